This design comes from an exercise in tuning for small area on the open sky130 flow, not from production work.
Where RTL was checked, it was by simulation tests only, not by an equivalence proof against the original.
Order is by start time. A run may have started before the one above it ended, and the first run may already hold edits.
Not every run is shown, and edits may drop behaviour that the tests do not exercise.
Only the layout flow was run in runs 4 to 6 and 9; the RTL was not checked for function there.
No activity file was given, so power comes from the tool's default toggle rates.

## design/flow/run.sh

```bash
#!/bin/bash
# synth_recipe.tcl (not shown) runs the flow's synth.tcl, then flattens the netlist and writes it again
# the make line also repeats each setting of config.mk as NAME=value (left out here)
make -C /OpenROAD-flow-scripts/flow DESIGN_CONFIG=/design/flow/config.mk WORK_HOME=/design/flow/orfs CLKGATE_MAP_FILE= SYNTH_SCRIPT=/design/flow/synth_recipe.tcl finish
```

## design/flow/config.mk

```make
export PLATFORM = sky130hd
export DESIGN_NAME = Guitar_Villains
export DESIGN_NICKNAME = Guitar_Villains
export VERILOG_FILES = /design/flow/design.v
export SDC_FILE = /design/flow/constraint.sdc
export NUM_CORES = 4
export LEC_CHECK = 0
export CAP_MARGIN = 20
export CORE_MARGIN = 2
export CORE_UTILIZATION = 40
export SLEW_MARGIN = 20
```

## design/flow/constraint.sdc

```tcl
create_clock -name core_clock -period 20.0 [get_ports {clk}]
set_input_delay 4.0000 -clock core_clock [delete_from_list [all_inputs] [get_ports {clk}]]
set_output_delay 4.0000 -clock core_clock [all_outputs]
set_load 0.01 [all_outputs]
```

## design/flow/design.v

```verilog
module bcd9comp1 (
  input logic [3:0] in,
  output logic [3:0] out
);
  always_comb
    case (in)
      4'b0000: out = 4'b1001;
      4'b0001: out = 4'b1000;
      4'b0010: out = 4'b0111;
      4'b0011: out = 4'b0110;
      4'b0100: out = 4'b0101;
      4'b0101: out = 4'b0100;
      4'b0110: out = 4'b0011;
      4'b0111: out = 4'b0010;
      4'b1000: out = 4'b0001;
      4'b1001: out = 4'b0000;
      default: out = 4'b0000;
    endcase
endmodule
module bcdadd1 (
  input logic [3:0] a, b,
  input logic ci,
  output logic [3:0] s,
  output logic co
);
  logic[4:0] result; 
  assign result = {1'b0, a} + {1'b0, b} + {4'b0, ci} ;
  assign {co, s} = (result[4] == 1'b1 || result[3:0] > 4'd9) ? result + 6 : result;
endmodule
module bcdadd4 (
  input logic [15:0] a, b,
  input logic ci,
  output logic [15:0] s,
  output logic co
);
  wire [2:0] x;
  bcdadd1 add1(.a(a[3:0]), .b(b[3:0]), .ci(ci), .s(s[3:0]), .co(x[0]));
  bcdadd1 add2(.a(a[7:4]), .b(b[7:4]), .ci(x[0]), .s(s[7:4]), .co(x[1]));
  bcdadd1 add3(.a(a[11:8]), .b(b[11:8]), .ci(x[1]), .s(s[11:8]), .co(x[2]));
  bcdadd1 add4(.a(a[15:12]), .b(b[15:12]), .ci(x[2]), .s(s[15:12]), .co(co));
endmodule
module bcdaddsub4 (
  input logic [15:0] a, b,
  input logic op,
  output logic [15:0] s
);
  logic [15:0] x;
  logic[15:0] z;
  logic co;
  bcd9comp1 comp(.in(b[3:0]), .out(x[3:0]));
  bcd9comp1 comp1(.in(b[7:4]), .out(x[7:4]));
  bcd9comp1 comp2(.in(b[11:8]), .out(x[11:8]));
  bcd9comp1 comp3(.in(b[15:12]), .out(x[15:12]));
  always_comb begin
    if(op)
      z = x; 
    else 
      z = b; 
  end
  bcdadd4 addsub(.a(a), .b(z), .ci(op), .s(s), .co(co));
endmodule
module bcdssdec (
    input logic enable,
    input logic [7:0] in,
    output logic [13:0] out
);
logic [6:0] SEG7 [15:0];
always_comb begin
    SEG7[4'b0000] = 7'b0111111;
    SEG7[4'b0001] = 7'b0000110;
    SEG7[4'b0010] = 7'b1011011;
    SEG7[4'b0011] = 7'b1001111;
    SEG7[4'b0100] = 7'b1100110;
    SEG7[4'b0101] = 7'b1101101;
    SEG7[4'b0110] = 7'b1111101;
    SEG7[4'b0111] = 7'b0000111;
    SEG7[4'b1000] = 7'b1111111;
    SEG7[4'b1001] = 7'b1100111;
    SEG7[4'b1010] = 7'b0000000;
    SEG7[4'b1011] = 7'b0000000;
    SEG7[4'b1100] = 7'b0000000;
    SEG7[4'b1101] = 7'b0000000;
    SEG7[4'b1110] = 7'b0000000;
    SEG7[4'b1111] = 7'b0000000;
end
assign out = (enable) ? {SEG7[in[7:4]], SEG7[in[3:0]]} : 0;
endmodule
module clk_div(
  input logic clk, n_rst,
  input logic [22:0] lim,
  input logic [2:0]mode,
  output logic hzX,
  output logic [22:0] counter
);
  logic [16:0] count;
  assign counter = {6'b0, count};
  always_ff @ (posedge clk, negedge n_rst) begin
    if (~n_rst) begin
      count <= 0;
      hzX <= 0;
    end
    else begin
      if ((counter == lim) && (mode == 3'd4)) begin
        count <= 0;
        hzX <= 1'b1;
      end
      else begin
        count <= count + 1;
        hzX <= 1'b0;
      end
    end
  end
endmodule
module diff_speed(
    input logic clk,
    input logic n_rst,
    input logic [2:0]mode,
    input logic pushed_1,
    output logic [22:0]diff_speed,
    output logic [1:0]level 
);
    localparam EASY = 2'd1;
    localparam MEDIUM = 2'd2;
    localparam HARD = 2'd3;
    localparam DIFF = 3'd3;
    logic [1:0]nxt_lvl;
    logic pb_1out;
    sync_posedgeqiao u4(.clk(clk), .n_rst(n_rst), .button(pushed_1), .posout(pb_1out));
    always_ff @(posedge clk, negedge n_rst)
    begin
        if(n_rst == 1'b0) begin
            level <= EASY;
        end
        else begin
            level <= nxt_lvl;
        end
    end
    always_comb begin
        if (mode == DIFF) begin
            if (pb_1out == 1'b1) begin
                case(level)
                    EASY: begin
                        nxt_lvl = MEDIUM;
                    end
                    MEDIUM: begin
                        nxt_lvl = HARD;
                    end
                    HARD: begin
                        nxt_lvl = EASY;
                    end
                    default: begin
                        nxt_lvl = EASY;
                    end
                endcase
            end
            else begin
                nxt_lvl = level;
            end
        end
        else begin
            nxt_lvl = level;
        end
    end
    always_comb begin
        if (level == EASY)
            diff_speed = 23'd50000;
        else if (level == MEDIUM)
            diff_speed = 23'd40000;
        else if (level == HARD)
            diff_speed = 23'd30000;
        else 
            diff_speed = 23'd50000;
    end
endmodule
module finish_counter (
    input logic clk, beat_clk, n_rst,
    output logic finish
);
logic [5:0] nxt_pulse, fin_pulse;
always_comb begin
    if ((beat_clk == 1'd1) && (fin_pulse != 6'd41))
        nxt_pulse = fin_pulse + 1;
    else if (fin_pulse == 6'd41)
        nxt_pulse = 6'b0;
    else   
        nxt_pulse = fin_pulse;
end
always_ff @ (posedge clk, negedge n_rst) begin
    if (!n_rst)
        fin_pulse <= 6'b0;
    else   
        fin_pulse <= nxt_pulse;
end
always_comb begin
    if (fin_pulse == 6'd41)
        finish = 1'b1;
    else
        finish = 1'b0;
end
endmodule
`default_nettype none
module hit_scanning_and_scoring(
  input logic clk, n_rst, pushed,
  input logic [2:0] mode,
  input logic [38:0] padded_notes,
  input logic [22:0] counter, lim,
  output logic [15:0] num_misses, num_hits, 
  output logic missed, good
);
  logic [2:0] next_acc, acc;
  logic [22:0] counts, next_count;
  logic [15:0] next_num_misses, next_num_hits;
  logic [15:0] add_hit, add_miss;
  logic [22:0] next_flash_counter_1, flash_counter_1, next_flash_counter_2, flash_counter_2;
  logic start_count, next_start_count, hit, next_hit, check, next_missed, next_good;
  negedge_det check_hit(.clk(clk), .n_rst(n_rst), .in(start_count), .neg_edge(check));  
  always_ff @ (posedge clk, negedge n_rst) begin
    if (~n_rst) begin
      counts <= 0;
      hit <= 0;
      start_count <= 0;
      num_misses <= 0;
      num_hits <= 0;
      acc <= 1;
      good <= 0;
      missed <= 0;
      flash_counter_1 <= 0;
      flash_counter_2 <= 0;
    end
    else begin
      acc <= next_acc;
      counts <= next_count;
      hit <= next_hit;
      start_count <= next_start_count;
      num_misses <= next_num_misses;
      num_hits <= next_num_hits;
      good <= next_good;
      missed <= next_missed;
      flash_counter_1 <= next_flash_counter_1;
      flash_counter_2 <= next_flash_counter_2;
    end
  end
  bcdaddsub4 addhit(.a(num_hits), .b({13'b0, acc}), .op(1'b0), .s(add_hit));
  bcdaddsub4 addmiss(.a(num_misses), .b(16'b1), .op(1'b0), .s(add_miss));
  always_comb begin
    next_num_misses = num_misses;
    next_num_hits = num_hits;
    next_hit = hit;
    next_acc = acc;
    next_good = good;
    next_missed = missed;
    next_flash_counter_2 = 0;
    next_flash_counter_1 = 0;
    if (mode == 3'd1) begin
      next_num_misses = 0;
      next_num_hits = 0;
    end
    if (good) begin
      if (flash_counter_1 == 10000) begin
        next_flash_counter_1 = 0;
        next_good = 0;
      end
      else
        next_flash_counter_1 = flash_counter_1 + 1;
    end
    if (missed) begin
      if (flash_counter_2 == 10000) begin
        next_flash_counter_2 = 0;
        next_missed = 0;
      end
      else
        next_flash_counter_2 = flash_counter_2 + 1;
    end
    if (padded_notes[37]) begin
      if (counter == lim - 23'd11000)
        next_start_count = 1'b1;
      else if (counter == 23'd11000)
        next_start_count = 1'b0;
      else
        next_start_count = start_count;
    end
    else if (counter == 11000)
      next_start_count = 1'b0;
    else
      next_start_count = start_count;
    if (start_count) begin
      next_count = counter + 1;
      if (pushed)
        next_good = 1'b1;
    end
    else begin
      next_count = 0;
      if (pushed)
        next_missed = 1'b1;
    end
    if ((counts >= 1 && counts <= 60000) || (counts >= 16000 && counts <= 22000)) begin
      if (pushed) begin
        next_hit = 1'b1;
        next_acc = 3;
      end
    end
    else if ((counts >= 6001 && counts <= 9000) || (counts >= 13000 && counts <= 1599)) begin
      if (pushed) begin
        next_hit = 1'b1;
        next_acc = 5;
      end
    end
    else if ((counts >= 9001) && (counts <= 12999)) begin
      if (pushed) begin
        next_hit = 1'b1;
        next_acc = 7;
      end
    end 
    else if (pushed) begin
        next_num_misses = num_misses + 1;
    end
    if (check) begin
      next_hit = 1'b0;
      if(hit)
        next_num_hits = add_hit;
      else
        next_num_misses = add_miss;
    end
  end
endmodule
module main_game (
  input logic [31 : 0] notes1, notes2,
  input logic [2:0] mode,
  input logic clk, n_rst, button_1, button_2, 
  input logic [22:0] diff,
  output logic [13:0] out,
  output logic [7:0] num_misses, num_hits, score,
  output logic hit, missed, beat_clk, flash_on, is_neg
);
  logic [38 : 0] padded_notes1, padded_notes2;
  logic [22:0] counter; 
  logic [23:0] flash_counter, next_flash_counter;
  logic [15:0] num_hits_1, num_misses_1, num_hits_2, num_misses_2, total_num_hits, total_num_misses, total_score;
  logic [3:0] nine_cmp1, nine_cmp2;
  logic [15:0] disp_neg;
  logic scroll, pushed_1, pushed_2, hit_1, hit_2, missed_1, missed_2;
  clk_div speed(.clk(clk), .n_rst(n_rst), .lim(diff), .hzX(scroll), .counter(counter), .mode(mode));
  sync_posedge edge_button_1(.mode(mode), .clk(clk), .n_rst(n_rst), .button(button_1), .posout(pushed_1));
  sync_posedge edge_button_2(.mode(mode), .clk(clk), .n_rst(n_rst), .button(button_2), .posout(pushed_2));
  scroll_and_display play_song(.mode(mode), .clk(clk), .n_rst(n_rst), .scroll(scroll), .notes1(notes1), .notes2(notes2), .padded_notes1(padded_notes1), .padded_notes2(padded_notes2), .out(out));
  hit_scanning_and_scoring scoring_button_1(.clk(clk), .n_rst(n_rst), .pushed(pushed_1), .mode(mode), .lim(diff), .padded_notes(padded_notes1), .counter(counter), .num_misses(num_misses_1), .num_hits(num_hits_1), .missed(missed_1), .good(hit_1));
  hit_scanning_and_scoring scoring_button_2(.clk(clk), .n_rst(n_rst), .pushed(pushed_2), .mode(mode), .lim(diff), .padded_notes(padded_notes2), .counter(counter), .num_misses(num_misses_2), .num_hits(num_hits_2), .missed(missed_2), .good(hit_2));
  assign beat_clk = scroll;
  bcdadd4 addhits(.a(num_hits_1), .b(num_hits_2), .ci(0), .s(total_num_hits), .co());
  bcdadd4 addmisses(.a(num_misses_1), .b(num_misses_2), .ci(0), .s(total_num_misses), .co());
  assign num_hits = (total_num_hits > 16'h99) ? 8'h99 : total_num_hits[7:0];
  assign num_misses = (total_num_misses > 16'h99) ? 8'h99 : total_num_misses[7:0];
  bcdaddsub4 calc_score(.a(total_num_hits), .b(total_num_misses), .op(1'b1), .s(total_score));
  bcd9comp1 comp(.in(total_score[3:0]), .out(nine_cmp1));
  bcd9comp1 comp1(.in(total_score[7:4]), .out(nine_cmp2));
  bcdadd4 make_neg(.a({8'b0, nine_cmp2, nine_cmp1}), .b(16'b0), .ci(1'b1), .s(disp_neg), .co());
  always_ff @ (posedge clk, negedge n_rst) begin
    if (~n_rst)
      flash_counter <= 0;
    else
      flash_counter <= next_flash_counter;
  end
  always_comb begin
    flash_on = 1'b1;
    is_neg = 0;
    next_flash_counter = flash_counter;  
    if (total_score > 16'h99 && total_score < 16'h5000)   
      score = 8'h99;
    else if (total_score >= 16'h5000) begin
      is_neg = 1'b1;
      if (flash_counter == 99999)  
        next_flash_counter = 0;
      else 
        next_flash_counter = flash_counter + 1;
      if (flash_counter < 49999) 
        flash_on = 1'b1;
      else
        flash_on = 1'b0;
      if (total_score <= 16'h9999 && total_score >= 16'h9901)
        score = disp_neg[7:0];  
      else
        score = 8'h99;  
    end
    else 
      score = total_score[7:0];  
  end
  assign missed  = missed_1 | missed_2;
  assign hit = hit_1 | hit_2;
endmodule
module negedge_det(
    input logic clk, n_rst, in,
    output logic neg_edge
);
  logic edge_1, edge_2;
  always_ff @ (posedge clk, negedge n_rst) begin
    if (~n_rst) begin
      edge_1 <= 0;
      edge_2 <= 0;
    end
    else begin
      edge_1 <= in;
      edge_2 <= edge_1;
    end
  end
  assign neg_edge = ~edge_1 & edge_2;
endmodule
module NEW_high_score_check (
    input logic clk, n_rst, score_tog, flash, is_neg,
    input logic [7:0] score, hits, misses,
    input logic [2:0] mode,
    output logic [13:0] SS_disp,
    output logic red, green
);
logic [7:0] next_high, highest_score;
logic [6:0] SEG7 [15:0];
localparam FINISH = 3'd6;
always_comb begin
    if (mode == FINISH) begin  
        if (score > highest_score && ~is_neg)
            next_high = score;
        else
            next_high = highest_score;
    end
    else   
        next_high = highest_score;
end
always_ff @ (posedge clk, negedge n_rst) begin
    if (!n_rst)
        highest_score <= 0;
    else
        highest_score <= next_high;
end
logic [1:0] nxt_mode, score_mode;
logic sync_edg_det;
sync_posedgeqiao u1(.clk(clk), .n_rst(n_rst), .button(score_tog), .posout(sync_edg_det));
localparam curr_score = 2'd0;
localparam hi_score = 2'd1;
localparam hit = 2'd2;
localparam miss = 2'd3;
always_comb begin
    SEG7[4'b0000] = 7'b0111111;
    SEG7[4'b0001] = 7'b0000110;
    SEG7[4'b0010] = 7'b1011011;
    SEG7[4'b0011] = 7'b1001111;
    SEG7[4'b0100] = 7'b1100110;
    SEG7[4'b0101] = 7'b1101101;
    SEG7[4'b0110] = 7'b1111101;
    SEG7[4'b0111] = 7'b0000111;
    SEG7[4'b1000] = 7'b1111111;
    SEG7[4'b1001] = 7'b1100111;
    SEG7[4'b1010] = 7'b0000000;
    SEG7[4'b1011] = 7'b0000000;
    SEG7[4'b1100] = 7'b0000000;
    SEG7[4'b1101] = 7'b0000000;
    SEG7[4'b1110] = 7'b0000000;
    SEG7[4'b1111] = 7'b0000000;
end
always_ff @ (posedge clk, negedge n_rst) begin
    if (!n_rst)
        score_mode <= curr_score;
    else 
        score_mode <= nxt_mode;
end
always_comb begin 
    case (score_mode)
        curr_score : begin
            SS_disp = (flash) ? {SEG7[score[7:4]], SEG7[score[3:0]]} : 0;
            red = 0;
            green = 0;
        end
        hi_score : begin
            SS_disp = {SEG7[highest_score[7:4]], SEG7[highest_score[3:0]]};
            red = 1;
            green = 1;
        end
        hit : begin
            SS_disp = {SEG7[hits[7:4]], SEG7[hits[3:0]]};
            red = 0;
            green = 1;
        end
        miss: begin
            SS_disp = {SEG7[misses[7:4]], SEG7[misses[3:0]]};
            red = 1;
            green = 0;
        end
        default: begin 
            SS_disp = {SEG7[score[7:4]], SEG7[score[3:0]]};
            red = 0;
            green = 0;
        end
    endcase
end
always_comb begin
    case (score_mode)
        curr_score : begin
            if (sync_edg_det == 1)
                nxt_mode = hi_score;
            else
                nxt_mode = curr_score;
        end
        hi_score : begin
            if (sync_edg_det == 1)
                nxt_mode = hit;
            else
                nxt_mode = hi_score;
        end
        hit : begin
            if (sync_edg_det == 1)
                nxt_mode = miss;
            else
                nxt_mode = hit;
        end
        miss : begin
            if (sync_edg_det == 1)
                nxt_mode = curr_score;
            else
                nxt_mode = miss;
        end
    endcase
end
endmodule
module note_led_display (
    input logic [2:0] mode, 
    input logic nrst, clk, 
    input logic [31:0] next_note1, next_note2, 
    input logic [4:0] next_idx1, next_idx2,
    output logic [6:0] display_note1 , display_note2);
    logic [6:0] next_d1, next_d2;
    always_ff @(posedge clk, negedge nrst) begin
        if(nrst == 1'b0) begin
            display_note1 <= 7'b0;
            display_note2 <= 7'b0;
        end
        else begin
            display_note1 <= next_d1;
            display_note2 <= next_d2;
        end
    end
    always_comb begin
        next_d1 = display_note1;
        next_d2 = display_note2;
        if(mode == 3'd2) begin 
            case(next_idx2)
            0: next_d2 = {next_note2[0], 6'b0};
            1: next_d2 = {next_note2[1:0], 5'b0};
            2: next_d2 = {next_note2[2:0], 4'b0};
            3: next_d2 = {next_note2[3:0], 3'b0};
            4: next_d2 = {next_note2[4:0], 2'b0};
            5: next_d2 = {next_note2[5:0], 1'b0};
            default: begin
                next_d2[0] = next_note2[next_idx2 - 6];
                next_d2[1] = next_note2[next_idx2 - 5];
                next_d2[2] = next_note2[next_idx2 - 4];
                next_d2[3] = next_note2[next_idx2 - 3];
                next_d2[4] = next_note2[next_idx2 - 2];
                next_d2[5] = next_note2[next_idx2 - 1];
                next_d2[6] = next_note2[next_idx2];
            end
            endcase
            case(next_idx1)
            0: next_d1 = {next_note1[0], 6'b0};
            1: next_d1 = {next_note1[1:0], 5'b0};
            2: next_d1 = {next_note1[2:0], 4'b0};
            3: next_d1 = {next_note1[3:0], 3'b0};
            4: next_d1 = {next_note1[4:0], 2'b0};
            5: next_d1 = {next_note1[5:0], 1'b0};
            default: begin
                next_d1[0] = next_note1[next_idx1 - 6];
                next_d1[1] = next_note1[next_idx1 - 5];
                next_d1[2] = next_note1[next_idx1 - 4];
                next_d1[3] = next_note1[next_idx1 - 3];
                next_d1[4] = next_note1[next_idx1 - 2];
                next_d1[5] = next_note1[next_idx1 - 1];
                next_d1[6] = next_note1[next_idx1];
            end
            endcase
        end
        else begin
            next_d1 = 0;
            next_d2 = 0;
        end
    end
    endmodule
module scroll_and_display (
    input logic clk, n_rst, scroll,
    input logic [31:0] notes1, notes2,
    input logic [2:0] mode,
    output logic [38:0] padded_notes1, padded_notes2,
    output logic [13:0] out
);
  logic [38 : 0] shift1, shift2;
  logic [6:0] curr1, curr2;
  always_ff @ (posedge clk, negedge n_rst) begin
    if (~n_rst) begin
      padded_notes1 <= {7'b0, 32'hcccccccc};
      padded_notes2 <= {7'b0, 32'hAAAAAAAA};
    end
    else begin
      padded_notes1 <= shift1;
      padded_notes2 <= shift2;
    end
  end
  always_comb begin
    if(mode == 3'd3) begin 
      shift1 = {7'b0, notes1};
      shift2 = {7'b0, notes2};   
    end
    else begin
      shift1 = padded_notes1;
      shift2 = padded_notes2;   
    end   
    if(mode == 3'd4) begin
      if (scroll) begin
        shift1 = padded_notes1 << 1;
        shift2 = padded_notes2 << 1;
      end
      else begin
        shift1 = padded_notes1;
        shift2 = padded_notes2;
      end
    end
    curr1 = padded_notes1[38: 32];
    curr2 = padded_notes2[38: 32];
    out = {curr2, curr1};
  end
endmodule
module song_display ( output logic toggle_green, toggle_red, input logic clk, nrst, toggle, input logic [2:0] mode,
                     input logic [1:0] note, output logic [31:0] note1, note2, output logic [6:0] units, tens, output logic [6:0] display_note1 , display_note2) ;
    logic toggle_state, next_green, next_red;
    logic [4:0] position;
    song_editor um (.clk(clk), .nrst(nrst), .toggle(toggle), .note(note), .note1(note1), 
                    .display_note1(display_note1), .display_note2(display_note2), 
                    .note2(note2), .position(position), .toggle_state(toggle_state), .mode(mode));
    ssdec mi6 (.in(position), .out(units), .tens(tens));
    always_ff @(posedge clk, negedge nrst) begin
        if(nrst == 1'b0) begin
            toggle_green <= 0;
            toggle_red <= 0;
        end
        else begin
            toggle_green <= next_green;
            toggle_red <= next_red;
        end
    end
    always_comb begin
        if(mode == 3'd2) begin
        next_green = ~toggle_state;
        next_red = toggle_state;
        end
        else begin
            next_green = 1'b0;
            next_red = 1'b0;
        end
    end
endmodule
module song_editor (  
    input logic clk, nrst, toggle, 
    input logic [2:0] mode,
    input logic [1:0] note,
    output logic [31:0] note1, note2, 
    output logic [6:0] display_note1 , display_note2,
    output logic [4:0] position, 
    output logic toggle_state
);
logic [31:0] next_note1, next_note2;
logic [4:0] idx_note1, idx_note2, next_idx1, next_idx2;
logic next_toggle;
logic [4:0] next_position;
logic [1:0] boton_e;
logic boton02e;
parameter [31:0] initial1 = 32'hcccccccc;
parameter [31:0] initial2 = 32'hAAAAAAAA;
sync_edge_det boton0e ( .clk(clk), .Rst(nrst), .button_i(note[0]), .sig_f(boton_e[0]));
sync_edge_det boton1e ( .clk(clk), .Rst(nrst), .button_i(note[1]), .sig_f(boton_e[1]));
sync_edge_det boton2e ( .clk(clk), .Rst(nrst), .button_i(toggle), .sig_f(boton02e));
note_led_display drum (.clk(clk), .nrst(nrst), .next_note1(next_note1), .next_note2(next_note2), .mode(mode),
                         .next_idx1(next_idx1), .next_idx2(next_idx2), .display_note1(display_note1), .display_note2(display_note2));
always_ff @(posedge clk, negedge nrst) begin
    if(nrst == 0) begin     
        idx_note1 <= 5'd31;
        idx_note2 <= 5'd31;
        position <= 5'd31;
        toggle_state <= 1'b0;
        note1 <= initial1;
        note2 <= initial2;
    end
    else begin
        idx_note1 <= next_idx1;
        idx_note2 <= next_idx2;
        position <= next_position;
        toggle_state <= next_toggle;
        note1 <= next_note1;
        note2 <= next_note2;
    end
end
always_comb begin
    if(mode == 3'd2) begin
    next_toggle = toggle_state;
        if(boton02e) begin
            next_toggle = ~toggle_state;
        end
        next_note1 = note1; 
        next_idx1 = idx_note1;
        next_note2 = note2; 
        next_idx2 = idx_note2;
        next_position = position;
        if(toggle_state) begin
            next_note1[idx_note1] = note1[idx_note1]; 
            next_idx1 = idx_note1;
            next_position = idx_note2;
            case(boton_e)
                1: begin next_note2[idx_note2] = 1'b0; next_idx2 = idx_note2 - 1; end
                2: begin next_note2[idx_note2] = 1'b1; next_idx2 = idx_note2 - 1;end
                default: begin next_note2[idx_note2] = note2[idx_note2] ; next_idx2 = idx_note2; end
            endcase  
        end
    else begin
        next_note2[idx_note2] = note2[idx_note2]; 
        next_idx2 = idx_note2;
        next_position = idx_note1;
        case(boton_e)
            1: begin next_note1[idx_note1] = 1'b0; next_idx1 = idx_note1 - 1; end
            2: begin next_note1[idx_note1] = 1'b1; next_idx1 = idx_note1 - 1; end
            default: begin next_note1[idx_note1] = note1[idx_note1] ; next_idx1 = idx_note1; end
        endcase
    end
end 
else begin 
    next_idx1 = 5'd31;
    next_idx2 = 5'd31;
    next_position = 5'd31;
    next_toggle = 1'b0;
    next_note1 = note1;
    next_note2 = note2;
end
end
endmodule
module ssdec (input logic [4:0] in, output logic [6:0] out, tens);
always_comb begin
case(in)
0: out = 7'b0111111;
1: out = 7'b0000110;
2: out = 7'b1011011;
3: out = 7'b1001111;
4: out = 7'b1100110;
5: out = 7'b1101101;
6: out = 7'b1111101;
7: out = 7'b0000111;
8: out = 7'b1111111;
9: out = 7'b1100111;
10: out = 7'b0111111;
11: out = 7'b0000110;
12: out = 7'b1011011;
13: out = 7'b1001111;
14: out = 7'b1100110;
15: out = 7'b1101101;
16: out = 7'b1111101;
17: out = 7'b0000111;
18: out = 7'b1111111;
19: out = 7'b1100111;
20: out = 7'b0111111;
21: out = 7'b0000110;
22: out = 7'b1011011;
23: out = 7'b1001111;
24: out = 7'b1100110;
25: out = 7'b1101101;
26: out = 7'b1111101;
27: out = 7'b0000111;
28: out = 7'b1111111;
29: out = 7'b1100111;
30: out = 7'b0111111;
31: out = 7'b0000110;
default: out = 7'b0;
endcase
if (in < 5'd10) begin
    tens = 7'b0111111;
end
else if(in < 5'd20)begin
    tens = 7'b0000110;
end
else if(in < 5'd30)begin
    tens = 7'b1011011;
end
else begin
    tens = 7'b1001111;
end
end
endmodule
module state_fsm(
    input logic clk,
    input logic n_rst,
    input logic pushed_3,
    input logic pushed_4,
    input logic fin_check,
    output logic [2:0]mode
);
    localparam IDLE = 3'd1;
    localparam EDIT = 3'd2;
    localparam DIFF = 3'd3;
    localparam RUN = 3'd4;
    localparam PAUSE = 3'd5;
    localparam FINISH = 3'd6;
    logic [2:0]nxt_mode;
    logic pb_3out;
    logic pb_4out;
    sync_posedgeqiao u2(.clk(clk), .n_rst(n_rst), .button(pushed_3), .posout(pb_3out));
    sync_posedgeqiao u3(.clk(clk), .n_rst(n_rst), .button(pushed_4), .posout(pb_4out));
    always_ff @( posedge clk, negedge n_rst)
    begin
        if (~n_rst) begin
            mode <= IDLE;
        end
        else begin
            mode <= nxt_mode;
        end
    end
    always_comb 
    begin
        if(pb_3out == 1'b1) begin
            case(mode)
                IDLE:
                    nxt_mode = EDIT;
                EDIT:
                    nxt_mode = DIFF;
                DIFF:
                    nxt_mode = RUN;
                RUN:
                    nxt_mode = PAUSE;
                PAUSE:
                    nxt_mode = RUN;
                FINISH:
                    nxt_mode = IDLE;
                default:
                    nxt_mode = IDLE;
            endcase
        end
        else if (pb_4out == 1'b1) begin
            if (mode != EDIT)
                nxt_mode = FINISH;
            else
                nxt_mode = mode;
        end
        else begin
            if(fin_check == 1'b1)
                nxt_mode = FINISH;
            else
                nxt_mode = mode;
        end
    end
endmodule
module sync_edge_det( input logic clk, Rst, button_i, output logic sig_f);
logic sync_b, edge_1, edge_2;
always_ff @(posedge clk, negedge Rst) begin
if(Rst == 1'b0) begin
    sync_b <= 1'b0;
    edge_1 <= 1'b0;
    edge_2 <= 1'b0;
end
else begin
    sync_b <= button_i;
    edge_1 <= sync_b;
    edge_2 <= edge_1;
end
end
assign sig_f = edge_1 & (~edge_2);
endmodule
module sync_posedge(
    input logic clk, n_rst, button,
    input logic [2:0] mode,
    output logic posout
);
    logic sync_out, edge_1, edge_2;  
    logic [22:0] counter, next_count;
    always_ff @ (posedge clk, negedge n_rst) begin
        if (~n_rst) begin
            sync_out <= 0;
            edge_1 <= 0;
            edge_2 <= 0;
            counter <= 0;
        end
        else begin
            sync_out <= button;
            edge_1 <= sync_out;
            edge_2 <= edge_1;
            counter <= next_count;
        end
    end
    always_comb begin
        next_count = 0;
        posout = 0;
        if (mode == 3'd4) begin
            posout = edge_1 & ~edge_2;
        end
    end
endmodule
module sync_posedgeqiao(
    input logic clk,
    input logic n_rst,
    input logic button,
    output logic posout
);
    logic Q1;
    logic Q2;
    logic sync_pb;
    always_ff @(posedge clk, negedge n_rst)
    begin
        if (n_rst == 1'b0)
        begin
            sync_pb <= 0;
            Q1 <= 0;
            Q2 <= 0;
        end
        else
        begin
            sync_pb <= button;
            Q1 <= sync_pb;
            Q2 <= Q1;
        end
    end
    assign posout = Q1 & ~Q2;
endmodule
module Guitar_Villains(
    input logic clk,
    input logic n_rst,
    input logic [3:0]button,
    input logic chip_select,
    output logic [6:0]top_row,
    output logic [6:0]bottom_row,
    output logic red_disp,
    output logic green_disp,
    output logic [6:0]ss0,
    output logic [6:0]ss1
);
  logic button2_act, button3_act;     
  logic [22:0]diff_speed;
  logic finishpulse;
  logic beat_clk;
  logic [31:0]notes[1:0];   
  logic [13:0]finish_vals;
  logic [2:0]mode; 
  logic [1:0]level;
  logic [7:0]score;
  logic [7:0]num_misses;
  logic [7:0]num_hits;
  logic toggle_state;
  logic [4:0]position;
  logic [13:0] curr_score;
  logic [13:0]outputs;
  logic hit;
  logic missed;
  logic flash_on;
  logic is_neg;
  logic toggle1;
  logic toggle2;
  logic [6:0]ed_disp1;
  logic [6:0]ed_disp2;
  logic [6:0]units;
  logic [6:0]tens;
  logic o_red;
  logic o_green;
  localparam IDLE = 3'd1;
  localparam EDIT = 3'd2;
  localparam DIFF = 3'd3;
  localparam RUN = 3'd4;
  localparam PAUSE = 3'd5;
  localparam FINISH = 3'd6;
  always_comb begin
    if(~chip_select) begin
      button2_act = button[2];
      button3_act= button[3]; 
  end
  else begin
    button2_act = 0;
    button3_act= 0; 
  end
  end
  always_comb begin
    if(~chip_select) begin
    case(mode)
      IDLE: begin
        green_disp = 1'b0;
        red_disp = 1'b0;
        top_row = 7'b1111111;
        bottom_row = 7'b1111111;
        ss1 = 7'b0;
        ss0 = 7'b0;
      end
      EDIT: begin
        green_disp = toggle1;
        red_disp = toggle2;
        top_row = ed_disp2;
        bottom_row = ed_disp1;
        ss0 = units;
        ss1 = tens;
      end
      DIFF: begin
        top_row = 7'b0;
        red_disp = 1'b0;
        green_disp = 1'b0;
        bottom_row = 7'b0;
        case(level)
          2'd1:
          begin
            ss0 = 7'b0000110;
            ss1 = 7'b1011110;
          end
          2'd2:
          begin
            ss0 = 7'b1011011;
            ss1 = 7'b1011110;
          end
          2'd3:
          begin
            ss0 = 7'b1001111;
            ss1 = 7'b1011110;
          end
          default:
          begin
            ss0 = 7'b0;
            ss1 = 7'b0;
          end
        endcase
      end
      RUN: begin
        green_disp = hit;
        red_disp = missed;
        top_row = outputs[6:0];
        bottom_row = outputs[13:7];
        {ss1, ss0} = curr_score;
      end
      PAUSE: begin
        green_disp = hit;
        red_disp = missed;
        top_row = outputs[6:0];
        bottom_row = outputs[13:7];
        {ss1, ss0} = curr_score;
      end
      FINISH: begin
        green_disp = o_green;
        red_disp = o_red;
        {ss1, ss0} = finish_vals;
        top_row = 7'b0;
        bottom_row = 7'b0;
      end
      default: begin
        green_disp = 1'b0;
        red_disp = 1'b0;
        top_row = 7'b0;
        bottom_row = 7'b0;
        ss1 = 7'b0;
        ss0 = 7'b0;
      end
    endcase
    end 
    else begin
       green_disp = 1'b0;
        red_disp = 1'b0;
        top_row = 7'b0;
        bottom_row = 7'b0;
        ss1 = 7'b0;
        ss0 = 7'b0;
    end
  end
  finish_counter pulseout(.clk(clk), .n_rst(n_rst), .beat_clk(beat_clk), .finish(finishpulse));
  state_fsm modetrans(.clk(clk), .n_rst(n_rst), .pushed_3(button2_act), .pushed_4(button3_act), .fin_check(finishpulse), .mode(mode));
  diff_speed lvls(.clk(clk), .n_rst(n_rst), .mode(mode), .pushed_1(button[1]), .diff_speed(diff_speed), .level(level));
  main_game game(.clk(clk), .n_rst(n_rst), .mode(mode), .notes1(notes[0]), .notes2(notes[1]), .diff(diff_speed), .button_1(button[0]), .button_2(button[1]), .out(outputs), .num_misses(num_misses), .num_hits(num_hits), .hit(hit), .missed(missed), .score(score), .beat_clk(beat_clk), .flash_on(flash_on), .is_neg(is_neg));
  bcdssdec curr_score_disp(.enable(flash_on), .in(score), .out(curr_score));
  NEW_high_score_check highest_score(.clk(clk), .n_rst(n_rst), .flash(flash_on), .is_neg(is_neg), .score(score), .mode(mode), .score_tog(button[0]), .hits(num_hits), .misses(num_misses), .SS_disp(finish_vals), .red(o_red), .green(o_green));
  song_display disp_song( .clk(clk), .nrst(n_rst), .toggle_green(toggle1), .toggle_red(toggle2), .toggle(button[3]), .note(button[1:0]), .mode(mode), .note1(notes[0]), .note2(notes[1]), .display_note1(ed_disp1), .display_note2(ed_disp2), .units(units), .tens(tens));
endmodule
```

==> reports/metrics.yaml, run 1 <==
status: "no timing/DRC/antenna violations"
grt_antenna_before_repair: 0
wl_per_cell_um: 19.4
multi_input_area_um2: 24400
pre_cts_ws_ns: 4.47
power.density_nw_per_um2: 125
fin_area_um2: 40900
slowest_delay_ns: 0.66
hold_depth: 0
r2r-end: "highest_score.highest_score[3]"
cts-root-buf: "clkbuf_16"
cts_resized: 0
grt_pass1_wl_mm: 182
drtIter0Drc: 3214
crit_arrival_ns: 12.34
gp_congestion: 0.940
path_class: "reg2out"
ys_async_sr_fraction: 1.00
cp_num_buf_inv: 6
numCtsBuffers: 55
rsz0062_at_grt: "no"
skew_ns: 0.0637
synth_nets: 4842
ys_warn_count: 25
synth_edf_count: 0
clockBufferDepth: 3
area_growth_syn_to_layout_pct: 8.09
fillerInstances: 9370
cts_max_level: 2
slowest_stage: "clkdlybuf4s50_1"
synth_cells: 4633
core_um2: 93600
rr_worst_depth: 48
worstSkewPairLatency_ns: 0.66
num_vias: 34615
io_buffers: 36
holdPathEnd: "disp_song.um.boton2e.edge_1"
holdBufCountCts: 0
synth.avg_cell_area_um2: 8.17
clk_pin_slew_worst_paths_ns: 0.06
via_per_inst: 5.96
fin_crit_ns: 16.34
min_from: "disp_song.um.boton2e.sync_b"
grt_usage: 0.226
crit_family: "adder cells"
ff2ff_setup_slack_ns: 8.19
synth_ff_type: "dfrtp_1"
finalSetupViolCount: 0
max_cap_violations: 0
routed_wl_mm: 113
synth.distinct_cells: 123
r2r-start: "game.scoring_button_2.num_misses[1]"
gr-total-overflow: 0
cts_tree: "built"
crit_top_cell: "fa_1"
drtPass1Iterations: 6
final-max-slew-violation-count: 0
start_util: 0.404
timing.final.crit_share: 0.817
cp-end-kind: "output pin"
path_max_fanout: 10
drc_errors: 0
layout-drive-gt1-share: 0.0824
synth-seq-area-share: 0.307
finalHoldViolCount: 0
synth_area_leaders: "dfrtp_1, ha_1, dfstp_2"
hpwlAfterDp_mm: 81.4
worstMarginPinSlew_ns: 1.13
final_core_util: 0.437
ff_latch_area_um2: 11600
num_rows: 112
relSlewSlack: 0.240
clock.fmax_ghz: 0.0612
ios: 37
fin_ws_ns: 3.66
ys_ff_latch: 460
grt_max_degree: 169
synth_top_area_cell: "dfrtp_1"
irDropWorstVdd_mv: 0.186
synth_area_um2: 37800
ant_nets: 0
synthTopCellsByCount: "nand2_1, nor2_1, dfrtp_1"
nets: 4716
die_x_um: 312
fin_setup_tns_ns: 0
dieArea_um2: 97100
synthMostInstantiatedCell: "nand2_1"
power_leakage_nw: 16.6
cp-start-kind: "register"
required_ns: 16.00
hp-class: "reg2reg"
hold-worst-slack_ns: 0.314
placed_area_um2: 39000
grt_pass1_vias: 32682
cts_setup_buffers: 0
numClockSinks: 460
die_y_um: 312
yosysTopAreaCellShare: 0.251
per-stage QoR:
stage	power [mW]	cells
after detailed placement	4.02	5703
after floorplan	3.31	4633
after CTS	5.09	5806
after global placement	4.01	5703
after global routing	5.50	5807
final	5.10	5808
kinds of logic (layout without fill, tap and decap cells):
logic type      Yosys count  in the layout  share of synthesized area
flops                   460            460                      0.307
mux                     213            213                     0.0628
compound gates         1345           1345                      0.234
xor+xnor                245            245                     0.0567
fa+ha+maj               205            205                     0.0721
other cells               0              1                          0
simple gates           1709           1709                      0.217
buf+inv                 456            376                     0.0510
state kept, by name, summed over array words and instances (netlist names), 8 cells and up:
name                                   flops
game.scoring_button_1.counts              18
disp_song.um.note2                        32
game.speed.count                          17
game.scoring_button_1.flash_counter_1     23
game.scoring_button_2.flash_counter_2     23
game.scoring_button_1.num_misses          16
disp_song.um.note1                        32
game.scoring_button_2.flash_counter_1     23
highest_score.highest_score                8
game.scoring_button_1.num_hits            16
game.scoring_button_2.counts              18
game.scoring_button_2.num_misses          16
game.flash_counter                        24
game.scoring_button_1.flash_counter_2     23
game.scoring_button_2.num_hits            16
game.play_song.padded_notes1              39
game.play_song.padded_notes2              39
layout by cell type (no fill, tap or decap), types with 46 or more instances in the layout:
cell type  count
a211oi_1      57
a21oi_1      310
a31oi_1       84
and3_1        69
buf_4         47
clkbuf_16     55
dfrtp_1      379
dfstp_2       81
ha_1         179
inv_1        177
mux2i_1      163
nand2_1      486
nand3_1      179
nand4_1       47
nor2_1       456
nor2b_1       72
nor3_1       100
o21ai_0      356
or3_1         46
xnor2_1      163
xor2_1        82
area by class of cell:
type	instances	share of cell area
Clock buffer	78	0.0377
Timing Repair Buffer	86	0.0192
Sequential cell	460	0.284
Tap cell	1254	0.0384
Clock inverter	25	0.00801
Multi-Input combinational cell	3717	0.596
Inverter	187	0.0172
Antenna cell	1	0.0000612
where the power goes:
part / leakage, nW / switching (mW) / internal (mW) / total (mW)
sequential: 6.03 / 0.0953 / 1.02 / 1.12
combinational: 9.71 / 1.80 / 1.14 / 2.94
clock: 0.902 / 0.431 / 0.607 / 1.04
routing by layer:
layer	routed length, um	share of wire	up-vias	track usage
met3	7090	0.063	243	0.0295
met1	51500	0.46	16569	0.317
met4	4220	0.037	0	0.0851
met5	0	0	-	0
met2	50000	0.44	1179	0.354
li1	-	-	16624	-
worst max path at each step:
stage	slack, ns	endpoint	from	cells past startpoint
after floorplan	6.44	ss0[5]	game.scoring_button_2.num_misses[0]	43
after global placement	4.75	ss0[3]	game.scoring_button_1.num_hits[0]	39
after detailed placement	4.47	ss0[3]	game.scoring_button_1.num_misses[1]	43
after CTS	3.72	ss0[3]	game.scoring_button_1.num_misses[1]	43
after global routing	2.86	ss0[3]	game.scoring_button_2.num_misses[1]	42
final	3.66	ss0[3]	game.scoring_button_2.num_misses[1]	43
worst reg2reg max path: cells and delay by family, from the launching register on:
family,cells,cell delay (ns)
XOR/XNOR,5,1.19
buffers and inverters,6,0.63
AO/OA/AOI/OAI,13,2.98
flip-flops,1,0.47
AND/OR/NAND/NOR,14,2.87
adder cells (fa/ha/maj),10,3.52
==> inputs of run 2 (changes only) <==
==> design/flow/design.v (replaced) <==
module gv_sync (
  input  logic clk, n_rst, in,
  output logic edge_o
);
  logic s1, s2, s3;
  always_ff @(posedge clk, negedge n_rst)
    if (!n_rst) {s1, s2, s3} <= 3'b0;
    else        {s1, s2, s3} <= {in, s1, s2};
  assign edge_o = s2 & ~s3;
endmodule
module gv_row (
  input  logic        clk, n_rst,
  input  logic        pushed,       
  input  logic        idle,
  input  logic        p37,          
  input  logic        set_win,      
  input  logic        clr_win,      
  input  logic        cnt_le,       
  output logic [15:0] nh, nm,
  output logic        good, missed
);
  logic sc, win, hit, ne1, ne2, chk;
  logic [13:0] fcg, fcm;
  function automatic [4:0] bcdadd1(input [3:0] a, input [3:0] b, input ci);
    logic [4:0] r;
    r = {1'b0, a} + {1'b0, b} + {4'b0, ci};
    bcdadd1 = (r[4] || r[3:0] > 4'd9) ? r + 5'd6 : r;
  endfunction
  function automatic [15:0] bcdinc(input [15:0] a);
    logic [4:0] d0, d1, d2, d3;
    d0 = bcdadd1(a[3:0], 4'd1, 1'b0);
    d1 = bcdadd1(a[7:4], 4'd0, d0[4]);
    d2 = bcdadd1(a[11:8], 4'd0, d1[4]);
    d3 = bcdadd1(a[15:12], 4'd0, d2[4]);
    bcdinc = {d3[3:0], d2[3:0], d1[3:0], d0[3:0]};
  endfunction
  function automatic [15:0] bcdadd3(input [15:0] a);
    logic [4:0] d0, d1, d2, d3;
    d0 = bcdadd1(a[3:0], 4'd3, 1'b0);
    d1 = bcdadd1(a[7:4], 4'd0, d0[4]);
    d2 = bcdadd1(a[11:8], 4'd0, d1[4]);
    d3 = bcdadd1(a[15:12], 4'd0, d2[4]);
    bcdadd3 = {d3[3:0], d2[3:0], d1[3:0], d0[3:0]};
  endfunction
  assign chk = ~ne1 & ne2;
  always_ff @(posedge clk, negedge n_rst) begin
    if (!n_rst) begin
      sc <= 0; win <= 0; hit <= 0; ne1 <= 0; ne2 <= 0;
      nh <= 0; nm <= 0; good <= 0; missed <= 0; fcg <= 0; fcm <= 0;
    end else begin
      if (p37 && set_win) sc <= 1'b1;
      else if (clr_win)   sc <= 1'b0;
      win <= sc & cnt_le;
      ne1 <= sc;
      ne2 <= ne1;
      if (chk) hit <= 1'b0;
      else if (pushed && win) hit <= 1'b1;
      if (chk && hit) nh <= bcdadd3(nh);
      else if (idle)  nh <= 16'd0;
      if (chk && !hit)          nm <= bcdinc(nm);
      else if (pushed && !win)  nm <= nm + 16'd1;
      else if (idle)            nm <= 16'd0;
      if (sc && pushed) good <= 1'b1;
      else if (good && fcg == 14'd10000) good <= 1'b0;
      fcg <= (good && fcg != 14'd10000) ? fcg + 14'd1 : 14'd0;
      if (!sc && pushed) missed <= 1'b1;
      else if (missed && fcm == 14'd10000) missed <= 1'b0;
      fcm <= (missed && fcm != 14'd10000) ? fcm + 14'd1 : 14'd0;
    end
  end
endmodule
module gv_notes #(parameter logic [31:0] INIT = 32'h0) (
  input  logic       clk, n_rst,
  input  logic       edit, run, diff, pause, first,
  input  logic       entry,      
  input  logic       b,          
  input  logic       scroll,     
  input  logic       done,       
  output logic [4:0] idx,
  output logic [6:0] v,          
  output logic [6:0] w           
);
  logic [31:0] n;
  logic [4:0] sel;
  logic rd;
  assign sel = edit ? idx - 5'd7 : idx;
  assign rd = n[sel];
  always_ff @(posedge clk, negedge n_rst) begin
    if (!n_rst) begin
      n <= INIT; idx <= 5'd31; v <= 7'd0; w <= 7'd0;
    end else begin
      if (entry) n[idx] <= b;
      if (edit) begin
        if (entry) idx <= idx - 5'd1;
      end else if (run) begin
        if (scroll && !done) idx <= idx - 5'd1;
      end else if (!pause)
        idx <= 5'd31;
      if (diff) v <= 7'd0;
      else if (scroll) v <= {v[5:0], rd & ~done};
      if (!edit) w <= 7'd0;
      else if (first) w <= entry ? n[30:24] : n[31:25];
      else if (entry) begin
        if (idx == 5'd0) w <= n[31:25];
        else w <= {w[5:0], (idx >= 5'd7) ? rd : 1'b0};
      end
    end
  end
endmodule
module Guitar_Villains(
    input logic clk,
    input logic n_rst,
    input logic [3:0]button,
    input logic chip_select,
    output logic [6:0]top_row,
    output logic [6:0]bottom_row,
    output logic red_disp,
    output logic green_disp,
    output logic [6:0]ss0,
    output logic [6:0]ss1
);
  localparam IDLE = 3'd1;
  localparam EDIT = 3'd2;
  localparam DIFF = 3'd3;
  localparam RUN = 3'd4;
  localparam PAUSE = 3'd5;
  localparam FINISH = 3'd6;
  function automatic [4:0] bcdadd1(input [3:0] a, input [3:0] b, input ci);
    logic [4:0] r;
    r = {1'b0, a} + {1'b0, b} + {4'b0, ci};
    bcdadd1 = (r[4] || r[3:0] > 4'd9) ? r + 5'd6 : r;
  endfunction
  function automatic [15:0] bcdadd4(input [15:0] a, input [15:0] b, input ci);
    logic [4:0] d0, d1, d2, d3;
    d0 = bcdadd1(a[3:0], b[3:0], ci);
    d1 = bcdadd1(a[7:4], b[7:4], d0[4]);
    d2 = bcdadd1(a[11:8], b[11:8], d1[4]);
    d3 = bcdadd1(a[15:12], b[15:12], d2[4]);
    bcdadd4 = {d3[3:0], d2[3:0], d1[3:0], d0[3:0]};
  endfunction
  function automatic [3:0] comp9(input [3:0] a);
    comp9 = (a <= 4'd9) ? 4'd9 - a : 4'd0;
  endfunction
  function automatic [6:0] seg7(input [3:0] a);
    case (a)
      4'd0: seg7 = 7'b0111111;
      4'd1: seg7 = 7'b0000110;
      4'd2: seg7 = 7'b1011011;
      4'd3: seg7 = 7'b1001111;
      4'd4: seg7 = 7'b1100110;
      4'd5: seg7 = 7'b1101101;
      4'd6: seg7 = 7'b1111101;
      4'd7: seg7 = 7'b0000111;
      4'd8: seg7 = 7'b1111111;
      4'd9: seg7 = 7'b1100111;
      default: seg7 = 7'b0000000;
    endcase
  endfunction
  logic e0, e1, e2, e3, e3r;
  gv_sync sy0 (.clk(clk), .n_rst(n_rst), .in(button[0]), .edge_o(e0));
  gv_sync sy1 (.clk(clk), .n_rst(n_rst), .in(button[1]), .edge_o(e1));
  gv_sync sy2 (.clk(clk), .n_rst(n_rst), .in(button[2] & ~chip_select), .edge_o(e2));
  gv_sync sy3 (.clk(clk), .n_rst(n_rst), .in(button[3] & ~chip_select), .edge_o(e3));
  gv_sync sy4 (.clk(clk), .n_rst(n_rst), .in(button[3]), .edge_o(e3r));
  logic [2:0] mode;
  logic m_idle, m_edit, m_diff, m_run, m_pause, m_fin;
  assign m_idle  = mode == IDLE;
  assign m_edit  = mode == EDIT;
  assign m_diff  = mode == DIFF;
  assign m_run   = mode == RUN;
  assign m_pause = mode == PAUSE;
  assign m_fin   = mode == FINISH;
  logic [5:0] fp;
  logic finish;
  assign finish = fp == 6'd41;
  always_ff @(posedge clk, negedge n_rst) begin
    if (!n_rst) mode <= IDLE;
    else if (e2) begin
      case (mode)
        IDLE: mode <= EDIT;
        EDIT: mode <= DIFF;
        DIFF: mode <= RUN;
        RUN: mode <= PAUSE;
        PAUSE: mode <= RUN;
        default: mode <= IDLE;
      endcase
    end else if (e3) begin
      if (!m_edit) mode <= FINISH;
    end else if (finish) mode <= FINISH;
  end
  logic [1:0] level;
  always_ff @(posedge clk, negedge n_rst) begin
    if (!n_rst) level <= 2'd1;
    else if (m_diff && e1) level <= (level == 2'd1) ? 2'd2 : (level == 2'd2) ? 2'd3 : 2'd1;
  end
  logic [16:0] cnt;
  logic hz;
  logic at_lim, set_win, clr_win, cnt_le;
  always_comb begin
    case (level)
      2'd2: begin at_lim = cnt == 17'd40000; set_win = cnt == 17'd29000; end
      2'd3: begin at_lim = cnt == 17'd30000; set_win = cnt == 17'd19000; end
      default: begin at_lim = cnt == 17'd50000; set_win = cnt == 17'd39000; end
    endcase
  end
  assign clr_win = cnt == 17'd11000;
  assign cnt_le = cnt <= 17'd59999;
  always_ff @(posedge clk, negedge n_rst) begin
    if (!n_rst) begin
      cnt <= 0; hz <= 0;
    end else begin
      hz <= at_lim & m_run;
      cnt <= (at_lim & m_run) ? 17'd0 : cnt + 17'd1;
    end
  end
  always_ff @(posedge clk, negedge n_rst) begin
    if (!n_rst) fp <= 0;
    else if (finish) fp <= 0;
    else if (hz) fp <= fp + 6'd1;
  end
  logic ts, tg, tr, first;
  logic [4:0] idx1, idx2, position;
  logic [6:0] v1, v2, w1, w2;
  logic done, scroll;
  logic ent, ent1, ent2;
  assign scroll = m_run & hz;
  assign ent = m_edit & (e0 ^ e1);
  assign ent1 = ent & ~ts;
  assign ent2 = ent & ts;
  assign first = ~(tg | tr);
  gv_notes #(.INIT(32'hcccccccc)) nt1 (.clk(clk), .n_rst(n_rst), .edit(m_edit), .run(m_run), .diff(m_diff),
    .pause(m_pause), .first(first), .entry(ent1), .b(e1), .scroll(scroll), .done(done), .idx(idx1), .v(v1), .w(w1));
  gv_notes #(.INIT(32'haaaaaaaa)) nt2 (.clk(clk), .n_rst(n_rst), .edit(m_edit), .run(m_run), .diff(m_diff),
    .pause(m_pause), .first(first), .entry(ent2), .b(e1), .scroll(scroll), .done(done), .idx(idx2), .v(v2), .w(w2));
  always_ff @(posedge clk, negedge n_rst) begin
    if (!n_rst) begin
      ts <= 0; tg <= 0; tr <= 0; position <= 5'd31; done <= 0;
    end else begin
      ts <= m_edit & (ts ^ e3r);
      tg <= m_edit & ~ts;
      tr <= m_edit & ts;
      position <= m_edit ? (ts ? idx2 : idx1) : 5'd31;
      if (m_diff) done <= 1'b0;
      else if (scroll && idx1 == 5'd0) done <= 1'b1;
    end
  end
  logic [15:0] nh1, nm1, nh2, nm2;
  logic good1, good2, missed1, missed2;
  gv_row r1 (.clk(clk), .n_rst(n_rst), .pushed(m_run & e0), .idle(m_idle), .p37(v1[5]),
    .set_win(set_win), .clr_win(clr_win), .cnt_le(cnt_le), .nh(nh1), .nm(nm1), .good(good1), .missed(missed1));
  gv_row r2 (.clk(clk), .n_rst(n_rst), .pushed(m_run & e1), .idle(m_idle), .p37(v2[5]),
    .set_win(set_win), .clr_win(clr_win), .cnt_le(cnt_le), .nh(nh2), .nm(nm2), .good(good2), .missed(missed2));
  logic [15:0] th, tm, tsc, tm9;
  logic [7:0] hits8, misses8, score, dneg;
  logic is_neg, flash_on;
  logic [16:0] fc;
  assign th = bcdadd4(nh1, nh2, 1'b0);
  assign tm = bcdadd4(nm1, nm2, 1'b0);
  assign tm9 = {comp9(tm[15:12]), comp9(tm[11:8]), comp9(tm[7:4]), comp9(tm[3:0])};
  assign tsc = bcdadd4(th, tm9, 1'b1);
  assign hits8 = (th > 16'h99) ? 8'h99 : th[7:0];
  assign misses8 = (tm > 16'h99) ? 8'h99 : tm[7:0];
  logic [15:0] dn16;
  assign dn16 = bcdadd4({8'b0, comp9(tsc[7:4]), comp9(tsc[3:0])}, 16'b0, 1'b1);
  assign dneg = dn16[7:0];
  assign is_neg = tsc >= 16'h5000;
  assign flash_on = ~is_neg | (fc < 17'd49999);
  always_comb begin
    if (tsc > 16'h99 && tsc < 16'h5000) score = 8'h99;
    else if (is_neg) score = (tsc <= 16'h9999 && tsc >= 16'h9901) ? dneg : 8'h99;
    else score = tsc[7:0];
  end
  always_ff @(posedge clk, negedge n_rst) begin
    if (!n_rst) fc <= 0;
    else if (is_neg) fc <= (fc == 17'd99999) ? 17'd0 : fc + 17'd1;
  end
  logic [7:0] hs;
  logic [1:0] sm;
  always_ff @(posedge clk, negedge n_rst) begin
    if (!n_rst) begin
      hs <= 0; sm <= 0;
    end else begin
      if (m_fin && score > hs && !is_neg) hs <= score;
      if (e0) sm <= sm + 2'd1;
    end
  end
  logic [7:0] dv;
  logic den;
  logic [3:0] pu;
  logic [1:0] pt;
  always_comb begin
    if (position >= 5'd30) begin pt = 2'd3; pu = position - 5'd30; end
    else if (position >= 5'd20) begin pt = 2'd2; pu = position - 5'd20; end
    else if (position >= 5'd10) begin pt = 2'd1; pu = position - 5'd10; end
    else begin pt = 2'd0; pu = position[3:0]; end
  end
  always_comb begin
    dv = score;
    den = flash_on;
    if (m_edit) begin
      dv = {2'b0, pt, pu}; den = 1'b1;
    end else if (m_fin) begin
      case (sm)
        2'd1: begin dv = hs; den = 1'b1; end
        2'd2: begin dv = hits8; den = 1'b1; end
        2'd3: begin dv = misses8; den = 1'b1; end
        default: ;
      endcase
    end
  end
  always_comb begin
    top_row = 7'b0; bottom_row = 7'b0; red_disp = 1'b0; green_disp = 1'b0;
    ss0 = 7'b0; ss1 = 7'b0;
    if (!chip_select) begin
      case (mode)
        IDLE: begin top_row = 7'h7f; bottom_row = 7'h7f; end
        EDIT: begin
          green_disp = tg; red_disp = tr; top_row = w2; bottom_row = w1;
          ss0 = seg7(dv[3:0]); ss1 = seg7(dv[7:4]);
        end
        DIFF: begin
          ss0 = seg7({2'b0, level}); ss1 = 7'b1011110;
        end
        RUN, PAUSE: begin
          green_disp = good1 | good2; red_disp = missed1 | missed2;
          top_row = v1; bottom_row = v2;
          if (den) begin ss0 = seg7(dv[3:0]); ss1 = seg7(dv[7:4]); end
        end
        FINISH: begin
          green_disp = (sm == 2'd1) | (sm == 2'd2);
          red_disp = (sm == 2'd1) | (sm == 2'd3);
          if (den) begin ss0 = seg7(dv[3:0]); ss1 = seg7(dv[7:4]); end
        end
        default: ;
      endcase
    end
  end
endmodule
==> run 2 against run 1 <==
Effect of this change: routed wire length fell by 42%; worst setup slack got worse by 1.1 ns; utilization rose by 0.80 points; area after synthesis fell by 35%; highest routed layer is now met5; critical path depth fell by 4; flip-flop and latch count fell by 144; sequential share of layout area rose by 1.2 points; largest cell class unchanged; design area fell by 34%; count of clock-buffer cells in the layout fell by 20; clock skew fell by 0.038 ns.
==> reports/metrics.yaml, run 2 <==
status: "no timing/DRC/antenna violations"
gr-total-overflow: 0  # unchanged
crit_family: "adder cells"
fin_setup_tns_ns: 0  # unchanged
synth.distinct_cells: 98  # -20%
num_rows: 90  # -20%
yosysTopAreaCellShare: 0.273  # +0.0223
n_antenna_cell: 0  # -1
synth_area_um2: 24500  # -35%
via_per_inst: 5.75  # -3.5%
skew_ns: 0.0260  # -0.0377 ns
final-max-slew-violation-count: 0  # unchanged
dieArea_um2: 63200  # -35%
num_vias: 21240  # -39%
hpwlAfterDp_mm: 48.5  # -40%
max_cap_violations: 0  # unchanged
core_um2: 60500  # -35%
die_y_um: 251  # -19%
ys_ff_latch: 316  # -31%
path_class: "reg2out"
grt_usage: 0.206  # -0.0206
cp-end-kind: "output pin"
drtIter0Drc: 1690  # -47%
largest_registers: "nt1.n: 32 flops, nt2.n: 32 flops"
grt_antenna_before_repair: 1  # +1
cp_num_buf_inv: 3  # -3
crit_arrival_ns: 13.45  # +1.11 ns
clockBufferDepth: 3  # unchanged
timing.final.crit_share: 0.873  # +0.0555
cts_resized: 0  # unchanged
slowest_delay_ns: 0.66  # about the same
gp_congestion: 0.900  # -4.3%
drtPass1Iterations: 5  # -1
rsz0062_at_grt: "no"
grt_pass1_vias: 20345  # -38%
start_util: 0.405  # +0.000577
hp-class: "reg2reg"
crit_top_cell: "fa_1"
ant_nets: 0  # unchanged
synth_top_area_cell: "dfrtp_1"
io_buffers: 36  # unchanged
synthTopCellsByCount: "nand2_1, nor2_1, dfrtp_1"
clock.fmax_ghz: 0.0573  # -6.4%
holdBufCountCts: 0  # unchanged
synth-seq-area-share: 0.325  # +0.0187
ys_async_sr_fraction: 1.00  # unchanged
layout-drive-gt1-share: 0.0821  # -0.000261
worstMarginPinSlew_ns: 0.990  # -0.145 ns
synth_area_leaders: "dfrtp_1, ha_1, dfstp_2"
wl_per_cell_um: 17.8  # -8.4%
path_max_fanout: 11  # +1
final_common_cell: "nand2_1"
cts_tree: "built"
finalHoldViolCount: 0  # unchanged
synth_cells: 2897  # -37%
cp-start-kind: "register"
synth_nets: 3090  # -36%
nets: 3073  # -35%
grt_pass1_wl_mm: 107  # -41%
numCtsBuffers: 40  # -27%
routed_wl_mm: 65.7  # -42%
slowest_stage: "a211oi_1"
clk_pin_slew_worst_paths_ns: 0.06  # about the same
numClockSinks: 316  # -31%
die_x_um: 251  # -19%
cts_max_level: 2  # unchanged
synth.avg_cell_area_um2: 8.45  # +3.5%
relSlewSlack: 0.336  # +0.0957
synth_edf_count: 0  # unchanged
cts_setup_buffers: 0  # unchanged
final_cell_mix: "nand2_1, nor2_1, dfrtp_1, a21oi_1, ha_1"
worstSkewPairLatency_ns: 0.57  # -0.09 ns
synthMostInstantiatedCell: "nand2_1"
synth_ff_type: "dfrtp_1"
finalSetupViolCount: 0  # unchanged
ios: 37  # unchanged
drc_errors: 0  # unchanged
grt_max_degree: 158  # -6.5%
area_growth_syn_to_layout_pct: 9.90
fin_crit_ns: 17.45  # +1.11 ns
required_ns: 16.00  # about the same
cts-root-buf: "clkbuf_16"
ys_warn_count: 5  # -80%
[run 2: changes by cell type after synthesis, sizes merged, moves of 55 or more]
cell,previous run,this run
a21oi,313,193
buf,76,21
clkbuf,193,99
dfrtp,379,267
mux2i,163,39
nand2,489,332
nand3,181,99
nor2,457,331
o21ai,371,173
xnor2,163,97
[run 2: through the flow]
step	utilization	cells	hold WS, ns	setup WS (ns)	cell area, um2
global route	0.445	3693	0.349	1.47	26900
finish	0.445	3693	0.352	2.55	26900
global placement	0.422	3620	0.331	3.68	25500
floorplan	-	2897	0.331	5.43	24500
detailed placement	0.422	3620	0.336	3.34	25500
CTS	0.445	3693	0.351	2.66	26900
[run 2: layer usage]
| layer | wire length [um] | up-vias | track usage | share of wire |
|---|---|---|---|---|
| met5 | 11 | - | 0 | 0.00017 |
| met4 | 1920 | 2 | 0.0656 | 0.029 |
| met3 | 3060 | 120 | 0.0302 | 0.047 |
| met2 | 30400 | 475 | 0.339 | 0.46 |
| met1 | 30400 | 10316 | 0.278 | 0.46 |
| li1 | - | 10327 | - | - |
[run 2: layout make-up]
| cell class | count | area [um2] |
|---|---|---|
| Fill cell | 5761 | 33600 |
| Multi-Input combinational cell | 2312 | 15500 |
| Sequential cell | 316 | 7970 |
| Clock buffer | 58 | 1160 |
| Tap cell | 782 | 978 |
| Timing Repair Buffer | 61 | 566 |
| Inverter | 149 | 559 |
| Clock inverter | 15 | 199 |
[run 2: worst paths after layout]
kind	startpoint	end	slack, ns	cells past startpoint
worst min-delay path	sy2.s1	sy2.s2	0.35	0
max in group asynchronous	n_rst	r1.nh[4]	15.12	2
worst max-delay path	r1.nm[0]	ss1[0]	2.55	39
min in group asynchronous	n_rst	nt2.n[22]	3.46	1
worst min register to register	sy2.s1	sy2.s2	0.35	0
worst max register to register	r1.nm[0]	hs[7]	7.36	44
[run 2: logic make-up after synthesis]
| group | synth area share |
|---|---|
| and+or+nand+nor | 0.217 |
| AOI/OAI and AO/OA | 0.195 |
| DFF | 0.325 |
| buffers and inverters | 0.0428 |
| adders and majority gates | 0.101 |
| xor gates and xnor gates | 0.0640 |
| muxes | 0.0537 |
Power of run 2 is not shown: the default activity estimate is doubtful for this run.
==> inputs of run 3 (changes only) <==
==> design/flow/design.v (replaced) <==
module gv_sync (
  input  logic clk, n_rst, in,
  output logic edge_o
);
  logic s1, s2, s3;
  always_ff @(posedge clk, negedge n_rst)
    if (!n_rst) {s1, s2, s3} <= 3'b0;
    else        {s1, s2, s3} <= {in, s1, s2};
  assign edge_o = s2 & ~s3;
endmodule
module gv_row (
  input  logic        clk, n_rst,
  input  logic        pushed,       
  input  logic        idle,
  input  logic        p37,          
  input  logic        set_win,      
  input  logic        clr_win,      
  input  logic        cnt_le,       
  output logic [15:0] nh, nm,
  output logic        good, missed
);
  logic sc, win, hit, ne1, ne2, chk, g_end, m_end;
  logic [13:0] fcg, fcm;
  logic [15:0] nh_inc, nm_inc;
  always_comb begin
    logic c;
    logic [3:0] d;
    d = nh[3:0];
    c = d >= 4'd7;
    nh_inc[3:0] = c ? d - 4'd7 : d + 4'd3;
    for (int k = 1; k < 4; k++) begin
      d = nh[4*k +: 4];
      nh_inc[4*k +: 4] = c ? ((d == 4'd9) ? 4'd0 : d + 4'd1) : d;
      c = c & (d == 4'd9);
    end
  end
  logic bcd_mode;
  assign bcd_mode = chk & ~hit;
  always_comb begin
    logic c, ov;
    logic [4:0] r;
    c = 1'b1;
    for (int k = 0; k < 4; k++) begin
      r = {1'b0, nm[4*k +: 4]} + {4'b0, c};
      ov = r[4] | (r[3] & (r[2] | r[1]));
      if (bcd_mode) begin
        nm_inc[4*k +: 4] = ov ? r[3:0] + 4'd6 : r[3:0];
        c = ov;
      end else begin
        nm_inc[4*k +: 4] = r[3:0];
        c = r[4];
      end
    end
  end
  function automatic [13:0] step14(input [13:0] a);
    step14 = {a[12:0], ~(a[13] ^ a[12])};
  endfunction
  assign chk = ~ne1 & ne2;
  assign g_end = fcg == 14'h184b;
  assign m_end = fcm == 14'h184b;
  always_ff @(posedge clk, negedge n_rst) begin
    if (!n_rst) begin
      sc <= 0; hit <= 0; ne1 <= 0; ne2 <= 0;
      nh <= 0; nm <= 0; good <= 0; missed <= 0;
    end else begin
      if (p37 && set_win) sc <= 1'b1;
      else if (clr_win)   sc <= 1'b0;
      ne1 <= sc;
      ne2 <= ne1;
      if (chk) hit <= 1'b0;
      else if (pushed && win) hit <= 1'b1;
      if (chk && hit) nh <= nh_inc;
      else if (idle)  nh <= 16'd0;
      if ((chk && !hit) || (pushed && !win)) nm <= nm_inc;
      else if (idle) nm <= 16'd0;
      if (sc && pushed) good <= 1'b1;
      else if (good && g_end) good <= 1'b0;
      if (!sc && pushed) missed <= 1'b1;
      else if (missed && m_end) missed <= 1'b0;
    end
  end
  always_ff @(posedge clk) begin
    win <= sc & cnt_le;
    fcg <= (good && !g_end) ? step14(fcg) : 14'd0;
    fcm <= (missed && !m_end) ? step14(fcm) : 14'd0;
  end
endmodule
module gv_notes #(parameter logic [31:0] INIT = 32'h0) (
  input  logic       clk, n_rst,
  input  logic       edit, clr, load24, load31, first,
  input  logic       entry,      
  input  logic       b,          
  input  logic       scroll,     
  input  logic       done,       
  input  logic       diff,
  output logic [4:0] p,
  output logic [6:0] x,
  output logic       p37
);
  logic [31:0] n;
  logic rd, dec;
  logic [4:0] pm1;
  assign rd = n[p];
  assign dec = entry | (scroll & ~done);
  always_comb begin
    logic bw;
    bw = 1'b1;
    for (int k = 0; k < 5; k++) begin
      pm1[k] = p[k] ^ bw;
      bw = bw & ~p[k];
    end
  end
  always_ff @(posedge clk, negedge n_rst) begin
    if (!n_rst) begin
      n <= INIT; p37 <= 1'b0;
    end else begin
      for (int j = 0; j < 32; j++)
        if (entry && p == 5'((j + 25) % 32)) n[j] <= b;
      if (diff) p37 <= 1'b0;
      else if (scroll) p37 <= x[4];
    end
  end
  always_ff @(posedge clk) begin
    if (load24) p <= 5'd24;
    else if (load31) p <= 5'd31;
    else if (dec) p <= pm1;
    if (clr) x <= 7'd0;
    else if (scroll) x <= {x[5:0], rd & ~done};
    else if (edit) begin
      if (first) x <= entry ? n[30:24] : n[31:25];
      else if (entry) begin
        if (p == 5'd25) x <= n[31:25];
        else x <= {x[5:0], (p <= 5'd24) ? rd : 1'b0};
      end
    end
  end
endmodule
module Guitar_Villains(
    input logic clk,
    input logic n_rst,
    input logic [3:0]button,
    input logic chip_select,
    output logic [6:0]top_row,
    output logic [6:0]bottom_row,
    output logic red_disp,
    output logic green_disp,
    output logic [6:0]ss0,
    output logic [6:0]ss1
);
  localparam IDLE = 3'd1;
  localparam EDIT = 3'd2;
  localparam DIFF = 3'd3;
  localparam RUN = 3'd4;
  localparam PAUSE = 3'd5;
  localparam FINISH = 3'd6;
  function automatic [4:0] bcdadd1(input [3:0] a, input [3:0] b, input ci);
    logic [4:0] r;
    logic ov;
    r = {1'b0, a} + {1'b0, b} + {4'b0, ci};
    ov = r[4] | (r[3] & (r[2] | r[1]));
    bcdadd1 = ov ? r + 5'd6 : r;
  endfunction
  function automatic [4:0] bcdadd1v(input [3:0] a, input [3:0] b, input ci);
    logic [4:0] r;
    logic ov;
    r = {1'b0, a} + {1'b0, b} + {4'b0, ci};
    ov = r[4] | (r[3] & (r[2] | r[1]));
    bcdadd1v = {ov, ov ? r[3:0] + 4'd6 : r[3:0]};
  endfunction
  function automatic [15:0] bcdadd4(input [15:0] a, input [15:0] b, input ci);
    logic [4:0] d0, d1, d2, d3;
    d0 = bcdadd1(a[3:0], b[3:0], ci);
    d1 = bcdadd1(a[7:4], b[7:4], d0[4]);
    d2 = bcdadd1(a[11:8], b[11:8], d1[4]);
    d3 = bcdadd1(a[15:12], b[15:12], d2[4]);
    bcdadd4 = {d3[3:0], d2[3:0], d1[3:0], d0[3:0]};
  endfunction
  function automatic [15:0] bcdadd4v(input [15:0] a, input [15:0] b, input ci);
    logic [4:0] d0, d1, d2, d3;
    d0 = bcdadd1v(a[3:0], b[3:0], ci);
    d1 = bcdadd1v(a[7:4], b[7:4], d0[4]);
    d2 = bcdadd1v(a[11:8], b[11:8], d1[4]);
    d3 = bcdadd1v(a[15:12], b[15:12], d2[4]);
    bcdadd4v = {d3[3:0], d2[3:0], d1[3:0], d0[3:0]};
  endfunction
  function automatic [3:0] comp9(input [3:0] a);
    comp9 = (a <= 4'd9) ? 4'd9 - a : 4'd0;
  endfunction
  function automatic [6:0] seg7(input [3:0] a);
    case (a)
      4'd0: seg7 = 7'b0111111;
      4'd1: seg7 = 7'b0000110;
      4'd2: seg7 = 7'b1011011;
      4'd3: seg7 = 7'b1001111;
      4'd4: seg7 = 7'b1100110;
      4'd5: seg7 = 7'b1101101;
      4'd6: seg7 = 7'b1111101;
      4'd7: seg7 = 7'b0000111;
      4'd8: seg7 = 7'b1111111;
      4'd9: seg7 = 7'b1100111;
      default: seg7 = 7'b0000000;
    endcase
  endfunction
  logic e0, e1, e2, e3, e3r;
  gv_sync sy0 (.clk(clk), .n_rst(n_rst), .in(button[0]), .edge_o(e0));
  gv_sync sy1 (.clk(clk), .n_rst(n_rst), .in(button[1]), .edge_o(e1));
  gv_sync sy2 (.clk(clk), .n_rst(n_rst), .in(button[2] & ~chip_select), .edge_o(e2));
  gv_sync sy3 (.clk(clk), .n_rst(n_rst), .in(button[3] & ~chip_select), .edge_o(e3));
  gv_sync sy4 (.clk(clk), .n_rst(n_rst), .in(button[3]), .edge_o(e3r));
  logic [2:0] mode;
  logic [1:0] level;
  logic m_idle, m_edit, m_diff, m_run, m_pause, m_fin;
  assign m_idle  = mode == IDLE;
  assign m_edit  = mode == EDIT;
  assign m_diff  = mode == DIFF;
  assign m_run   = mode == RUN;
  assign m_pause = mode == PAUSE;
  assign m_fin   = mode == FINISH;
  logic [5:0] fp;
  logic finish;
  assign finish = fp == 6'h34;
  always_ff @(posedge clk, negedge n_rst) begin
    if (!n_rst) mode <= IDLE;
    else if (e2) begin
      case (mode)
        IDLE: mode <= EDIT;
        EDIT: mode <= DIFF;
        DIFF: mode <= RUN;
        RUN: mode <= PAUSE;
        PAUSE: mode <= RUN;
        default: mode <= IDLE;
      endcase
    end else if (e3) begin
      if (!m_edit) mode <= FINISH;
    end else if (finish) mode <= FINISH;
  end
  always_ff @(posedge clk, negedge n_rst) begin
    if (!n_rst) level <= 2'd1;
    else if (m_diff && e1) level <= (level == 2'd1) ? 2'd2 : (level == 2'd2) ? 2'd3 : 2'd1;
  end
  localparam logic [16:0] C50000 = 17'h05de1, C40000 = 17'h13ec6, C30000 = 17'h06390;
  localparam logic [16:0] C39000 = 17'h0581d, C29000 = 17'h0f637, C19000 = 17'h10d19;
  localparam logic [16:0] C11000 = 17'h1c182, C59999 = 17'h12d38, CLAST = 17'h10000;
  logic [16:0] cnt, cnt_step;
  logic hz, ge60k;
  logic at_lim, set_win, clr_win;
  always_comb begin
    case (level)
      2'd2: begin at_lim = cnt == C40000; set_win = cnt == C29000; end
      2'd3: begin at_lim = cnt == C30000; set_win = cnt == C19000; end
      default: begin at_lim = cnt == C50000; set_win = cnt == C39000; end
    endcase
  end
  assign clr_win = cnt == C11000;
  assign cnt_step = {cnt[15:0], ~(cnt[16] ^ cnt[13]) ^ (&cnt[15:0])};
  always_ff @(posedge clk, negedge n_rst) begin
    if (!n_rst) begin
      cnt <= 0; hz <= 0; ge60k <= 0;
    end else begin
      hz <= at_lim & m_run;
      cnt <= (at_lim & m_run) ? 17'd0 : cnt_step;
      ge60k <= (cnt == C59999) | (ge60k & (cnt != CLAST));
    end
  end
  always_ff @(posedge clk, negedge n_rst) begin
    if (!n_rst) fp <= 0;
    else if (finish) fp <= 0;
    else if (hz) fp <= {fp[4:0], ~(fp[5] ^ fp[4])};
  end
  logic ts, tg, tr, first;
  logic [4:0] p1, p2, position;
  logic [6:0] x1, x2;
  logic p37_1, p37_2;
  logic done, scroll, xclr, load24;
  logic ent, ent1, ent2;
  assign scroll = m_run & hz;
  assign ent = m_edit & (e0 ^ e1);
  assign ent1 = ent & ~ts;
  assign ent2 = ent & ts;
  assign first = ~(tg | tr);
  assign load24 = m_idle | m_fin;
  assign xclr = load24 | m_diff;
  gv_notes #(.INIT(32'hcccccccc)) nt1 (.clk(clk), .n_rst(n_rst), .edit(m_edit), .clr(xclr),
    .load24(load24), .load31(m_diff), .first(first), .entry(ent1), .b(e1), .scroll(scroll),
    .done(done), .diff(m_diff), .p(p1), .x(x1), .p37(p37_1));
  gv_notes #(.INIT(32'haaaaaaaa)) nt2 (.clk(clk), .n_rst(n_rst), .edit(m_edit), .clr(xclr),
    .load24(load24), .load31(m_diff), .first(first), .entry(ent2), .b(e1), .scroll(scroll),
    .done(done), .diff(m_diff), .p(p2), .x(x2), .p37(p37_2));
  always_ff @(posedge clk) begin
    ts <= m_edit & (ts ^ e3r);
    tg <= m_edit & ~ts;
    tr <= m_edit & ts;
    position <= m_edit ? (ts ? p2 : p1) : 5'd24;
    if (m_diff) done <= 1'b0;
    else if (scroll && p1 == 5'd0) done <= 1'b1;
  end
  logic [15:0] nh1, nm1, nh2, nm2;
  logic good1, good2, missed1, missed2;
  gv_row r1 (.clk(clk), .n_rst(n_rst), .pushed(m_run & e0), .idle(m_idle), .p37(p37_1),
    .set_win(set_win), .clr_win(clr_win), .cnt_le(~ge60k), .nh(nh1), .nm(nm1), .good(good1), .missed(missed1));
  gv_row r2 (.clk(clk), .n_rst(n_rst), .pushed(m_run & e1), .idle(m_idle), .p37(p37_2),
    .set_win(set_win), .clr_win(clr_win), .cnt_le(~ge60k), .nh(nh2), .nm(nm2), .good(good2), .missed(missed2));
  logic [15:0] th, tm, tsc, tm9;
  logic [7:0] hits8, misses8, score, dneg;
  logic is_neg, flash_on, fl;
  logic [16:0] fc;
  assign th = bcdadd4v(nh1, nh2, 1'b0);
  assign tm = bcdadd4(nm1, nm2, 1'b0);
  assign tm9 = {comp9(tm[15:12]), comp9(tm[11:8]), comp9(tm[7:4]), comp9(tm[3:0])};
  assign tsc = bcdadd4v(th, tm9, 1'b1);
  assign hits8 = (th[15:8] != 8'h00) ? 8'h99 : th[7:0];
  assign misses8 = (tm > 16'h99) ? 8'h99 : tm[7:0];
  logic [4:0] dn0, dn1;
  assign dn0 = bcdadd1v(comp9(tsc[3:0]), 4'd0, 1'b1);
  assign dn1 = bcdadd1v(comp9(tsc[7:4]), 4'd0, dn0[4]);
  assign dneg = {dn1[3:0], dn0[3:0]};
  assign is_neg = tsc[15:12] >= 4'd5;
  assign flash_on = ~is_neg | ~fl;
  always_comb begin
    if (tsc[15:8] == 8'h00) score = tsc[7:0];
    else if (tsc[15:8] == 8'h99 && tsc[7:0] != 8'h00) score = dneg;
    else score = 8'h99;
  end
  always_ff @(posedge clk, negedge n_rst) begin
    if (!n_rst) begin
      fc <= 0; fl <= 0;
    end else if (is_neg) begin
      fc <= (fc == 17'h0546b) ? 17'd0 : {fc[15:0], ~(fc[16] ^ fc[13])};
      if (fc == 17'h0546b) fl <= 1'b0;
      else if (fc == 17'h12ef0) fl <= 1'b1;
    end
  end
  logic [7:0] hs;
  logic [1:0] sm;
  always_ff @(posedge clk, negedge n_rst) begin
    if (!n_rst) begin
      hs <= 0; sm <= 0;
    end else begin
      if (m_fin && score > hs && !is_neg) hs <= score;
      if (e0) sm <= sm + 2'd1;
    end
  end
  logic [7:0] dv, pbcd;
  logic den;
  always_comb begin
    case (position)    
      5'd0: pbcd = 8'h07;  5'd1: pbcd = 8'h08;  5'd2: pbcd = 8'h09;  5'd3: pbcd = 8'h10;
      5'd4: pbcd = 8'h11;  5'd5: pbcd = 8'h12;  5'd6: pbcd = 8'h13;  5'd7: pbcd = 8'h14;
      5'd8: pbcd = 8'h15;  5'd9: pbcd = 8'h16;  5'd10: pbcd = 8'h17; 5'd11: pbcd = 8'h18;
      5'd12: pbcd = 8'h19; 5'd13: pbcd = 8'h20; 5'd14: pbcd = 8'h21; 5'd15: pbcd = 8'h22;
      5'd16: pbcd = 8'h23; 5'd17: pbcd = 8'h24; 5'd18: pbcd = 8'h25; 5'd19: pbcd = 8'h26;
      5'd20: pbcd = 8'h27; 5'd21: pbcd = 8'h28; 5'd22: pbcd = 8'h29; 5'd23: pbcd = 8'h30;
      5'd24: pbcd = 8'h31; 5'd25: pbcd = 8'h00; 5'd26: pbcd = 8'h01; 5'd27: pbcd = 8'h02;
      5'd28: pbcd = 8'h03; 5'd29: pbcd = 8'h04; 5'd30: pbcd = 8'h05; default: pbcd = 8'h06;
    endcase
  end
  always_comb begin
    dv = score;
    den = flash_on;
    if (m_edit) begin
      dv = pbcd; den = 1'b1;
    end else if (m_fin) begin
      case (sm)
        2'd1: begin dv = hs; den = 1'b1; end
        2'd2: begin dv = hits8; den = 1'b1; end
        2'd3: begin dv = misses8; den = 1'b1; end
        default: ;
      endcase
    end
  end
  always_comb begin
    top_row = 7'b0; bottom_row = 7'b0; red_disp = 1'b0; green_disp = 1'b0;
    ss0 = 7'b0; ss1 = 7'b0;
    if (!chip_select) begin
      case (mode)
        IDLE: begin top_row = 7'h7f; bottom_row = 7'h7f; end
        EDIT: begin
          green_disp = tg; red_disp = tr; top_row = x2; bottom_row = x1;
          ss0 = seg7(dv[3:0]); ss1 = seg7(dv[7:4]);
        end
        DIFF: begin
          ss0 = seg7({2'b0, level}); ss1 = 7'b1011110;
        end
        RUN, PAUSE: begin
          green_disp = good1 | good2; red_disp = missed1 | missed2;
          top_row = x1; bottom_row = x2;
          if (den) begin ss0 = seg7(dv[3:0]); ss1 = seg7(dv[7:4]); end
        end
        FINISH: begin
          green_disp = (sm == 2'd1) | (sm == 2'd2);
          red_disp = (sm == 2'd1) | (sm == 2'd3);
          if (den) begin ss0 = seg7(dv[3:0]); ss1 = seg7(dv[7:4]); end
        end
        default: ;
      endcase
    end
  end
endmodule
--- a/design/flow/config.mk
+++ b/design/flow/config.mk
@@ -5,6 +5,7 @@
 export SDC_FILE = /design/flow/constraint.sdc
 export NUM_CORES = 4
 export LEC_CHECK = 0
+export ABC_AREA = 1
 export CAP_MARGIN = 20
 export CORE_MARGIN = 2
 export CORE_UTILIZATION = 40
==> run 3 against run 2 <==
Effect of this change: still clean on timing, DRC and antenna; critical path depth up 31; register-to-register slack better by 0.32 ns; area after synthesis down 19%.
==> reports/metrics.yaml, run 3 <==
status: "no timing/DRC/antenna violations"
grt_pass1_wl_mm: 83.4  # -22%
drtIter0Drc: 1096  # -35%
die_y_um: 227  # -9.8%
largest_registers: "nt1.n: 32 flops, nt2.n: 32 flops"
grt_usage: 0.199  # -0.00703
skew_ns: 0.0222  # -0.00380 ns
synthTopCellsByCount: "nand2_1, inv_1, nor2_1"
cp-start-kind: "register"
cts_tree: "built"
pre_cts_ws_ns: 3.57  # +0.229 ns
synthMostInstantiatedCell: "nand2_1"
ys_ff_latch: 307  # -2.8%
ys_warn_count: 5  # unchanged
start_util: 0.405  # +0.000449
grt_antenna_before_repair: 1  # unchanged
ant_nets: 0  # unchanged
ys_async_sr_fraction: 0.700  # -0.300
crit_top_cell: "inv_1"
slowest_delay_ns: 0.64  # -0.02 ns
holdBufCountCts: 0  # unchanged
path_class: "reg2out"
gr-total-overflow: 0  # unchanged
clockBufferDepth: 3  # unchanged
num_rows: 81  # -10%
timing.final.crit_share: 0.849  # -0.0231
routed_wl_mm: 49.9  # -24%
num_vias: 17388  # -18%
synth_ff_type: "dfrtp_1"
rsz0062_at_grt: "no"
dieArea_um2: 51400  # -19%
grt_pass1_vias: 17161  # -16%
synth.avg_cell_area_um2: 7.51  # -11%
path_max_fanout: 21  # +10
finalHoldViolCount: 0  # unchanged
synth_area_um2: 19800  # -19%
synth_cells: 2642  # -8.8%
layout-drive-gt1-share: 0.0680  # -0.0141
fin_area_um2: 22100  # -18%
rr_worst_depth: 72  # +64%
hold_depth: 0  # unchanged
final_cell_mix: "nand2_1, inv_1, nor2_1, o21ai_0, dfrtp_1"
cts_setup_buffers: 0  # unchanged
grt_max_degree: 90  # -43%
synth_edf_count: 0  # unchanged
n_antenna_cell: 0  # unchanged
hp-class: "reg2reg"
synth.distinct_cells: 67  # -32%
finalSetupViolCount: 0  # unchanged
cp-end-kind: "output pin"
max_cap_violations: 0  # unchanged
fin_setup_tns_ns: 0  # unchanged
clk_pin_slew_worst_paths_ns: 0.06  # about the same
relSlewSlack: 0.325  # -0.0109
final-max-slew-violation-count: 0  # unchanged
clock.fmax_ghz: 0.0589  # +2.7%
placed_area_um2: 20900  # -18%
wl_per_cell_um: 14.8  # -17%
numCtsBuffers: 38  # -5.0%
final_common_cell: "nand2_1"
io_buffers: 36  # unchanged
synth_nets: 2836  # -8.2%
core_um2: 49000  # -19%
synth_area_leaders: "dfrtp_1, ha_1, dfxtp_1"
cts_resized: 0  # unchanged
worstMarginPinSlew_ns: 1.01  # +0.0192 ns
synth-seq-area-share: 0.366  # +0.0407
fin_crit_ns: 16.99  # -0.463 ns
die_x_um: 227  # -9.8%
nets: 2869  # -6.6%
area_growth_syn_to_layout_pct: 11.4
ios: 37  # unchanged
drtPass1Iterations: 6  # +1
drc_errors: 0  # unchanged
cts_max_level: 2  # unchanged
via_per_inst: 5.16  # -10%
yosysTopAreaCellShare: 0.228  # -0.0446
fin_ws_ns: 3.01  # +0.463 ns
slowest_stage: "clkdlybuf4s50_1"
required_ns: 16.00  # about the same
cts-root-buf: "clkbuf_16"
worstSkewPairLatency_ns: 0.56  # about the same
hpwlAfterDp_mm: 37.1  # -24%
gp_congestion: 0.885  # -1.7%
crit_arrival_ns: 12.99  # -0.46 ns
numClockSinks: 307  # -2.8%
synth_top_area_cell: "dfrtp_1"
-- run 3: kinds of logic after synthesis --
family,Yosys count,share of synthesized area
AO/OA/AOI/OAI,545,0.157
adder cells (fa/ha/maj),187,0.126
AND/OR/NAND/NOR,1053,0.228
buffers and inverters,486,0.0923
flip-flops,307,0.366
multiplexers,5,0.00252
XOR/XNOR,59,0.0279
-- run 3: worst paths after layout --
check	startpoint	to	slack [ns]
max in group asynchronous	n_rst	hs[4]	14.37
setup reg to reg	r1.nm[0]	hs[6]	7.68
min in group asynchronous	n_rst	r2.nm[14]	3.49
hold / removal	sy3.s1	sy3.s2	0.34
setup / recovery	r1.nm[0]	ss1[0]	3.01
hold reg to reg	sy3.s1	sy3.s2	0.34
-- run 3: cell type report --
type / instances / area [um2]
Fill cell: 4820 / 26800
Tap cell: 664 / 831
Clock inverter: 12 / 120
Sequential cell: 307 / 7260
Inverter: 435 / 1630
Clock buffer: 57 / 1080
Timing Repair Buffer: 44 / 425
Multi-Input combinational cell: 1849 / 10700
-- run 3: per-layer routing --
layer | vias up | GRT usage | share of wire
met5 | - | 0 | 0.00026
met4 | 2 | 0.0677 | 0.028
met3 | 90 | 0.0272 | 0.039
met2 | 335 | 0.349 | 0.48
met1 | 8221 | 0.249 | 0.45
li1 | 8740 | - | -
-- run 3: critical path, delay by kind of cell, from the launching register on --
family | cells | cell delay [ns]
compound gates | 2 | 0.36
xor+xnor | 3 | 0.59
fa+ha+maj | 19 | 5.31
buf+inv | 19 | 2.14
flops | 1 | 0.41
simple gates | 27 | 3.59
-- run 3: per-stage QoR --
step,hold slack (ns),cells,util
after global routing,0.353,3368,0.452
after global placement,0.331,3299,0.427
after detailed placement,0.336,3299,0.427
after CTS,0.348,3368,0.451
after floorplan,0.331,2642,-
final,0.344,3368,0.452
Power of run 3 is not shown: the default activity estimate is doubtful for this run.
==> inputs of run 4 (changes only) <==
--- a/design/flow/design.v
+++ b/design/flow/design.v
@@ -26,29 +26,43 @@
     logic c;
     logic [3:0] d;
     d = nh[3:0];
-    c = d >= 4'd7;
-    nh_inc[3:0] = c ? d - 4'd7 : d + 4'd3;
+    c = d[3] | (d[2] & d[1] & d[0]);            
+    nh_inc[0] = ~d[0];
+    nh_inc[1] = c ? (d[3] & d[0]) : ~(d[1] ^ d[0]);
+    nh_inc[2] = ~c & (d[2] ^ (d[1] | d[0]));
+    nh_inc[3] = ~c & d[2] & (d[1] | d[0]);
     for (int k = 1; k < 4; k++) begin
       d = nh[4*k +: 4];
-      nh_inc[4*k +: 4] = c ? ((d == 4'd9) ? 4'd0 : d + 4'd1) : d;
-      c = c & (d == 4'd9);
+      nh_inc[4*k]     = d[0] ^ c;
+      nh_inc[4*k + 1] = d[1] ^ (c & d[0] & ~d[3]);
+      nh_inc[4*k + 2] = d[2] ^ (c & d[1] & d[0]);
+      nh_inc[4*k + 3] = d[3] ^ (c & ((d[2] & d[1] & d[0]) | (d[3] & d[0])));
+      c = c & d[3] & d[0];                       
     end
   end
   logic bcd_mode;
   assign bcd_mode = chk & ~hit;
   always_comb begin
-    logic c, ov;
-    logic [4:0] r;
+    logic c, ov, c4;
+    logic [3:0] d, r;
     c = 1'b1;
     for (int k = 0; k < 4; k++) begin
-      r = {1'b0, nm[4*k +: 4]} + {4'b0, c};
-      ov = r[4] | (r[3] & (r[2] | r[1]));
+      d = nm[4*k +: 4];
+      r[0] = d[0] ^ c;
+      r[1] = d[1] ^ (c & d[0]);
+      r[2] = d[2] ^ (c & d[1] & d[0]);
+      r[3] = d[3] ^ (c & d[2] & d[1] & d[0]);
+      c4 = c & d[3] & d[2] & d[1] & d[0];
+      ov = c4 | (r[3] & (r[2] | r[1]));
       if (bcd_mode) begin
-        nm_inc[4*k +: 4] = ov ? r[3:0] + 4'd6 : r[3:0];
+        nm_inc[4*k]     = r[0];
+        nm_inc[4*k + 1] = r[1] ^ ov;
+        nm_inc[4*k + 2] = r[2] ^ (ov & ~r[1]);
+        nm_inc[4*k + 3] = r[3] ^ (ov & (r[2] | r[1]));
         c = ov;
       end else begin
-        nm_inc[4*k +: 4] = r[3:0];
-        c = r[4];
+        nm_inc[4*k +: 4] = r;
+        c = c4;
       end
     end
   end
@@ -153,35 +167,32 @@
   localparam RUN = 3'd4;
   localparam PAUSE = 3'd5;
   localparam FINISH = 3'd6;
-  function automatic [4:0] bcdadd1(input [3:0] a, input [3:0] b, input ci);
-    logic [4:0] r;
-    logic ov;
-    r = {1'b0, a} + {1'b0, b} + {4'b0, ci};
-    ov = r[4] | (r[3] & (r[2] | r[1]));
-    bcdadd1 = ov ? r + 5'd6 : r;
-  endfunction
-  function automatic [4:0] bcdadd1v(input [3:0] a, input [3:0] b, input ci);
-    logic [4:0] r;
-    logic ov;
-    r = {1'b0, a} + {1'b0, b} + {4'b0, ci};
-    ov = r[4] | (r[3] & (r[2] | r[1]));
-    bcdadd1v = {ov, ov ? r[3:0] + 4'd6 : r[3:0]};
-  endfunction
-  function automatic [15:0] bcdadd4(input [15:0] a, input [15:0] b, input ci);
-    logic [4:0] d0, d1, d2, d3;
-    d0 = bcdadd1(a[3:0], b[3:0], ci);
-    d1 = bcdadd1(a[7:4], b[7:4], d0[4]);
-    d2 = bcdadd1(a[11:8], b[11:8], d1[4]);
-    d3 = bcdadd1(a[15:12], b[15:12], d2[4]);
-    bcdadd4 = {d3[3:0], d2[3:0], d1[3:0], d0[3:0]};
+  function automatic [4:0] bdig(input [3:0] a, input [3:0] b, input ci, input weird);
+    logic [4:0] c;
+    logic [3:0] z;
+    logic ov, k;
+    c[0] = ci;
+    for (int i = 0; i < 4; i++) begin
+      z[i] = a[i] ^ b[i] ^ c[i];
+      c[i+1] = (a[i] & b[i]) | (c[i] & (a[i] ^ b[i]));
+    end
+    ov = c[4] | (z[3] & (z[2] | z[1]));
+    k = ov & (z[2] | z[1]);
+    bdig[0] = z[0];
+    bdig[1] = z[1] ^ ov;
+    bdig[2] = z[2] ^ (ov & ~z[1]);
+    bdig[3] = z[3] ^ k;
+    bdig[4] = weird ? ov & ~(c[4] & z[3] & (z[2] | z[1])) : ov;
   endfunction
-  function automatic [15:0] bcdadd4v(input [15:0] a, input [15:0] b, input ci);
-    logic [4:0] d0, d1, d2, d3;
-    d0 = bcdadd1v(a[3:0], b[3:0], ci);
-    d1 = bcdadd1v(a[7:4], b[7:4], d0[4]);
-    d2 = bcdadd1v(a[11:8], b[11:8], d1[4]);
-    d3 = bcdadd1v(a[15:12], b[15:12], d2[4]);
-    bcdadd4v = {d3[3:0], d2[3:0], d1[3:0], d0[3:0]};
+  function automatic [15:0] badd(input [15:0] a, input [15:0] b, input ci, input weird);
+    logic [4:0] d;
+    logic c;
+    c = ci;
+    for (int i = 0; i < 4; i++) begin
+      d = bdig(a[4*i +: 4], b[4*i +: 4], c, weird);
+      badd[4*i +: 4] = d[3:0];
+      c = d[4];
+    end
   endfunction
   function automatic [3:0] comp9(input [3:0] a);
     comp9 = (a <= 4'd9) ? 4'd9 - a : 4'd0;
@@ -304,17 +315,17 @@
   logic [7:0] hits8, misses8, score, dneg;
   logic is_neg, flash_on, fl;
   logic [16:0] fc;
-  assign th = bcdadd4v(nh1, nh2, 1'b0);
-  assign tm = bcdadd4(nm1, nm2, 1'b0);
+  assign th = badd(nh1, nh2, 1'b0, 1'b0);
+  assign tm = badd(nm1, nm2, 1'b0, 1'b1);
   assign tm9 = {comp9(tm[15:12]), comp9(tm[11:8]), comp9(tm[7:4]), comp9(tm[3:0])};
-  assign tsc = bcdadd4v(th, tm9, 1'b1);
+  assign tsc = badd(th, tm9, 1'b1, 1'b0);
   assign hits8 = (th[15:8] != 8'h00) ? 8'h99 : th[7:0];
-  assign misses8 = (tm > 16'h99) ? 8'h99 : tm[7:0];
-  logic [4:0] dn0, dn1;
-  assign dn0 = bcdadd1v(comp9(tsc[3:0]), 4'd0, 1'b1);
-  assign dn1 = bcdadd1v(comp9(tsc[7:4]), 4'd0, dn0[4]);
-  assign dneg = {dn1[3:0], dn0[3:0]};
-  assign is_neg = tsc[15:12] >= 4'd5;
+  assign misses8 = ((tm[15:8] != 8'h00) || (tm[7:4] > 4'd9) || (tm[7:4] == 4'd9 && tm[3:0] > 4'd9)) ? 8'h99 : tm[7:0];
+  logic z0;
+  assign z0 = tsc[3:0] == 4'd0;
+  assign dneg[3:0] = z0 ? 4'd0 : 4'd10 - tsc[3:0];
+  assign dneg[7:4] = 4'd9 - tsc[7:4] + {3'b0, z0};
+  assign is_neg = tsc[15] | (tsc[14] & (tsc[13] | tsc[12]));
   assign flash_on = ~is_neg | ~fl;
   always_comb begin
     if (tsc[15:8] == 8'h00) score = tsc[7:0];
--- a/design/flow/config.mk
+++ b/design/flow/config.mk
@@ -8,5 +8,6 @@
 export ABC_AREA = 1
 export CAP_MARGIN = 20
 export CORE_MARGIN = 2
-export CORE_UTILIZATION = 40
+export CORE_UTILIZATION = 60
+export CTS_BUF_LIST = sky130_fd_sc_hd__clkbuf_8
 export SLEW_MARGIN = 20
==> run 4 against run 3 <==
Effect of this change: area after synthesis down 7.2%; register-to-register slack worse by 2.1 ns; global-route usage up 8.3 points; worst setup slack worse by 2.0 ns; largest cell class unchanged; cell count down 16%; count of clock-buffer cells in the layout up 11; critical endpoint is now ss0[3]; routed wire length down 10%; via count down 8.2%; still clean.
==> reports/metrics.yaml, run 4 <==
status: "no timing/DRC/antenna violations"
wl_per_cell_um: 15.7  # +6.2%
synth_area_leaders: "dfrtp_1, dfxtp_1, nand2_1"
synth.avg_cell_area_um2: 7.80  # +3.8%
routed_wl_mm: 44.7  # -10%
synth_edf_count: 0  # unchanged
rr_worst_depth: 63  # -13%
max_cap_violations: 0  # unchanged
instances_no_fill: 2843  # -16%
yosysTopAreaCellShare: 0.246  # +0.0177
numClockSinks: 307  # unchanged
multi_input_area_um2: 9440  # -12%
final-max-slew-violation-count: 0  # unchanged
final_core_util: 0.665  # +0.214
ys_warn_count: 5  # unchanged
grt_pass1_wl_mm: 73.3  # -12%
num_vias: 15956  # -8.2%
grt_usage: 0.281  # +0.0826
met3_usage: 0.0430  # +0.0158
path_class: "reg2out"
synthTopCellsByCount: "nand2_1, inv_1, nor2_1"
synth_nets: 2508  # -12%
ys_async_sr_fraction: 0.700  # unchanged
synth_ff_type: "dfrtp_1"
hp-class: "reg2reg"
clk_pin_slew_worst_paths_ns: 0.06  # about the same
die_y_um: 179  # -21%
grt_util_met1: 0.390  # +0.141
area_growth_syn_to_layout_pct: 9.94
nets: 2550  # -11%
dieArea_um2: 32100  # -38%
drtIter0Drc: 992  # -9.5%
ys_ff_latch: 307  # unchanged
power.density_nw_per_um2: 153
gp_congestion: 0.953  # +7.7%
clock.fmax_ghz: 0.0528  # -10%
cts_max_level: 2  # unchanged
crit_top_cell: "fa_1"
cts_tree: "built"
cp-start-kind: "register"
gr-total-overflow: 0  # unchanged
worstMarginPinSlew_ns: 1.02  # +0.0143 ns
num_rows: 64  # -21%
final_common_cell: "nand2_1"
cp_num_buf_inv: 11  # -8
fillerInstances: 2611  # -46%
fin_ws_ns: 1.05  # -1.96 ns
grt_pass1_vias: 15032  # -12%
hpwlAfterDp_mm: 32.6  # -12%
irDropWorstVdd_mv: 0.149
timing.final.crit_share: 0.948  # +0.0980
power_leakage_nw: 9.34
pre_cts_ws_ns: 1.37  # -2.20 ns
final_cell_mix: "nand2_1, inv_1, nor2_1, o21ai_0, dfrtp_1"
fin_crit_ns: 18.95  # +1.96 ns
path_max_fanout: 5  # -76%
ff2ff_setup_slack_ns: 5.61  # -2.07 ns
required_ns: 16.00  # about the same
hold_depth: 0  # unchanged
grt_antenna_before_repair: 0  # -1
drc_errors: 0  # unchanged
holdBufCountCts: 0  # unchanged
ios: 37  # unchanged
synth_area_um2: 18400  # -7.2%
fin_setup_tns_ns: 0  # unchanged
n_antenna_cell: 0  # unchanged
cp-end-kind: "output pin"
dpl.cell_count: 2745  # -17%
drtPass1Iterations: 5  # -1
synth-seq-area-share: 0.395  # +0.0284
slowest_delay_ns: 0.56  # -0.08 ns
ff_latch_area_um2: 7260  # unchanged
start_util: 0.605  # +0.200
synth.distinct_cells: 65  # -3.0%
cts-root-buf: "clkbuf_8"
grt_max_degree: 84  # -6.7%
finalHoldViolCount: 0  # unchanged
numCtsBuffers: 53  # +39%
layout-drive-gt1-share: 0.0891  # +0.0210
skew_ns: 0.0274  # +0.00518 ns
synth_cells: 2362  # -11%
via_per_inst: 5.61  # +8.7%
gr-usage-met2: 0.454  # +0.104
synthMostInstantiatedCell: "nand2_1"
crit_arrival_ns: 14.95  # +1.96 ns
synth_top_area_cell: "dfrtp_1"
path_depth: 62  # -11%
slowest_stage: "clkdlybuf4s50_1"
io_buffers: 36  # unchanged
rsz0062_at_grt: "no"
crit_family: "adder cells"
largest_registers: "nt1.n: 32 flops, nt2.n: 32 flops"
finalSetupViolCount: 0  # unchanged
relSlewSlack: 0.313  # -0.0116
die_x_um: 179  # -21%
grt-busiest-layer: "met2"
worstSkewPairLatency_ns: 0.61  # +0.05 ns
ant_nets: 0  # unchanged
core_um2: 30400  # -38%
clockBufferDepth: 3  # unchanged
[run 4: cell types whose count changed after synthesis, sizes merged, moves of 10 or more]
| cell | previous run | this run |
|---|---|---|
| a21oi | 178 | 137 |
| a31oi | 29 | 44 |
| fa | 21 | 45 |
| ha | 166 | 94 |
| inv | 429 | 397 |
| nand2 | 460 | 416 |
| nand3 | 165 | 81 |
| nor2 | 343 | 268 |
| nor4 | 15 | 27 |
| o21ai | 214 | 246 |
| xnor2 | 24 | 14 |
| xor2 | 35 | 21 |
[run 4: cell families after synthesis]
kind of cell               after synthesis  synth area share
AOI/OAI and AO/OA                      559             0.175
DFF                                    307             0.395
buffers and inverters                  462            0.0950
adders and majority gates              139             0.113
xor gates and xnor gates                35            0.0166
and+or+nand+nor                        860             0.206
[run 4: final timing paths]
kind | from | end
worst max-delay path | r1.nm[0] | ss0[3]
worst min-delay path | sy0.s1 | sy0.s2
worst max register to register | r1.nm[0] | hs[2]
worst min register to register | sy0.s1 | sy0.s2
max in group asynchronous | n_rst | nt1.n[25]
min in group asynchronous | n_rst | r2.nh[12]
[run 4: worst reg2reg max path, delay by kind of cell (launching register included)]
family	cells	cell delay (ns)
fa+ha+maj	24	8.77
buf+inv	11	1.03
xor+xnor	4	0.80
flops	1	0.43
simple gates	19	2.54
compound gates	5	0.72
[run 4: cell type report]
cell class,instances,area share
clock buffers,68,0.0462
clock inverters,30,0.00711
inverters,402,0.0747
multi-input cells,1593,0.466
flip-flops and latches,307,0.359
well taps,396,0.0245
repair buffers,47,0.0225
[run 4: what timing repair did]
action                                  4_1_cts  5_1_grt
setup buffers                                 0        0
gates resized for setup                       0       10
endpoints found under the setup margin        0       10
[run 4: stage by stage]
step | area, um2 | total power, mW | hold slack [ns]
detailed placement | 19100 | 2.48 | 0.336
global route | 20200 | 3.38 | 0.352
CTS | 20200 | 3.07 | 0.350
floorplan | 18400 | 2.04 | 0.331
finish | 20200 | 3.09 | 0.347
global placement | 19100 | 2.44 | 0.332
[run 4: where the power goes]
part | leakage (nW) | internal, mW | switching, mW
clock network | 0.633 | 0.306 | 0.267
registers | 3.49 | 0.715 | 0.0777
logic | 5.22 | 0.584 | 1.14
total | 9.34 | 1.61 | 1.48
[run 4: per-layer routing]
layer	part of all wire	wire length, um	vias up
met5	0	0	-
met4	0.027	1220	0
met3	0.051	2290	90
met2	0.46	20400	405
met1	0.47	20800	7574
li1	-	-	7887
==> inputs of run 5 (changes only) <==
--- a/design/flow/config.mk
+++ b/design/flow/config.mk
@@ -10,4 +10,6 @@
 export CORE_MARGIN = 2
 export CORE_UTILIZATION = 60
 export CTS_BUF_LIST = sky130_fd_sc_hd__clkbuf_8
+export CTS_CLUSTER_DIAMETER = 80
+export CTS_CLUSTER_SIZE = 15
 export SLEW_MARGIN = 20
==> run 5 against run 4 <==
Effect of this change: first-iteration DRC count shrank 3.2%; routed wire length down 2.1%; critical path type unchanged; clock skew hardly changed; cell count shrank 1.9%; largest cell class unchanged; still clean on timing, DRC and antenna; sequential share of layout area rose by 1.0 points; clock power down 35%; critical endpoint is now ss1[6].
==> reports/metrics.yaml, run 5 <==
slowest_delay_ns: 0.60  # +0.04 ns
synth_area_um2: 18400  # unchanged
drc_errors: 0  # unchanged
clock.fmax_ghz: 0.0528  # about the same
drtIter0Drc: 960  # -3.2%
synth.distinct_cells: 65  # unchanged
cp-start-kind: "register"
instances_no_fill: 2790  # -1.9%
fillerInstances: 2649  # +1.5%
r2r-end: "hs[6]"
yosysTopAreaCellShare: 0.246  # unchanged
final_core_util: 0.647  # -0.0187
fin_crit_ns: 18.95  # +0.00148 ns
skew_ns: 0.0269  # -0.000461 ns
start_util: 0.605  # unchanged
crit_family: "adder cells"
crit_top_cell: "fa_1"
layout-drive-gt1-share: 0.0706  # -0.0185
io_buffers: 36  # unchanged
routed_wl_mm: 43.8  # -2.1%
clk_pin_slew_worst_paths_ns: 0.11  # +0.05 ns
path_class: "reg2out"
worstSkewPairLatency_ns: 0.59  # -0.02 ns
hold-worst-slack_ns: 0.339  # -0.00756 ns
finalHoldViolCount: 0  # unchanged
grt_pass1_wl_mm: 72.1  # -1.6%
synth.avg_cell_area_um2: 7.80  # unchanged
cts_tree: "built"
n_antenna_cell: 0  # unchanged
final-max-slew-violation-count: 0  # unchanged
grt_antenna_before_repair: 0  # unchanged
irDropWorstVdd_mv: 0.147  # -1.5%
synthMostInstantiatedCell: "nand2_1"
hp-class: "reg2reg"
crit_arrival_ns: 14.95  # about the same
grt_usage: 0.275  # -0.00569
synth_nets: 2508  # unchanged
synth_edf_count: 0  # unchanged
synth-seq-area-share: 0.395  # unchanged
largest_registers: "nt1.n: 32 flops, nt2.n: 32 flops"
final_common_cell: "nand2_1"
nets: 2522  # -1.1%
clockBufferDepth: 3  # unchanged
grt_max_degree: 84  # unchanged
ys_ff_latch: 307  # unchanged
status: "no timing/DRC/antenna violations"
hold_depth: 0  # unchanged
cts-root-buf: "clkbuf_8"
gp_congestion: 0.953  # unchanged
placed_area_um2: 19100  # unchanged
wl_per_cell_um: 15.7  # -0.21%
synthTopCellsByCount: "nand2_1, inv_1, nor2_1"
ys_warn_count: 5  # unchanged
synth_area_leaders: "dfrtp_1, dfxtp_1, nand2_1"
fin_setup_tns_ns: 0  # unchanged
cp_num_buf_inv: 12  # +1
ys_async_sr_fraction: 0.700  # unchanged
numCtsBuffers: 25  # -53%
path_depth: 63  # +1.6%
num_vias: 15704  # -1.6%
relSlewSlack: 0.295  # -0.0186
hpwlAfterDp_mm: 32.6  # unchanged
num_rows: 64  # unchanged
drtPass1Iterations: 5  # unchanged
holdPathEnd: "sy4.s2"
cp-end-kind: "output pin"
dieArea_um2: 32100  # unchanged
gr-total-overflow: 0  # unchanged
slowest_stage: "clkdlybuf4s50_1"
synth_cells: 2362  # unchanged
synth_ff_type: "dfrtp_1"
cts_max_level: 1  # -1
path_max_fanout: 5  # unchanged
synth_top_area_cell: "dfrtp_1"
timing.final.crit_share: 0.948  # about the same
worstMarginPinSlew_ns: 1.05  # +0.0277 ns
finalSetupViolCount: 0  # unchanged
rsz0062_at_grt: "no"
rr_worst_depth: 63  # unchanged
ff2ff_setup_slack_ns: 5.61  # about the same
final_cell_mix: "nand2_1, inv_1, nor2_1, o21ai_0, dfrtp_1"
grt_pass1_vias: 14744  # -1.9%
ios: 37  # unchanged
numClockSinks: 307  # unchanged
via_per_inst: 5.63  # +0.29%
dpl.cell_count: 2745  # unchanged
ant_nets: 0  # unchanged
required_ns: 16.00  # about the same
max_cap_violations: 0  # unchanged
core_um2: 30400  # unchanged
power_leakage_nw: 9.01  # -3.6%
die_y_um: 179  # unchanged
die_x_um: 179  # unchanged
area_growth_syn_to_layout_pct: 6.86
power.density_nw_per_um2: 147  # -3.9%
fin_area_um2: 19700  # -2.8%
min_from: "sy4.s1"
r2r-start: "r1.nm[0]"
run 5: cell counts after synthesis:
Identical to the previous run, type by type.
run 5: how the worst max path moves through the flow:
stage | end | start
2_1_floorplan | ss0[3] | r1.nm[0]
3_3_place_gp | ss0[3] | r1.nm[0]
3_5_place_dp | ss0[3] | r1.nm[0]
4_1_cts | ss0[3] | r1.nm[0]
5_1_grt | ss1[6] | r1.nm[0]
6_report | ss1[6] | r1.nm[0]
run 5: timing repair:
item / 4_1_cts / 5_1_grt
setup buffers: 0 / 0
gates resized for setup: 0 / 10
hold endpoints to repair: 0 / 0
hold buffers: 0 / 0
endpoints found under the setup margin: 0 / 10
run 5: cell type report:
cell class	count	area [um2]	area share
flip-flops and latches	307	7260	0.369
well taps	396	495	0.0252
inverters	402	1510	0.0768
multi-input cells	1593	9440	0.480
clock inverters	20	166	0.00846
clock buffers	25	344	0.0175
repair buffers	47	453	0.0230
run 5: kinds of logic (layout without fill, tap and decap cells):
group,count (synthesis),after routing,share of synthesized area
fa+ha+maj,139,139,0.113
flops,307,307,0.395
compound gates,559,559,0.175
xor+xnor,35,35,0.0166
simple gates,860,860,0.206
buf+inv,462,494,0.0950
run 5: through the flow:
| stage | worst slack (ns) | total power [mW] |
|---|---|---|
| CTS | 0.683 | 2.86 |
| global route | 0.00150 | 3.17 |
| global placement | 1.66 | 2.44 |
| finish | 1.05 | 2.89 |
| floorplan | 2.95 | 2.04 |
| detailed placement | 1.37 | 2.48 |
run 5: power breakdown:
part | leakage (nW) | switching (mW) | internal (mW) | total (mW)
logic | 5.20 | 1.14 | 0.585 | 1.72
clock network | 0.314 | 0.214 | 0.157 | 0.371
registers | 3.49 | 0.0771 | 0.714 | 0.791
run 5: per-layer routing:
layer  wire (um)  global-route usage
met2       19800               0.445
met5           0                   0
met3        2060              0.0307
met1       20600               0.391
met4        1330              0.0820
run 5: worst register-to-register path: cells and delay by family, from the launching register on:
| kind | cells | cell delay [ns] |
|---|---|---|
| buffers and inverters | 11 | 1.04 |
| flip-flops | 1 | 0.44 |
| AND/OR/NAND/NOR | 19 | 2.55 |
| XOR/XNOR | 4 | 0.81 |
| adder cells (fa/ha/maj) | 24 | 8.76 |
| AO/OA/AOI/OAI | 5 | 0.73 |
==> inputs of run 6 (changes only) <==
--- a/design/flow/config.mk
+++ b/design/flow/config.mk
@@ -9,7 +9,7 @@
 export CAP_MARGIN = 20
 export CORE_MARGIN = 2
 export CORE_UTILIZATION = 60
-export CTS_BUF_LIST = sky130_fd_sc_hd__clkbuf_8
-export CTS_CLUSTER_DIAMETER = 80
-export CTS_CLUSTER_SIZE = 15
+export CTS_BUF_LIST = sky130_fd_sc_hd__clkbuf_16
+export CTS_CLUSTER_DIAMETER = 100
+export CTS_CLUSTER_SIZE = 24
 export SLEW_MARGIN = 20
==> run 6 against run 5 <==
Effect of this change: synthesized cell count did not move; total power fell by 0.23%; still clean on timing, DRC and antenna; area after synthesis did not move; count of clock-buffer cells in the layout fell by 8; first-iteration DRC count rose by 4.9%; utilization fell by 0.12 points; critical path depth did not move; fmax barely moved; critical endpoint unchanged; routed wire length fell by 0.26%; clock power barely moved.
==> reports/metrics.yaml, run 6 <==
rr_worst_depth: 63  # unchanged
final_cell_mix: "nand2_1, inv_1, nor2_1, o21ai_0, dfrtp_1"
synth_nets: 2508  # unchanged
grt_usage: 0.274  # -0.00142
fin_ws_ns: 1.05  # +0.000530 ns
ff2ff_setup_slack_ns: 5.61  # about the same
hold_depth: 0  # unchanged
path_class: "reg2out"
cp-start-kind: "register"
clock.fmax_ghz: 0.0528  # about the same
yosysTopAreaCellShare: 0.246  # unchanged
holdBufCountCts: 0  # unchanged
gr-total-overflow: 0  # unchanged
cts_max_level: 1  # unchanged
largest_registers: "nt1.n: 32 flops, nt2.n: 32 flops"
slowest_stage: "clkdlybuf4s50_1"
synth_top_area_cell: "dfrtp_1"
finalHoldViolCount: 0  # unchanged
ys_warn_count: 5  # unchanged
path_max_fanout: 5  # unchanged
gp_congestion: 0.953  # unchanged
synth_edf_count: 0  # unchanged
grt_antenna_before_repair: 0  # unchanged
routed_wl_mm: 43.7  # -0.26%
synth_cells: 2362  # unchanged
io_buffers: 36  # unchanged
crit_top_cell: "fa_1"
rsz0062_at_grt: "no"
finalSetupViolCount: 0  # unchanged
synth.distinct_cells: 65  # unchanged
clk_pin_slew_worst_paths_ns: 0.10  # about the same
grt_pass1_vias: 14583  # -1.1%
fin_area_um2: 19600  # -0.18%
synthMostInstantiatedCell: "nand2_1"
synth_area_leaders: "dfrtp_1, dfxtp_1, nand2_1"
core_um2: 30400  # unchanged
cts_tree: "built"
worstSkewPairLatency_ns: 0.51  # -0.08 ns
via_per_inst: 5.66  # +0.60%
relSlewSlack: 0.294  # -0.000618
hpwlAfterDp_mm: 32.6  # unchanged
timing.final.crit_share: 0.948  # about the same
nets: 2514  # -0.32%
die_y_um: 179  # unchanged
skew_ns: 0.0221  # -0.00477 ns
die_x_um: 179  # unchanged
crit_arrival_ns: 14.95  # about the same
hp-class: "reg2reg"
numCtsBuffers: 17  # -32%
cts-root-buf: "clkbuf_16"
synthTopCellsByCount: "nand2_1, inv_1, nor2_1"
num_rows: 64  # unchanged
layout-drive-gt1-share: 0.0660  # -0.00457
fillerInstances: 2673  # +0.91%
power.density_nw_per_um2: 147  # about the same
power_leakage_nw: 8.93  # -0.83%
start_util: 0.605  # unchanged
placed_area_um2: 19100  # unchanged
final_common_cell: "nand2_1"
clockBufferDepth: 3  # unchanged
irDropWorstVdd_mv: 0.146  # -0.69%
ant_nets: 0  # unchanged
dieArea_um2: 32100  # unchanged
hold-worst-slack_ns: 0.341  # +0.00132 ns
num_vias: 15707  # +0.019%
synth_ff_type: "dfrtp_1"
ys_async_sr_fraction: 0.700  # unchanged
final-max-slew-violation-count: 0  # unchanged
n_antenna_cell: 0  # unchanged
fin_setup_tns_ns: 0  # unchanged
fin_crit_ns: 18.95  # -0.000530 ns
worstMarginPinSlew_ns: 1.05  # +0.000920 ns
drtPass1Iterations: 5  # unchanged
cp-end-kind: "output pin"
numClockSinks: 307  # unchanged
drtIter0Drc: 1007  # +4.9%
synth-seq-area-share: 0.395  # unchanged
ys_ff_latch: 307  # unchanged
area_growth_syn_to_layout_pct: 6.66
pre_cts_ws_ns: 1.37  # unchanged
status: "no timing/DRC/antenna violations"
cts_setup_buffers: 0  # unchanged
ios: 37  # unchanged
drc_errors: 0  # unchanged
slowest_delay_ns: 0.62  # +0.02 ns
grt_max_degree: 84  # unchanged
synth_area_um2: 18400  # unchanged
wl_per_cell_um: 15.8  # +0.31%
required_ns: 16.00  # about the same
grt_pass1_wl_mm: 71.7  # -0.59%
synth.avg_cell_area_um2: 7.80  # unchanged
max_cap_violations: 0  # unchanged
==> run 6: cell families (layout without fill, tap and decap cells) <==
logic type                 Yosys count  after routing  share of synthesized area
DFF                                307            307                      0.395
AOI/OAI and AO/OA                  559            559                      0.175
buffers and inverters              462            478                     0.0950
and+or+nand+nor                    860            860                      0.206
adders and majority gates          139            139                      0.113
xor gates and xnor gates            35             35                     0.0166
==> run 6: critical path, delay by kind of cell, from the launching register on <==
family	cells	cell delay [ns]
XOR/XNOR	3	0.53
AO/OA/AOI/OAI	7	1.23
adder cells (fa/ha/maj)	24	8.67
flip-flops	1	0.45
AND/OR/NAND/NOR	17	2.22
buffers and inverters	12	1.34
==> run 6: through the flow <==
step | power (mW) | util | instances
final | 2.88 | 0.645 | 2774
after global routing | 3.17 | 0.645 | 2774
after CTS | 2.86 | 0.645 | 2774
after detailed placement | 2.48 | 0.628 | 2745
after global placement | 2.44 | 0.628 | 2745
after floorplan | 2.04 | - | 2362
==> run 6: path summary, 6_finish.rpt <==
| path | to | start |
|---|---|---|
| max in group asynchronous | nt1.n[16] | n_rst |
| min | sy2.s2 | sy2.s1 |
| min in group asynchronous | r1.nh[9] | n_rst |
| max reg2reg | hs[6] | r1.nm[0] |
| max | ss1[6] | r1.nm[0] |
| min reg2reg | sy2.s2 | sy2.s1 |
==> run 6: repair_timing <==
item / CTS / global route
gates resized for setup: 0 / 5
endpoints found under the hold margin: 0 / 0
endpoints found under the setup margin: 0 / 7
==> run 6: routing by layer <==
layer,vias up,global-route usage,share of wire
li1,7780,-,-
met1,7493,0.391,0.48
met2,363,0.446,0.45
met3,71,0.0276,0.044
met4,0,0.0749,0.027
met5,-,0,0
==> run 6: layout make-up <==
cell class / count / area (um2) / share of cell area
timing repair buffer: 47 / 448 / 0.0228
sequential: 307 / 7260 / 0.370
tap: 396 / 495 / 0.0252
clock buffer: 17 / 425 / 0.0217
clock inverter: 12 / 67.6 / 0.00344
inverter: 402 / 1510 / 0.0770
multi-input combinational: 1593 / 9430 / 0.480
==> run 6: report_power, final <==
| group | internal (mW) | switching (mW) |
|---|---|---|
| Sequential | 0.714 | 0.0779 |
| Clock | 0.160 | 0.211 |
| Combinational | 0.583 | 1.13 |
==> inputs of run 7 (changes only) <==
--- a/design/flow/design.v
+++ b/design/flow/design.v
@@ -66,12 +66,12 @@
       end
     end
   end
-  function automatic [13:0] step14(input [13:0] a);
-    step14 = {a[12:0], ~(a[13] ^ a[12])};
+  function automatic [13:0] step14n(input [13:0] a);
+    step14n = {a[12:0], a[13] ^ a[12]};
   endfunction
   assign chk = ~ne1 & ne2;
-  assign g_end = fcg == 14'h184b;
-  assign m_end = fcm == 14'h184b;
+  assign g_end = fcg == ~14'h184b;
+  assign m_end = fcm == ~14'h184b;
   always_ff @(posedge clk, negedge n_rst) begin
     if (!n_rst) begin
       sc <= 0; hit <= 0; ne1 <= 0; ne2 <= 0;
@@ -95,13 +95,13 @@
   end
   always_ff @(posedge clk) begin
     win <= sc & cnt_le;
-    fcg <= (good && !g_end) ? step14(fcg) : 14'd0;
-    fcm <= (missed && !m_end) ? step14(fcm) : 14'd0;
+    fcg <= (good && !g_end) ? step14n(fcg) : 14'h3fff;
+    fcm <= (missed && !m_end) ? step14n(fcm) : 14'h3fff;
   end
 endmodule
 module gv_notes #(parameter logic [31:0] INIT = 32'h0) (
   input  logic       clk, n_rst,
-  input  logic       edit, clr, load24, load31, first,
+  input  logic       load24, load31,
   input  logic       entry,      
   input  logic       b,          
   input  logic       scroll,     
@@ -138,14 +138,12 @@
     if (load24) p <= 5'd24;
     else if (load31) p <= 5'd31;
     else if (dec) p <= pm1;
-    if (clr) x <= 7'd0;
+    if (load24) x <= n[31:25];
+    else if (diff) x <= 7'd0;
     else if (scroll) x <= {x[5:0], rd & ~done};
-    else if (edit) begin
-      if (first) x <= entry ? n[30:24] : n[31:25];
-      else if (entry) begin
-        if (p == 5'd25) x <= n[31:25];
-        else x <= {x[5:0], (p <= 5'd24) ? rd : 1'b0};
-      end
+    else if (entry) begin
+      if (p == 5'd25) x <= n[31:25];
+      else x <= {x[5:0], (p <= 5'd24) ? rd : 1'b0};
     end
   end
 endmodule
@@ -282,7 +280,7 @@
   logic [4:0] p1, p2, position;
   logic [6:0] x1, x2;
   logic p37_1, p37_2;
-  logic done, scroll, xclr, load24;
+  logic done, scroll, load24;
   logic ent, ent1, ent2;
   assign scroll = m_run & hz;
   assign ent = m_edit & (e0 ^ e1);
@@ -290,12 +288,9 @@
   assign ent2 = ent & ts;
   assign first = ~(tg | tr);
   assign load24 = m_idle | m_fin;
-  assign xclr = load24 | m_diff;
-  gv_notes #(.INIT(32'hcccccccc)) nt1 (.clk(clk), .n_rst(n_rst), .edit(m_edit), .clr(xclr),
-    .load24(load24), .load31(m_diff), .first(first), .entry(ent1), .b(e1), .scroll(scroll),
+  gv_notes #(.INIT(32'hcccccccc)) nt1 (.clk(clk), .n_rst(n_rst), .load24(load24), .load31(m_diff), .entry(ent1), .b(e1), .scroll(scroll),
     .done(done), .diff(m_diff), .p(p1), .x(x1), .p37(p37_1));
-  gv_notes #(.INIT(32'haaaaaaaa)) nt2 (.clk(clk), .n_rst(n_rst), .edit(m_edit), .clr(xclr),
-    .load24(load24), .load31(m_diff), .first(first), .entry(ent2), .b(e1), .scroll(scroll),
+  gv_notes #(.INIT(32'haaaaaaaa)) nt2 (.clk(clk), .n_rst(n_rst), .load24(load24), .load31(m_diff), .entry(ent2), .b(e1), .scroll(scroll),
     .done(done), .diff(m_diff), .p(p2), .x(x2), .p37(p37_2));
   always_ff @(posedge clk) begin
     ts <= m_edit & (ts ^ e3r);
@@ -386,7 +381,8 @@
       case (mode)
         IDLE: begin top_row = 7'h7f; bottom_row = 7'h7f; end
         EDIT: begin
-          green_disp = tg; red_disp = tr; top_row = x2; bottom_row = x1;
+          green_disp = tg; red_disp = tr;
+          if (!first) begin top_row = x2; bottom_row = x1; end
           ss0 = seg7(dv[3:0]); ss1 = seg7(dv[7:4]);
         end
         DIFF: begin
==> run 7 against run 6 <==
Effect of this change: sequential share of layout area grew 1.3 points; critical path type unchanged; still clean; design area down 1.6%; highest routed layer unchanged; sequential power rose by 2%; first-iteration DRC count up 20%; synthesized cell count shrank 5.6%.
==> reports/metrics.yaml, run 7 <==
synth_area_um2: 18000  # -2.3%
final_cell_mix: "nand2_1, inv_1, nor2_1, dfrtp_1, o21ai_0"
skew_ns: 0.0485  # +0.0264 ns
placed_area_um2: 18700  # -2.1%
start_util: 0.608  # +0.00333
grt_usage: 0.276  # +0.00183
synth.avg_cell_area_um2: 8.07  # +3.5%
grt_max_degree: 78  # -7.1%
gp_congestion: 0.914  # -4.1%
dieArea_um2: 31400  # -2.3%
worstSkewPairLatency_ns: 0.54  # +0.03 ns
fillerInstances: 2567  # -4.0%
hpwlAfterDp_mm: 31.4  # -3.9%
instances_no_fill: 2644  # -4.7%
fin_setup_tns_ns: 0  # unchanged
power.density_nw_per_um2: 151  # +3.1%
synth_edf_count: 14  # +14
timing.final.crit_share: 0.949  # +0.00160
synth.distinct_cells: 61  # -6.2%
worstSetupEndpoint: "ss1[3]"
synth_top_area_cell: "dfrtp_1"
r2r-end: "hs[2]"
slowest_delay_ns: 0.57  # -0.05 ns
ant_nets: 0  # unchanged
nets: 2389  # -5.0%
r2r-start: "r1.nm[0]"
die_x_um: 177  # -1.1%
synth_ff_type: "dfrtp_1"
num_rows: 63  # -1.6%
synth_area_leaders: "dfrtp_1, dfxtp_1, nand2_1"
final_core_util: 0.654  # +0.00836
status: "no timing/DRC/antenna violations"
via_per_inst: 5.69  # +0.43%
grt_pass1_vias: 14380  # -1.4%
crit_top_cell: "fa_1"
synth_nets: 2375  # -5.3%
cts-root-buf: "clkbuf_16"
area_growth_syn_to_layout_pct: 7.45
finalHoldViolCount: 0  # unchanged
drtPass1Iterations: 6  # +1
clockBufferDepth: 3  # unchanged
synthMostInstantiatedCell: "nand2_1"
synthTopCellsByCount: "nand2_1, inv_1, nor2_1"
yosysTopAreaCellShare: 0.252  # +0.00585
path_class: "reg2out"
relSlewSlack: 0.347  # +0.0529
synth_cells: 2229  # -5.6%
die_y_um: 177  # -1.1%
io_buffers: 36  # unchanged
clock.fmax_ghz: 0.0527  # -0.17%
slowest_stage: "fa_1"
fin_crit_ns: 18.98  # +0.0321 ns
dpl.cell_count: 2612  # -4.8%
hold-worst-slack_ns: 0.360  # +0.0191 ns
ys_async_sr_fraction: 0.700  # unchanged
layout-drive-gt1-share: 0.0790  # +0.0129
num_vias: 15036  # -4.3%
fin_area_um2: 19300  # -1.6%
ys_warn_count: 5  # unchanged
irDropWorstVdd_mv: 0.199  # +36%
path_max_fanout: 5  # unchanged
required_ns: 16.00  # about the same
rr_worst_depth: 65  # +3.2%
max_cap_violations: 0  # unchanged
worstMarginPinSlew_ns: 0.979  # -0.0723 ns
hp-class: "reg2reg"
grt_antenna_before_repair: 0  # unchanged
cts_max_level: 1  # unchanged
numCtsBuffers: 17  # unchanged
gr-total-overflow: 0  # unchanged
wl_per_cell_um: 16.0  # +1.9%
routed_wl_mm: 42.4  # -2.9%
n_antenna_cell: 0  # unchanged
synth-seq-area-share: 0.412  # +0.0172
crit_arrival_ns: 14.98  # +0.03 ns
cts_tree: "built"
core_um2: 29600  # -2.9%
grt_pass1_wl_mm: 70.9  # -1.1%
cp-start-kind: "register"
finalPower_mw: 2.92  # +1.4%
ff2ff_setup_slack_ns: 5.38  # -0.23 ns
numClockSinks: 307  # unchanged
final-max-slew-violation-count: 0  # unchanged
drc_errors: 0  # unchanged
power_leakage_nw: 9.04  # +1.3%
clk_pin_slew_worst_paths_ns: 0.09  # about the same
pre_cts_ws_ns: 1.18  # -0.183 ns
largest_registers: "nt1.n: 32 flops, nt2.n: 32 flops"
ys_ff_latch: 307  # unchanged
drtIter0Drc: 1208  # +20%
cp-end-kind: "output pin"
crit_path_start: "r1.nm[0]"
final_common_cell: "nand2_1"
finalSetupViolCount: 0  # unchanged
fin_ws_ns: 1.02  # -0.0321 ns
ios: 37  # unchanged
[run 7: changes by cell type after synthesis, sizes merged, moves of 8 or more]
cell    previous run  this run
dfxtp             92        78
or2               13        42
o21ai            246       179
edfxtp             0        14
inv              397       367
nand2            416       405
nor2             268       200
a31oi             44        54
nand4             30        41
o22ai             40        48
[run 7: final cells by class]
type	instances	area, um2	share of cell area
Timing Repair Buffer	50	470	0.0243
Clock inverter	13	78.8	0.00408
Multi-Input combinational cell	1492	9050	0.468
Tap cell	390	488	0.0252
Clock buffer	17	425	0.0220
Sequential cell	307	7400	0.383
Inverter	375	1410	0.0730
[run 7: logic make-up (layout without fill, tap and decap cells)]
family                     after synthesis  after routing  share of synthesized area
DFF                                    307            307                      0.412
muxes                                    2              2                    0.00125
adders and majority gates              139            139                      0.115
and+or+nand+nor                        816            816                      0.203
xor gates and xnor gates                33             33                     0.0161
buffers and inverters                  430            455                     0.0906
AOI/OAI and AO/OA                      502            502                      0.162
[run 7: report_power, final]
| group | internal, mW | total (mW) | switching [mW] |
|---|---|---|---|
| Combinational | 0.617 | 1.74 | 1.12 |
| Sequential | 0.734 | 0.805 | 0.0712 |
| Clock | 0.161 | 0.374 | 0.214 |
[run 7: worst min path at each step]
stage | startpoint | endpoint | slack [ns] | cells past startpoint
after detailed placement | sy2.s1 | sy2.s2 | 0.34 | 0
after global placement | sy2.s1 | sy2.s2 | 0.33 | 0
after CTS | sy3.s1 | sy3.s2 | 0.36 | 0
final | sy3.s1 | sy3.s2 | 0.36 | 0
after global routing | sy2.s2 | sy2.s3 | 0.37 | 0
after floorplan | sy0.s1 | sy0.s2 | 0.33 | 0
[run 7: worst max-delay path: cells and delay by family (launching register included)]
kind                       cells  cell delay [ns]
AOI/OAI and AO/OA              5             0.92
buffers and inverters         12             1.32
adders and majority gates     24             8.88
xor gates and xnor gates       2             0.39
DFF                            1             0.44
and+or+nand+nor               18             2.51
[run 7: metal layers]
| layer | share of wire | track usage | up-vias |
|---|---|---|---|
| met4 | 0.032 | 0.0888 | 0 |
| met3 | 0.044 | 0.0288 | 75 |
| met1 | 0.44 | 0.365 | 7175 |
| li1 | - | - | 7392 |
| met2 | 0.49 | 0.475 | 394 |
| met5 | 0 | 0 | - |
[run 7: timing repair]
item	in CTS	in global routing
setup endpoints to repair	0	14
resized for setup	0	19
setup buffers	0	2
hold buffers	0	0
==> inputs of run 8 (changes only) <==
==> design/flow/flow/run.sh (new file) <==
#!/bin/bash
# Own layout flow: the standard ORFS flow (standard.sh, unchanged synthesis),
# with two settings passed to ORFS's own scripts through the environment:
#  - port buffers use the smallest buffer cell instead of clkdlybuf4s50_1;
#  - clock tree synthesis without dummy loads, with clkbuf_16 leaf clusters of up to 24 sinks.
# Each tool's full output stays in orfs/logs/; make's output goes to flow.log.
set -euo pipefail
export BUFFER_PORTS_ARGS="-buffer_cell sky130_fd_sc_hd__buf_1"
export CTS_ARGS="-sink_clustering_enable -repair_clock_nets -dont_use_dummy_load -buf_list sky130_fd_sc_hd__clkbuf_16 -sink_clustering_size 24 -sink_clustering_max_diameter 100"
bash standard.sh > flow.log 2>&1
==> design/flow/standard.sh (new file) <==
#!/bin/bash
# synth_recipe.tcl (not shown) runs the flow's synth.tcl, then flattens the netlist and writes it again
# the make line also repeats each setting of config.mk as NAME=value (left out here)
make -C /OpenROAD-flow-scripts/flow DESIGN_CONFIG=/design/flow/config.mk WORK_HOME=/design/flow/orfs CLKGATE_MAP_FILE= SYNTH_SCRIPT=/design/flow/synth_recipe.tcl "${@:-finish}"
removed: design/flow/run.sh
==> run 8 against run 7 <==
Effect of this change: clock skew is 0.036 ns higher; area after synthesis is the same; worst hold slack got worse by 0.0043 ns; clock power fell by 6.7%; fmax grew 0.23%; via count down 1.3%; flip-flop and latch count stayed put; first-iteration DRC count fell by 11%; synthesized cell count did not move; cell count down 0.57%; routed wire length decreased by 0.58%; worst setup slack better by 0.043 ns; critical path type unchanged; critical endpoint is now ss1[5].
==> reports/metrics.yaml, run 8 <==
cp-end-kind: "output pin"
power.density_nw_per_um2: 145  # -3.9%
min_from: "sy0.s1"
core_um2: 29600  # unchanged
ant_nets: 0  # unchanged
numClockSinks: 307  # unchanged
yosysTopAreaCellShare: 0.252  # unchanged
irDropWorstVdd_mv: 0.155  # -22%
layout-drive-gt1-share: 0.0724  # -0.00662
grt_pass1_wl_mm: 69.8  # -1.5%
fin_setup_tns_ns: 0  # unchanged
crit_arrival_ns: 14.94  # -0.04 ns
rr_worst_depth: 60  # -7.7%
synth_area_um2: 18000  # unchanged
final_cell_mix: "nand2_1, inv_1, nor2_1, dfrtp_1, o21ai_0"
largest_registers: "nt1.n: 32 flops, nt2.n: 32 flops"
ios: 37  # unchanged
relSlewSlack: 0.272  # -0.0747
hold_depth: 0  # unchanged
synth_ff_type: "dfrtp_1"
required_ns: 16.00  # about the same
path_class: "reg2out"
path_max_fanout: 5  # unchanged
synth.avg_cell_area_um2: 8.07  # unchanged
cts_max_level: 1  # unchanged
worstSkewPairLatency_ns: 0.53  # about the same
cts_tree: "built"
grt_max_degree: 64  # -18%
io_buffers: 36  # unchanged
fin_area_um2: 18900  # -2.1%
synth.distinct_cells: 61  # unchanged
num_vias: 14840  # -1.3%
num_rows: 63  # unchanged
fillerInstances: 2593  # +1.0%
grt_antenna_before_repair: 0  # unchanged
hp-class: "reg2reg"
timing.final.crit_share: 0.947  # -0.00216
nets: 2387  # -0.084%
clockBufferDepth: 3  # unchanged
r2r-end: "hs[5]"
placed_area_um2: 18500  # -1.2%
final-max-slew-violation-count: 0  # unchanged
synth_cells: 2229  # unchanged
holdPathEnd: "sy0.s2"
die_y_um: 177  # unchanged
start_util: 0.608  # unchanged
multi_input_area_um2: 8970  # -0.88%
synth_top_area_cell: "dfrtp_1"
slowest_delay_ns: 0.61  # +0.04 ns
cts-root-buf: "clkbuf_16"
via_per_inst: 5.64  # -0.74%
status: "no timing/DRC/antenna violations"
ys_async_sr_fraction: 0.700  # unchanged
die_x_um: 177  # unchanged
slowest_stage: "fa_1"
dieArea_um2: 31400  # unchanged
hpwlAfterDp_mm: 31.5  # +0.58%
rsz0062_at_grt: "no"
skew_ns: 0.0843  # +0.0357 ns
area_growth_syn_to_layout_pct: 5.22
final_common_cell: "nand2_1"
synthMostInstantiatedCell: "nand2_1"
synth-seq-area-share: 0.412  # unchanged
grt_pass1_vias: 14373  # -0.049%
routed_wl_mm: 42.2  # -0.58%
drtIter0Drc: 1072  # -11%
synth_area_leaders: "dfrtp_1, dfxtp_1, nand2_1"
drc_errors: 0  # unchanged
n_antenna_cell: 0  # unchanged
gp_congestion: 0.899  # -1.6%
clock.fmax_ghz: 0.0528  # +0.23%
r2r-start: "r1.nm[0]"
gr-total-overflow: 0  # unchanged
ys_warn_count: 5  # unchanged
cp-start-kind: "register"
drtPass1Iterations: 5  # -1
synthTopCellsByCount: "nand2_1, inv_1, nor2_1"
worstMarginPinSlew_ns: 1.09  # +0.112 ns
ys_ff_latch: 307  # unchanged
fin_crit_ns: 18.94  # -0.0432 ns
synth_edf_count: 14  # unchanged
power_leakage_nw: 8.86  # -2.1%
finalSetupViolCount: 0  # unchanged
finalHoldViolCount: 0  # unchanged
ff_latch_area_um2: 7400  # unchanged
cts_setup_buffers: 0  # unchanged
wl_per_cell_um: 16.0  # about the same
clk_pin_slew_worst_paths_ns: 0.09  # about the same
crit_top_cell: "fa_1"
synth_nets: 2375  # unchanged
grt_usage: 0.272  # -0.00388
ff2ff_setup_slack_ns: 5.39  # about the same
numCtsBuffers: 17  # unchanged
max_cap_violations: 0  # unchanged
[run 8: cell count changes in the layout (fill, tap and decap cells not counted), moves of 3 or more]
| cell | before | now |
|---|---|---|
| o21ai_2 | 4 | 1 |
| o21ai_0 | 168 | 172 |
| buf_1 | 0 | 35 |
| clkdlybuf4s50_1 | 35 | 0 |
| inv_1 | 362 | 352 |
[run 8: cells by family after synthesis]
group,share of synthesized area
buffers and inverters,0.0906
XOR/XNOR,0.0161
AND/OR/NAND/NOR,0.203
adder cells (fa/ha/maj),0.115
flip-flops,0.412
AO/OA/AOI/OAI,0.162
multiplexers,0.00125
[run 8: what timing repair did]
item | 4_1_cts | 5_1_grt
resized for setup | 0 | 1
setup endpoints to repair | 0 | 1
hold buffers | 0 | 0
[run 8: metrics by stage]
step                instances  setup WS (ns)  power [mW]  utilization  hold WS, ns
detailed placement       2612           1.43        2.38        0.626        0.335
global placement         2612           1.84        2.33        0.626        0.332
finish                   2629           1.06        2.75        0.640        0.355
global route             2629          0.189        3.03        0.640        0.377
floorplan                2229           2.69        2.01            -        0.331
CTS                      2629          0.903        2.74        0.640        0.357
[run 8: metal layers]
metal | GRT usage | up-vias | share of wire | routed length [um]
li1 | - | 7386 | - | -
met1 | 0.361 | 7087 | 0.45 | 18900
met5 | 0 | - | 0 | 0
met2 | 0.480 | 303 | 0.49 | 20700
met4 | 0.0699 | 0 | 0.024 | 1000
met3 | 0.0234 | 64 | 0.037 | 1540
[run 8: final cells by class]
type,count,share of cell area
clock buffers,17,0.0225
multi-input cells,1492,0.474
repair buffers,48,0.0121
flip-flops and latches,307,0.391
inverters,375,0.0745
well taps,390,0.0258
[run 8: worst max path at each step]
stage,startpoint,to,slack [ns],depth (start not counted)
floorplan,r1.nm[0],ss1[3],2.69,60
global placement,r1.nm[0],ss1[5],1.84,58
detailed placement,r1.nm[0],ss1[5],1.43,58
CTS,r1.nm[0],ss1[5],0.90,58
global route,r1.nm[0],ss1[3],0.19,61
finish,r1.nm[0],ss1[5],1.06,58
[run 8: power by group]
part           total (mW)  switching, mW  internal (mW)
Combinational        1.59           1.04          0.548
Clock               0.349          0.196          0.153
Sequential          0.810         0.0763          0.734
Total                2.75           1.31           1.43
[run 8: critical path: cells and delay by family (launching register included)]
kind                       cells  cell delay (ns)
AOI/OAI and AO/OA              6             1.63
xor gates and xnor gates       2             0.39
adders and majority gates     24             9.00
buffers and inverters         11             0.89
DFF                            1             0.44
and+or+nand+nor               15             2.11
==> inputs of run 9 (changes only) <==
--- a/design/flow/design.v
+++ b/design/flow/design.v
@@ -343,7 +343,7 @@
       hs <= 0; sm <= 0;
     end else begin
       if (m_fin && score > hs && !is_neg) hs <= score;
-      if (e0) sm <= sm + 2'd1;
+      if (e0) sm <= {sm[0], ~sm[1]};    
     end
   end
   logic [7:0] dv, pbcd;
@@ -360,46 +360,38 @@
       5'd28: pbcd = 8'h03; 5'd29: pbcd = 8'h04; 5'd30: pbcd = 8'h05; default: pbcd = 8'h06;
     endcase
   end
+  logic m_rp, show_x;
+  assign m_rp = m_run | m_pause;
+  assign show_x = ~chip_select & (m_rp | (m_edit & ~first));
   always_comb begin
     dv = score;
     den = flash_on;
     if (m_edit) begin
       dv = pbcd; den = 1'b1;
+    end else if (m_diff) begin
+      dv = {6'b0, level}; den = 1'b1;
     end else if (m_fin) begin
       case (sm)
         2'd1: begin dv = hs; den = 1'b1; end
-        2'd2: begin dv = hits8; den = 1'b1; end
-        2'd3: begin dv = misses8; den = 1'b1; end
+        2'd3: begin dv = hits8; den = 1'b1; end
+        2'd2: begin dv = misses8; den = 1'b1; end
         default: ;
       endcase
-    end
+    end else if (m_idle) den = 1'b0;
   end
+  logic [6:0] s0, s1;
+  assign s0 = seg7(dv[3:0]);
+  assign s1 = m_diff ? 7'b1011110 : seg7(dv[7:4]);
+  assign ss0 = (den & ~chip_select) ? s0 : 7'b0;
+  assign ss1 = (den & ~chip_select) ? s1 : 7'b0;
+  assign top_row = (~chip_select & m_idle) ? 7'h7f : show_x ? (m_edit ? x2 : x1) : 7'b0;
+  assign bottom_row = (~chip_select & m_idle) ? 7'h7f : show_x ? (m_edit ? x1 : x2) : 7'b0;
   always_comb begin
-    top_row = 7'b0; bottom_row = 7'b0; red_disp = 1'b0; green_disp = 1'b0;
-    ss0 = 7'b0; ss1 = 7'b0;
+    green_disp = 1'b0; red_disp = 1'b0;
     if (!chip_select) begin
-      case (mode)
-        IDLE: begin top_row = 7'h7f; bottom_row = 7'h7f; end
-        EDIT: begin
-          green_disp = tg; red_disp = tr;
-          if (!first) begin top_row = x2; bottom_row = x1; end
-          ss0 = seg7(dv[3:0]); ss1 = seg7(dv[7:4]);
-        end
-        DIFF: begin
-          ss0 = seg7({2'b0, level}); ss1 = 7'b1011110;
-        end
-        RUN, PAUSE: begin
-          green_disp = good1 | good2; red_disp = missed1 | missed2;
-          top_row = x1; bottom_row = x2;
-          if (den) begin ss0 = seg7(dv[3:0]); ss1 = seg7(dv[7:4]); end
-        end
-        FINISH: begin
-          green_disp = (sm == 2'd1) | (sm == 2'd2);
-          red_disp = (sm == 2'd1) | (sm == 2'd3);
-          if (den) begin ss0 = seg7(dv[3:0]); ss1 = seg7(dv[7:4]); end
-        end
-        default: ;
-      endcase
+      if (m_edit) begin green_disp = tg; red_disp = tr; end
+      else if (m_rp) begin green_disp = good1 | good2; red_disp = missed1 | missed2; end
+      else if (m_fin) begin green_disp = sm[0]; red_disp = sm[0] ^ sm[1]; end
     end
   end
 endmodule
==> design/flow/flow/run.sh (replaced) <==
#!/bin/bash
# Own layout flow: the standard ORFS flow (standard.sh), with settings
# passed to ORFS's own scripts through the environment:
#  - half-adder cells are not used (Yosys's extract_fa then leaves half-adder
#    logic to ABC, which maps it with smaller gates); registers are unchanged;
#  - port buffers use the smallest buffer cell instead of clkdlybuf4s50_1;
#  - clock tree synthesis without dummy loads, clkbuf_16 leaf clusters of up
#    to 24 sinks.
# Each tool's full output stays in orfs/logs/; make's output goes to flow.log.
set -euo pipefail
export DONT_USE_CELLS="sky130_fd_sc_hd__ha_1 sky130_fd_sc_hd__ha_2 sky130_fd_sc_hd__ha_4"
export BUFFER_PORTS_ARGS="-buffer_cell sky130_fd_sc_hd__buf_1"
export CTS_ARGS="-sink_clustering_enable -repair_clock_nets -dont_use_dummy_load -buf_list sky130_fd_sc_hd__clkbuf_16 -sink_clustering_size 24 -sink_clustering_max_diameter 100"
bash standard.sh > flow.log 2>&1
==> run 9 against run 8 <==
Effect of this change: first-iteration DRC count increased by 13%; count of clock-buffer cells in the layout shrank 1; die area decreased by 0.79%; flip-flop and latch count unchanged; via count up 0.53%; largest cell class unchanged; register-to-register slack better by 0.14 ns; worst hold slack better by 0.0014 ns; global-route usage increased by 0.12 points; total power down 15%; sequential power down 2%; cell count rose by 1.0%; still clean on timing, DRC and antenna; utilization shrank 0.43 points.
==> reports/metrics.yaml, run 9 <==
max_cap_violations: 0  # unchanged
hold_depth: 0  # unchanged
core_um2: 29500  # -0.27%
yosysTopAreaCellShare: 0.254  # +0.00207
die_x_um: 176  # -0.40%
power.density_nw_per_um2: 124  # -15%
gp_congestion: 0.915  # +1.7%
num_vias: 14919  # +0.53%
irDropWorstVdd_mv: 0.152  # -1.9%
dieArea_um2: 31100  # -0.79%
ff2ff_setup_slack_ns: 5.53  # +0.14 ns
synth_edf_count: 14  # unchanged
met3_usage: 0.0265  # +0.00308
io_buffers: 36  # unchanged
cts_tree: "built"
area_growth_syn_to_layout_pct: 5.10
grt_pass1_vias: 14321  # -0.36%
path_class: "reg2out"
cts_max_level: 1  # unchanged
routed_wl_mm: 42.2  # about the same
rsz0062_at_grt: "no"
synth_area_leaders: "dfrtp_1, nand2_1, dfxtp_1"
cts-root-buf: "clkbuf_16"
synthMostInstantiatedCell: "nand2_1"
synth.avg_cell_area_um2: 7.93  # -1.7%
synth_nets: 2395  # +0.84%
drtPass1Iterations: 7  # +2
required_ns: 16.00  # about the same
fin_setup_tns_ns: 0  # unchanged
die_y_um: 176  # -0.40%
synth_ff_type: "dfrtp_1"
hp-class: "reg2reg"
finalSetupViolCount: 0  # unchanged
skew_ns: 0.0522  # -0.0320 ns
path_max_fanout: 9  # +4
synth_cells: 2249  # +0.90%
ys_ff_latch: 307  # unchanged
grt_max_degree: 83  # +30%
nets: 2414  # +1.1%
cts_resized: 0  # unchanged
instances_no_fill: 2656  # +1.0%
worstSkewPairLatency_ns: 0.52  # about the same
grt_antenna_before_repair: 0  # unchanged
layout-drive-gt1-share: 0.0622  # -0.0101
finalHoldViolCount: 0  # unchanged
power_leakage_nw: 8.83  # -0.30%
clk_pin_slew_worst_paths_ns: 0.10  # about the same
ios: 37  # unchanged
synthTopCellsByCount: "nand2_1, inv_1, nor2_1"
synth.distinct_cells: 62  # +1.6%
path_depth: 66  # +14%
drc_errors: 0  # unchanged
relSlewSlack: 0.368  # +0.0957
holdBufCountCts: 0  # unchanged
hpwlAfterDp_mm: 31.7  # +0.48%
start_util: 0.605  # -0.00334
gr-total-overflow: 0  # unchanged
crit_family: "adder cells"
crit_top_cell: "fa_1"
worstMarginPinSlew_ns: 0.948  # -0.143 ns
ys_async_sr_fraction: 0.700  # unchanged
grt-busiest-layer: "met2"
synth_area_um2: 17800  # -0.81%
numClockSinks: 307  # unchanged
cp-start-kind: "register"
fin_ws_ns: 1.24  # +0.179 ns
wl_per_cell_um: 15.9  # -1.0%
rr_worst_depth: 66  # +10%
slowest_stage: "fa_1"
grt_util_met1: 0.357  # -0.00442
final_core_util: 0.636  # -0.00427
final_cell_mix: "nand2_1, inv_1, nor2_1, o21ai_0, dfrtp_1"
pre_cts_ws_ns: 1.69  # +0.263 ns
synth-seq-area-share: 0.415  # +0.00338
grt_usage: 0.273  # +0.00125
gr-usage-met2: 0.472  # -0.00735
final_common_cell: "nand2_1"
cp_num_buf_inv: 15  # +4
slowest_delay_ns: 0.54  # -0.07 ns
final-max-slew-violation-count: 0  # unchanged
dpl.cell_count: 2640  # +1.1%
drtIter0Drc: 1214  # +13%
crit_arrival_ns: 14.76  # -0.18 ns
cp-end-kind: "output pin"
n_antenna_cell: 0  # unchanged
grt_pass1_wl_mm: 69.4  # -0.60%
via_per_inst: 5.62  # -0.49%
cts_setup_buffers: 0  # unchanged
status: "no timing/DRC/antenna violations"
ys_warn_count: 5  # unchanged
num_rows: 63  # unchanged
synth_top_area_cell: "dfrtp_1"
largest_registers: "nt1.n: 32 flops, nt2.n: 32 flops"
clockBufferDepth: 3  # unchanged
numCtsBuffers: 16  # -1
fin_crit_ns: 18.76  # -0.179 ns
timing.final.crit_share: 0.938  # -0.00896
ant_nets: 0  # unchanged
clock.fmax_ghz: 0.0533  # +0.96%
run 9: area by class of cell:
type | instances | area [um2]
fillers | 2625 | 10700
flip-flops and latches | 307 | 7400
multi-input cells | 1523 | 8850
inverters | 379 | 1420
repair buffers | 41 | 180
well taps | 390 | 488
clock buffers | 16 | 400
run 9: worst paths after layout:
path                           from       end
setup / recovery           r1.nm[0]    ss1[3]
hold / removal               sy2.s1    sy2.s2
setup reg to reg           r1.nm[0]     hs[2]
hold reg to reg              sy2.s1    sy2.s2
max in group asynchronous     n_rst  nt1.n[5]
min in group asynchronous     n_rst  r1.nh[4]
run 9: stage by stage:
step	total power [mW]	hold WS, ns	cell area, um2
2_1_floorplan	1.68	0.331	17800
3_3_place_gp	1.94	0.332	18300
3_5_place_dp	1.98	0.342	18300
4_1_cts	2.33	0.364	18700
5_1_grt	2.55	0.369	18700
6_report	2.32	0.357	18700
run 9: per-layer routing:
| layer | vias to the layer above | wire length [um] |
|---|---|---|
| met4 | 0 | 1570 |
| met2 | 402 | 20500 |
| li1 | 7369 | - |
| met5 | - | 0 |
| met3 | 88 | 1910 |
| met1 | 7060 | 18200 |
run 9: cells by family (layout without fill, tap and decap cells):
family	Yosys count	after routing	synth area share
compound gates	446	446	0.143
fa+ha+maj	139	139	0.116
buf+inv	419	436	0.0887
xor+xnor	27	27	0.0133
mux	4	4	0.00238
flops	307	307	0.415
simple gates	907	907	0.222
run 9: worst reg2reg max path: cells and delay by family, from the launching register on:
kind / cells / cell delay, ns
adder cells (fa/ha/maj): 24 / 8.45
AND/OR/NAND/NOR: 21 / 2.89
buffers and inverters: 14 / 1.26
AO/OA/AOI/OAI: 5 / 1.00
flip-flops: 1 / 0.44
XOR/XNOR: 2 / 0.37
run 9: where the power goes:
| group | switching (mW) | internal, mW |
|---|---|---|
| combinational | 0.787 | 0.402 |
| clock | 0.195 | 0.144 |
| sequential | 0.0714 | 0.724 |
==> inputs of run 10 (changes only) <==
--- a/design/flow/design.v
+++ b/design/flow/design.v
@@ -66,12 +66,12 @@
       end
     end
   end
-  function automatic [13:0] step14n(input [13:0] a);
-    step14n = {a[12:0], a[13] ^ a[12]};
+  function automatic [13:0] step14(input [13:0] a);
+    step14 = {a[12:0], a[13] ^ a[12]};
   endfunction
   assign chk = ~ne1 & ne2;
-  assign g_end = fcg == ~14'h184b;
-  assign m_end = fcm == ~14'h184b;
+  assign g_end = &fcg;
+  assign m_end = &fcm;
   always_ff @(posedge clk, negedge n_rst) begin
     if (!n_rst) begin
       sc <= 0; hit <= 0; ne1 <= 0; ne2 <= 0;
@@ -95,8 +95,8 @@
   end
   always_ff @(posedge clk) begin
     win <= sc & cnt_le;
-    fcg <= (good && !g_end) ? step14n(fcg) : 14'h3fff;
-    fcm <= (missed && !m_end) ? step14n(fcm) : 14'h3fff;
+    fcg <= (good && !g_end) ? step14(fcg) : 14'h01aa;
+    fcm <= (missed && !m_end) ? step14(fcm) : 14'h01aa;
   end
 endmodule
 module gv_notes #(parameter logic [31:0] INIT = 32'h0) (
@@ -307,15 +307,16 @@
   gv_row r2 (.clk(clk), .n_rst(n_rst), .pushed(m_run & e1), .idle(m_idle), .p37(p37_2),
     .set_win(set_win), .clr_win(clr_win), .cnt_le(~ge60k), .nh(nh2), .nm(nm2), .good(good2), .missed(missed2));
   logic [15:0] th, tm, tsc, tm9;
-  logic [7:0] hits8, misses8, score, dneg;
+  logic [7:0] score, dneg;
   logic is_neg, flash_on, fl;
   logic [16:0] fc;
   assign th = badd(nh1, nh2, 1'b0, 1'b0);
   assign tm = badd(nm1, nm2, 1'b0, 1'b1);
   assign tm9 = {comp9(tm[15:12]), comp9(tm[11:8]), comp9(tm[7:4]), comp9(tm[3:0])};
   assign tsc = badd(th, tm9, 1'b1, 1'b0);
-  assign hits8 = (th[15:8] != 8'h00) ? 8'h99 : th[7:0];
-  assign misses8 = ((tm[15:8] != 8'h00) || (tm[7:4] > 4'd9) || (tm[7:4] == 4'd9 && tm[3:0] > 4'd9)) ? 8'h99 : tm[7:0];
+  logic sat_h, sat_m;
+  assign sat_h = th[15:8] != 8'h00;
+  assign sat_m = (tm[15:8] != 8'h00) || (tm[7:4] > 4'd9) || (tm[7:4] == 4'd9 && tm[3:0] > 4'd9);
   logic z0;
   assign z0 = tsc[3:0] == 4'd0;
   assign dneg[3:0] = z0 ? 4'd0 : 4'd10 - tsc[3:0];
@@ -363,22 +364,26 @@
   logic m_rp, show_x;
   assign m_rp = m_run | m_pause;
   assign show_x = ~chip_select & (m_rp | (m_edit & ~first));
+  logic [7:0] dvr;
+  logic sat;
   always_comb begin
-    dv = score;
+    dvr = score;
     den = flash_on;
+    sat = 1'b0;
     if (m_edit) begin
-      dv = pbcd; den = 1'b1;
+      dvr = pbcd; den = 1'b1;
     end else if (m_diff) begin
-      dv = {6'b0, level}; den = 1'b1;
+      dvr = {6'b0, level}; den = 1'b1;
     end else if (m_fin) begin
       case (sm)
-        2'd1: begin dv = hs; den = 1'b1; end
-        2'd3: begin dv = hits8; den = 1'b1; end
-        2'd2: begin dv = misses8; den = 1'b1; end
+        2'd1: begin dvr = hs; den = 1'b1; end
+        2'd3: begin dvr = th[7:0]; sat = sat_h; den = 1'b1; end
+        2'd2: begin dvr = tm[7:0]; sat = sat_m; den = 1'b1; end
         default: ;
       endcase
     end else if (m_idle) den = 1'b0;
   end
+  assign dv = sat ? 8'h99 : dvr;
   logic [6:0] s0, s1;
   assign s0 = seg7(dv[3:0]);
   assign s1 = m_diff ? 7'b1011110 : seg7(dv[7:4]);
==> design/flow/flow/run.sh (replaced) <==
#!/bin/bash
# Own layout flow: the standard ORFS flow (standard.sh) with these changes,
# all passed to ORFS's own scripts:
#  - half-adder cells are added to the don't-use list, so Yosys's extract_fa
#    leaves XOR logic to ABC, which maps it with smaller gates (the registers
#    and everything else in synthesis are unchanged);
#  - port buffers use the smallest buffer cell instead of clkdlybuf4s50_1;
#  - clock tree synthesis without dummy loads, clkbuf_16 leaf clusters of up
#    to 24 sinks.
# Each tool's full output stays in orfs/logs/; make's output goes to flow.log.
set -euo pipefail
platform_dont_use=$(sed -n '/^export DONT_USE_CELLS += /,/[^\\]$/p' \
  "$FLOW_HOME/platforms/sky130hd/config.mk" | tr -d '\\' | sed 's/export DONT_USE_CELLS += //' | tr -s ' \n' ' ')
export BUFFER_PORTS_ARGS="-buffer_cell sky130_fd_sc_hd__buf_1"
export CTS_ARGS="-sink_clustering_enable -repair_clock_nets -dont_use_dummy_load -buf_list sky130_fd_sc_hd__clkbuf_16 -sink_clustering_size 24 -sink_clustering_max_diameter 100"
bash standard.sh "DONT_USE_CELLS=$platform_dont_use sky130_fd_sc_hd__ha_1 sky130_fd_sc_hd__ha_2 sky130_fd_sc_hd__ha_4" finish > flow.log 2>&1
--- a/design/flow/config.mk
+++ b/design/flow/config.mk
@@ -8,8 +8,6 @@
 export ABC_AREA = 1
 export CAP_MARGIN = 20
 export CORE_MARGIN = 2
-export CORE_UTILIZATION = 60
-export CTS_BUF_LIST = sky130_fd_sc_hd__clkbuf_16
-export CTS_CLUSTER_DIAMETER = 100
-export CTS_CLUSTER_SIZE = 24
+export CORE_UTILIZATION = 75
+export PLACE_DENSITY = 0.85
 export SLEW_MARGIN = 20
==> run 10 against run 9 <==
Effect of this change: clock skew shrank 0.0042 ns; cell count decreased by 2.5%; routed wire length shrank 2.3%; design area is 4.2% lower; flip-flop and latch count is the same; critical endpoint is now ss0[3]; largest cell class unchanged; combinational power is 6% lower; still clean; fmax grew 8.0%; die area is 22% lower; critical path depth shrank 8.
==> reports/metrics.yaml, run 10 <==
status: "no timing/DRC/antenna violations"
synth_cells: 2291  # +1.9%
final_common_cell: "nand2_1"
wl_per_cell_um: 15.9  # +0.15%
clock.fmax_ghz: 0.0576  # +8.0%
clockBufferDepth: 3  # unchanged
numCtsBuffers: 17  # +1
ff2ff_setup_slack_ns: 7.25  # +1.72 ns
r2r-end: "hs[1]"
synth_edf_count: 14  # unchanged
relSlewSlack: 0.280  # -0.0880
cts-root-buf: "clkbuf_16"
synthMostInstantiatedCell: "nand2_1"
synth_area_leaders: "dfrtp_1, nand2_1, dfxtp_1"
max_cap_violations: 0  # unchanged
worstSkewPairLatency_ns: 0.51  # about the same
ys_warn_count: 5  # unchanged
crit_path_start: "r2.nm[0]"
path_class: "reg2out"
die_x_um: 155  # -12%
numClockSinks: 307  # unchanged
gr-total-overflow: 0  # unchanged
hpwlAfterDp_mm: 30.5  # -3.7%
grt_pass1_vias: 14282  # -0.27%
ys_ff_latch: 307  # unchanged
finalHoldViolCount: 0  # unchanged
final_cell_mix: "nand2_1, inv_1, nor2_1, dfrtp_1, o21ai_0"
gp_congestion: 0.972  # +6.3%
r2r-start: "r2.nm[0]"
num_rows: 55  # -13%
fin_crit_ns: 17.37  # -1.40 ns
fin_setup_tns_ns: 0  # unchanged
synth_nets: 2343  # -2.2%
synth_top_area_cell: "dfrtp_1"
worstSetupEndpoint: "ss0[3]"
ios: 37  # unchanged
power_leakage_nw: 8.40  # -4.9%
routed_wl_mm: 41.2  # -2.3%
synth.avg_cell_area_um2: 7.50  # -5.4%
drc_errors: 0  # unchanged
cp-start-kind: "register"
dieArea_um2: 24100  # -22%
rsz0062_at_grt: "no"
nets: 2359  # -2.3%
via_per_inst: 5.94  # +5.8%
cts_tree: "built"
final-max-slew-violation-count: 0  # unchanged
synthTopCellsByCount: "nand2_1, inv_1, nor2_1"
holdBufCountCts: 0  # unchanged
slowest_stage: "fa_1"
drtIter0Drc: 1724  # +42%
grt_antenna_before_repair: 0  # unchanged
largest_registers: "nt1.n: 32 flops, nt2.n: 32 flops"
rr_worst_depth: 60  # -9.1%
cts_resized: 0  # unchanged
yosysTopAreaCellShare: 0.264  # +0.00967
required_ns: 16.00  # about the same
path_max_fanout: 8  # -1
slowest_delay_ns: 0.62  # +0.08 ns
grt_max_degree: 79  # -4.8%
clk_pin_slew_worst_paths_ns: 0.09  # about the same
timing.final.crit_share: 0.868  # -0.0698
die_y_um: 155  # -12%
grt_usage: 0.341  # +0.0676
worstMarginPinSlew_ns: 1.08  # +0.128 ns
cts_setup_buffers: 0  # unchanged
cp-end-kind: "output pin"
core_um2: 22600  # -23%
ys_async_sr_fraction: 0.700  # unchanged
synth_area_um2: 17200  # -3.7%
synth-seq-area-share: 0.431  # +0.0158
n_antenna_cell: 0  # unchanged
crit_arrival_ns: 13.37  # -1.39 ns
finalPower_mw: 2.26  # -2.9%
start_util: 0.761  # +0.156
power.density_nw_per_um2: 126  # +1.4%
irDropWorstVdd_mv: 0.122  # -20%
cts_max_level: 1  # unchanged
drtPass1Iterations: 6  # -1
skew_ns: 0.0480  # -0.00424 ns
io_buffers: 36  # unchanged
grt_pass1_wl_mm: 67.2  # -3.1%
fillerInstances: 1540  # -41%
ant_nets: 0  # unchanged
num_vias: 15396  # +3.2%
hp-class: "reg2reg"
synth_ff_type: "dfrtp_1"
crit_top_cell: "fa_1"
area_growth_syn_to_layout_pct: 4.52
synth.distinct_cells: 60  # -3.2%
finalSetupViolCount: 0  # unchanged
layout-drive-gt1-share: 0.0555  # -0.00669
-- run 10: changes by cell type after synthesis, sizes merged, moves of 7 or more --
cell	delta
a22o	+7
a22oi	+8
inv	+35
nor3	-9
a31oi	+8
o22ai	+7
ha	-94
nand2	+48
nor2	+89
or2	-32
o21ai	-32
nand3	+10
-- run 10: area by class of cell --
| cell class | count | area [um2] | area share |
|---|---|---|---|
| repair buffers | 39 | 161 | 0.00899 |
| clock buffers | 17 | 425 | 0.0237 |
| well taps | 285 | 357 | 0.0199 |
| multi-input cells | 1524 | 8040 | 0.448 |
| inverters | 418 | 1570 | 0.0876 |
| flip-flops and latches | 307 | 7400 | 0.412 |
-- run 10: worst min-delay path by stage --
stage | slack [ns] | cells past startpoint | startpoint | end
floorplan | 0.33 | 0 | sy0.s1 | sy0.s2
global placement | 0.33 | 0 | sy2.s1 | sy2.s2
detailed placement | 0.34 | 0 | sy0.s1 | sy0.s2
CTS | 0.31 | 0 | sy1.s1 | sy1.s2
global route | 0.31 | 0 | sy1.s1 | sy1.s2
finish | 0.31 | 0 | sy1.s1 | sy1.s2
-- run 10: logic make-up after synthesis --
| group | Yosys count | share of synthesized area |
|---|---|---|
| XOR/XNOR | 24 | 0.0122 |
| adder cells (fa/ha/maj) | 45 | 0.0524 |
| AND/OR/NAND/NOR | 1012 | 0.252 |
| buffers and inverters | 460 | 0.101 |
| flip-flops | 307 | 0.431 |
| AO/OA/AOI/OAI | 440 | 0.150 |
| multiplexers | 3 | 0.00175 |
-- run 10: where the power goes --
part / leakage [nW] / switching [mW] / total (mW) / internal (mW)
registers: 3.52 / 0.0570 / 0.785 / 0.728
logic: 4.67 / 0.783 / 1.12 / 0.341
clock network: 0.209 / 0.195 / 0.347 / 0.153
-- run 10: routing by layer --
layer  global-route usage  wire length, um  part of all wire
met1                0.483            17500              0.42
met2                0.570            19600              0.48
met3               0.0351             3200             0.078
met4               0.0887              923             0.022
met5                    0                0                 0
-- run 10: through the flow --
step                      hold WS (ns)   util  cell area [um2]  setup slack, ns  instances
after floorplan                  0.331      -            17200             4.16       2291
after global placement           0.333  0.777            17500             3.71       2573
after detailed placement         0.338  0.777            17500             3.21       2573
after CTS                        0.311  0.796            18000             2.72       2590
after global routing             0.310  0.796            18000             1.76       2590
final                            0.311  0.796            18000             2.63       2590
-- run 10: critical path, delay by kind of cell (launching register included) --
family / cells / cell delay, ns
DFF: 1 / 0.45
adders and majority gates: 19 / 7.74
buffers and inverters: 11 / 0.85
and+or+nand+nor: 22 / 2.70
AOI/OAI and AO/OA: 6 / 1.09
==> inputs of run 11 (changes only) <==
==> design/flow/flow/run.sh (replaced) <==
#!/bin/bash
# Own layout flow: the standard ORFS flow (standard.sh) with these changes,
# all made through ORFS's own variables:
#  - synthesis maps the logic with an area-oriented ABC script (abc_area.script
#    here: two rounds of &dch / &nf with area recovery, no buffering or gate
#    upsizing); ORFS's scripts are used from a copy whose abc_area.script is
#    this one. Registers and every other synthesis step are unchanged;
#  - half-adder cells are added to the don't-use list, so Yosys's extract_fa
#    leaves XOR logic to ABC;
#  - port buffers use the smallest buffer cell instead of clkdlybuf4s50_1;
#  - clock tree synthesis without dummy loads, clkbuf_16 leaf clusters of up
#    to 24 sinks.
# Each tool's full output stays in orfs/logs/; make's output goes to flow.log.
set -euo pipefail
here=$(pwd)
platform_dont_use=$(sed -n '/^export DONT_USE_CELLS += /,/[^\\]$/p' \
  "$FLOW_HOME/platforms/sky130hd/config.mk" | tr -d '\\' | sed 's/export DONT_USE_CELLS += //' | tr -s ' \n' ' ')
rm -rf "$here/orfs_scripts"
cp -r "$FLOW_HOME/scripts" "$here/orfs_scripts"
cp "$here/flow/abc_area.script" "$here/orfs_scripts/abc_area.script"
export BUFFER_PORTS_ARGS="-buffer_cell sky130_fd_sc_hd__buf_1"
export CTS_ARGS="-sink_clustering_enable -repair_clock_nets -dont_use_dummy_load -buf_list sky130_fd_sc_hd__clkbuf_16 -sink_clustering_size 24 -sink_clustering_max_diameter 100"
bash standard.sh "SCRIPTS_DIR=$here/orfs_scripts" \
  "DONT_USE_CELLS=$platform_dont_use sky130_fd_sc_hd__ha_1 sky130_fd_sc_hd__ha_2 sky130_fd_sc_hd__ha_4" \
  finish > flow.log 2>&1
==> design/flow/flow/abc_area.script (new file) <==
strash
&get -n
&st
&dch
&nf -R 1000
&st
&dch
&nf -R 1000
&put
topo
stime -c
--- a/design/flow/config.mk
+++ b/design/flow/config.mk
@@ -8,6 +8,8 @@
 export ABC_AREA = 1
 export CAP_MARGIN = 20
 export CORE_MARGIN = 2
-export CORE_UTILIZATION = 75
-export PLACE_DENSITY = 0.85
+export CORE_UTILIZATION = 60
+export CTS_BUF_LIST = sky130_fd_sc_hd__clkbuf_16
+export CTS_CLUSTER_DIAMETER = 100
+export CTS_CLUSTER_SIZE = 24
 export SLEW_MARGIN = 20
==> run 11 against run 10 <==
Effect of this change: worst setup slack got worse by 1.6 ns; clock power about the same; routed wire length decreased by 4.3%; largest power group unchanged.
==> reports/metrics.yaml, run 11 <==
status: "no timing/DRC/antenna violations"
gr-total-overflow: 0  # unchanged
finalHoldViolCount: 0  # unchanged
grt_pass1_vias: 12656  # -11%
synth_top_area_cell: "dfrtp_1"
skew_ns: 0.0398  # -0.00821 ns
synth_cells: 1722  # -25%
cp-start-kind: "register"
ant_nets: 0  # unchanged
num_vias: 13304  # -14%
irDropWorstVdd_mv: 0.0988  # -19%
synth.distinct_cells: 68  # +13%
crit_top_cell: "fa_1"
path_class: "reg2out"
path_max_fanout: 8  # unchanged
drtIter0Drc: 1390  # -19%
worstMarginPinSlew_ns: 1.06  # -0.0183 ns
synth.avg_cell_area_um2: 9.28  # +24%
fin_ws_ns: 1.03  # -1.60 ns
crit_arrival_ns: 14.97  # +1.60 ns
cts_setup_buffers: 0  # unchanged
hp-class: "reg2reg"
p_clk_frac: 0.159  # +0.005
ff_latch_area_um2: 7400  # unchanged
worstSkewPairLatency_ns: 0.51  # about the same
cts_resized: 0  # unchanged
power.density_nw_per_um2: 127  # +1.3%
multi_input_area_um2: 8290  # +3.1%
io_buffers: 36  # unchanged
die_x_um: 167  # +7.6%
ys_ff_latch: 307  # unchanged
fin_area_um2: 17100  # -4.6%
comb_power_share: 0.466  # -0.032
swShare: 0.429  # -0.0294
clock.fmax_ghz: 0.0527  # -8.4%
timing.final.crit_share: 0.948  # +0.0801
relSlewSlack: 0.292  # +0.0122
holdBufCountCts: 0  # unchanged
fin_setup_tns_ns: 0  # unchanged
hpwlAfterDp_mm: 28.3  # -7.3%
synth_area_um2: 16000  # -7.0%
grt_pass1_wl_mm: 65.6  # -2.5%
synth_edf_count: 14  # unchanged
clockBufferDepth: 3  # unchanged
p_switching_mw: 0.936  # -9.6%
grt_max_degree: 158  # +100%
area_growth_syn_to_layout_pct: 7.22
largest_registers: "nt1.n: 32 flops, nt2.n: 32 flops"
slowest_stage: "o21ai_0"
via_per_inst: 6.25  # +5.2%
numClockSinks: 307  # unchanged
fin_crit_ns: 18.97  # +1.60 ns
fillerInstances: 2240  # +45%
synth-seq-area-share: 0.464  # +0.0326
final_cell_mix: "nand2_1, dfrtp_1, o21ai_0, nor2_1, a21oi_1"
instances_no_fill: 2128  # -18%
p_seq_frac: 0.375  # +0.027
grt_antenna_before_repair: 0  # unchanged
dieArea_um2: 27900  # +16%
pre_cts_ws_ns: 1.69  # -1.51 ns
ys_async_sr_fraction: 0.700  # unchanged
drc_errors: 0  # unchanged
grt_usage: 0.286  # -0.0544
slowest_delay_ns: 0.66  # +0.04 ns
cts_max_level: 1  # unchanged
clk_pin_slew_worst_paths_ns: 0.09  # about the same
placed_area_um2: 16700  # -4.8%
final_common_cell: "nand2_1"
p_int_mw: 1.24  # +1.9%
num_rows: 59  # +7.3%
wl_per_cell_um: 18.5  # +16%
yosysTopAreaCellShare: 0.284  # +0.0200
synth_area_leaders: "dfrtp_1, dfxtp_1, fa_1"
layout-drive-gt1-share: 0.0424  # -0.0131
cp-end-kind: "output pin"
gp_congestion: 0.937  # -3.6%
synthTopCellsByCount: "nand2_1, dfrtp_1, o21ai_0"
max_cap_violations: 0  # unchanged
dpl.cell_count: 2111  # -18%
cts_tree: "built"
nets: 1847  # -22%
drtPass1Iterations: 6  # unchanged
ys_warn_count: 5  # unchanged
synth_nets: 1774  # -24%
ios: 37  # unchanged
n_antenna_cell: 0  # unchanged
cts-root-buf: "clkbuf_16"
synth_ff_type: "dfrtp_1"
required_ns: 16.00  # about the same
synthMostInstantiatedCell: "nand2_1"
power_leakage_nw: 6.67  # -21%
start_util: 0.611  # -0.150
final-max-slew-violation-count: 0  # unchanged
core_um2: 26100  # +16%
routed_wl_mm: 39.4  # -4.3%
finalPower_mw: 2.18  # -3.4%
finalSetupViolCount: 0  # unchanged
rsz0062_at_grt: "no"
die_y_um: 167  # +7.6%
numCtsBuffers: 17  # unchanged
[run 11: cell count changes after synthesis, moves of 47 or more]
| cell | change |
|---|---|
| nand2_1 | -241 |
| nor2_1 | -181 |
| clkinv_1 | +67 |
| inv_1 | -397 |
| and2_0 | +47 |
| nand2b_1 | +51 |
| nor2b_1 | +47 |
[run 11: path summary, 6_finish.rpt]
kind                           from  endpoint  slack [ns]  depth (start not counted)
setup / recovery           r1.nm[0]    ss0[3]        1.03                         52
hold reg to reg              sy2.s1    sy2.s2        0.35                          0
hold / removal               sy2.s1    sy2.s2        0.35                          0
min in group asynchronous     n_rst    fc[10]        3.58                          1
max in group asynchronous     n_rst  nt2.n[4]       15.09                          2
setup reg to reg           r1.nm[0]     hs[0]        4.80                         52
[run 11: area by class of cell]
cell class,instances,area share
clock buffers,17,0.0248
inverters,76,0.0167
multi-input cells,1337,0.484
flip-flops and latches,307,0.432
well taps,335,0.0245
repair buffers,56,0.0176
[run 11: per-stage QoR]
| step | util | hold slack, ns |
|---|---|---|
| 6_report | 0.655 | 0.355 |
| 3_3_place_gp | 0.639 | 0.333 |
| 3_5_place_dp | 0.639 | 0.336 |
| 2_1_floorplan | - | 0.331 |
| 4_1_cts | 0.655 | 0.358 |
| 5_1_grt | 0.655 | 0.368 |
[run 11: power groups by stage]
stage / registers [mW] / clock network [mW] / logic [mW]
finish: 0.817 / 0.347 / 1.02
global route: 0.829 / 0.375 / 1.12
CTS: 0.815 / 0.357 / 1.00
detailed placement: 0.826 / 0 / 0.991
global placement: 0.822 / 0 / 0.978
floorplan: 0.793 / 0 / 0.741
[run 11: critical path, delay by kind of cell (launching register included)]
kind | cells | cell delay, ns
compound gates | 13 | 3.51
xor+xnor | 1 | 0.42
fa+ha+maj | 19 | 7.68
buf+inv | 9 | 0.87
flops | 1 | 0.48
simple gates | 10 | 1.49
[run 11: logic make-up after synthesis]
family,Yosys count,synth area share
and+or+nand+nor,702,0.213
AOI/OAI and AO/OA,506,0.199
DFF,307,0.464
buffers and inverters,78,0.0183
xor gates and xnor gates,52,0.0285
adders and majority gates,47,0.0576
muxes,30,0.0200
[run 11: metal layers]
metal / GRT usage / wire, um / vias up
met3: 0.0324 / 2200 / 76
met1: 0.399 / 17500 / 6415
li1: - / - / 6377
met2: 0.477 / 18400 / 436
met4: 0.0881 / 1270 / 0
met5: 0 / 0 / -
==> inputs of run 12 (changes only) <==
==> design/flow/flow/run.sh (replaced) <==
#!/bin/bash
# Own layout flow: the standard ORFS flow (standard.sh) with these changes,
# all passed to ORFS's own scripts:
#  - half-adder cells are added to the don't-use list, so Yosys's extract_fa
#    leaves XOR logic to ABC, which maps it with smaller gates (the registers
#    and everything else in synthesis are unchanged);
#  - port buffers use the smallest buffer cell instead of clkdlybuf4s50_1;
#  - clock tree synthesis without dummy loads, clkbuf_16 leaf clusters of up
#    to 24 sinks.
# Each tool's full output stays in orfs/logs/; make's output goes to flow.log.
set -euo pipefail
platform_dont_use=$(sed -n '/^export DONT_USE_CELLS += /,/[^\\]$/p' \
  "$FLOW_HOME/platforms/sky130hd/config.mk" | tr -d '\\' | sed 's/export DONT_USE_CELLS += //' | tr -s ' \n' ' ')
export BUFFER_PORTS_ARGS="-buffer_cell sky130_fd_sc_hd__buf_1"
export CTS_ARGS="-sink_clustering_enable -repair_clock_nets -dont_use_dummy_load -buf_list sky130_fd_sc_hd__clkbuf_16 -sink_clustering_size 24 -sink_clustering_max_diameter 100"
bash standard.sh "DONT_USE_CELLS=$platform_dont_use sky130_fd_sc_hd__ha_1 sky130_fd_sc_hd__ha_2 sky130_fd_sc_hd__ha_4" finish > flow.log 2>&1
removed: design/flow/flow/abc_area.script
==> run 12 against run 11 <==
Effect of this change: worst hold slack got worse by 0.0015 ns; sequential power fell by 3.9%; sequential share of layout area fell by 2.3 points; fmax rose by 9.5%; die area rose by 7.4%; via count rose by 12%; flip-flop and latch count did not move; cell count rose by 26%; worst setup slack improved by 1.6 ns; clock skew fell by 0.0068 ns; critical path type unchanged; largest cell class unchanged; highest routed layer unchanged.
==> reports/metrics.yaml, run 12 <==
status: "no timing/DRC/antenna violations"
timing.final.crit_share: 0.866  # -0.0820
comb_power_share: 0.498  # +0.032
fin_setup_tns_ns: 0  # unchanged
required_ns: 16.00  # about the same
synth_ff_type: "dfrtp_1"
hold-worst-slack_ns: 0.353  # -0.00151 ns
die_y_um: 173  # +3.6%
cts_max_level: 1  # unchanged
final-max-slew-violation-count: 0  # unchanged
pre_cts_ws_ns: 3.18  # +1.49 ns
drtIter0Drc: 1205  # -13%
dieArea_um2: 30000  # +7.4%
crit_top_cell: "fa_1"
wl_per_cell_um: 15.2  # -18%
finalPower_mw: 2.26  # +3.5%
power_leakage_nw: 8.40  # +26%
ys_async_sr_fraction: 0.700  # unchanged
swShare: 0.459  # +0.0296
ff2ff_setup_slack_ns: 7.31  # +2.51 ns
num_rows: 61  # +3.4%
grt_usage: 0.273  # -0.0134
die_x_um: 173  # +3.6%
worstMarginPinSlew_ns: 1.02  # -0.0354 ns
slowest_stage: "fa_1"
finalHoldViolCount: 0  # unchanged
synth.avg_cell_area_um2: 7.50  # -19%
wl_met2_mm: 18.6  # +1.1%
fin_crit_ns: 17.33  # -1.64 ns
power.density_nw_per_um2: 125  # -2.0%
cp-start-kind: "register"
max_cap_violations: 0  # unchanged
nets: 2360  # +28%
ant_nets: 0  # unchanged
cts_setup_buffers: 0  # unchanged
hpwlAfterDp_mm: 30.6  # +8.3%
final_common_cell: "nand2_1"
hp-class: "reg2reg"
grt_pass1_wl_mm: 68.3  # +4.1%
synth_area_leaders: "dfrtp_1, nand2_1, dfxtp_1"
layout-drive-gt1-share: 0.0559  # +0.0136
finalSetupViolCount: 0  # unchanged
n_antenna_cell: 0  # unchanged
ys_warn_count: 5  # unchanged
gr-total-overflow: 0  # unchanged
synthTopCellsByCount: "nand2_1, inv_1, nor2_1"
worstSkewPairLatency_ns: 0.51  # about the same
cts_resized: 0  # unchanged
clock.fmax_ghz: 0.0577  # +9.5%
synth_edf_count: 14  # unchanged
path_class: "reg2out"
start_util: 0.614  # +0.00221
area_growth_syn_to_layout_pct: 5.26
path_max_fanout: 9  # +1
grt_max_degree: 79  # -50%
yosysTopAreaCellShare: 0.264  # -0.0200
numClockSinks: 307  # unchanged
ios: 37  # unchanged
instances_no_fill: 2684  # +26%
slowest_delay_ns: 0.63  # -0.03 ns
fillerInstances: 2519  # +12%
grt_pass1_vias: 14093  # +11%
relSlewSlack: 0.316  # +0.0237
irDropWorstVdd_mv: 0.104  # +5.6%
numCtsBuffers: 17  # unchanged
crit_arrival_ns: 13.33  # -1.64 ns
clk_pin_slew_worst_paths_ns: 0.10  # about the same
drtPass1Iterations: 5  # -1
synthMostInstantiatedCell: "nand2_1"
clockBufferDepth: 3  # unchanged
drc_errors: 0  # unchanged
final_cell_mix: "nand2_1, inv_1, nor2_1, dfrtp_1, o21ai_0"
synth_cells: 2291  # +33%
rsz0062_at_grt: "no"
synth.distinct_cells: 60  # -12%
skew_ns: 0.0330  # -0.00676 ns
gp_congestion: 0.954  # +1.7%
io_buffers: 36  # unchanged
fin_ws_ns: 2.67  # +1.64 ns
synth_top_area_cell: "dfrtp_1"
dpl.cell_count: 2667  # +26%
wl_met1_mm: 19.6  # +12%
cts_tree: "built"
synth_nets: 2343  # +32%
ys_ff_latch: 307  # unchanged
p_clk_frac: 0.154  # -0.005
grt_antenna_before_repair: 0  # unchanged
largest_registers: "nt1.n: 32 flops, nt2.n: 32 flops"
p_int_mw: 1.22  # -1.9%
core_um2: 28000  # +7.2%
synth-seq-area-share: 0.431  # -0.0326
synth_area_um2: 17200  # +7.6%
p_seq_frac: 0.348  # -0.027
cts-root-buf: "clkbuf_16"
via_per_inst: 5.55  # -11%
met3WireLength_mm: 1.79  # -19%
routed_wl_mm: 40.9  # +3.7%
num_vias: 14894  # +12%
top_layer_used: "met4"
p_switching_mw: 1.04  # +11%
cp-end-kind: "output pin"
holdBufCountCts: 0  # unchanged
==> run 12: changes by cell type after synthesis, sizes merged, moves of 17 or more <==
cell / change
a21oi: +20
nand2b: -51
nand2: +270
inv: +407
a31oi: -17
xnor2: -31
and2: -45
clkinv: -65
nor2: +190
nor2b: -47
clkbuf: +41
o22ai: +33
a22o: -17
a22oi: -20
==> run 12: power groups by stage <==
stage                     Sequential (mW)  Clock, mW  Combinational, mW
after global routing                0.796      0.375               1.28
final                               0.785      0.348               1.12
after floorplan                     0.777          0              0.876
after global placement              0.793          0               1.09
after CTS                           0.783      0.356               1.11
after detailed placement            0.795          0               1.10
==> run 12: metrics by stage <==
step | util | instance area (um2)
after floorplan | - | 17200
after global placement | 0.631 | 17700
after detailed placement | 0.631 | 17700
after CTS | 0.646 | 18100
after global routing | 0.646 | 18100
final | 0.646 | 18100
==> run 12: cell type report <==
cell class | count | area [um2] | area share
Clock buffer | 17 | 425 | 0.0235
Multi-Input combinational cell | 1524 | 8040 | 0.444
Tap cell | 378 | 473 | 0.0261
Inverter | 418 | 1570 | 0.0870
Sequential cell | 307 | 7400 | 0.409
Timing Repair Buffer | 40 | 173 | 0.00954
==> run 12: per-layer routing <==
layer  vias to the layer above  GRT usage
met5                         -          0
li1                       7401          -
met4                         0     0.0738
met1                      7063      0.402
met2                       383      0.439
met3                        47     0.0213
==> run 12: logic make-up after synthesis <==
kind of cell,share of synthesized area
muxes,0.00175
adders and majority gates,0.0524
buffers and inverters,0.101
xor gates and xnor gates,0.0122
AOI/OAI and AO/OA,0.150
DFF,0.431
and+or+nand+nor,0.252
==> run 12: critical path: cells and delay by family, from the launching register on <==
kind / cells / cell delay (ns)
simple gates: 15 / 1.83
compound gates: 9 / 1.82
buf+inv: 12 / 0.97
fa+ha+maj: 19 / 7.73
flops: 1 / 0.46
==> run 12: final timing paths <==
check                         start        end  depth (start not counted)
setup / recovery           r2.nm[0]     ss0[3]                         55
hold / removal               sy0.s1     sy0.s2                          0
setup reg to reg           r2.nm[0]      hs[3]                         57
hold reg to reg              sy0.s1     sy0.s2                          0
max in group asynchronous     n_rst  nt1.n[17]                          3
min in group asynchronous     n_rst   r1.nm[9]                          1
==> inputs of run 13 (changes only) <==
--- a/design/flow/design.v
+++ b/design/flow/design.v
@@ -14,12 +14,13 @@
   input  logic        idle,
   input  logic        p37,          
   input  logic        set_win,      
-  input  logic        clr_win,      
+  input  logic        at11001,      
+  input  logic        at11002,      
   input  logic        cnt_le,       
   output logic [15:0] nh, nm,
   output logic        good, missed
 );
-  logic sc, win, hit, ne1, ne2, chk, g_end, m_end;
+  logic scx, sc, win, hit, chk, g_end, m_end;
   logic [13:0] fcg, fcm;
   logic [15:0] nh_inc, nm_inc;
   always_comb begin
@@ -69,18 +70,17 @@
   function automatic [13:0] step14(input [13:0] a);
     step14 = {a[12:0], a[13] ^ a[12]};
   endfunction
-  assign chk = ~ne1 & ne2;
+  assign sc = scx & ~(at11001 | at11002);
+  assign chk = scx & at11002;
   assign g_end = &fcg;
   assign m_end = &fcm;
   always_ff @(posedge clk, negedge n_rst) begin
     if (!n_rst) begin
-      sc <= 0; hit <= 0; ne1 <= 0; ne2 <= 0;
+      scx <= 0; hit <= 0;
       nh <= 0; nm <= 0; good <= 0; missed <= 0;
     end else begin
-      if (p37 && set_win) sc <= 1'b1;
-      else if (clr_win)   sc <= 1'b0;
-      ne1 <= sc;
-      ne2 <= ne1;
+      if (p37 && set_win) scx <= 1'b1;
+      else if (at11002)   scx <= 1'b0;
       if (chk) hit <= 1'b0;
       else if (pushed && win) hit <= 1'b1;
       if (chk && hit) nh <= nh_inc;
@@ -249,10 +249,10 @@
   end
   localparam logic [16:0] C50000 = 17'h05de1, C40000 = 17'h13ec6, C30000 = 17'h06390;
   localparam logic [16:0] C39000 = 17'h0581d, C29000 = 17'h0f637, C19000 = 17'h10d19;
-  localparam logic [16:0] C11000 = 17'h1c182, C59999 = 17'h12d38, CLAST = 17'h10000;
+  localparam logic [16:0] C11001 = 17'h18304, C11002 = 17'h10608, C59999 = 17'h12d38, CLAST = 17'h10000;
   logic [16:0] cnt, cnt_step;
   logic hz, ge60k;
-  logic at_lim, set_win, clr_win;
+  logic at_lim, set_win, at11001, at11002;
   always_comb begin
     case (level)
       2'd2: begin at_lim = cnt == C40000; set_win = cnt == C29000; end
@@ -260,7 +260,8 @@
       default: begin at_lim = cnt == C50000; set_win = cnt == C39000; end
     endcase
   end
-  assign clr_win = cnt == C11000;
+  assign at11001 = cnt == C11001;
+  assign at11002 = cnt == C11002;
   assign cnt_step = {cnt[15:0], ~(cnt[16] ^ cnt[13]) ^ (&cnt[15:0])};
   always_ff @(posedge clk, negedge n_rst) begin
     if (!n_rst) begin
@@ -303,9 +304,9 @@
   logic [15:0] nh1, nm1, nh2, nm2;
   logic good1, good2, missed1, missed2;
   gv_row r1 (.clk(clk), .n_rst(n_rst), .pushed(m_run & e0), .idle(m_idle), .p37(p37_1),
-    .set_win(set_win), .clr_win(clr_win), .cnt_le(~ge60k), .nh(nh1), .nm(nm1), .good(good1), .missed(missed1));
+    .set_win(set_win), .at11001(at11001), .at11002(at11002), .cnt_le(~ge60k), .nh(nh1), .nm(nm1), .good(good1), .missed(missed1));
   gv_row r2 (.clk(clk), .n_rst(n_rst), .pushed(m_run & e1), .idle(m_idle), .p37(p37_2),
-    .set_win(set_win), .clr_win(clr_win), .cnt_le(~ge60k), .nh(nh2), .nm(nm2), .good(good2), .missed(missed2));
+    .set_win(set_win), .at11001(at11001), .at11002(at11002), .cnt_le(~ge60k), .nh(nh2), .nm(nm2), .good(good2), .missed(missed2));
   logic [15:0] th, tm, tsc, tm9;
   logic [7:0] score, dneg;
   logic is_neg, flash_on, fl;
==> design/flow/flow/run.sh (replaced) <==
#!/bin/bash
# Own layout flow: the standard ORFS flow (standard.sh) with these changes,
# all made through ORFS's own variables:
#  - synthesis maps the logic with an area-oriented ABC script (abc_area.script
#    here: three rounds of &dch / &nf with area recovery, no buffering or gate
#    upsizing); ORFS's scripts are used from a copy whose abc_area.script is
#    this one. Registers and every other synthesis step are unchanged;
#  - half-adder cells are added to the don't-use list, so Yosys's extract_fa
#    leaves XOR logic to ABC;
#  - port buffers use the smallest buffer cell instead of clkdlybuf4s50_1;
#  - clock tree synthesis without dummy loads, clkbuf_16 leaf clusters of up
#    to 24 sinks.
# Each tool's full output stays in orfs/logs/; make's output goes to flow.log.
set -euo pipefail
here=$(pwd)
platform_dont_use=$(sed -n '/^export DONT_USE_CELLS += /,/[^\\]$/p' \
  "$FLOW_HOME/platforms/sky130hd/config.mk" | tr -d '\\' | sed 's/export DONT_USE_CELLS += //' | tr -s ' \n' ' ')
rm -rf "$here/orfs_scripts"
cp -r "$FLOW_HOME/scripts" "$here/orfs_scripts"
cp "$here/flow/abc_area.script" "$here/orfs_scripts/abc_area.script"
export BUFFER_PORTS_ARGS="-buffer_cell sky130_fd_sc_hd__buf_1"
export CTS_ARGS="-sink_clustering_enable -repair_clock_nets -dont_use_dummy_load -buf_list sky130_fd_sc_hd__clkbuf_16 -sink_clustering_size 24 -sink_clustering_max_diameter 100"
bash standard.sh "SCRIPTS_DIR=$here/orfs_scripts" \
  "DONT_USE_CELLS=$platform_dont_use sky130_fd_sc_hd__ha_1 sky130_fd_sc_hd__ha_2 sky130_fd_sc_hd__ha_4" \
  finish > flow.log 2>&1
==> design/flow/flow/abc_area.script (new file) <==
strash
&get -n
&st
&dch
&nf -R 1000
&st
&dch
&nf -R 1000
&st
&dch
&nf -R 1000
&put
topo
stime -c
==> run 13 against run 12 <==
Effect of this change: worst setup slack got worse by 1.6 ns; sequential power rose by 2%; count of clock-buffer cells in the layout shrank 1; register-to-register slack lost 1.5 ns; critical path depth shrank 4; die area decreased by 7.6%; combinational power is 19% lower; sequential share of layout area up 2.1 points; design area shrank 6.2%; worst hold slack about the same; critical endpoint is now ss1[3].
==> reports/metrics.yaml, run 13 <==
status: "no timing/DRC/antenna violations"
num_vias: 13028  # -13%
rr_worst_depth: 53  # -7.0%
required_ns: 16.00  # about the same
synthMostInstantiatedCell: "nand2_1"
cts-root-buf: "clkbuf_16"
p_seq_frac: 0.391  # +0.043
gp_congestion: 0.895  # -6.1%
numClockSinks: 303  # -1.3%
synth.distinct_cells: 61  # +1.7%
cp-start-kind: "register"
irDropWorstVdd_mv: 0.0900  # -14%
ys_async_sr_fraction: 0.696  # -0.00396
synth_nets: 1795  # -23%
die_x_um: 167  # -3.9%
slowest_delay_ns: 0.61  # -0.02 ns
ys_warn_count: 5  # unchanged
synth_top_family_by_area: "simple AND/OR/NAND/NOR gates"
grt_pass1_vias: 12095  # -14%
swShare: 0.415  # -0.0435
clockBufferDepth: 3  # unchanged
synthAdderAreaFrac: 0.0568  # +0.00443
drc_errors: 0  # unchanged
gr-total-overflow: 0  # unchanged
final_cell_mix: "nand2_1, o21ai_0, dfrtp_1, nor2_1, a21oi_1"
grt_pass1_wl_mm: 61.2  # -10%
cts_setup_buffers: 0  # unchanged
r2r-end: "hs[3]"
skew_ns: 0.0437  # +0.0107 ns
rsz0062_at_grt: "no"
fillerInstances: 2213  # -12%
drtPass1Iterations: 5  # unchanged
synth_ff_type: "dfrtp_1"
worstSkewPairLatency_ns: 0.52  # about the same
routed_wl_mm: 36.0  # -12%
grt_max_degree: 78  # -1.3%
power.density_nw_per_um2: 120  # -3.7%
hold-worst-slack_ns: 0.353  # -0.000280 ns
synth_edf_count: 14  # unchanged
ff2ff_setup_slack_ns: 5.79  # -1.52 ns
ios: 37  # unchanged
p_int_mw: 1.19  # -2.3%
cp-end-kind: "output pin"
finalSetupViolCount: 0  # unchanged
comb_power_share: 0.446  # -0.052
synth_top_area_cell: "dfrtp_1"
synth.avg_cell_area_um2: 9.09  # +21%
drtIter0Drc: 1031  # -14%
fin_setup_tns_ns: 0  # unchanged
synth_cells: 1743  # -24%
core_um2: 26000  # -7.2%
numCtsBuffers: 16  # -1
max_cap_violations: 0  # unchanged
final_core_util: 0.653  # +0.00744
io_buffers: 36  # unchanged
clk_pin_slew_worst_paths_ns: 0.09  # about the same
die_y_um: 167  # -3.9%
power_leakage_nw: 6.58  # -22%
yosysTopAreaCellShare: 0.280  # +0.0160
n_antenna_cell: 0  # unchanged
nets: 1864  # -21%
layout-drive-gt1-share: 0.0420  # -0.0140
via_per_inst: 6.07  # +9.5%
synth_xor_xnor_area_share: 0.0276  # +0.0154
grt_usage: 0.263  # -0.0103
wl_per_cell_um: 16.8  # +10%
grt_antenna_before_repair: 0  # unchanged
path_class: "reg2out"
final_common_cell: "nand2_1"
synthMuxAreaShare: 0.0187  # +0.0170
finalHoldViolCount: 0  # unchanged
synth_compound_area_frac: 0.193  # +0.0438
synth_area_leaders: "dfrtp_1, dfxtp_1, fa_1"
synthTopCellsByCount: "nand2_1, o21ai_0, dfrtp_1"
ant_nets: 0  # unchanged
fin_crit_ns: 18.88  # +1.56 ns
final-max-slew-violation-count: 0  # unchanged
synth_area_um2: 15800  # -7.8%
clock.fmax_ghz: 0.0530  # -8.2%
worstSetupEndpoint: "ss1[3]"
dieArea_um2: 27700  # -7.6%
cts_max_level: 1  # unchanged
p_switching_mw: 0.847  # -18%
slowest_stage: "fa_1"
synthSimpleGateAreaFrac: 0.224  # -0.0284
relSlewSlack: 0.258  # -0.0576
crit_top_cell: "fa_1"
p_clk_frac: 0.163  # +0.009
crit_arrival_ns: 14.88  # +1.55 ns
ys_ff_latch: 303  # -1.3%
num_rows: 59  # -3.3%
worstMarginPinSlew_ns: 1.10  # +0.0800 ns
timing.final.crit_share: 0.944  # +0.0778
crit_path_start: "r2.nm[0]"
synth-seq-area-share: 0.461  # +0.0301
area_growth_syn_to_layout_pct: 7.12
cts_tree: "built"
hp-class: "reg2reg"
path_max_fanout: 7  # -2
r2r-start: "r2.nm[0]"
hpwlAfterDp_mm: 25.8  # -16%
start_util: 0.610  # -0.00369
min_from: "sy0.s1"
largest_registers: "nt1.n: 32 flops, nt2.n: 32 flops"
run 13: what timing repair did:
action	4_1_cts	5_1_grt
setup endpoints to repair	0	14
resized for setup	0	5
hold buffers	0	0
run 13: power by group through the flow:
stage	clock network [mW]	registers (mW)	logic, mW
after floorplan	0	0.781	0.670
after global placement	0	0.806	0.856
after detailed placement	0	0.807	0.882
after CTS	0.343	0.797	0.886
after global routing	0.363	0.812	1.02
final	0.332	0.798	0.909
run 13: worst max-delay path: cells and delay by family (launching register included):
kind / cells / cell delay, ns
adder cells (fa/ha/maj): 19 / 8.13
XOR/XNOR: 1 / 0.22
AND/OR/NAND/NOR: 12 / 2.80
flip-flops: 1 / 0.48
AO/OA/AOI/OAI: 13 / 2.23
buffers and inverters: 6 / 0.54
run 13: how the worst min path moves through the flow:
stage	endpoint	slack, ns	depth (start not counted)
2_1_floorplan	sy0.s2	0.33	0
3_3_place_gp	sy1.s2	0.33	0
3_5_place_dp	sy0.s2	0.33	0
4_1_cts	sy0.s2	0.35	0
5_1_grt	sy1.s2	0.36	0
6_report	sy0.s2	0.35	0
run 13: area by class of cell:
cell class              instances  area [um2]  area share
repair buffers                 53         279      0.0164
clock buffers                  16         400      0.0236
flip-flops and latches        303        7300       0.430
inverters                      78         293      0.0172
multi-input cells            1360        8280       0.488
well taps                     335         419      0.0247
run 13: logic make-up (layout without fill, tap and decap cells):
kind of cell               count (synthesis)  after routing
AOI/OAI and AO/OA                        500            500
adders and majority gates                 45             45
muxes                                     28             28
and+or+nand+nor                          737            737
buffers and inverters                     80            147
DFF                                      303            303
xor gates and xnor gates                  50             50
run 13: through the flow:
step	cells	worst slack, ns	cell area [um2]	power [mW]
finish	2145	1.12	17000	2.04
detailed placement	2127	1.25	16500	1.69
global route	2145	0.0537	17000	2.19
floorplan	1743	2.24	15800	1.45
global placement	2127	1.61	16500	1.66
CTS	2143	0.638	16900	2.03
run 13: metal layers:
layer  vias to the layer above  wire (um)  track usage
met5                         -          0            0
met4                         0        710       0.0562
met3                        49       1880       0.0304
met2                       352      15900        0.401
met1                      6237      17500        0.407
li1                       6390          -            -
==> inputs of run 14 (changes only) <==
==> design/flow/config.mk (replaced) <==
export PLATFORM = sky130hd
export DESIGN_NAME = Guitar_Villains
export DESIGN_NICKNAME = Guitar_Villains
export VERILOG_FILES = /design/flow/design.v
export SDC_FILE = /design/flow/constraint.sdc
export NUM_CORES = 4
export LEC_CHECK = 0
export ABC_AREA = 1
export CAP_MARGIN = 0
export CORE_MARGIN = 2
export CORE_UTILIZATION = 60
export GPL_TIMING_DRIVEN = 0
export SLEW_MARGIN = 0
==> run 14 against run 13 <==
Effect of this change: worst setup slack lost 0.023 ns; count of clock-buffer cells in the layout is the same; critical path depth is the same; sequential share of layout area shrank 0.15 points; non-clock buffer count shrank 4; clock skew grew 0.0015 ns; design area grew 0.38%; clock power is essentially flat; combinational power grew 1%; via count is essentially flat; critical endpoint unchanged.
==> reports/metrics.yaml, run 14 <==
worstMarginPinSlew_ns: 1.34  # +0.239 ns
cts_max_level: 1  # unchanged
fin_setup_tns_ns: 0  # unchanged
holdBufCountCts: 0  # unchanged
grt_antenna_before_repair: 0  # unchanged
ys_warn_count: 5  # unchanged
synth_top_area_cell: "dfrtp_1"
die_x_um: 167  # unchanged
layout-drive-gt1-share: 0.0404  # -0.00157
fin_ws_ns: 1.09  # -0.0233 ns
grt_pass1_vias: 12335  # +2.0%
finalHoldViolCount: 0  # unchanged
skew_ns: 0.0452  # +0.00154 ns
slowest_delay_ns: 0.63  # +0.02 ns
n_antenna_cell: 0  # unchanged
drtPass1Iterations: 5  # unchanged
gr-total-overflow: 0  # unchanged
max_cap_violations: 0  # unchanged
clk_pin_slew_worst_paths_ns: 0.09  # about the same
nets: 1860  # -0.21%
largest_registers: "nt1.n: 32 flops, nt2.n: 32 flops"
power_leakage_nw: 6.58  # about the same
synthMostInstantiatedCell: "nand2_1"
irDropWorstVdd_mv: 0.0990  # +10%
cts-root-buf: "clkbuf_16"
cp-end-kind: "output pin"
synth_cells: 1743  # unchanged
routed_wl_mm: 36.0  # +0.11%
p_clk_frac: 0.163  # about the same
grt_max_degree: 49  # -37%
ff2ff_setup_slack_ns: 5.60  # -0.19 ns
swShare: 0.416  # about the same
required_ns: 16.00  # about the same
fin_crit_ns: 18.91  # +0.0233 ns
ys_ff_latch: 303  # unchanged
ios: 37  # unchanged
die_y_um: 167  # unchanged
path_class: "reg2out"
wl_per_cell_um: 16.8  # +0.30%
crit_arrival_ns: 14.91  # +0.03 ns
gp_congestion: 0.901  # +0.67%
dieArea_um2: 27700  # unchanged
num_rows: 59  # unchanged
rsz0062_at_grt: "no"
ant_nets: 0  # unchanged
yosysTopAreaCellShare: 0.280  # unchanged
ys_async_sr_fraction: 0.696  # unchanged
clock.fmax_ghz: 0.0529  # -0.12%
power.density_nw_per_um2: 121  # +0.46%
pre_cts_ws_ns: 0.915  # -0.337 ns
via_per_inst: 6.09  # +0.23%
p_int_mw: 1.20  # +0.79%
finalSetupViolCount: 0  # unchanged
hpwlAfterDp_mm: 26.0  # +1.1%
grt_pass1_wl_mm: 61.2  # about the same
io_buffers: 36  # unchanged
synth_nets: 1795  # unchanged
drtIter0Drc: 1060  # +2.8%
synth.avg_cell_area_um2: 9.09  # unchanged
synth_ff_type: "dfrtp_1"
numCtsBuffers: 16  # unchanged
wl_met1_mm: 17.5  # -0.43%
synth.distinct_cells: 61  # unchanged
synth_area_leaders: "dfrtp_1, dfxtp_1, fa_1"
timing.final.crit_share: 0.945  # +0.00116
fillerInstances: 2168  # -2.0%
final_cell_mix: "nand2_1, o21ai_0, dfrtp_1, nor2_1, a21oi_1"
start_util: 0.610  # unchanged
area_growth_syn_to_layout_pct: 7.53
status: "no timing/DRC/antenna violations"
crit_top_cell: "fa_1"
clockBufferDepth: 3  # unchanged
worstSkewPairLatency_ns: 0.52  # about the same
synth_area_um2: 15800  # unchanged
synth-seq-area-share: 0.461  # unchanged
relSlewSlack: 0.104  # -0.154
cts_tree: "built"
met3WireLength_mm: 1.83  # -2.6%
synthTopCellsByCount: "nand2_1, o21ai_0, dfrtp_1"
final-max-slew-violation-count: 0  # unchanged
top_layer_used: "met4"
core_um2: 26000  # unchanged
synth_edf_count: 14  # unchanged
cp-start-kind: "register"
slowest_stage: "fa_1"
p_switching_mw: 0.855  # +0.93%
numClockSinks: 303  # unchanged
num_vias: 13034  # +0.046%
wl_met2_mm: 15.9  # about the same
final_common_cell: "nand2_1"
hp-class: "reg2reg"
p_seq_frac: 0.389  # -0.002
grt_usage: 0.263  # about the same
comb_power_share: 0.448  # +0.002
path_max_fanout: 7  # unchanged
drc_errors: 0  # unchanged
[run 14: cell counts after synthesis]
No cell type changed its count.
[run 14: area by class of cell]
type | instances | area (um2) | area share
buffer | 2 | 7.51 | 0.000441
clock buffer | 16 | 400 | 0.0235
inverter | 78 | 293 | 0.0172
multi-input combinational | 1360 | 8300 | 0.487
sequential | 303 | 7310 | 0.429
tap | 335 | 419 | 0.0246
timing repair buffer | 47 | 315 | 0.0185
[run 14: kinds of logic (layout without fill, tap and decap cells)]
| logic type | count (synthesis) | count (layout) | share of synthesized area |
|---|---|---|---|
| mux | 28 | 28 | 0.0187 |
| buf+inv | 80 | 143 | 0.0189 |
| compound gates | 500 | 500 | 0.193 |
| fa+ha+maj | 45 | 45 | 0.0568 |
| flops | 303 | 303 | 0.461 |
| xor+xnor | 50 | 50 | 0.0276 |
| simple gates | 737 | 737 | 0.224 |
[run 14: timing repair]
item | CTS | global route
setup buffers | 0 | 1
gates resized for setup | 0 | 10
setup endpoints to repair | 0 | 14
endpoints found under the hold margin | 0 | 0
[run 14: metal layers]
| metal | track usage | vias to the layer above |
|---|---|---|
| met2 | 0.406 | 336 |
| li1 | - | 6367 |
| met4 | 0.0697 | 0 |
| met3 | 0.0328 | 63 |
| met1 | 0.396 | 6268 |
| met5 | 0 | - |
[run 14: critical path, delay by kind of cell (launching register included)]
kind                       cells  cell delay (ns)
adders and majority gates     19             8.15
xor gates and xnor gates       1             0.22
and+or+nand+nor               12             2.84
AOI/OAI and AO/OA             13             2.14
buffers and inverters          6             0.56
DFF                            1             0.45
[run 14: path summary, 6_finish.rpt]
| path | startpoint | end | cells past startpoint |
|---|---|---|---|
| setup / recovery | r2.nm[0] | ss1[3] | 51 |
| hold / removal | sy2.s1 | sy2.s2 | 0 |
| setup reg to reg | r2.nm[0] | hs[2] | 50 |
| hold reg to reg | sy2.s1 | sy2.s2 | 0 |
| max in group asynchronous | n_rst | nt2.n[11] | 5 |
| min in group asynchronous | n_rst | r1.nh[12] | 1 |
[run 14: per-stage QoR]
stage	power [mW]	instance area, um2	utilization	instances	hold WS (ns)
3_5_place_dp	1.69	16600	0.638	2124	0.336
3_3_place_gp	1.64	16400	0.631	2114	0.333
6_report	2.06	17000	0.656	2141	0.358
4_1_cts	2.03	17000	0.654	2140	0.359
2_1_floorplan	1.45	15800	-	1743	0.331
5_1_grt	2.22	17000	0.656	2141	0.366
[run 14: power groups by stage]
stage	clock, mW	sequential (mW)	combinational (mW)
3_3_place_gp	0	0.806	0.835
3_5_place_dp	0	0.808	0.886
6_report	0.335	0.799	0.922
5_1_grt	0.365	0.812	1.04
4_1_cts	0.343	0.797	0.890
2_1_floorplan	0	0.781	0.670
==> inputs of run 15 (changes only) <==
--- a/design/flow/flow/run.sh
+++ b/design/flow/flow/run.sh
@@ -9,7 +9,7 @@
 #    leaves XOR logic to ABC;
 #  - port buffers use the smallest buffer cell instead of clkdlybuf4s50_1;
 #  - clock tree synthesis without dummy loads, clkbuf_16 leaf clusters of up
-#    to 24 sinks.
+#    to 30 sinks.
 # Each tool's full output stays in orfs/logs/; make's output goes to flow.log.
 set -euo pipefail
 here=$(pwd)
@@ -19,7 +19,7 @@
 cp -r "$FLOW_HOME/scripts" "$here/orfs_scripts"
 cp "$here/flow/abc_area.script" "$here/orfs_scripts/abc_area.script"
 export BUFFER_PORTS_ARGS="-buffer_cell sky130_fd_sc_hd__buf_1"
-export CTS_ARGS="-sink_clustering_enable -repair_clock_nets -dont_use_dummy_load -buf_list sky130_fd_sc_hd__clkbuf_16 -sink_clustering_size 24 -sink_clustering_max_diameter 100"
+export CTS_ARGS="-sink_clustering_enable -repair_clock_nets -dont_use_dummy_load -buf_list sky130_fd_sc_hd__clkbuf_16 -sink_clustering_size 30 -sink_clustering_max_diameter 120"
 bash standard.sh "SCRIPTS_DIR=$here/orfs_scripts" \
   "DONT_USE_CELLS=$platform_dont_use sky130_fd_sc_hd__ha_1 sky130_fd_sc_hd__ha_2 sky130_fd_sc_hd__ha_4" \
   finish > flow.log 2>&1
--- a/design/flow/config.mk
+++ b/design/flow/config.mk
@@ -6,8 +6,10 @@
 export NUM_CORES = 4
 export LEC_CHECK = 0
 export ABC_AREA = 1
-export CAP_MARGIN = 0
+export CAP_MARGIN = 20
 export CORE_MARGIN = 2
 export CORE_UTILIZATION = 60
-export GPL_TIMING_DRIVEN = 0
-export SLEW_MARGIN = 0
+export CTS_BUF_LIST = sky130_fd_sc_hd__clkbuf_16
+export CTS_CLUSTER_DIAMETER = 100
+export CTS_CLUSTER_SIZE = 24
+export SLEW_MARGIN = 20
==> run 15 against run 14 <==
Effect of this change: still clean on timing, DRC and antenna; clock power shrank 6.6%; utilization is 0.44 points lower; critical path depth stayed put; area after synthesis is the same; critical endpoint unchanged; largest power group unchanged; highest routed layer unchanged.
==> reports/metrics.yaml, run 15 <==
fin_setup_tns_ns: 0  # unchanged
fin_crit_ns: 18.87  # -0.0379 ns
numCtsBuffers: 14  # -2
p_int_mw: 1.18  # -2.2%
synth_edf_count: 14  # unchanged
rr_worst_depth: 53  # +6.0%
max_cap_violations: 0  # unchanged
ys_ff_latch: 303  # unchanged
ant_nets: 0  # unchanged
synthTopCellsByCount: "nand2_1, o21ai_0, dfrtp_1"
drtPass1Iterations: 5  # unchanged
die_x_um: 167  # unchanged
crit_top_cell: "fa_1"
crit_path_start: "r2.nm[0]"
ys_warn_count: 5  # unchanged
via_per_inst: 6.08  # -0.19%
num_rows: 59  # unchanged
p_seq_frac: 0.395  # +0.006
hpwlAfterDp_mm: 25.8  # -1.1%
wl_per_cell_um: 16.8  # -0.30%
layout-drive-gt1-share: 0.0409  # +0.000508
relSlewSlack: 0.266  # +0.162
hold-worst-slack_ns: 0.344  # -0.0145 ns
cts_max_level: 1  # unchanged
grt_max_degree: 78  # +59%
synth_ff_type: "dfrtp_1"
worstSetupEndpoint: "ss1[3]"
cp-start-kind: "register"
r2r-end: "hs[3]"
multi_input_area_um2: 8280  # -0.23%
synth.avg_cell_area_um2: 9.09  # unchanged
ios: 37  # unchanged
io_buffers: 36  # unchanged
fillerInstances: 2214  # +2.1%
synth_cells: 1743  # unchanged
cts-root-buf: "clkbuf_16"
path_depth: 51  # unchanged
clockBufferDepth: 3  # unchanged
r2r-start: "r2.nm[0]"
ys_async_sr_fraction: 0.696  # unchanged
gp_congestion: 0.895  # -0.67%
nets: 1862  # +0.11%
synthMostInstantiatedCell: "nand2_1"
rsz0062_at_grt: "no"
grt_usage: 0.262  # -0.000875
slowest_stage: "fa_1"
holdBufCountCts: 0  # unchanged
timing.final.crit_share: 0.943  # -0.00189
worstSkewPairLatency_ns: 0.53  # about the same
grt_pass1_vias: 12126  # -1.7%
synth_top_area_cell: "dfrtp_1"
ff2ff_setup_slack_ns: 5.79  # +0.19 ns
die_y_um: 167  # unchanged
synth_area_leaders: "dfrtp_1, dfxtp_1, fa_1"
skew_ns: 0.0671  # +0.0218 ns
largest_registers: "nt1.n: 32 flops, nt2.n: 32 flops"
clk_pin_slew_worst_paths_ns: 0.11  # +0.02 ns
yosysTopAreaCellShare: 0.280  # unchanged
finalHoldViolCount: 0  # unchanged
final_common_cell: "nand2_1"
slowest_delay_ns: 0.61  # -0.02 ns
p_clk_frac: 0.155  # -0.008
power_leakage_nw: 6.56  # -0.36%
drtIter0Drc: 1009  # -4.8%
cts_tree: "built"
power.density_nw_per_um2: 119  # -1.2%
comb_power_share: 0.450  # +0.002
n_antenna_cell: 0  # unchanged
ff_latch_area_um2: 7300  # about the same
cp-end-kind: "output pin"
worstMarginPinSlew_ns: 1.10  # -0.244 ns
numClockSinks: 303  # unchanged
status: "no timing/DRC/antenna violations"
irDropWorstVdd_mv: 0.0933  # -5.8%
finalSetupViolCount: 0  # unchanged
swShare: 0.418  # +0.00225
cts_setup_buffers: 0  # unchanged
gr-total-overflow: 0  # unchanged
drc_errors: 0  # unchanged
routed_wl_mm: 36.0  # -0.21%
path_max_fanout: 7  # unchanged
start_util: 0.610  # unchanged
final-max-slew-violation-count: 0  # unchanged
grt_antenna_before_repair: 0  # unchanged
clock.fmax_ghz: 0.0530  # +0.20%
core_um2: 26000  # unchanged
num_vias: 13021  # -0.10%
hp-class: "reg2reg"
dieArea_um2: 27700  # unchanged
synth-seq-area-share: 0.461  # unchanged
synth_area_um2: 15800  # unchanged
area_growth_syn_to_layout_pct: 6.81
synth.distinct_cells: 61  # unchanged
cp_num_buf_inv: 6  # unchanged
synth_nets: 1795  # unchanged
p_switching_mw: 0.844  # -1.3%
crit_arrival_ns: 14.87  # -0.04 ns
grt_pass1_wl_mm: 61.2  # unchanged
final_cell_mix: "nand2_1, o21ai_0, dfrtp_1, nor2_1, a21oi_1"
path_class: "reg2out"
crit_family: "adder cells"
required_ns: 16.00  # about the same
run 15: cell counts after synthesis:
Identical to the previous run, type by type.
run 15: worst min path at each step:
stage | endpoint | startpoint | slack (ns) | cells after the start
2_1_floorplan | sy0.s2 | sy0.s1 | 0.33 | 0
3_3_place_gp | sy1.s2 | sy1.s1 | 0.33 | 0
3_5_place_dp | sy0.s2 | sy0.s1 | 0.33 | 0
4_1_cts | sy0.s2 | sy0.s1 | 0.36 | 0
5_1_grt | sy1.s2 | sy1.s1 | 0.35 | 0
6_report | sy0.s2 | sy0.s1 | 0.34 | 0
run 15: kinds of logic (layout without fill, tap and decap cells):
kind of cell / Yosys count / in the layout / synth area share
compound gates: 500 / 500 / 0.193
xor+xnor: 50 / 50 / 0.0276
fa+ha+maj: 45 / 45 / 0.0568
buf+inv: 80 / 145 / 0.0189
flops: 303 / 303 / 0.461
mux: 28 / 28 / 0.0187
simple gates: 737 / 737 / 0.224
run 15: power groups by stage:
stage                     Clock, mW  Combinational (mW)  Sequential, mW
final                         0.313               0.908           0.799
after global routing          0.341                1.02           0.812
after CTS                     0.322               0.885           0.796
after detailed placement          0               0.882           0.807
after global placement            0               0.856           0.806
after floorplan                   0               0.670           0.781
run 15: timing repair:
action | CTS | global route
gates resized for setup | 0 | 5
setup endpoints to repair | 0 | 14
hold endpoints to repair | 0 | 0
run 15: area by class of cell:
type                    count  area share
inverters                  78      0.0173
flip-flops and latches    303       0.432
well taps                 335      0.0248
clock buffers              14      0.0207
multi-input cells        1360       0.489
repair buffers             53      0.0165
run 15: layer usage:
| metal | track usage | up-vias | routed length, um |
|---|---|---|---|
| met3 | 0.0259 | 52 | 1690 |
| met2 | 0.399 | 344 | 15500 |
| li1 | - | 6375 | - |
| met4 | 0.0615 | 0 | 833 |
| met5 | 0 | - | 0 |
| met1 | 0.408 | 6250 | 17900 |
run 15: per-stage QoR:
step,util,worst slack [ns],area (um2),total power [mW],instances
2_1_floorplan,-,2.24,15800,1.45,1743
3_3_place_gp,0.636,1.61,16500,1.66,2127
3_5_place_dp,0.636,1.25,16500,1.69,2127
4_1_cts,0.649,0.637,16900,2.00,2141
5_1_grt,0.651,0.0589,16900,2.17,2143
6_report,0.651,1.13,16900,2.02,2143
==> inputs of run 16 (changes only) <==
--- a/design/flow/design.v
+++ b/design/flow/design.v
@@ -4,8 +4,9 @@
 );
   logic s1, s2, s3;
   always_ff @(posedge clk, negedge n_rst)
-    if (!n_rst) {s1, s2, s3} <= 3'b0;
-    else        {s1, s2, s3} <= {in, s1, s2};
+    if (!n_rst) {s1, s2} <= 2'b0;
+    else        {s1, s2} <= {in, s1};
+  always_ff @(posedge clk) s3 <= s2;
   assign edge_o = s2 & ~s3;
 endmodule
 module gv_row (
--- a/design/flow/flow/run.sh
+++ b/design/flow/flow/run.sh
@@ -9,7 +9,7 @@
 #    leaves XOR logic to ABC;
 #  - port buffers use the smallest buffer cell instead of clkdlybuf4s50_1;
 #  - clock tree synthesis without dummy loads, clkbuf_16 leaf clusters of up
-#    to 30 sinks.
+#    to 24 sinks.
 # Each tool's full output stays in orfs/logs/; make's output goes to flow.log.
 set -euo pipefail
 here=$(pwd)
@@ -19,7 +19,7 @@
 cp -r "$FLOW_HOME/scripts" "$here/orfs_scripts"
 cp "$here/flow/abc_area.script" "$here/orfs_scripts/abc_area.script"
 export BUFFER_PORTS_ARGS="-buffer_cell sky130_fd_sc_hd__buf_1"
-export CTS_ARGS="-sink_clustering_enable -repair_clock_nets -dont_use_dummy_load -buf_list sky130_fd_sc_hd__clkbuf_16 -sink_clustering_size 30 -sink_clustering_max_diameter 120"
+export CTS_ARGS="-sink_clustering_enable -repair_clock_nets -dont_use_dummy_load -buf_list sky130_fd_sc_hd__clkbuf_16 -sink_clustering_size 24 -sink_clustering_max_diameter 100"
 bash standard.sh "SCRIPTS_DIR=$here/orfs_scripts" \
   "DONT_USE_CELLS=$platform_dont_use sky130_fd_sc_hd__ha_1 sky130_fd_sc_hd__ha_2 sky130_fd_sc_hd__ha_4" \
   finish > flow.log 2>&1
==> run 16 against run 15 <==
Effect of this change: design area barely moved; non-clock buffer count is 2 lower; area after synthesis down 0.11%; sequential power about the same; highest routed layer unchanged; critical path type unchanged; routed wire length grew 1.1%; via count down 1.3%; count of clock-buffer cells in the layout up 2; fmax rose by 1.7%; clock skew decreased by 0.039 ns; synthesized cell count fell by 1.4%; register-to-register slack worse by 0.22 ns; sequential share of layout area fell by 0.13 points.
==> reports/metrics.yaml, run 16 <==
synth.distinct_cells: 67  # +9.8%
drtPass1Iterations: 5  # unchanged
skew_ns: 0.0284  # -0.0387 ns
numCtsBuffers: 16  # +2
dieArea_um2: 27700  # -0.11%
num_rows: 59  # unchanged
final-max-slew-violation-count: 0  # unchanged
die_x_um: 166  # about the same
rsz0062_at_grt: "no"
grt_antenna_before_repair: 0  # unchanged
final_cell_mix: "nand2_1, dfrtp_1, o21ai_0, nor2_1, a21oi_1"
finalHoldViolCount: 0  # unchanged
required_ns: 16.00  # about the same
fillerInstances: 2186  # -1.3%
wl_per_cell_um: 17.2  # +2.3%
fin_setup_tns_ns: 0  # unchanged
yosysTopAreaCellShare: 0.272  # -0.00760
synth.avg_cell_area_um2: 9.21  # +1.3%
timing.final.crit_share: 0.928  # -0.0153
final_common_cell: "nand2_1"
crit_top_cell: "fa_1"
io_buffers: 36  # unchanged
synth_top_area_cell: "dfrtp_1"
hold-worst-slack_ns: 0.355  # +0.0108 ns
relSlewSlack: 0.232  # -0.0338
slowest_stage: "fa_1"
synth_ff_type: "dfrtp_1"
die_y_um: 166  # about the same
cts_max_level: 1  # unchanged
n_antenna_cell: 0  # unchanged
fin_crit_ns: 18.56  # -0.306 ns
synth_cells: 1718  # -1.4%
hp-class: "reg2reg"
path_class: "reg2out"
synthTopCellsByCount: "nand2_1, dfrtp_1, o21ai_0"
ys_warn_count: 5  # unchanged
start_util: 0.609  # -0.000674
synthMostInstantiatedCell: "nand2_1"
worstSkewPairLatency_ns: 0.51  # -0.02 ns
path_max_fanout: 8  # +1
rr_worst_depth: 55  # +3.8%
gr-usage-met2: 0.448  # +0.0496
grt_pass1_wl_mm: 61.5  # +0.42%
power.density_nw_per_um2: 125  # +4.7%
synth_area_um2: 15800  # -0.11%
power_leakage_nw: 6.53  # -0.41%
instances_no_fill: 2118  # -1.2%
cts_resized: 0  # unchanged
fin_ws_ns: 1.44  # +0.306 ns
synth_area_leaders: "dfrtp_1, dfxtp_1, fa_1"
ys_async_sr_fraction: 0.680  # -0.0165
irDropWorstVdd_mv: 0.113  # +21%
nets: 1837  # -1.3%
synth_nets: 1770  # -1.4%
cts_setup_buffers: 0  # unchanged
cp-end-kind: "output pin"
crit_arrival_ns: 14.56  # -0.31 ns
hold_depth: 0  # unchanged
clk_pin_slew_worst_paths_ns: 0.10  # about the same
clockBufferDepth: 3  # unchanged
numClockSinks: 303  # unchanged
routed_wl_mm: 36.4  # +1.1%
worstMarginPinSlew_ns: 1.15  # +0.0505 ns
finalSetupViolCount: 0  # unchanged
ys_ff_latch: 303  # unchanged
slowest_delay_ns: 0.63  # +0.02 ns
synth_edf_count: 14  # unchanged
via_per_inst: 6.07  # about the same
gp_congestion: 0.941  # +5.1%
ios: 37  # unchanged
holdBufCountCts: 0  # unchanged
drc_errors: 0  # unchanged
cp-start-kind: "register"
largest_registers: "nt1.n: 32 flops, nt2.n: 32 flops"
dpl.cell_count: 2102  # -1.2%
status: "no timing/DRC/antenna violations"
cts_tree: "built"
gr-total-overflow: 0  # unchanged
max_cap_violations: 0  # unchanged
synth-seq-area-share: 0.460  # -0.00107
pre_cts_ws_ns: 2.06  # +0.807 ns
clock.fmax_ghz: 0.0539  # +1.7%
met3_usage: 0.0342  # +0.00832
grt_pass1_vias: 12231  # +0.87%
core_um2: 26000  # unchanged
layout-drive-gt1-share: 0.0398  # -0.00111
hpwlAfterDp_mm: 25.9  # +0.50%
grt_max_degree: 78  # unchanged
grt-busiest-layer: "met2"
ant_nets: 0  # unchanged
cts-root-buf: "clkbuf_16"
area_growth_syn_to_layout_pct: 6.87  # about the same
grt_usage: 0.264  # +0.00195
num_vias: 12857  # -1.3%
drtIter0Drc: 890  # -12%
grt_util_met1: 0.366  # -0.0415
[run 16: changes by cell type in the layout (fill, tap and decap cells not counted), moves of 8 or more]
| cell | previous run | this run |
|---|---|---|
| nand2_1 | 238 | 217 |
| a41oi_1 | 1 | 13 |
| nor2b_1 | 42 | 32 |
| a22oi_1 | 48 | 36 |
| a31oi_1 | 23 | 46 |
| o21ai_0 | 177 | 161 |
| nand3_1 | 91 | 82 |
| and2_0 | 51 | 60 |
| nor2_1 | 145 | 134 |
| xor2_1 | 13 | 21 |
[run 16: report_power, final]
group	switching, mW	total (mW)	internal, mW	leakage [nW]
registers	0.0845	0.800	0.716	3.44
clock network	0.190	0.335	0.144	0.197
logic	0.619	0.979	0.359	2.90
[run 16: critical path, delay by kind of cell (launching register included)]
kind | cells | cell delay, ns
buffers and inverters | 8 | 0.79
xor gates and xnor gates | 3 | 0.51
AOI/OAI and AO/OA | 12 | 2.27
DFF | 1 | 0.51
and+or+nand+nor | 13 | 2.03
adders and majority gates | 19 | 7.94
[run 16: final timing paths]
kind | startpoint | endpoint | slack, ns
worst max-delay path | r2.nm[0] | ss1[3] | 1.44
worst min-delay path | sy0.s1 | sy0.s2 | 0.35
worst max register to register | r2.nm[0] | hs[6] | 5.57
worst min register to register | sy0.s1 | sy0.s2 | 0.35
max in group asynchronous | n_rst | fp[3] | 14.76
min in group asynchronous | n_rst | r1.nh[15] | 3.71
[run 16: cells by family after synthesis]
kind of cell,synth area share
flops,0.460
buf+inv,0.0197
fa+ha+maj,0.0582
compound gates,0.205
mux,0.0173
xor+xnor,0.0310
simple gates,0.209
[run 16: layer usage]
layer / up-vias / part of all wire
li1: 6330 / -
met1: 6211 / 0.45
met2: 278 / 0.49
met3: 38 / 0.046
met4: 0 / 0.016
met5: - / 0
[run 16: area by class of cell]
cell class / count / area (um2) / area share
Sequential cell: 303 / 7280 / 0.430
Clock buffer: 16 / 400 / 0.0237
Tap cell: 335 / 419 / 0.0248
Multi-Input combinational cell: 1332 / 8260 / 0.488
Timing Repair Buffer: 51 / 251 / 0.0149
Inverter: 81 / 304 / 0.0180
[run 16: through the flow]
stage               cell area, um2  utilization  power, mW
global route                 16900        0.651       2.28
detailed placement           16500        0.635       1.77
finish                       16900        0.651       2.11
CTS                          16900        0.650       2.11
floorplan                    15800            -       1.51
global placement             16500        0.635       1.75
==> inputs of run 17 (changes only) <==
--- a/design/flow/flow/run.sh
+++ b/design/flow/flow/run.sh
@@ -2,7 +2,8 @@
 # Own layout flow: the standard ORFS flow (standard.sh) with these changes,
 # all made through ORFS's own variables:
 #  - synthesis maps the logic with an area-oriented ABC script (abc_area.script
-#    here: three rounds of &dch / &nf with area recovery, no buffering or gate
+#    here: five rounds of &b / &dch / &nf with relaxed delay and pin
+#    permutation, no buffering or gate
 #    upsizing); ORFS's scripts are used from a copy whose abc_area.script is
 #    this one. Registers and every other synthesis step are unchanged;
 #  - half-adder cells are added to the don't-use list, so Yosys's extract_fa
==> design/flow/flow/abc_area.script (replaced) <==
strash
&get -n
&st
&b
&dch
&nf -R 1000 -p
&st
&b
&dch
&nf -R 1000 -p
&st
&b
&dch
&nf -R 1000 -p
&st
&b
&dch
&nf -R 1000 -p
&st
&b
&dch
&nf -R 1000 -p
&put
topo
stime -c
==> run 17 against run 16 <==
Effect of this change: sequential power grew 2%; critical endpoint is now ss0[3]; worst setup slack lost 0.39 ns; largest cell class unchanged; largest power group unchanged; sequential share of layout area grew 0.57 points; critical path depth shrank 3; critical path type unchanged; synthesized cell count shrank 0.99%; area after synthesis shrank 1.2%; still clean; via count grew 0.51%.
==> reports/metrics.yaml, run 17 <==
yosysTopAreaCellShare: 0.275  # +0.00326
path_max_fanout: 9  # +1
fillerInstances: 2193  # +0.32%
synthTopCellsByCount: "nor2_1, dfrtp_1, nand2_1"
max_cap_violations: 0  # unchanged
hpwlAfterDp_mm: 26.7  # +3.1%
finalSetupViolCount: 0  # unchanged
ys_ff_latch: 303  # unchanged
ys_warn_count: 5  # unchanged
synth-seq-area-share: 0.465  # +0.00552
slowest_delay_ns: 0.56  # -0.07 ns
synthMostInstantiatedCell: "nor2_1"
die_y_um: 165  # -0.58%
status: "no timing/DRC/antenna violations"
numClockSinks: 303  # unchanged
synth_cells: 1701  # -0.99%
grt_max_degree: 73  # -6.4%
synth_compound_area_frac: 0.199  # -0.00618
synth_nets: 1753  # -0.96%
rsz0062_at_grt: "no"
p_switching_mw: 0.981  # +9.6%
crit_top_cell: "fa_1"
holdBufCountCts: 0  # unchanged
gp_congestion: 0.939  # -0.14%
cts_setup_buffers: 0  # unchanged
cp-end-kind: "output pin"
comb_power_share: 0.495  # +0.032
synth_top_family_by_area: "simple AND/OR/NAND/NOR gates"
wl_per_cell_um: 17.4  # +1.5%
finalHoldViolCount: 0  # unchanged
synthSimpleGateAreaFrac: 0.217  # +0.00835
rr_worst_depth: 50  # -9.1%
hp-class: "reg2reg"
worstSkewPairLatency_ns: 0.51  # about the same
numCtsBuffers: 16  # unchanged
clock.fmax_ghz: 0.0528  # -2.0%
relSlewSlack: 0.336  # +0.104
path_class: "reg2out"
largest_registers: "nt1.n: 32 flops, nt2.n: 32 flops"
p_int_mw: 1.29  # +5.9%
grt_pass1_vias: 11660  # -4.7%
synth_area_um2: 15600  # -1.2%
finalPower_mw: 2.27  # +7.5%
gr-total-overflow: 0  # unchanged
fin_crit_ns: 18.95  # +0.388 ns
crit_arrival_ns: 14.95  # +0.39 ns
cts-root-buf: "clkbuf_16"
ff2ff_setup_slack_ns: 5.05  # -0.52 ns
hold_depth: 0  # unchanged
power.density_nw_per_um2: 136  # +8.9%
io_buffers: 36  # unchanged
die_x_um: 165  # -0.58%
synth_area_leaders: "dfrtp_1, dfxtp_1, fa_1"
core_um2: 25800  # -0.57%
cts_tree: "built"
final-max-slew-violation-count: 0  # unchanged
pre_cts_ws_ns: 1.63  # -0.425 ns
synth.avg_cell_area_um2: 9.20  # -0.20%
layout-drive-gt1-share: 0.0386  # -0.00121
final_common_cell: "nor2_1"
holdPathEnd: "sy3.s2"
n_antenna_cell: 0  # unchanged
synth_edf_count: 14  # unchanged
fin_ws_ns: 1.05  # -0.388 ns
p_seq_frac: 0.359  # -0.020
cp-start-kind: "register"
start_util: 0.605  # -0.00378
skew_ns: 0.0295  # +0.00111 ns
synth_top_area_cell: "dfrtp_1"
num_rows: 59  # unchanged
ios: 37  # unchanged
timing.final.crit_share: 0.947  # +0.0194
clockBufferDepth: 3  # unchanged
synth.distinct_cells: 65  # -3.0%
cts_max_level: 1  # unchanged
cp_num_buf_inv: 7  # -1
p_clk_frac: 0.146  # -0.012
nets: 1815  # -1.2%
slowest_stage: "fa_1"
synth_xor_xnor_area_share: 0.0269  # -0.00411
power_leakage_nw: 6.58  # +0.73%
r2r-start: "r1.nm[0]"
grt_antenna_before_repair: 0  # unchanged
synthAdderAreaFrac: 0.0576  # -0.000582
drtPass1Iterations: 6  # +1
clk_pin_slew_worst_paths_ns: 0.09  # about the same
min_from: "sy3.s1"
num_vias: 12923  # +0.51%
dieArea_um2: 27400  # -1.2%
grt_pass1_wl_mm: 58.8  # -4.3%
final_cell_mix: "nor2_1, dfrtp_1, nand2_1, a21oi_1, o21ai_0"
drc_errors: 0  # unchanged
fin_setup_tns_ns: 0  # unchanged
crit_family: "adder cells"
synthMuxAreaShare: 0.0174  # +0.000128
routed_wl_mm: 36.5  # +0.48%
required_ns: 16.00  # about the same
swShare: 0.432  # +0.00845
grt_usage: 0.266  # +0.00254
drtIter0Drc: 1169  # +31%
area_growth_syn_to_layout_pct: 6.74
via_per_inst: 6.17  # +1.6%
ys_async_sr_fraction: 0.680  # unchanged
r2r-end: "hs[4]"
synth_ff_type: "dfrtp_1"
ant_nets: 0  # unchanged
irDropWorstVdd_mv: 0.131  # +16%
worstMarginPinSlew_ns: 0.995  # -0.153 ns
cts_resized: 0  # unchanged
==> run 17: how the worst max path moves through the flow <==
| stage | startpoint | endpoint | slack (ns) | cells after the start |
|---|---|---|---|---|
| final | r1.nm[0] | ss0[3] | 1.05 | 52 |
| after CTS | r1.nm[0] | ss0[3] | 1.05 | 52 |
| after global placement | r1.nm[0] | ss0[3] | 2.07 | 52 |
| after floorplan | r1.nm[0] | ss0[3] | 2.00 | 46 |
| after detailed placement | r1.nm[0] | ss0[3] | 1.63 | 52 |
| after global routing | r1.nm[0] | ss1[6] | 0.27 | 53 |
==> run 17: through the flow <==
step | area, um2 | hold WS, ns | utilization | cells
6_report | 16700 | 0.359 | 0.646 | 2096
5_1_grt | 16700 | 0.365 | 0.646 | 2096
4_1_cts | 16700 | 0.358 | 0.646 | 2096
3_5_place_dp | 16300 | 0.336 | 0.630 | 2080
3_3_place_gp | 16300 | 0.332 | 0.630 | 2080
2_1_floorplan | 15600 | 0.331 | - | 1701
==> run 17: power groups by stage <==
stage	Combinational (mW)	Sequential, mW	Clock (mW)
floorplan	0.837	0.793	0
global placement	1.08	0.824	0
detailed placement	1.10	0.826	0
CTS	1.11	0.814	0.341
global route	1.24	0.829	0.361
finish	1.13	0.815	0.331
==> run 17: metal layers <==
| layer | up-vias | GRT usage | part of all wire |
|---|---|---|---|
| li1 | 6277 | - | - |
| met1 | 6267 | 0.382 | 0.46 |
| met2 | 337 | 0.441 | 0.47 |
| met3 | 42 | 0.0265 | 0.045 |
| met4 | 0 | 0.0603 | 0.019 |
| met5 | - | 0 | 0 |
==> run 17: cell families (layout without fill, tap and decap cells) <==
logic type | count (synthesis) | in the layout
compound gates | 519 | 519
xor+xnor | 48 | 48
fa+ha+maj | 45 | 45
buf+inv | 69 | 129
flops | 303 | 303
mux | 26 | 26
simple gates | 691 | 691
==> run 17: cell type report <==
type | count | area (um2) | share of cell area
Timing Repair Buffer | 46 | 214 | 0.0128
Multi-Input combinational cell | 1329 | 8130 | 0.487
Inverter | 67 | 251 | 0.0151
Tap cell | 335 | 419 | 0.0251
Sequential cell | 303 | 7280 | 0.436
Clock buffer | 16 | 400 | 0.0240
==> inputs of run 18 (changes only) <==
--- a/design/flow/design.v
+++ b/design/flow/design.v
@@ -280,6 +280,7 @@
   end
   logic ts, tg, tr, first;
   logic [4:0] p1, p2, position;
+  logic entp;
   logic [6:0] x1, x2;
   logic p37_1, p37_2;
   logic done, scroll, load24;
@@ -289,6 +290,7 @@
   assign ent1 = ent & ~ts;
   assign ent2 = ent & ts;
   assign first = ~(tg | tr);
+  assign position = first ? 5'd24 : (tr ? p2 : p1) + {4'b0, entp};
   assign load24 = m_idle | m_fin;
   gv_notes #(.INIT(32'hcccccccc)) nt1 (.clk(clk), .n_rst(n_rst), .load24(load24), .load31(m_diff), .entry(ent1), .b(e1), .scroll(scroll),
     .done(done), .diff(m_diff), .p(p1), .x(x1), .p37(p37_1));
@@ -298,7 +300,7 @@
     ts <= m_edit & (ts ^ e3r);
     tg <= m_edit & ~ts;
     tr <= m_edit & ts;
-    position <= m_edit ? (ts ? p2 : p1) : 5'd24;
+    entp <= ent;
     if (m_diff) done <= 1'b0;
     else if (scroll && p1 == 5'd0) done <= 1'b1;
   end
==> run 18 against run 17 <==
Effect of this change: worst hold slack got worse by 0.0065 ns; clock skew up 0.014 ns; area after synthesis down 0.20%; first-iteration DRC count rose by 8.4%; non-clock buffer count grew 3; count of clock-buffer cells in the layout stayed put; synthesized cell count is 0.41% lower; critical endpoint unchanged; largest cell class unchanged; highest routed layer unchanged.
==> reports/metrics.yaml, run 18 <==
swShare: 0.441  # +0.00894
clockBufferDepth: 3  # unchanged
gp_congestion: 0.917  # -2.3%
start_util: 0.606  # about the same
nets: 1811  # -0.22%
grt_pass1_vias: 12019  # +3.1%
slowest_stage: "a211oi_1"
skew_ns: 0.0438  # +0.0144 ns
fillerInstances: 2183  # -0.46%
synth_ff_type: "dfrtp_1"
synthTopCellsByCount: "nor2_1, dfrtp_1, nand2_1"
clock.fmax_ghz: 0.0534  # +1.2%
via_per_inst: 6.16  # about the same
crit_top_cell: "fa_1"
finalHoldViolCount: 0  # unchanged
finalPower_mw: 2.41  # +5.9%
grt_usage: 0.278  # +0.0111
worstSkewPairLatency_ns: 0.52  # about the same
required_ns: 16.00  # about the same
layout-drive-gt1-share: 0.0393  # +0.000657
synthMostInstantiatedCell: "nor2_1"
relSlewSlack: 0.329  # -0.00664
cts-root-buf: "clkbuf_16"
hpwlAfterDp_mm: 27.2  # +1.9%
ios: 37  # unchanged
yosysTopAreaCellShare: 0.276  # +0.000551
gr-total-overflow: 0  # unchanged
fin_area_um2: 16700  # about the same
worstMarginPinSlew_ns: 0.995  # +0.000442 ns
pre_cts_ws_ns: 1.72  # +0.0843 ns
hp-class: "reg2reg"
num_vias: 12886  # -0.29%
synth.distinct_cells: 66  # +1.5%
synth_nets: 1746  # -0.40%
timing.final.crit_share: 0.936  # -0.0110
ys_warn_count: 5  # unchanged
slowest_delay_ns: 0.71  # +0.15 ns
ant_nets: 0  # unchanged
synth_cells: 1694  # -0.41%
largest_registers: "nt1.n: 32 flops, nt2.n: 32 flops"
die_x_um: 165  # about the same
cts_max_level: 1  # unchanged
synth-seq-area-share: 0.460  # -0.00548
final_cell_mix: "nor2_1, dfrtp_1, nand2_1, o21ai_0, a21oi_1"
ys_ff_latch: 298  # -1.7%
routed_wl_mm: 37.3  # +2.0%
multi_input_area_um2: 8210  # +1.0%
clk_pin_slew_worst_paths_ns: 0.09  # about the same
die_y_um: 165  # about the same
finalSetupViolCount: 0  # unchanged
io_buffers: 36  # unchanged
final-max-slew-violation-count: 0  # unchanged
path_class: "reg2out"
cts_setup_buffers: 0  # unchanged
cp-end-kind: "output pin"
ff_latch_area_um2: 7180  # -1.4%
status: "no timing/DRC/antenna violations"
core_um2: 25800  # -0.29%
drtIter0Drc: 1267  # +8.4%
fin_setup_tns_ns: 0  # unchanged
cts_tree: "built"
synth_edf_count: 14  # unchanged
crit_arrival_ns: 14.73  # -0.22 ns
synth_area_um2: 15600  # -0.20%
irDropWorstVdd_mv: 0.195  # +49%
cp-start-kind: "register"
grt_max_degree: 66  # -9.6%
synth.avg_cell_area_um2: 9.21  # +0.21%
p_switching_mw: 1.06  # +8.1%
n_antenna_cell: 0  # unchanged
path_max_fanout: 7  # -2
fin_ws_ns: 1.27  # +0.220 ns
num_rows: 59  # unchanged
numCtsBuffers: 16  # unchanged
max_cap_violations: 0  # unchanged
power.density_nw_per_um2: 144  # +6.0%
synth_top_area_cell: "dfrtp_1"
power_leakage_nw: 6.58  # about the same
rsz0062_at_grt: "no"
holdBufCountCts: 0  # unchanged
wl_per_cell_um: 17.8  # +2.2%
grt_antenna_before_repair: 0  # unchanged
placed_area_um2: 16300  # -0.12%
drtPass1Iterations: 5  # -1
synth_area_leaders: "dfrtp_1, dfxtp_1, fa_1"
hold-worst-slack_ns: 0.352  # -0.00646 ns
area_growth_syn_to_layout_pct: 6.85
fin_crit_ns: 18.73  # -0.220 ns
p_seq_frac: 0.338  # -0.021
drc_errors: 0  # unchanged
dieArea_um2: 27300  # -0.20%
numClockSinks: 298  # -1.7%
ys_async_sr_fraction: 0.691  # +0.0114
comb_power_share: 0.525  # +0.030
p_int_mw: 1.35  # +4.3%
p_clk_frac: 0.137  # -0.009
grt_pass1_wl_mm: 61.2  # +4.0%
## run 18: cell types whose count changed in the layout (fill, tap and decap cells not counted), sizes merged, moves of 6 or more
| cell | before | now |
|---|---|---|
| nor2 | 182 | 173 |
| a31o | 1 | 8 |
| o211ai | 4 | 11 |
| nor2b | 44 | 55 |
| a21oi | 159 | 141 |
| a22o | 23 | 16 |
| clkinv | 67 | 61 |
| nand3 | 52 | 45 |
| o21ai | 145 | 151 |
## run 18: stage by stage
stage / util / std cells
2_1_floorplan: - / 1694
3_3_place_gp: 0.632 / 2076
3_5_place_dp: 0.632 / 2076
4_1_cts: 0.647 / 2092
5_1_grt: 0.647 / 2092
6_report: 0.647 / 2092
## run 18: metal layers
metal  share of wire  global-route usage
met1            0.46               0.404
met2            0.47               0.451
met3           0.048              0.0287
met4           0.022              0.0650
met5               0                   0
## run 18: logic make-up (layout without fill, tap and decap cells)
family,count (synthesis),in the layout,share of synthesized area
buffers and inverters,63,126,0.0151
flip-flops,298,298,0.460
multiplexers,30,30,0.0200
AO/OA/AOI/OAI,514,514,0.199
AND/OR/NAND/NOR,696,696,0.221
XOR/XNOR,48,48,0.0269
adder cells (fa/ha/maj),45,45,0.0577
## run 18: critical path, delay by kind of cell (launching register included)
| kind | cells | cell delay, ns |
|---|---|---|
| and+or+nand+nor | 10 | 1.91 |
| adders and majority gates | 19 | 7.99 |
| xor gates and xnor gates | 2 | 0.25 |
| DFF | 1 | 0.44 |
| buffers and inverters | 7 | 0.70 |
| AOI/OAI and AO/OA | 9 | 2.89 |
## run 18: layout make-up
class,count,share of cell area
Sequential cell,298,0.430
Multi-Input combinational cell,1333,0.492
Timing Repair Buffer,49,0.0142
Clock buffer,16,0.0240
Tap cell,335,0.0251
Inverter,61,0.0137
## run 18: worst paths after layout
kind | cells past startpoint | slack, ns | startpoint | to
setup / recovery | 47 | 1.27 | r1.nm[1] | ss0[3]
hold / removal | 0 | 0.35 | sy0.s1 | sy0.s2
setup reg to reg | 53 | 5.60 | r1.nm[1] | hs[3]
hold reg to reg | 0 | 0.35 | sy0.s1 | sy0.s2
max in group asynchronous | 3 | 14.69 | n_rst | nt1.n[29]
min in group asynchronous | 1 | 3.45 | n_rst | fc[8]
## run 18: power by group through the flow
stage | Combinational [mW] | Sequential (mW) | Clock (mW)
6_report | 1.26 | 0.813 | 0.330
5_1_grt | 1.41 | 0.826 | 0.360
4_1_cts | 1.25 | 0.810 | 0.341
3_5_place_dp | 1.23 | 0.821 | 0
3_3_place_gp | 1.20 | 0.817 | 0
2_1_floorplan | 0.951 | 0.790 | 0
## run 18: repair_timing
| item | in CTS | in global routing |
|---|---|---|
| endpoints found under the hold margin | 0 | 0 |
| resized for setup | 0 | 1 |
| endpoints found under the setup margin | 0 | 1 |
==> inputs of run 19 (changes only) <==
--- a/design/flow/flow/run.sh
+++ b/design/flow/flow/run.sh
@@ -10,7 +10,7 @@
 #    leaves XOR logic to ABC;
 #  - port buffers use the smallest buffer cell instead of clkdlybuf4s50_1;
 #  - clock tree synthesis without dummy loads, clkbuf_16 leaf clusters of up
-#    to 24 sinks.
+#    to 27 sinks.
 # Each tool's full output stays in orfs/logs/; make's output goes to flow.log.
 set -euo pipefail
 here=$(pwd)
@@ -20,7 +20,7 @@
 cp -r "$FLOW_HOME/scripts" "$here/orfs_scripts"
 cp "$here/flow/abc_area.script" "$here/orfs_scripts/abc_area.script"
 export BUFFER_PORTS_ARGS="-buffer_cell sky130_fd_sc_hd__buf_1"
-export CTS_ARGS="-sink_clustering_enable -repair_clock_nets -dont_use_dummy_load -buf_list sky130_fd_sc_hd__clkbuf_16 -sink_clustering_size 24 -sink_clustering_max_diameter 100"
+export CTS_ARGS="-sink_clustering_enable -repair_clock_nets -dont_use_dummy_load -buf_list sky130_fd_sc_hd__clkbuf_16 -sink_clustering_size 27 -sink_clustering_max_diameter 110"
 bash standard.sh "SCRIPTS_DIR=$here/orfs_scripts" \
   "DONT_USE_CELLS=$platform_dont_use sky130_fd_sc_hd__ha_1 sky130_fd_sc_hd__ha_2 sky130_fd_sc_hd__ha_4" \
   finish > flow.log 2>&1
==> run 19 against run 18 <==
Effect of this change: still clean on timing, DRC and antenna; via count is 0.24% lower; count of clock-buffer cells in the layout down 1; synthesized cell count is the same; utilization is 0.097 points lower; area after synthesis did not move; critical path depth stayed put; clock power is 2% lower; design area shrank 0.15%; global-route usage up 0.17 points; sequential share of layout area up 0.065 points; largest cell class unchanged; largest power group unchanged.
==> reports/metrics.yaml, run 19 <==
synth.distinct_cells: 66  # unchanged
skew_ns: 0.0420  # -0.00184 ns
n_antenna_cell: 0  # unchanged
path_max_fanout: 7  # unchanged
worstMarginPinSlew_ns: 0.978  # -0.0177 ns
synth_cells: 1694  # unchanged
drc_errors: 0  # unchanged
fillerInstances: 2191  # +0.37%
irDropWorstVdd_mv: 0.194  # -0.66%
clock.fmax_ghz: 0.0533  # -0.26%
cts_max_level: 1  # unchanged
numClockSinks: 298  # unchanged
ys_warn_count: 5  # unchanged
cp_num_buf_inv: 7  # unchanged
yosysTopAreaCellShare: 0.276  # unchanged
num_vias: 12855  # -0.24%
cts_tree: "built"
required_ns: 16.00  # about the same
synth_top_area_cell: "dfrtp_1"
synth_area_um2: 15600  # unchanged
grt_usage: 0.279  # +0.00168
ys_ff_latch: 298  # unchanged
grt_antenna_before_repair: 0  # unchanged
ant_nets: 0  # unchanged
cts-root-buf: "clkbuf_16"
ys_async_sr_fraction: 0.691  # unchanged
synth_nets: 1746  # unchanged
final_core_util: 0.646  # -0.000971
final_cell_mix: "nor2_1, dfrtp_1, nand2_1, o21ai_0, a21oi_1"
slowest_stage: "a211oi_1"
start_util: 0.606  # unchanged
area_growth_syn_to_layout_pct: 6.69
status: "no timing/DRC/antenna violations"
max_cap_violations: 0  # unchanged
grt_pass1_wl_mm: 61.3  # +0.25%
rsz0062_at_grt: "no"
core_um2: 25800  # unchanged
crit_arrival_ns: 14.78  # +0.05 ns
ff_latch_area_um2: 7180  # unchanged
synthMostInstantiatedCell: "nor2_1"
cts_setup_buffers: 0  # unchanged
crit_top_cell: "fa_1"
num_rows: 59  # unchanged
slowest_delay_ns: 0.72  # about the same
power_leakage_nw: 6.57  # -0.19%
die_y_um: 165  # unchanged
path_class: "reg2out"
synth_ff_type: "dfrtp_1"
layout-drive-gt1-share: 0.0387  # -0.000547
synth_edf_count: 14  # unchanged
drtPass1Iterations: 5  # unchanged
nets: 1810  # -0.055%
gr-total-overflow: 0  # unchanged
numCtsBuffers: 15  # -1
die_x_um: 165  # unchanged
grt_pass1_vias: 12011  # -0.067%
largest_registers: "nt1.n: 32 flops, nt2.n: 32 flops"
hpwlAfterDp_mm: 27.2  # unchanged
finalHoldViolCount: 0  # unchanged
gp_congestion: 0.917  # unchanged
io_buffers: 36  # unchanged
cp-start-kind: "register"
finalSetupViolCount: 0  # unchanged
final-max-slew-violation-count: 0  # unchanged
worstSkewPairLatency_ns: 0.52  # about the same
synth_area_leaders: "dfrtp_1, dfxtp_1, fa_1"
dieArea_um2: 27300  # unchanged
routed_wl_mm: 37.4  # +0.40%
synth.avg_cell_area_um2: 9.21  # unchanged
ios: 37  # unchanged
clk_pin_slew_worst_paths_ns: 0.11  # +0.02 ns
timing.final.crit_share: 0.939  # +0.00244
drtIter0Drc: 1214  # -4.2%
ff2ff_setup_slack_ns: 5.54  # -0.06 ns
fin_setup_tns_ns: 0  # unchanged
relSlewSlack: 0.341  # +0.0120
fin_crit_ns: 18.78  # +0.0487 ns
wl_per_cell_um: 17.9  # +0.45%
multi_input_area_um2: 8210  # unchanged
hp-class: "reg2reg"
synthTopCellsByCount: "nor2_1, dfrtp_1, nand2_1"
via_per_inst: 6.15  # -0.19%
cp-end-kind: "output pin"
power.density_nw_per_um2: 144  # -0.24%
grt_max_degree: 66  # unchanged
clockBufferDepth: 3  # unchanged
crit_family: "adder cells"
synth-seq-area-share: 0.460  # unchanged
[run 19: cell counts after synthesis]
No cell type changed its count.
[run 19: cells by family (layout without fill, tap and decap cells)]
logic type | count (synthesis) | in the layout | synth area share
AND/OR/NAND/NOR | 696 | 696 | 0.221
AO/OA/AOI/OAI | 514 | 514 | 0.199
flip-flops | 298 | 298 | 0.460
buffers and inverters | 63 | 125 | 0.0151
XOR/XNOR | 48 | 48 | 0.0269
adder cells (fa/ha/maj) | 45 | 45 | 0.0577
multiplexers | 30 | 30 | 0.0200
[run 19: path summary, 6_finish.rpt]
| kind | from | end | cells after the start |
|---|---|---|---|
| hold reg to reg | sy0.s2 | sy0.s3 | 0 |
| setup reg to reg | r1.nm[1] | hs[3] | 53 |
| setup / recovery | r1.nm[1] | ss0[3] | 47 |
| max in group asynchronous | n_rst | nt1.n[29] | 3 |
| hold / removal | sy0.s2 | sy0.s3 | 0 |
| min in group asynchronous | n_rst | fc[8] | 1 |
[run 19: timing repair]
action | CTS | global route
setup endpoints to repair | 0 | 1
hold endpoints to repair | 0 | 0
hold buffers | 0 | 0
gates resized for setup | 0 | 1
[run 19: cell type report]
cell class	count	area share
clock buffers	15	0.0225
inverters	61	0.0137
multi-input cells	1333	0.493
flip-flops and latches	298	0.431
well taps	335	0.0252
repair buffers	49	0.0142
[run 19: report_power, final]
part	leakage [nW]	switching (mW)	internal, mW
Sequential	3.40	0.0947	0.718
Combinational	2.98	0.777	0.484
Clock	0.185	0.188	0.136
Total	6.57	1.06	1.34
[run 19: worst reg2reg max path, delay by kind of cell (launching register included)]
kind | cells | cell delay (ns)
compound gates | 11 | 2.39
xor+xnor | 3 | 0.42
fa+ha+maj | 19 | 7.93
buf+inv | 7 | 0.64
flops | 1 | 0.45
simple gates | 13 | 2.45
[run 19: through the flow]
step / worst slack [ns] / cell area [um2] / hold slack [ns] / cells / power (mW)
finish: 1.22 / 16700 / 0.341 / 2091 / 2.40
global route: 0.210 / 16700 / 0.343 / 2091 / 2.59
global placement: 2.22 / 16300 / 0.331 / 2076 / 2.02
detailed placement: 1.72 / 16300 / 0.335 / 2076 / 2.06
CTS: 1.13 / 16600 / 0.339 / 2091 / 2.39
floorplan: 2.23 / 15600 / 0.331 / 1694 / 1.74
[run 19: routing by layer]
| layer | global-route usage | vias to the layer above | wire length (um) |
|---|---|---|---|
| met1 | 0.407 | 6232 | 17600 |
| li1 | - | 6276 | - |
| met3 | 0.0285 | 55 | 1680 |
| met2 | 0.453 | 292 | 17400 |
| met5 | 0 | - | 0 |
| met4 | 0.0658 | 0 | 767 |

==> static timing again, ports no longer ideal <==
How much do the figures lean on ideal ports? The routed layouts below were timed once more, with nothing changed but the port constraints.
Step 1 (the two cells are an assumption about what drives the block):
set clk [get_ports {clk}]
set_driving_cell -lib_cell sky130_fd_sc_hd__clkbuf_16 $clk
set_driving_cell -lib_cell sky130_fd_sc_hd__buf_2 [delete_from_list [all_inputs] $clk]
Step 2, shift: input delay + t, output delay - t, t = (earliest + latest rising clock arrival at the registers) / 2. This alone moves slack from input paths to output paths.
a / b / c = no drivers / after step 1 / after step 2; a / b = the first two.
run | shift t [ns] | setup slack, ns | slew at the worst register clock pin (ns) | worst data-port slew with drivers (ns)
run 1 | 0.699 | 3.658 / 3.590 / 4.288 | 0.07 / 0.07 | 0.07
run 2 | 0.618 | 2.548 / 2.490 / 3.108 | 0.06 / 0.06 | 0.05
run 3 | 0.609 | 3.010 / 2.954 / 3.563 | 0.06 / 0.06 | 0.05
run 4 | 0.644 | 1.049 / 0.999 / 1.643 | 0.07 / 0.07 | 0.05
run 5 | 0.623 | 1.048 / 0.998 / 1.621 | 0.11 / 0.11 | 0.05
run 6 | 0.558 | 1.048 / 0.995 / 1.553 | 0.10 / 0.10 | 0.05
run 7 | 0.566 | 1.016 / 0.962 / 1.527 | 0.11 / 0.11 | 0.06
run 8 | 0.544 | 1.060 / 1.007 / 1.551 | 0.11 / 0.11 | 0.06
run 9 | 0.552 | 1.239 / 1.184 / 1.736 | 0.10 / 0.10 | 0.03
run 10 | 0.534 | 2.634 / 2.583 / 3.117 | 0.10 / 0.10 | 0.03
run 11 | 0.544 | 1.033 / 0.982 / 1.526 | 0.10 / 0.10 | 0.06
run 12 | 0.547 | 2.673 / 2.620 / 3.167 | 0.10 / 0.10 | 0.03
run 13 | 0.546 | 1.117 / 1.069 / 1.616 | 0.10 / 0.10 | 0.03
run 14 | 0.548 | 1.094 / 1.044 / 1.592 | 0.10 / 0.10 | 0.05
run 15 | 0.542 | 1.132 / 1.084 / 1.626 | 0.12 / 0.12 | 0.03
run 16 | 0.546 | 1.438 / 1.386 / 1.933 | 0.10 / 0.10 | 0.03
run 17 | 0.544 | 1.051 / 1.000 / 1.544 | 0.10 / 0.10 | 0.04
run 18 | 0.547 | 1.271 / 1.223 / 1.770 | 0.10 / 0.10 | 0.04
run 19 | 0.551 | 1.222 / 1.170 / 1.722 | 0.11 / 0.11 | 0.04
After both steps setup and hold are still met in every run listed.
